This is an optimization exercise on Yosys and OpenROAD, whose aim is small area, not a production implementation. Where RTL was checked, it was by simulation tests only, not by an equivalence proof against the original. The runs stand in the order in which they began. Some may have run side by side, so a run need not build on the results above it, and the first need not be the original design. Not every run is shown, and edits may drop behaviour that the tests do not exercise. The RTL of runs 1, 2, 7, 8, 14 and 15 was laid out without a check of its function.

--- run.sh ---
#!/bin/bash
# synth_recipe.tcl (not shown) runs the flow's synth.tcl, then flattens the netlist and writes it again
# the make line also repeats each setting of config.mk as NAME=value (left out here)
make -C /OpenROAD-flow-scripts/flow DESIGN_CONFIG=/design/flow/config.mk WORK_HOME=/design/flow/orfs CLKGATE_MAP_FILE= SYNTH_SCRIPT=/design/flow/synth_recipe.tcl finish
--- config.mk ---
export PLATFORM = sky130hd
export DESIGN_NAME = play_core
export DESIGN_NICKNAME = play_core
export VERILOG_FILES = /design/flow/design.v
export SDC_FILE = /design/flow/constraint.sdc
export NUM_CORES = 4
export LEC_CHECK = 0
export CAP_MARGIN = 20
export CORE_MARGIN = 2
export CORE_UTILIZATION = 40
export PLACE_DENSITY = 0.6
export SLEW_MARGIN = 20
--- constraint.sdc ---
create_clock -name core_clock -period 12.0 [get_ports {clk}]
set_input_delay 2.4000 -clock core_clock [delete_from_list [all_inputs] [get_ports {clk}]]
set_output_delay 2.4000 -clock core_clock [all_outputs]
set_load 0.01 [all_outputs]
--- design.v ---
`timescale 1ns / 1ps
module dirc_updater(
    input [1:0] dirc,
    input [6:0] x, y,
    output reg [6:0] update_x, update_y
);
    always @( * ) begin
        case ( dirc )
            2'b00: begin
                if ( x == 0 ) update_x = 74;
                else update_x = x - 1;
                update_y = y;
            end
            2'b01: begin
                if ( x == 74 ) update_x = 0;
                else update_x = x + 1;
                update_y = y;
            end
            2'b10: begin
                update_x = x;
                if ( y == 0 ) update_y = 74;
                else update_y = y - 1;
            end
            2'b11: begin
                update_x = x;
                if ( y == 74 ) update_y = 0;
                else update_y = y + 1;
            end
        endcase
    end
endmodule
module rand_core(
    input               clk,         
    input               rstn,        
    input               new_en,      
    output reg [31:0] rand_code
    );
parameter seed = 32'h3ecd12;   
parameter feedback = 32'h280c97;   
reg        new_d;
wire feedback_item = ^( feedback & rand_code );
always @( posedge clk ) begin
    if( !rstn )
        new_d <= 1'b0;
    else
        new_d <= new_en;
end
always @( posedge clk ) begin
    if( !rstn ) 
        rand_code <= seed;
    else if( ~new_d & new_en )
        rand_code <= { feedback_item, rand_code[31:1] };
    else if( rand_code == 32'd0 )
        rand_code <= seed;
end
endmodule
`timescale 1ns / 1ps
module play_core #(
    parameter time_per_step = 200,
    parameter time_per_food = 3,
    parameter total_food = 36,
    parameter food_a_color = 12'h48F,
    parameter food_b_color = 12'h00F,
    parameter WRITE_SNAKE = 2'b00,
    parameter UPDATE_SNAKE = 2'b01,
    parameter PAUSING = 2'b10,
    parameter GAME_OVER = 2'b11,
    parameter IDLE = 5'b00000,
    parameter DEL_TAILA = 5'b00001,
    parameter DEL_TAILB = 5'b00010,
    parameter PNT_TAILA = 5'b00011,
    parameter PNT_TAILB = 5'b00100,
    parameter PNT_HEADA = 5'b00101,
    parameter PNT_HEADB = 5'b00110,
    parameter JUG_EATA = 5'b00111,
    parameter JUG_EATB = 5'b01000,
    parameter CHANGE_DIRC_TAILA = 5'b01001,
    parameter CHANGE_DIRC_TAILB = 5'b01010,
    parameter EXT_TAILA = 5'b01011,
    parameter GET_INFO_TAILA = 5'b01100,
    parameter CHANGE_TO_TAILB = 5'b01101,
    parameter GET_INFO_TAILB = 5'b01110,
    parameter EXT_TAILB = 5'b01111,
    parameter SET_FOOD = 5'b10000,
    parameter GET_INFO_FOOD = 5'b10001,
    parameter JUG_FOOD_LOCTION = 5'b10010,
    parameter CHANGE_DIRC = 5'b10011,
    parameter LOCK_A = 5'b10100,
    parameter LOCK_B = 5'b10101,
    parameter LOCK = 5'b10110
)(
    input clk,
    input rst,
    input play, pause,
    input [11:0] head_a_color, head_b_color,
    input [11:0] body_a_color, body_b_color,
    input BTNL_a, BTNR_a, BTNU_a, BTND_a,
    input BTNL_b, BTNR_b, BTNU_b, BTND_b,
    input [15:0] rdata,
    output reg [1:0] who_win,
    output reg over,
    output integer len_a, len_b,
    output [2:0] food_time_out,
    output reg [5:0] food_count,
    output wire [12:0] waddr,
    output reg [15:0] wdata,
    output reg we
);
    reg [1:0] state;
    reg paint_a;
    reg [4:0] update_state;
    integer time_count;
    reg [6:0] head_a_x, tail_a_x, head_b_x, tail_b_x, write_x;
    reg [6:0] head_a_y, tail_a_y, head_b_y, tail_b_y, write_y;
    reg [1:0] dirc_a, dirc_b, tail_dirc_a, tail_dirc_b;
    reg [1:0] dirc;
    reg [6:0] ptr_x, ptr_y;
    wire [6:0] uptr_x, uptr_y;
    dirc_updater updater( dirc, ptr_x, ptr_y, uptr_x, uptr_y );
    reg s1, s2, s3;
    wire play_PS;
    always@(posedge clk)begin
        if ( rst ) begin
            s1 <= 0;
            s2 <= 0;
            s3 <= 0;
        end
        else begin
            s1 <= play;
            s2 <= s1;
            s3 <= s2;
        end
    end
    assign play_PS = s2 & (~s3);
    always @(*) begin
        case ( update_state )
            PNT_TAILA: begin
                dirc = rdata[3:2];
                ptr_x = tail_a_x; ptr_y = tail_a_y;
            end
            PNT_TAILB: begin
                dirc = rdata[3:2];
                ptr_x = tail_b_x; ptr_y = tail_b_y;
            end
            PNT_HEADA: begin
                dirc = dirc_a;
                ptr_x = head_a_x; ptr_y = head_a_y;
            end
            PNT_HEADB: begin
                dirc = dirc_b;
                ptr_x = head_b_x; ptr_y = head_b_y;
            end
            CHANGE_DIRC_TAILA: begin
                dirc = { rdata[3], ~rdata[2] };
                ptr_x = tail_a_x; ptr_y = tail_a_y;
            end
            EXT_TAILA: begin
                dirc = tail_dirc_a;
                ptr_x = write_x; ptr_y = write_y;
            end
            CHANGE_TO_TAILB: begin
                dirc = tail_dirc_b;
                ptr_x = tail_b_x; ptr_y = tail_b_y;
            end
            EXT_TAILB: begin
                dirc = tail_dirc_b;
                ptr_x = write_x; ptr_y = write_y;
            end
            default: begin
                dirc = 0;
                ptr_x = 0; ptr_y = 0;
            end
        endcase
    end
    reg eaten;
    reg [4:0] eat_a, eat_b;
    reg [6:0] food_time;
    wire [31:0] rand_num;
    assign food_time_out = food_time[6:4];
    rand_core rand_gen(
        clk, ~rst, 
        time_count[1:0] == 2'b00, 
        rand_num
    );
    assign waddr = write_x + 
        { write_y, 6'b000000 } + { write_y, 3'b000 } + 
        { write_y, 1'b0 } + write_y;
    always @( posedge clk ) begin
        if ( rst ) begin
        state <= GAME_OVER;
        update_state <= IDLE;
        we <= 0;
        over <= 0;
        paint_a <= 0;
        time_count <= 0;
        head_a_x <= 0; tail_a_x <= 0; head_b_x <= 0; tail_b_x <= 0; write_x <= 0;
        head_a_y <= 0; tail_a_y <= 0; head_b_y <= 0; tail_b_y <= 0; write_y <= 0;
        dirc_a <= 0; dirc_b <= 0; tail_dirc_a <= 0; tail_dirc_b <= 0;
        eaten <= 0; eat_a <= 0; eat_b <= 0;
        food_time <= 0;
        who_win <= 0;
        len_a <= 0; len_b <= 0;
        food_count <= 0;
        wdata <= 0;
        end
        else
        case ( state )
            GAME_OVER: begin
                time_count <= 0;
                over <= 0;
                we <= 0;
                update_state <= LOCK;
                if ( play_PS ) begin
                    over <= 0;
                    state <= IDLE;
                    paint_a <= 1;
                    update_state <= IDLE;
                    head_a_x <= 25; tail_a_x <= 25; head_b_x <= 49; tail_b_x <= 49;
                    head_a_y <= 49; tail_a_y <= 25; head_b_y <= 25; tail_b_y <= 49;
                    dirc_a <= 2'b11; dirc_b <= 2'b10;
                    len_a <= 25; len_b <= 25;
                    write_x <= 25; write_y <= 49;
                    wdata <= { head_a_color, 4'b1101 };
                    we <= 1;
                end
            end
            WRITE_SNAKE: begin
                time_count <= 0;
                if ( paint_a ) begin
                    if ( write_y == 25 ) begin
                        write_x <= 49;
                        wdata <= { head_b_color, 4'b1010 };
                        paint_a <= 0;
                    end
                    else begin
                        write_y <= write_y - 1;
                        wdata <= { body_a_color, 4'b1101 }; 
                    end
                end
                else begin
                    if ( write_y == 49 ) begin
                        we <= 0;
                        state <= UPDATE_SNAKE;
                        update_state <= IDLE;
                    end
                    else begin
                        write_y <= write_y + 1;
                        wdata <= { body_b_color, 4'b1010 }; 
                    end
                end
            end
            UPDATE_SNAKE: begin
                if ( time_count == time_per_step - ( 36 - food_count ) * time_per_food ) begin
                    time_count <= 1;
                    update_state <= DEL_TAILA;
                end
                else time_count <= time_count + 1;
                if ( pause && ( update_state == 5'b10011 || update_state == 5'b10100) )
                    state <= PAUSING;
                case ( update_state )
                    IDLE: begin
                        we <= 0;
                        who_win <= 0; eaten <= 1;
                        food_count <= total_food;
                        food_time <= 0;
                        eat_a <= 0; eat_b <= 0;
                    end
                    DEL_TAILA: begin
                        we <= 1;
                        wdata <= 0;
                        write_x <= tail_a_x; write_y <= tail_a_y;
                        update_state <= DEL_TAILB;
                    end
                    DEL_TAILB: begin
                        wdata <= 0;
                        write_x <= tail_b_x; write_y <= tail_b_y;
                        update_state <= PNT_TAILA;
                    end
                    PNT_TAILA: begin
                        wdata <= { body_a_color, dirc_a, 2'b01 };
                        write_x <= head_a_x; write_y <= head_a_y;
                        tail_a_x <= uptr_x; tail_a_y <= uptr_y;
                        update_state <= PNT_TAILB;
                    end
                    PNT_TAILB: begin
                        wdata <= { body_b_color, dirc_b, 2'b10 };
                        write_x <= head_b_x; write_y <= head_b_y;
                        tail_b_x <= uptr_x; tail_b_y <= uptr_y;
                        update_state <= PNT_HEADA;
                    end
                    PNT_HEADA: begin
                        wdata <= { head_a_color, dirc_a, 2'b01 };
                        write_x <= uptr_x; write_y <= uptr_y;
                        head_a_x <= uptr_x; head_a_y <= uptr_y;
                        update_state <= PNT_HEADB;
                    end
                    PNT_HEADB: begin
                        wdata <= { head_b_color, dirc_b, 2'b10 };
                        write_x <= uptr_x; write_y <= uptr_y;
                        head_b_x <= uptr_x; head_b_y <= uptr_y;
                        update_state <= JUG_EATA;
                    end
                    JUG_EATA: begin
                        case ( rdata[1:0] )
                            2'b01: who_win <= 2'b01;
                            2'b10: who_win <= 2'b01;
                            2'b11: begin
                                eaten <= 1;
                                if ( rdata[2] ) begin
                                    eat_a <= { 1'b1, food_time[6:3] };
                                    food_time <= 0;
                                end
                                else eat_a <= 16;
                            end
                        endcase
                        write_x <= tail_a_x; write_y <= tail_a_y;
                        we <= 0;
                        update_state <= JUG_EATB;
                    end
                    JUG_EATB: begin
                        case ( rdata[1:0] )
                            2'b00: begin
                                if ( who_win[0] ) begin
                                    state <= GAME_OVER;
                                    over <= 1;
                                end
                            end
                            2'b01: begin
                                if ( who_win[0] || ( head_a_x == head_b_x && head_a_y == head_b_y ) ) begin
                                    if ( len_a == len_b )     who_win <= 2'b11;
                                    else if ( len_a < len_b ) who_win <= 2'b01;
                                    else                      who_win <= 2'b10; 
                                end
                                else who_win <= 2'b10;
                                state <= GAME_OVER;
                                over <= 1;
                            end
                            2'b10: begin
                                if ( who_win[0] ) begin
                                    if ( len_a == len_b )     who_win <= 2'b11;
                                    else if ( len_a < len_b ) who_win <= 2'b01;
                                    else                      who_win <= 2'b10; 
                                end
                                else who_win <= 2'b10;
                                state <= GAME_OVER;
                                over <= 1;
                            end
                            2'b11: begin
                                eaten <= 1;
                                if ( rdata[2] ) begin
                                    eat_b <= { 1'b1, food_time[6:3] };
                                    food_time <= 0;
                                end
                                else eat_b <= 16;
                                if ( who_win[0] ) begin
                                    state <= GAME_OVER;
                                    over <= 1;
                                end
                            end
                        endcase
                        write_x <= tail_b_x; write_y <= tail_b_y;
                        update_state <= CHANGE_DIRC_TAILA;
                    end
                    CHANGE_DIRC_TAILA: begin
                        we <= 1;
                        tail_dirc_a <= { rdata[3], ~rdata[2] };
                        wdata <= rdata;
                        write_x <= uptr_x; write_y <= uptr_y;
                        update_state <= CHANGE_DIRC_TAILB;
                    end
                    CHANGE_DIRC_TAILB: begin
                        tail_dirc_b <= { rdata[3], ~rdata[2] };
                        update_state <= EXT_TAILA;
                    end
                    EXT_TAILA: begin
                        if ( eat_a == 0 || rdata[1:0] != 2'b00 ) begin
                            wdata <= rdata;
                            eat_a <= 0;
                            update_state <= CHANGE_TO_TAILB;
                        end
                        else begin
                            tail_a_x <= write_x; tail_a_y <= write_y;
                            write_x <= uptr_x; write_y <= uptr_y;
                            eat_a <= eat_a - 1; len_a <= len_a + 1;
                            update_state <= GET_INFO_TAILA;
                        end
                    end
                    GET_INFO_TAILA: update_state <= EXT_TAILA;
                    CHANGE_TO_TAILB: begin
                        wdata <= { body_b_color, 
                            tail_dirc_b[1], ~tail_dirc_b[0], 2'b10 };
                        write_x <= uptr_x; write_y <= uptr_y;
                        update_state <= GET_INFO_TAILB;
                    end
                    GET_INFO_TAILB: update_state <= EXT_TAILB;
                    EXT_TAILB: begin
                        if ( eat_b == 0 || rdata[1:0] != 2'b00 ) begin
                            wdata <= rdata;
                            eat_b <= 0;
                            update_state <= SET_FOOD;
                        end
                        else begin
                            tail_b_x <= write_x; tail_b_y <= write_y;
                            write_x <= uptr_x; write_y <= uptr_y;
                            eat_b <= eat_b - 1; len_b <= len_b + 1;
                            update_state <= GET_INFO_TAILB;
                        end
                    end
                    SET_FOOD: begin
                        if ( eaten ) begin
                            if ( food_count == 0 ) begin
                                if ( len_a == len_b )     who_win <= 2'b11;
                                else if ( len_a < len_b ) who_win <= 2'b01;
                                else                      who_win <= 2'b10;
                                state <= GAME_OVER;
                                over <= 1;
                            end
                            else begin
                                we <= 0;
                                eaten <= 0;
                                food_count <= food_count - 1;
                                if ( food_count[1:0] == 2'b01 ) begin
                                    food_time <= 7'b1111111;
                                    wdata <= { food_b_color, 4'b0111 };
                                end
                                else begin
                                    food_time <= 7'b0000000;
                                    wdata <= { food_a_color, 4'b0011 };
                                end
                                write_x <= rand_num[31:16] % 75;
                                write_y <= rand_num[15:0] % 75;
                                update_state <= GET_INFO_FOOD;
                            end
                        end
                        else begin
                            we <= 0;
                            if ( food_count[1:0] == 2'b00 && food_time != 0 )
                                food_time <= food_time - 1;
                            update_state <= CHANGE_DIRC;
                        end
                    end
                    GET_INFO_FOOD: update_state <= JUG_FOOD_LOCTION;
                    JUG_FOOD_LOCTION: begin
                        if ( rdata[1] | rdata[0] ) begin
                            write_x <= rand_num[31:16] % 75;
                            write_y <= rand_num[15:0] % 75;
                            update_state <= GET_INFO_FOOD;
                        end
                        else begin
                            we <= 1;
                            update_state <= CHANGE_DIRC;
                        end
                    end
                    CHANGE_DIRC: begin
                        we <= 0;
                        if ( dirc_a[1] ) begin
                            if ( BTNL_a ) begin
                                dirc_a <= 2'b00;
                                update_state <= LOCK_A;
                            end
                            else if ( BTNR_a ) begin
                                dirc_a <= 2'b01;
                                update_state <= LOCK_A;
                            end
                        end
                        else begin
                            if ( BTNU_a ) begin
                                dirc_a <= 2'b10;
                                update_state <= LOCK_A;
                            end
                            else if ( BTND_a ) begin
                                dirc_a <= 2'b11;
                                update_state <= LOCK_A;
                            end
                        end
                        if ( dirc_b[1] ) begin
                            if ( BTNL_b ) begin
                                dirc_b <= 2'b00;
                                update_state <= LOCK_B;
                            end
                            else if ( BTNR_b ) begin
                                dirc_b <= 2'b01;
                                update_state <= LOCK_B;
                            end
                        end
                        else begin
                            if ( BTNU_b ) begin
                                dirc_b <= 2'b10;
                                update_state <= LOCK_B;
                            end
                            else if ( BTND_b ) begin
                                dirc_b <= 2'b11;
                                update_state <= LOCK_B;
                            end
                        end
                    end
                    LOCK_A: begin
                        if ( dirc_b[1] ) begin
                            if ( BTNL_b ) begin
                                dirc_b <= 2'b00;
                                update_state <= LOCK;
                            end
                            else if ( BTNR_b ) begin
                                dirc_b <= 2'b01;
                                update_state <= LOCK;
                            end
                        end
                        else begin
                            if ( BTNU_b ) begin
                                dirc_b <= 2'b10;
                                update_state <= LOCK;
                            end
                            else if ( BTND_b ) begin
                                dirc_b <= 2'b11;
                                update_state <= LOCK;
                            end
                        end
                    end
                    LOCK_B: begin
                        if ( dirc_a[1] ) begin
                            if ( BTNL_a ) begin
                                dirc_a <= 2'b00;
                                update_state <= LOCK;
                            end
                            else if ( BTNR_a ) begin
                                dirc_a <= 2'b01;
                                update_state <= LOCK;
                            end
                        end
                        else begin
                            if ( BTNU_a ) begin
                                dirc_a <= 2'b10;
                                update_state <= LOCK;
                            end
                            else if ( BTND_a ) begin
                                dirc_a <= 2'b11;
                                update_state <= LOCK;
                            end
                        end
                    end
                    LOCK:;
                    default: update_state <= CHANGE_DIRC;
                endcase
            end
            PAUSING: begin
                if ( play_PS ) state <= UPDATE_SNAKE;
            end
        endcase
    end
endmodule
==> results_dict.tcl, run 1 <==
set metrics [dict create \
    cts_sinks 262 \
    routed_via_density 6.24 \
    firstDrtPassIters 10 \
    drc 0 \
    io_buffers 181 \
    library_cell_used_as_clock_root_buffer "sky130_fd_sc_hd__clkbuf_16" \
    worst_skew_pair_later_pin_latency_ns 0.57 \
    synth_seq_cells 262 \
    startpoint_types "flop" \
    synth-async-reset-ratio 0 \
    post-dp-hpwl_mm 70.7 \
    die_width_um 266 \
    finalHoldViolations 0 \
    timing_worst_setup_path_type "flop to flop" \
    slew_violations 0 \
    worst-slew-pin-transition_ns 1.08 \
    relSlewSlack 0.279 \
    yosysWarningCount 3 \
    num_vias 30300 \
    number_of_distinct_library_cells_after_synthesis 135 \
    post_route_cells_drive_above_1_share 0.0889 \
    critPathSlowestCell "sky130_fd_sc_hd__xnor2_1" \
    holdCritPathClass "flop to flop" \
    synthFlopType "sky130_fd_sc_hd__dfxtp_1" \
    boundaryPins 182 \
    synth.avg_cell_area_um2 7.12 \
    route.final.wire_length_mm 97.2 \
    clk_transition_reported_paths_ns 0.06 \
    synth_seq_area_share 0.191 \
    netlist_area_mm2 0.0275 \
    final_setup_violations 0 \
    cp_slowest_stage_delay_ns 0.68 \
    clock_tree_from_tritoncts "yes" \
    finClkSkew_ns 0.0269 \
    drv_cap 0 \
    tns_ns 0 \
    core-area_mm2 0.0683 \
    placement_rows 96 \
    run_status "finished clean" \
    die_area_mm2 0.0709 \
    route.detailed.wl_per_inst_um 20.0 \
    syn_inst 3866 \
    vias_in_the_first_global_route 27900 \
    starting_density 0.403 \
    grt_max_degree 96 \
    max_clock_freq_mhz 90.0 \
    grt_first_pass_wirelength_mm 154 \
    timing.critical_path.fanout_max 13 \
    numCtsBuffers 35 \
    area_growth_pct 14.8 \
    final_period_minus_worst_setup_slack_ns 11.11 \
    fillerInstances 6950 \
    remaining_overflow_grt 0 \
    max-clock-path-buffers 3 \
    place_congestion 0.923 \
    ctsHtreeMaxLevel 2 \
    antenna_found_initial 2 \
    number_of_routed_nets_with_antenna_violations 0 \
    final.period_utilization 0.926 \
    dieHeight_um 266 \
    number_of_enable_flip_flop_cells_after_synthesis 0 \
    grtUsageTotal 0.263 \
    grt_setup_unrepaired "true" \
    crit_required_ns 12.40 \
    final_nets 4157 \
    antenna_cells 0 \
    timing.critical_path.arrival_ns 11.51 \
    worstSetupEndpointType "flop" \
    detailedRoute.firstIterationViolations 3366 \
]
-- per-stage QoR --
step / instance area, um^2 / util / instances / setup slack (ns) / hold slack, ns
6_report: 31600 / 0.462 / 4864 / 0.888 / 0.450
5_1_grt: 31600 / 0.462 / 4864 / -0.0631 / 0.489
4_1_cts: 31400 / 0.460 / 4862 / 0.454 / 0.451
3_5_place_dp: 30300 / 0.443 / 4802 / 0.506 / 0.443
3_3_place_gp: 30300 / 0.443 / 4802 / 0.797 / 0.441
2_1_floorplan: 27500 / - / 3866 / 1.69 / 0.414
-- cells in the final DEF, fill, tap and decap left out, types with 33 or more instances in the layout --
master                              n
sky130_fd_sc_hd__a211oi_1          51
sky130_fd_sc_hd__a21o_1            36
sky130_fd_sc_hd__a21oi_1          304
sky130_fd_sc_hd__a222oi_1          36
sky130_fd_sc_hd__a22oi_1           94
sky130_fd_sc_hd__a31oi_1           63
sky130_fd_sc_hd__and2_1            41
sky130_fd_sc_hd__and3_1            59
sky130_fd_sc_hd__buf_4            113
sky130_fd_sc_hd__clkbuf_16         35
sky130_fd_sc_hd__clkdlybuf4s50_1  180
sky130_fd_sc_hd__dfxtp_1          261
sky130_fd_sc_hd__ha_1             107
sky130_fd_sc_hd__inv_1            125
sky130_fd_sc_hd__mux2i_1           39
sky130_fd_sc_hd__nand2_1          355
sky130_fd_sc_hd__nand2b_1          51
sky130_fd_sc_hd__nand3_1          161
sky130_fd_sc_hd__nand4_1           51
sky130_fd_sc_hd__nor2_1           458
sky130_fd_sc_hd__nor2b_1           33
sky130_fd_sc_hd__nor3_1           114
sky130_fd_sc_hd__nor4_1            41
sky130_fd_sc_hd__o211ai_1          46
sky130_fd_sc_hd__o21ai_0          229
sky130_fd_sc_hd__o22ai_1           36
sky130_fd_sc_hd__or3_1             39
sky130_fd_sc_hd__xnor2_1          146
sky130_fd_sc_hd__xor2_1            53
-- final cells by class --
class                   count  area (um^2)  area share
clock buffers              42          942      0.0298
multi-input cells        3236        21000       0.663
clock inverters            18          195     0.00618
inverters                 130          488      0.0154
well taps                 882         1100      0.0349
flip-flops and latches    262         5250       0.166
repair buffers            294         2660      0.0842
-- flip-flops by register name (all words and copies together), names as in the netlist, 16 cells and up --
name and flops:
rand_gen.rand_code 32, wdata 16, len_b 32, time_count 32
len_a 32
-- cell families after synthesis --
logic type,after synthesis,share of synthesized area
fa+ha+maj,127,0.0614
simple gates,1559,0.278
mux,61,0.0237
flops,262,0.191
xor+xnor,205,0.0658
compound gates,1284,0.324
buf+inv,368,0.0558
-- worst paths after layout --
check                           cells after the start  slack [ns]          to                   start
worst max-delay path                               41        0.89  write_y[6]  rand_gen.rand_code[11]
worst min-delay path                                2        0.45    wdata[3]                wdata[3]
worst max register to register                     41        0.89  write_y[6]  rand_gen.rand_code[11]
worst min register to register                      2        0.45    wdata[3]                wdata[3]
-- timing repair --
action / in CTS / in global routing
resized for setup: 0 / 34
setup endpoints to repair: 0 / 12
hold buffers: 0 / 0
buffers inserted: 0 / 2
-- critical path, delay by kind of cell (launching register included) --
kind | cells | cell delay, ns
multiplexers | 3 | 1.29
XOR/XNOR | 3 | 1.11
adder cells (fa/ha/maj) | 3 | 0.72
AND/OR/NAND/NOR | 15 | 3.13
flip-flops | 1 | 0.63
AO/OA/AOI/OAI | 16 | 3.84
buffers and inverters | 1 | 0.21
-- synthesized netlist by cell type (all sizes together), types with 41 or more instances --
cell / number / share of area
a31oi: 65 / 0.016
nor2: 469 / 0.065
nor4: 44 / 0.010
nand4: 52 / 0.012
dfxtp: 262 / 0.19
inv: 126 / 0.017
nand3: 164 / 0.030
xor2: 54 / 0.017
buf: 71 / 0.015
a22oi: 95 / 0.026
nand2b: 53 / 0.012
ha: 107 / 0.049
clkbuf: 167 / 0.023
nor3: 121 / 0.023
o21ai: 252 / 0.048
and2: 45 / 0.010
mux2i: 44 / 0.017
nand2: 359 / 0.049
a211oi: 60 / 0.018
and3: 59 / 0.013
or3: 41 / 0.0095
o211ai: 49 / 0.014
a21oi: 319 / 0.060
xnor2: 151 / 0.049
-- metal layers --
layer,track usage,wire [um],vias up
li1,-,-,14600
met1,0.370,44600,14300
met2,0.413,43000,1226
met3,0.0399,6990,200
met4,0.0767,2530,4
met5,0,26,-
Power of run 1 is not shown: the default activity estimate is doubtful for this run.
==> run 2, diff against run 1 <==
==> design.v (replaced) <==
module dirc_updater(
    input [1:0] dirc,
    input [6:0] x, y,
    output [6:0] update_x, update_y
);
    wire [6:0] c = dirc[1] ? y : x;
    wire [6:0] n = dirc[0] ? ((c == 7'd74) ? 7'd0 : c + 7'd1)
                           : ((c == 7'd0) ? 7'd74 : c - 7'd1);
    assign update_x = dirc[1] ? x : n;
    assign update_y = dirc[1] ? n : y;
endmodule
module rand_core(
    input             clk,
    input             rstn,
    input             new_en,
    output reg [31:0] rand_code,
    output reg [6:0]  rand_x,      
    output reg [6:0]  rand_y       
);
parameter seed = 32'h3ecd12;
parameter feedback = 32'h280c97;
reg new_d;
wire feedback_item = ^( feedback & rand_code );
function [6:0] half75(input [6:0] r, input b);
    half75 = { 1'b0, r[6:1] } + ( ( r[0] == b ) ? 7'd0 : ( b ? 7'd37 : 7'd38 ) );
endfunction
function [6:0] top75(input [6:0] h, input t);
    top75 = t ? ( ( h >= 7'd7 ) ? h - 7'd7 : h + 7'd68 ) : h;
endfunction
always @( posedge clk ) begin
    if( !rstn )
        new_d <= 1'b0;
    else
        new_d <= new_en;
end
always @( posedge clk ) begin
    if( !rstn ) begin
        rand_code <= seed;
        rand_x <= seed[31:16] % 75;
        rand_y <= seed[15:0] % 75;
    end
    else if( ~new_d & new_en ) begin
        rand_code <= { feedback_item, rand_code[31:1] };
        rand_x <= top75( half75( rand_x, rand_code[16] ), feedback_item );
        rand_y <= top75( half75( rand_y, rand_code[0] ), rand_code[16] );
    end
end
endmodule
`timescale 1ns / 1ps
module play_core #(
    parameter time_per_step = 200,
    parameter time_per_food = 3,
    parameter total_food = 36,
    parameter food_a_color = 12'h48F,
    parameter food_b_color = 12'h00F,
    parameter WRITE_SNAKE = 2'b00,
    parameter UPDATE_SNAKE = 2'b01,
    parameter PAUSING = 2'b10,
    parameter GAME_OVER = 2'b11,
    parameter IDLE = 5'b00000,
    parameter DEL_TAILA = 5'b00001,
    parameter DEL_TAILB = 5'b00010,
    parameter PNT_TAILA = 5'b00011,
    parameter PNT_TAILB = 5'b00100,
    parameter PNT_HEADA = 5'b00101,
    parameter PNT_HEADB = 5'b00110,
    parameter JUG_EATA = 5'b00111,
    parameter JUG_EATB = 5'b01000,
    parameter CHANGE_DIRC_TAILA = 5'b01001,
    parameter CHANGE_DIRC_TAILB = 5'b01010,
    parameter EXT_TAILA = 5'b01011,
    parameter GET_INFO_TAILA = 5'b01100,
    parameter CHANGE_TO_TAILB = 5'b01101,
    parameter GET_INFO_TAILB = 5'b01110,
    parameter EXT_TAILB = 5'b01111,
    parameter SET_FOOD = 5'b10000,
    parameter GET_INFO_FOOD = 5'b10001,
    parameter JUG_FOOD_LOCTION = 5'b10010,
    parameter CHANGE_DIRC = 5'b10011,
    parameter LOCK_A = 5'b10100,
    parameter LOCK_B = 5'b10101,
    parameter LOCK = 5'b10110
)(
    input clk,
    input rst,
    input play, pause,
    input [11:0] head_a_color, head_b_color,
    input [11:0] body_a_color, body_b_color,
    input BTNL_a, BTNR_a, BTNU_a, BTND_a,
    input BTNL_b, BTNR_b, BTNU_b, BTND_b,
    input [15:0] rdata,
    output reg [1:0] who_win,
    output reg over,
    output [31:0] len_a, len_b,
    output [2:0] food_time_out,
    output reg [5:0] food_count,
    output wire [12:0] waddr,
    output reg [15:0] wdata,
    output reg we
);
    reg [1:0] state;
    reg paint_a;
    reg [4:0] update_state;
    reg [31:0] time_count;
    reg [6:0] head_a_x, tail_a_x, head_b_x, tail_b_x, write_x;
    reg [6:0] head_a_y, tail_a_y, head_b_y, tail_b_y, write_y;
    reg [1:0] dirc_a, dirc_b;
    reg [1:0] tail_dirc_b;
    reg [10:0] len_a_r, len_b_r;
    assign len_a = { 21'd0, len_a_r };
    assign len_b = { 21'd0, len_b_r };
    reg [1:0] dirc;
    reg [6:0] ptr_x, ptr_y;
    wire [6:0] uptr_x, uptr_y;
    dirc_updater updater( dirc, ptr_x, ptr_y, uptr_x, uptr_y );
    reg s1, s2, s3;
    wire play_PS = s2 & (~s3);
    always@(posedge clk)begin
        if ( rst ) begin
            s1 <= 0;
            s2 <= 0;
            s3 <= 0;
        end
        else begin
            s1 <= play;
            s2 <= s1;
            s3 <= s2;
        end
    end
    always @(*) begin
        case ( update_state )
            IDLE: begin
                dirc = { 1'b1, ~paint_a };
                ptr_x = write_x; ptr_y = write_y;
            end
            PNT_TAILA: begin
                dirc = rdata[3:2];
                ptr_x = tail_a_x; ptr_y = tail_a_y;
            end
            PNT_TAILB: begin
                dirc = rdata[3:2];
                ptr_x = tail_b_x; ptr_y = tail_b_y;
            end
            PNT_HEADA: begin
                dirc = dirc_a;
                ptr_x = head_a_x; ptr_y = head_a_y;
            end
            PNT_HEADB: begin
                dirc = dirc_b;
                ptr_x = head_b_x; ptr_y = head_b_y;
            end
            CHANGE_DIRC_TAILA: begin
                dirc = { rdata[3], ~rdata[2] };
                ptr_x = tail_a_x; ptr_y = tail_a_y;
            end
            CHANGE_TO_TAILB: begin
                dirc = tail_dirc_b;
                ptr_x = tail_b_x; ptr_y = tail_b_y;
            end
            default: begin
                dirc = { wdata[3], ~wdata[2] };
                ptr_x = write_x; ptr_y = write_y;
            end
        endcase
    end
    reg eaten;
    reg [4:0] eat_a, eat_b;
    reg [2:0] ft_hi;
    reg [3:0] ft_lo;
    wire [6:0] food_time = { ft_hi, ft_lo };
    wire [31:0] rand_num;
    wire [6:0] rand_x, rand_y;
    assign food_time_out = ft_hi;
    rand_core rand_gen(
        clk, ~rst,
        time_count[1:0] == 2'b00,
        rand_num, rand_x, rand_y
    );
    assign waddr = write_x +
        { write_y, 6'b000000 } + { write_y, 3'b000 } +
        { write_y, 1'b0 } + write_y;
    wire [1:0] len_cmp = ( len_a_r == len_b_r ) ? 2'b11 :
                         ( len_a_r < len_b_r ) ? 2'b01 : 2'b10;
    wire expire = ( time_count[31:8] == 24'd0 ) &&
                  ( time_count[7:0] == 8'd92 + { food_count, 1'b0 } + food_count );
    always @( posedge clk ) begin
        if ( rst ) begin
            state <= GAME_OVER;
            we <= 0;
            over <= 0;
            write_x <= 0; write_y <= 0;
            ft_hi <= 0;
            who_win <= 0;
            len_a_r <= 0; len_b_r <= 0;
            food_count <= 0;
        end
        else
        case ( state )
            GAME_OVER: begin
                over <= 0;
                we <= 0;
                if ( play_PS ) begin
                    state <= WRITE_SNAKE;
                    len_a_r <= 25; len_b_r <= 25;
                    write_x <= 25; write_y <= 49;
                    we <= 1;
                end
            end
            WRITE_SNAKE: begin
                if ( paint_a ) begin
                    if ( write_y == 25 ) write_x <= 49;
                    else write_y <= uptr_y;
                end
                else begin
                    if ( write_y == 49 ) begin
                        we <= 0;
                        state <= UPDATE_SNAKE;
                    end
                    else write_y <= uptr_y;
                end
            end
            UPDATE_SNAKE: begin
                if ( pause && ( update_state == CHANGE_DIRC || update_state == LOCK_A ) )
                    state <= PAUSING;
                case ( update_state )
                    IDLE: begin
                        we <= 0;
                        who_win <= 0;
                        food_count <= total_food;
                        ft_hi <= 0;
                    end
                    DEL_TAILA: begin
                        we <= 1;
                        write_x <= tail_a_x; write_y <= tail_a_y;
                    end
                    DEL_TAILB: begin
                        write_x <= tail_b_x; write_y <= tail_b_y;
                    end
                    PNT_TAILA: begin
                        write_x <= head_a_x; write_y <= head_a_y;
                    end
                    PNT_TAILB: begin
                        write_x <= head_b_x; write_y <= head_b_y;
                    end
                    PNT_HEADA, PNT_HEADB, CHANGE_TO_TAILB: begin
                        write_x <= uptr_x; write_y <= uptr_y;
                    end
                    JUG_EATA: begin
                        if ( rdata[1:0] == 2'b01 || rdata[1:0] == 2'b10 ) who_win <= 2'b01;
                        if ( rdata[1:0] == 2'b11 && rdata[2] ) ft_hi <= 0;
                        write_x <= tail_a_x; write_y <= tail_a_y;
                        we <= 0;
                    end
                    JUG_EATB: begin
                        case ( rdata[1:0] )
                            2'b00: begin
                                if ( who_win[0] ) over <= 1;
                            end
                            2'b01: begin
                                if ( who_win[0] || ( head_a_x == head_b_x && head_a_y == head_b_y ) )
                                    who_win <= len_cmp;
                                else who_win <= 2'b10;
                                over <= 1;
                            end
                            2'b10: begin
                                if ( who_win[0] ) who_win <= len_cmp;
                                else who_win <= 2'b10;
                                over <= 1;
                            end
                            2'b11: begin
                                if ( rdata[2] ) ft_hi <= 0;
                                if ( who_win[0] ) over <= 1;
                            end
                        endcase
                        if ( rdata[1:0] != 2'b00 && rdata[1:0] != 2'b11 || who_win[0] )
                            state <= GAME_OVER;
                        write_x <= tail_b_x; write_y <= tail_b_y;
                    end
                    CHANGE_DIRC_TAILA: begin
                        we <= 1;
                        write_x <= uptr_x; write_y <= uptr_y;
                    end
                    EXT_TAILA: begin
                        if ( !( eat_a == 0 || rdata[1:0] != 2'b00 ) ) begin
                            write_x <= uptr_x; write_y <= uptr_y;
                            len_a_r <= len_a_r + 1;
                        end
                    end
                    EXT_TAILB: begin
                        if ( !( eat_b == 0 || rdata[1:0] != 2'b00 ) ) begin
                            write_x <= uptr_x; write_y <= uptr_y;
                            len_b_r <= len_b_r + 1;
                        end
                    end
                    SET_FOOD: begin
                        if ( eaten ) begin
                            if ( food_count == 0 ) begin
                                who_win <= len_cmp;
                                state <= GAME_OVER;
                                over <= 1;
                            end
                            else begin
                                we <= 0;
                                food_count <= food_count - 1;
                                ft_hi <= ( food_count[1:0] == 2'b01 ) ? 3'b111 : 3'b000;
                                write_x <= rand_x;
                                write_y <= rand_y;
                            end
                        end
                        else begin
                            we <= 0;
                            if ( food_count[1:0] == 2'b00 && food_time != 0 )
                                ft_hi <= ft_hi - ( ft_lo == 0 );
                        end
                    end
                    JUG_FOOD_LOCTION: begin
                        if ( rdata[1] | rdata[0] ) begin
                            write_x <= rand_x;
                            write_y <= rand_y;
                        end
                        else we <= 1;
                    end
                    CHANGE_DIRC: we <= 0;
                    default: ;
                endcase
            end
            PAUSING: begin
                if ( play_PS ) state <= UPDATE_SNAKE;
            end
        endcase
    end
    always @( posedge clk ) begin
        case ( state )
            GAME_OVER: begin
                update_state <= LOCK;
                if ( play_PS ) begin
                    paint_a <= 1;
                    update_state <= IDLE;
                    head_a_x <= 25; tail_a_x <= 25; head_b_x <= 49; tail_b_x <= 49;
                    head_a_y <= 49; tail_a_y <= 25; head_b_y <= 25; tail_b_y <= 49;
                    dirc_a <= 2'b11; dirc_b <= 2'b10;
                    wdata <= { head_a_color, 4'b1101 };
                end
            end
            WRITE_SNAKE: begin
                if ( paint_a ) begin
                    if ( write_y == 25 ) begin
                        wdata <= { head_b_color, 4'b1010 };
                        paint_a <= 0;
                    end
                    else wdata <= { body_a_color, 4'b1101 };
                end
                else begin
                    if ( write_y == 49 ) update_state <= IDLE;
                    else wdata <= { body_b_color, 4'b1010 };
                end
            end
            UPDATE_SNAKE: begin
                if ( expire ) update_state <= DEL_TAILA;
                case ( update_state )
                    IDLE: begin
                        eaten <= 1;
                        ft_lo <= 0;
                        eat_a <= 0; eat_b <= 0;
                    end
                    DEL_TAILA: begin
                        wdata <= 0;
                        update_state <= DEL_TAILB;
                    end
                    DEL_TAILB: begin
                        wdata <= 0;
                        update_state <= PNT_TAILA;
                    end
                    PNT_TAILA: begin
                        wdata <= { body_a_color, dirc_a, 2'b01 };
                        tail_a_x <= uptr_x; tail_a_y <= uptr_y;
                        update_state <= PNT_TAILB;
                    end
                    PNT_TAILB: begin
                        wdata <= { body_b_color, dirc_b, 2'b10 };
                        tail_b_x <= uptr_x; tail_b_y <= uptr_y;
                        update_state <= PNT_HEADA;
                    end
                    PNT_HEADA: begin
                        wdata <= { head_a_color, dirc_a, 2'b01 };
                        head_a_x <= uptr_x; head_a_y <= uptr_y;
                        update_state <= PNT_HEADB;
                    end
                    PNT_HEADB: begin
                        wdata <= { head_b_color, dirc_b, 2'b10 };
                        head_b_x <= uptr_x; head_b_y <= uptr_y;
                        update_state <= JUG_EATA;
                    end
                    JUG_EATA: begin
                        if ( rdata[1:0] == 2'b11 ) begin
                            eaten <= 1;
                            if ( rdata[2] ) begin
                                eat_a <= { 1'b1, food_time[6:3] };
                                ft_lo <= 0;
                            end
                            else eat_a <= 16;
                        end
                        update_state <= JUG_EATB;
                    end
                    JUG_EATB: begin
                        if ( rdata[1:0] == 2'b11 ) begin
                            eaten <= 1;
                            if ( rdata[2] ) begin
                                eat_b <= { 1'b1, food_time[6:3] };
                                ft_lo <= 0;
                            end
                            else eat_b <= 16;
                        end
                        update_state <= CHANGE_DIRC_TAILA;
                    end
                    CHANGE_DIRC_TAILA: begin
                        wdata <= rdata;
                        update_state <= CHANGE_DIRC_TAILB;
                    end
                    CHANGE_DIRC_TAILB: begin
                        tail_dirc_b <= { rdata[3], ~rdata[2] };
                        update_state <= EXT_TAILA;
                    end
                    EXT_TAILA: begin
                        if ( eat_a == 0 || rdata[1:0] != 2'b00 ) begin
                            wdata <= rdata;
                            eat_a <= 0;
                            update_state <= CHANGE_TO_TAILB;
                        end
                        else begin
                            tail_a_x <= write_x; tail_a_y <= write_y;
                            eat_a <= eat_a - 1;
                            update_state <= GET_INFO_TAILA;
                        end
                    end
                    GET_INFO_TAILA: update_state <= EXT_TAILA;
                    CHANGE_TO_TAILB: begin
                        wdata <= { body_b_color,
                            tail_dirc_b[1], ~tail_dirc_b[0], 2'b10 };
                        update_state <= GET_INFO_TAILB;
                    end
                    GET_INFO_TAILB: update_state <= EXT_TAILB;
                    EXT_TAILB: begin
                        if ( eat_b == 0 || rdata[1:0] != 2'b00 ) begin
                            wdata <= rdata;
                            eat_b <= 0;
                            update_state <= SET_FOOD;
                        end
                        else begin
                            tail_b_x <= write_x; tail_b_y <= write_y;
                            eat_b <= eat_b - 1;
                            update_state <= GET_INFO_TAILB;
                        end
                    end
                    SET_FOOD: begin
                        if ( eaten ) begin
                            if ( food_count != 0 ) begin
                                eaten <= 0;
                                if ( food_count[1:0] == 2'b01 ) begin
                                    ft_lo <= 4'b1111;
                                    wdata <= { food_b_color, 4'b0111 };
                                end
                                else begin
                                    ft_lo <= 4'b0000;
                                    wdata <= { food_a_color, 4'b0011 };
                                end
                                update_state <= GET_INFO_FOOD;
                            end
                        end
                        else begin
                            if ( food_count[1:0] == 2'b00 && food_time != 0 )
                                ft_lo <= ft_lo - 1;
                            update_state <= CHANGE_DIRC;
                        end
                    end
                    GET_INFO_FOOD: update_state <= JUG_FOOD_LOCTION;
                    JUG_FOOD_LOCTION: begin
                        if ( rdata[1] | rdata[0] ) update_state <= GET_INFO_FOOD;
                        else update_state <= CHANGE_DIRC;
                    end
                    CHANGE_DIRC: begin
                        if ( dirc_a[1] ) begin
                            if ( BTNL_a ) begin
                                dirc_a <= 2'b00;
                                update_state <= LOCK_A;
                            end
                            else if ( BTNR_a ) begin
                                dirc_a <= 2'b01;
                                update_state <= LOCK_A;
                            end
                        end
                        else begin
                            if ( BTNU_a ) begin
                                dirc_a <= 2'b10;
                                update_state <= LOCK_A;
                            end
                            else if ( BTND_a ) begin
                                dirc_a <= 2'b11;
                                update_state <= LOCK_A;
                            end
                        end
                        if ( dirc_b[1] ) begin
                            if ( BTNL_b ) begin
                                dirc_b <= 2'b00;
                                update_state <= LOCK_B;
                            end
                            else if ( BTNR_b ) begin
                                dirc_b <= 2'b01;
                                update_state <= LOCK_B;
                            end
                        end
                        else begin
                            if ( BTNU_b ) begin
                                dirc_b <= 2'b10;
                                update_state <= LOCK_B;
                            end
                            else if ( BTND_b ) begin
                                dirc_b <= 2'b11;
                                update_state <= LOCK_B;
                            end
                        end
                    end
                    LOCK_A: begin
                        if ( dirc_b[1] ) begin
                            if ( BTNL_b ) begin
                                dirc_b <= 2'b00;
                                update_state <= LOCK;
                            end
                            else if ( BTNR_b ) begin
                                dirc_b <= 2'b01;
                                update_state <= LOCK;
                            end
                        end
                        else begin
                            if ( BTNU_b ) begin
                                dirc_b <= 2'b10;
                                update_state <= LOCK;
                            end
                            else if ( BTND_b ) begin
                                dirc_b <= 2'b11;
                                update_state <= LOCK;
                            end
                        end
                    end
                    LOCK_B: begin
                        if ( dirc_a[1] ) begin
                            if ( BTNL_a ) begin
                                dirc_a <= 2'b00;
                                update_state <= LOCK;
                            end
                            else if ( BTNR_a ) begin
                                dirc_a <= 2'b01;
                                update_state <= LOCK;
                            end
                        end
                        else begin
                            if ( BTNU_a ) begin
                                dirc_a <= 2'b10;
                                update_state <= LOCK;
                            end
                            else if ( BTND_a ) begin
                                dirc_a <= 2'b11;
                                update_state <= LOCK;
                            end
                        end
                    end
                    default: ;
                endcase
            end
            default: ;
        endcase
    end
    always @( posedge clk ) begin
        if ( rst || state == GAME_OVER || state == WRITE_SNAKE )
            time_count <= 0;
        else if ( state == UPDATE_SNAKE ) begin
            if ( expire ) time_count <= 1;
            else time_count <= time_count + 1;
        end
    end
endmodule
--- a/config.mk
+++ b/config.mk
@@ -7,6 +7,7 @@
 export LEC_CHECK = 0
+export ABC_AREA = 1
 export CAP_MARGIN = 20
 export CORE_MARGIN = 2
-export CORE_UTILIZATION = 40
-export PLACE_DENSITY = 0.6
+export CORE_UTILIZATION = 60
+export PLACE_DENSITY = 0.75
 export SLEW_MARGIN = 20
==> results_dict.tcl, run 2 <==
set metrics [dict create \
    run_status "finished clean" \
    firstDrtPassIters 6 \
    dieHeight_um 168 \
    timing.critical_path.fanout_max 9 \
    cts_sinks 232 \
    synth_seq_cells 232 \
    boundaryPins 182 \
    clock_tree_from_tritoncts "yes" \
    number_of_routed_nets_with_antenna_violations 0 \
    syn_inst 2227 \
    remaining_overflow_grt 0 \
    final_setup_violations 0 \
    route.final.wire_length_mm 53.2 \
    timing.critical_path.arrival_ns 4.86 \
    tns_ns 0 \
    drv_cap 0 \
    io_buffers 139 \
    yosysWarningCount 2 \
    yosys.area.top_type_share 0.183 \
    final.period_utilization 0.605 \
    yosys.cell_count.top_type "sky130_fd_sc_hd__nand2_1" \
    worstSetupEndpointType "primary output" \
    critPathSlowestCell "sky130_fd_sc_hd__dfxtp_1" \
    synth-async-reset-ratio 0 \
    grt_first_pass_wirelength_mm 83.2 \
    m1WireLength_mm 21.6 \
    post-dp-hpwl_mm 39.2 \
    finClkSkew_ns 0.0218 \
    finalHoldViolations 0 \
    holdCritPathClass "flop to flop" \
    antenna_found_initial 0 \
    post_route_cells_drive_above_1_share 0.0568 \
    max_clock_freq_mhz 138 \
    final_period_minus_worst_setup_slack_ns 7.26 \
    top_layer "met4" \
    routed_via_density 6.03 \
    place_inst 2654 \
    cp_slowest_stage_delay_ns 0.61 \
    clk_transition_reported_paths_ns 0.06 \
    critical-path-top-cell-by-count "sky130_fd_sc_hd__a21oi_1" \
    synth_seq_area_share 0.348 \
    number_of_enable_flip_flop_cells_after_synthesis 99 \
    largestRegisters "rand_gen.rand_code x32, time_count x32, wdata x16" \
    wl_met3_mm 6.19 \
    synth_top_area_cell "sky130_fd_sc_hd__edfxtp_1" \
    synth_commonest_cells "470 x sky130_fd_sc_hd__nand2_1, 265 x sky130_fd_sc_hd__inv_1, 253 x sky130_fd_sc_hd__nor2_1" \
    grt_setup_unrepaired "false" \
    worst_hold_slack_ns 0.440 \
    post-cts-setup-buffers 0 \
    detailedRoute.firstIterationViolations 2161 \
    vias_in_the_first_global_route 15500 \
    die_area_mm2 0.0283 \
    netlist_area_mm2 0.0162 \
    ctsHtreeMaxLevel 1 \
    timing_worst_setup_path_type "flop to primary output" \
    antenna_cells 0 \
    final_nets 2523 \
    library_cell_used_as_clock_root_buffer "sky130_fd_sc_hd__clkbuf_16" \
    relSlewSlack 0.251 \
    numCtsBuffers 26 \
    met2_wirelength_mm 23.5 \
    worst_skew_pair_later_pin_latency_ns 0.56 \
    synthFlopType "sky130_fd_sc_hd__dfxtp_1" \
    num_vias 16300 \
    route.detailed.wl_per_inst_um 19.7 \
    startpoint_types "flop" \
    most_frequent_cells_in_the_layout "470 x sky130_fd_sc_hd__nand2_1, 264 x sky130_fd_sc_hd__inv_1, 252 x sky130_fd_sc_hd__nor2_1" \
    grtUsageTotal 0.368 \
    grt_max_degree 48 \
    slew_violations 0 \
    synth.top_cells.by_area "sky130_fd_sc_hd__edfxtp_1 18%, sky130_fd_sc_hd__dfxtp_1 16%, sky130_fd_sc_hd__nand2_1 11%" \
    number_of_cells_upsized_or_downsized_after_cts 0 \
    final_cell_count_no_fill 2702 \
    worst-slew-pin-transition_ns 1.11 \
    layout_commonest_cell "sky130_fd_sc_hd__nand2_1" \
    placedInstanceArea_mm2 0.0177 \
    drc 0 \
    hold_buffers 0 \
    place_congestion 1.04 \
    placement_rows 60 \
    max-clock-path-buffers 3 \
    synth.avg_cell_area_um2 7.28 \
    starting_density 0.606 \
    number_of_distinct_library_cells_after_synthesis 63 \
    final_design_area_no_fill_mm2 0.0186 \
    die_width_um 168 \
    area_growth_pct 14.8 \
    cp_cell_sequence "fa_1, fa_1, fa_1, ha_1, a21oi_1, inv_1, a21oi_1, o21ai_0, a21oi_1, o21ai_0, a21oi_1, xor2_1, clkdlybuf4s50_1" \
    core-area_mm2 0.0267 \
    crit_required_ns 9.60 \
]
run 2: final cells by class:
class,count,area (um^2)
clock buffers,37,785
clock inverters,11,134
fillers,2262,8120
inverters,285,1070
multi-input cells,1641,9050
flip-flops and latches,232,5640
well taps,341,427
repair buffers,155,1510
run 2: critical path: cells and delay by family, from the launching register on:
kind	cells	cell delay, ns
adders and majority gates	4	1.90
AOI/OAI and AO/OA	6	1.04
DFF	1	0.61
buffers and inverters	2	0.60
xor gates and xnor gates	1	0.17
run 2: final timing paths:
| path | start | end | slack [ns] | depth (start not counted) |
|---|---|---|---|---|
| worst max-delay path | write_y[3] | waddr[12] | 4.74 | 13 |
| worst min-delay path | s1 | s2 | 0.44 | 2 |
| worst max register to register | update_state[2] | head_a_y[0] | 6.79 | 19 |
| worst min register to register | s1 | s2 | 0.44 | 2 |
run 2: logic make-up (layout without fill, tap and decap cells):
family / Yosys count / in the layout / synth area share
xor gates and xnor gates: 63 / 63 / 0.0340
other: 1 / 42 / 0.000231
AOI/OAI and AO/OA: 413 / 413 / 0.151
and+or+nand+nor: 1017 / 1017 / 0.272
buffers and inverters: 395 / 488 / 0.106
adders and majority gates: 106 / 106 / 0.0892
DFF: 232 / 232 / 0.348
run 2: per-layer routing:
metal,track usage,vias to the layer above
met2,0.586,1018
met3,0.0849,168
met4,0.125,0
met5,0,-
met1,0.496,7483
li1,-,7635
run 2: through the flow:
step | setup WS [ns] | utilization
after detailed placement | 5.34 | 0.662
after CTS | 4.73 | 0.696
final | 4.74 | 0.696
after global routing | 4.41 | 0.696
after global placement | 5.41 | 0.662
after floorplan | 6.23 | -
Power of run 2 is not shown: the default activity estimate is doubtful for this run.
==> run 3, diff against run 2 <==
==> design.v (replaced) <==
module dirc_updater(
    input [1:0] dirc,
    input [6:0] x, y,
    output [6:0] update_x, update_y
);
    wire [6:0] c = dirc[1] ? y : x;
    wire [6:0] n = dirc[0] ? ((c == 7'd74) ? 7'd0 : c + 7'd1)
                           : ((c == 7'd0) ? 7'd74 : c - 7'd1);
    assign update_x = dirc[1] ? x : n;
    assign update_y = dirc[1] ? n : y;
endmodule
module waddr_gen(input [6:0] x, y, output [12:0] a);
    wire s0, c0;
    assign {c0, s0} = x[0] + y[0];
    wire s1, c1;
    assign {c1, s1} = x[1] + y[1] + y[0];
    wire s2, c2;
    assign {c2, s2} = c0 + s1;
    wire s3, c3;
    assign {c3, s3} = x[2] + y[2] + y[1];
    wire s4, c4;
    assign {c4, s4} = c1 + c2 + s3;
    wire s5, c5;
    assign {c5, s5} = x[3] + y[3] + y[2];
    wire s6, c6;
    assign {c6, s6} = y[0] + c3 + c4;
    wire s7, c7;
    assign {c7, s7} = s5 + s6;
    wire s8, c8;
    assign {c8, s8} = x[4] + y[4] + y[3];
    wire s9, c9;
    assign {c9, s9} = y[1] + c5 + c6;
    wire s10, c10;
    assign {c10, s10} = c7 + s8 + s9;
    wire s11, c11;
    assign {c11, s11} = x[5] + y[5] + y[4];
    wire s12, c12;
    assign {c12, s12} = y[2] + c8 + c9;
    wire s13, c13;
    assign {c13, s13} = c10 + s11 + s12;
    wire s14, c14;
    assign {c14, s14} = x[6] + y[6] + y[5];
    wire s15, c15;
    assign {c15, s15} = y[3] + y[0] + c11;
    wire s16, c16;
    assign {c16, s16} = c12 + c13 + s14;
    wire s17, c17;
    assign {c17, s17} = s15 + s16;
    wire s18, c18;
    assign {c18, s18} = y[6] + y[4] + y[1];
    wire s19, c19;
    assign {c19, s19} = c14 + c15 + c16;
    wire s20, c20;
    assign {c20, s20} = c17 + s18 + s19;
    wire s21, c21;
    assign {c21, s21} = y[5] + y[2] + c18;
    wire s22, c22;
    assign {c22, s22} = c19 + c20 + s21;
    wire s23, c23;
    assign {c23, s23} = y[6] + y[3] + c21;
    wire s24, c24;
    assign {c24, s24} = c22 + s23;
    wire s25, c25;
    assign {c25, s25} = y[4] + c23 + c24;
    wire s26, c26;
    assign {c26, s26} = y[5] + c25;
    wire s27, c27;
    assign {c27, s27} = y[6] + c26;
    assign a = {s27, s26, s25, s24, s22, s20, s17, s13, s10, s7, s4, s2, s0};
endmodule
module rand_core(
    input             clk,
    input             rstn,
    input             new_en,
    output reg [31:0] rand_code,
    output reg [6:0]  rand_x,      
    output reg [6:0]  rand_y       
);
parameter seed = 32'h3ecd12;
parameter feedback = 32'h280c97;
reg new_d;
wire feedback_item = ^( feedback & rand_code );
function [6:0] half75(input [6:0] r, input b);
    half75 = { 1'b0, r[6:1] } + ( ( r[0] == b ) ? 7'd0 : ( b ? 7'd37 : 7'd38 ) );
endfunction
function [6:0] top75(input [6:0] h, input t);
    top75 = t ? ( ( h >= 7'd7 ) ? h - 7'd7 : h + 7'd68 ) : h;
endfunction
always @( posedge clk ) begin
    if( !rstn )
        new_d <= 1'b0;
    else
        new_d <= new_en;
end
always @( posedge clk ) begin
    if( !rstn ) begin
        rand_code <= seed;
        rand_x <= seed[31:16] % 75;
        rand_y <= seed[15:0] % 75;
    end
    else if( ~new_d & new_en ) begin
        rand_code <= { feedback_item, rand_code[31:1] };
        rand_x <= top75( half75( rand_x, rand_code[16] ), feedback_item );
        rand_y <= top75( half75( rand_y, rand_code[0] ), rand_code[16] );
    end
end
endmodule
`timescale 1ns / 1ps
module play_core #(
    parameter time_per_step = 200,
    parameter time_per_food = 3,
    parameter total_food = 36,
    parameter food_a_color = 12'h48F,
    parameter food_b_color = 12'h00F,
    parameter WRITE_SNAKE = 2'b00,
    parameter UPDATE_SNAKE = 2'b01,
    parameter PAUSING = 2'b10,
    parameter GAME_OVER = 2'b11,
    parameter IDLE = 5'b00000,
    parameter DEL_TAILA = 5'b00001,
    parameter DEL_TAILB = 5'b00010,
    parameter PNT_TAILA = 5'b00011,
    parameter PNT_TAILB = 5'b00100,
    parameter PNT_HEADA = 5'b00101,
    parameter PNT_HEADB = 5'b00110,
    parameter JUG_EATA = 5'b00111,
    parameter JUG_EATB = 5'b01000,
    parameter CHANGE_DIRC_TAILA = 5'b01001,
    parameter CHANGE_DIRC_TAILB = 5'b01010,
    parameter EXT_TAILA = 5'b01011,
    parameter GET_INFO_TAILA = 5'b01100,
    parameter CHANGE_TO_TAILB = 5'b01101,
    parameter GET_INFO_TAILB = 5'b01110,
    parameter EXT_TAILB = 5'b01111,
    parameter SET_FOOD = 5'b10000,
    parameter GET_INFO_FOOD = 5'b10001,
    parameter JUG_FOOD_LOCTION = 5'b10010,
    parameter CHANGE_DIRC = 5'b10011,
    parameter LOCK_A = 5'b10100,
    parameter LOCK_B = 5'b10101,
    parameter LOCK = 5'b10110
)(
    input clk,
    input rst,
    input play, pause,
    input [11:0] head_a_color, head_b_color,
    input [11:0] body_a_color, body_b_color,
    input BTNL_a, BTNR_a, BTNU_a, BTND_a,
    input BTNL_b, BTNR_b, BTNU_b, BTND_b,
    input [15:0] rdata,
    output reg [1:0] who_win,
    output reg over,
    output [31:0] len_a, len_b,
    output [2:0] food_time_out,
    output reg [5:0] food_count,
    output wire [12:0] waddr,
    output reg [15:0] wdata,
    output reg we
);
    reg [1:0] state;
    reg paint_a;
    reg [4:0] update_state;
    wire st_go = ( state == GAME_OVER );
    wire st_ws = ( state == WRITE_SNAKE );
    wire st_up = ( state == UPDATE_SNAKE );
    wire u_idle   = st_up & ( update_state == IDLE );
    wire u_dela   = st_up & ( update_state == DEL_TAILA );
    wire u_delb   = st_up & ( update_state == DEL_TAILB );
    wire u_pnta   = st_up & ( update_state == PNT_TAILA );
    wire u_pntb   = st_up & ( update_state == PNT_TAILB );
    wire u_hda    = st_up & ( update_state == PNT_HEADA );
    wire u_hdb    = st_up & ( update_state == PNT_HEADB );
    wire u_jea    = st_up & ( update_state == JUG_EATA );
    wire u_jeb    = st_up & ( update_state == JUG_EATB );
    wire u_cdta   = st_up & ( update_state == CHANGE_DIRC_TAILA );
    wire u_cdtb   = st_up & ( update_state == CHANGE_DIRC_TAILB );
    wire u_exta   = st_up & ( update_state == EXT_TAILA );
    wire u_gia    = st_up & ( update_state == GET_INFO_TAILA );
    wire u_cttb   = st_up & ( update_state == CHANGE_TO_TAILB );
    wire u_gib    = st_up & ( update_state == GET_INFO_TAILB );
    wire u_extb   = st_up & ( update_state == EXT_TAILB );
    wire u_setf   = st_up & ( update_state == SET_FOOD );
    wire u_gif    = st_up & ( update_state == GET_INFO_FOOD );
    wire u_jfl    = st_up & ( update_state == JUG_FOOD_LOCTION );
    wire u_cd     = st_up & ( update_state == CHANGE_DIRC );
    wire u_locka  = st_up & ( update_state == LOCK_A );
    wire u_lockb  = st_up & ( update_state == LOCK_B );
    reg s1, s2, s3;
    wire play_PS = s2 & (~s3);
    always@(posedge clk)begin
        if ( rst ) begin
            s1 <= 0;
            s2 <= 0;
            s3 <= 0;
        end
        else begin
            s1 <= play;
            s2 <= s1;
            s3 <= s2;
        end
    end
    wire start = st_go & play_PS;
    reg [31:0] time_count;
    wire expire = ( time_count[31:8] == 24'd0 ) &&
                  ( time_count[7:0] == 8'd92 + { food_count, 1'b0 } + food_count );
    always @( posedge clk ) begin
        if ( rst | st_go | st_ws )
            time_count <= 0;
        else if ( st_up ) begin
            if ( expire ) time_count <= 1;
            else time_count <= time_count + 1;
        end
    end
    reg eaten;
    reg [4:0] eat_a, eat_b;
    reg [2:0] ft_hi;
    reg [3:0] ft_lo;
    wire [6:0] food_time = { ft_hi, ft_lo };
    assign food_time_out = ft_hi;
    wire [31:0] rand_num;
    wire [6:0] rand_x, rand_y;
    rand_core rand_gen(
        clk, ~rst,
        time_count[1:0] == 2'b00,
        rand_num, rand_x, rand_y
    );
    reg [6:0] head_a_x, tail_a_x, head_b_x, tail_b_x, write_x;
    reg [6:0] head_a_y, tail_a_y, head_b_y, tail_b_y, write_y;
    reg [1:0] dirc_a, dirc_b;
    reg [1:0] tail_dirc_b;
    wire kind_empty = ( rdata[1:0] == 2'b00 );
    wire grow_a = u_exta & ( eat_a != 0 ) & kind_empty;
    wire grow_b = u_extb & ( eat_b != 0 ) & kind_empty;
    wire end_a  = u_exta & ~( ( eat_a != 0 ) & kind_empty );
    wire end_b  = u_extb & ~( ( eat_b != 0 ) & kind_empty );
    wire place_food = u_setf & eaten & ( food_count != 0 );
    wire retry_food = u_jfl & ( rdata[1] | rdata[0] );
    reg [1:0] dirc;
    reg [6:0] ptr_x, ptr_y;
    wire [6:0] uptr_x, uptr_y;
    always @(*) begin
        if ( u_pnta | u_cdta ) begin
            ptr_x = tail_a_x; ptr_y = tail_a_y;
        end
        else if ( u_pntb | u_cttb ) begin
            ptr_x = tail_b_x; ptr_y = tail_b_y;
        end
        else if ( u_hda ) begin
            ptr_x = head_a_x; ptr_y = head_a_y;
        end
        else if ( u_hdb ) begin
            ptr_x = head_b_x; ptr_y = head_b_y;
        end
        else begin
            ptr_x = write_x; ptr_y = write_y;
        end
        if ( st_ws )
            dirc = { 1'b1, ~paint_a };        
        else if ( u_pnta | u_pntb )
            dirc = rdata[3:2];
        else if ( u_cdta )
            dirc = { rdata[3], ~rdata[2] };
        else if ( u_hda )
            dirc = dirc_a;
        else if ( u_hdb )
            dirc = dirc_b;
        else if ( u_cttb )
            dirc = tail_dirc_b;
        else
            dirc = { wdata[3], ~wdata[2] };
    end
    dirc_updater updater( dirc, ptr_x, ptr_y, uptr_x, uptr_y );
    wire ws_a_end = paint_a & ( write_y == 25 );
    wire ws_b_end = ~paint_a & ( write_y == 49 );
    always @( posedge clk ) begin
        if ( rst ) begin
            write_x <= 0; write_y <= 0;
        end
        else if ( start ) begin
            write_x <= 25; write_y <= 49;
        end
        else if ( st_ws ) begin
            if ( ws_a_end ) write_x <= 49;
            else if ( !ws_b_end ) write_y <= uptr_y;
        end
        else if ( u_dela | u_jea ) begin
            write_x <= tail_a_x; write_y <= tail_a_y;
        end
        else if ( u_delb | u_jeb ) begin
            write_x <= tail_b_x; write_y <= tail_b_y;
        end
        else if ( u_pnta ) begin
            write_x <= head_a_x; write_y <= head_a_y;
        end
        else if ( u_pntb ) begin
            write_x <= head_b_x; write_y <= head_b_y;
        end
        else if ( u_hda | u_hdb | u_cdta | u_cttb | grow_a | grow_b ) begin
            write_x <= uptr_x; write_y <= uptr_y;
        end
        else if ( place_food | retry_food ) begin
            write_x <= rand_x; write_y <= rand_y;
        end
    end
    always @( posedge clk ) begin
        if ( start ) begin
            head_a_x <= 25; tail_a_x <= 25; head_b_x <= 49; tail_b_x <= 49;
            head_a_y <= 49; tail_a_y <= 25; head_b_y <= 25; tail_b_y <= 49;
        end
        else begin
            if ( u_pnta ) begin
                tail_a_x <= uptr_x; tail_a_y <= uptr_y;
            end
            else if ( grow_a ) begin
                tail_a_x <= write_x; tail_a_y <= write_y;
            end
            if ( u_pntb ) begin
                tail_b_x <= uptr_x; tail_b_y <= uptr_y;
            end
            else if ( grow_b ) begin
                tail_b_x <= write_x; tail_b_y <= write_y;
            end
            if ( u_hda ) begin
                head_a_x <= uptr_x; head_a_y <= uptr_y;
            end
            if ( u_hdb ) begin
                head_b_x <= uptr_x; head_b_y <= uptr_y;
            end
        end
        if ( u_cdtb ) tail_dirc_b <= { rdata[3], ~rdata[2] };
    end
    waddr_gen addr( write_x, write_y, waddr );
    wire heads_meet = ( head_a_x == head_b_x ) && ( head_a_y == head_b_y );
    wire turn_a = dirc_a[1] ? ( BTNL_a | BTNR_a ) : ( BTNU_a | BTND_a );
    wire [1:0] new_dirc_a = dirc_a[1] ? { 1'b0, ~BTNL_a } : { 1'b1, ~BTNU_a };
    wire turn_b = dirc_b[1] ? ( BTNL_b | BTNR_b ) : ( BTNU_b | BTND_b );
    wire [1:0] new_dirc_b = dirc_b[1] ? { 1'b0, ~BTNL_b } : { 1'b1, ~BTNU_b };
    always @( posedge clk ) begin
        if ( start ) begin
            dirc_a <= 2'b11; dirc_b <= 2'b10;
        end
        else begin
            if ( ( u_cd | u_lockb ) & turn_a ) dirc_a <= new_dirc_a;
            if ( ( u_cd | u_locka ) & turn_b ) dirc_b <= new_dirc_b;
        end
    end
    wire [1:0] len_cmp = ( len_a_r == len_b_r ) ? 2'b11 :
                         ( len_a_r < len_b_r ) ? 2'b01 : 2'b10;
    wire a_hit = ( rdata[1:0] == 2'b01 ) | ( rdata[1:0] == 2'b10 );
    wire food_end = u_setf & eaten & ( food_count == 0 );
    wire jeb_over = u_jeb & ( a_hit | who_win[0] );
    always @( posedge clk ) begin
        if ( rst )
            state <= GAME_OVER;
        else if ( start )
            state <= WRITE_SNAKE;
        else if ( st_ws & ws_b_end )
            state <= UPDATE_SNAKE;
        else if ( jeb_over | food_end )
            state <= GAME_OVER;
        else if ( pause & ( u_cd | u_locka ) )
            state <= PAUSING;
        else if ( ( state == PAUSING ) & play_PS )
            state <= UPDATE_SNAKE;
    end
    always @( posedge clk ) begin
        if ( start ) paint_a <= 1;
        else if ( st_ws & ws_a_end ) paint_a <= 0;
    end
    always @( posedge clk ) begin
        if ( st_go )
            update_state <= play_PS ? IDLE : LOCK;
        else if ( st_up ) begin
            if ( u_dela ) update_state <= DEL_TAILB;
            else if ( u_delb ) update_state <= PNT_TAILA;
            else if ( u_pnta ) update_state <= PNT_TAILB;
            else if ( u_pntb ) update_state <= PNT_HEADA;
            else if ( u_hda ) update_state <= PNT_HEADB;
            else if ( u_hdb ) update_state <= JUG_EATA;
            else if ( u_jea ) update_state <= JUG_EATB;
            else if ( u_jeb ) update_state <= CHANGE_DIRC_TAILA;
            else if ( u_cdta ) update_state <= CHANGE_DIRC_TAILB;
            else if ( u_cdtb ) update_state <= EXT_TAILA;
            else if ( grow_a ) update_state <= GET_INFO_TAILA;
            else if ( end_a ) update_state <= CHANGE_TO_TAILB;
            else if ( u_gia ) update_state <= EXT_TAILA;
            else if ( u_cttb ) update_state <= GET_INFO_TAILB;
            else if ( u_gib ) update_state <= EXT_TAILB;
            else if ( grow_b ) update_state <= GET_INFO_TAILB;
            else if ( end_b ) update_state <= SET_FOOD;
            else if ( place_food | retry_food ) update_state <= GET_INFO_FOOD;
            else if ( u_setf & ~eaten ) update_state <= CHANGE_DIRC;
            else if ( u_gif ) update_state <= JUG_FOOD_LOCTION;
            else if ( u_jfl ) update_state <= CHANGE_DIRC;
            else if ( u_cd & turn_b ) update_state <= LOCK_B;
            else if ( u_cd & turn_a ) update_state <= LOCK_A;
            else if ( ( u_locka & turn_b ) | ( u_lockb & turn_a ) ) update_state <= LOCK;
            else if ( expire ) update_state <= DEL_TAILA;
        end
    end
    always @( posedge clk ) begin
        if ( rst )
            we <= 0;
        else if ( start | u_dela | u_cdta | ( u_jfl & ~( rdata[1] | rdata[0] ) ) )
            we <= 1;
        else if ( st_go | ( st_ws & ws_b_end ) | u_idle | u_jea | place_food |
                  ( u_setf & ~eaten ) | u_cd )
            we <= 0;
    end
    always @( posedge clk ) begin
        if ( start )
            wdata <= { head_a_color, 4'b1101 };
        else if ( st_ws ) begin
            if ( ws_a_end ) wdata <= { head_b_color, 4'b1010 };
            else if ( paint_a ) wdata <= { body_a_color, 4'b1101 };
            else if ( !ws_b_end ) wdata <= { body_b_color, 4'b1010 };
        end
        else if ( u_dela | u_delb )
            wdata <= 0;
        else if ( u_pnta )
            wdata <= { body_a_color, dirc_a, 2'b01 };
        else if ( u_pntb )
            wdata <= { body_b_color, dirc_b, 2'b10 };
        else if ( u_hda )
            wdata <= { head_a_color, dirc_a, 2'b01 };
        else if ( u_hdb )
            wdata <= { head_b_color, dirc_b, 2'b10 };
        else if ( u_cdta | end_a | end_b )
            wdata <= rdata;
        else if ( u_cttb )
            wdata <= { body_b_color, tail_dirc_b[1], ~tail_dirc_b[0], 2'b10 };
        else if ( place_food )
            wdata <= ( food_count[1:0] == 2'b01 ) ? { food_b_color, 4'b0111 }
                                                  : { food_a_color, 4'b0011 };
    end
    reg [10:0] len_a_r, len_b_r;
    assign len_a = { 21'd0, len_a_r };
    assign len_b = { 21'd0, len_b_r };
    always @( posedge clk ) begin
        if ( rst ) begin
            over <= 0;
            who_win <= 0;
            len_a_r <= 0; len_b_r <= 0;
            food_count <= 0;
            ft_hi <= 0;
        end
        else begin
            over <= jeb_over | food_end;
            if ( u_idle ) who_win <= 0;
            else if ( u_jea & a_hit ) who_win <= 2'b01;
            else if ( u_jeb & ( rdata[1:0] == 2'b01 ) )
                who_win <= ( who_win[0] | heads_meet ) ? len_cmp : 2'b10;
            else if ( u_jeb & ( rdata[1:0] == 2'b10 ) )
                who_win <= who_win[0] ? len_cmp : 2'b10;
            else if ( food_end ) who_win <= len_cmp;
            if ( start ) begin
                len_a_r <= 25; len_b_r <= 25;
            end
            else begin
                if ( grow_a ) len_a_r <= len_a_r + 1;
                if ( grow_b ) len_b_r <= len_b_r + 1;
            end
            if ( u_idle ) food_count <= total_food;
            else if ( place_food ) food_count <= food_count - 1;
            if ( u_idle ) ft_hi <= 0;
            else if ( ( u_jea | u_jeb ) & ( rdata[2:0] == 3'b111 ) ) ft_hi <= 0;
            else if ( place_food ) ft_hi <= ( food_count[1:0] == 2'b01 ) ? 3'b111 : 3'b000;
            else if ( u_setf & ~eaten & ( food_count[1:0] == 2'b00 ) & ( food_time != 0 ) )
                ft_hi <= ft_hi - ( ft_lo == 0 );
        end
    end
    always @( posedge clk ) begin
        if ( u_idle ) ft_lo <= 0;
        else if ( ( u_jea | u_jeb ) & ( rdata[2:0] == 3'b111 ) ) ft_lo <= 0;
        else if ( place_food ) ft_lo <= ( food_count[1:0] == 2'b01 ) ? 4'b1111 : 4'b0000;
        else if ( u_setf & ~eaten & ( food_count[1:0] == 2'b00 ) & ( food_time != 0 ) )
            ft_lo <= ft_lo - 1;
        if ( u_idle | place_food ) eaten <= u_idle;
        else if ( ( u_jea | u_jeb ) & ( rdata[1:0] == 2'b11 ) ) eaten <= 1;
        if ( u_idle ) eat_a <= 0;
        else if ( u_jea & ( rdata[1:0] == 2'b11 ) )
            eat_a <= rdata[2] ? { 1'b1, food_time[6:3] } : 5'd16;
        else if ( end_a ) eat_a <= 0;
        else if ( grow_a ) eat_a <= eat_a - 1;
        if ( u_idle ) eat_b <= 0;
        else if ( u_jeb & ( rdata[1:0] == 2'b11 ) )
            eat_b <= rdata[2] ? { 1'b1, food_time[6:3] } : 5'd16;
        else if ( end_b ) eat_b <= 0;
        else if ( grow_b ) eat_b <= eat_b - 1;
    end
endmodule
==> results_dict.tcl, run 3 <==
set metrics [dict create \
    grtUsageTotal 0.345 \
    io_buffers 139 \
    number_of_enable_flip_flop_cells_after_synthesis 20 \
    synth.top_cells.by_area "sky130_fd_sc_hd__dfxtp_1 27%, sky130_fd_sc_hd__nand2_1 11%, sky130_fd_sc_hd__inv_1 6.8%" \
    library_cell_used_as_clock_root_buffer "sky130_fd_sc_hd__clkbuf_16" \
    synthFlopType "sky130_fd_sc_hd__dfxtp_1" \
    worstSetupEndpointType "primary output" \
    die_area_mm2 0.0276 \
    synth_top_area_cell "sky130_fd_sc_hd__dfxtp_1" \
    slew_violations 0 \
    route.detailed.wl_per_inst_um 17.8 \
    number_of_distinct_library_cells_after_synthesis 57 \
    synth_seq_area_share 0.307 \
    cts_sinks 232 \
    area_growth_pct 14.4 \
    fillerInstances 2287 \
    yosys.area.top_type_share 0.269 \
    place_congestion 0.996 \
    hold_buffers 0 \
    ff_latch_area_mm2 0.00484 \
    clk_transition_reported_paths_ns 0.06 \
    synth_seq_cells 232 \
    timing.critical_path.arrival_ns 7.18 \
    finalHoldViolations 0 \
    number_of_routed_nets_with_antenna_violations 0 \
    grt_setup_unrepaired "false" \
    cell_class_contributing_the_biggest_share_of_worst_path_delay "adder cells" \
    rr_worst_depth 18 \
    crit_path_end "waddr[12]" \
    drc 0 \
    antenna_found_initial 0 \
    crit_required_ns 9.60 \
    post-cts-setup-buffers 0 \
    cp_slowest_stage_delay_ns 0.61 \
    post-dp-hpwl_mm 36.0 \
    synth-async-reset-ratio 0 \
    grt_first_pass_wirelength_mm 78.1 \
    largestRegisters "rand_gen.rand_code x32, time_count x32, wdata x16" \
    yosysWarningCount 2 \
    final_nets 2585 \
    finClkSkew_ns 0.0122 \
    remaining_overflow_grt 0 \
    die_width_um 166 \
    critical-path-top-cell-by-count "sky130_fd_sc_hd__fa_1" \
    starting_density 0.608 \
    final.period_utilization 0.798 \
    boundaryPins 182 \
    layout_commonest_cell "sky130_fd_sc_hd__nand2_1" \
    number_of_cells_upsized_or_downsized_after_cts 0 \
    cp_cell_sequence "fa_1, ha_1, fa_1, fa_1, fa_1, fa_1, fa_1, inv_1, fa_1, inv_1, fa_1, fa_1, fa_1, ha_1, fa_1, ha_1, xor2_1, clkdlybuf4s50_1" \
    routed_via_density 5.87 \
    worst-slew-pin-transition_ns 1.02 \
    synth.avg_cell_area_um2 6.78 \
    syn_inst 2324 \
    post_route_cells_drive_above_1_share 0.0598 \
    timing.rr.end "write_y[2]" \
    netlist_area_mm2 0.0158 \
    critPathSlowestCell "sky130_fd_sc_hd__dfxtp_1" \
    timing_worst_setup_path_type "flop to primary output" \
    tns_ns 0 \
    run_status "finished clean" \
    ctsHtreeMaxLevel 1 \
    clock_tree_from_tritoncts "yes" \
    setup.reg_to_reg.worst_slack_ns 7.26 \
    cp.depth 18 \
    max-clock-path-buffers 3 \
    core-area_mm2 0.0259 \
    numCtsBuffers 27 \
    route.final.wire_length_mm 49.4 \
    max_clock_freq_mhz 104 \
    yosys.cell_count.top_type "sky130_fd_sc_hd__nand2_1" \
    crit-reg2reg-launch "state[1]" \
    worstSetupStartpoint "write_y[1]" \
    final_period_minus_worst_setup_slack_ns 9.58 \
    most_frequent_cells_in_the_layout "467 x sky130_fd_sc_hd__nand2_1, 287 x sky130_fd_sc_hd__inv_1, 255 x sky130_fd_sc_hd__nor2_1" \
    holdCritPathClass "flop to flop" \
    relSlewSlack 0.315 \
    worst_skew_pair_later_pin_latency_ns 0.56 \
    firstDrtPassIters 8 \
    final_setup_violations 0 \
    grt_max_degree 47 \
    detailedRoute.firstIterationViolations 1760 \
    drv_cap 0 \
    startpoint_types "flop" \
    multi_input_comb_area_mm2 0.00923 \
    vias_in_the_first_global_route 15100 \
    worst_hold_slack_ns 0.408 \
    timing.critical_path.fanout_max 9 \
    synth_commonest_cells "467 x sky130_fd_sc_hd__nand2_1, 287 x sky130_fd_sc_hd__inv_1, 259 x sky130_fd_sc_hd__nor2_1" \
    dieHeight_um 166 \
    placement_rows 59 \
    worstPathBufferInverterCount 3 \
    num_vias 16300 \
    antenna_cells 0 \
]
-- run 3: layout make-up --
cell class	instances	share of cell area
clock buffer	39	0.0428
clock inverter	10	0.00520
inverter	304	0.0633
multi-input combinational	1698	0.512
sequential	232	0.269
tap	335	0.0232
timing repair buffer	157	0.0847
-- run 3: stage by stage --
| stage | util | worst slack (ns) | cell area [um^2] | cells |
|---|---|---|---|---|
| after floorplan | - | 3.71 | 15900 | 2365 |
| after global placement | 0.662 | 3.07 | 17200 | 2726 |
| after detailed placement | 0.662 | 2.99 | 17200 | 2726 |
| after CTS | 0.696 | 2.38 | 18000 | 2775 |
| after global routing | 0.696 | 2.07 | 18000 | 2775 |
| final | 0.696 | 2.42 | 18000 | 2775 |
-- run 3: worst min-delay path by stage --
stage,startpoint,endpoint,slack (ns),cells past startpoint
5_1_grt,s1,s2,0.43,2
2_1_floorplan,s1,s2,0.39,2
3_3_place_gp,s1,s2,0.41,2
3_5_place_dp,s1,s2,0.41,2
4_1_cts,s1,s2,0.41,2
6_report,s1,s2,0.41,2
-- run 3: logic make-up (layout without fill, tap and decap cells) --
logic type,after synthesis,after routing,synth area share
flops,232,232,0.307
fa+ha+maj,89,89,0.0821
simple gates,1021,1021,0.281
other cells,1,42,0.000238
compound gates,497,497,0.184
buf+inv,435,510,0.118
xor+xnor,49,49,0.0272
-- run 3: worst min-delay path, cell delays in order (launching register included) --
cell                      delay [ns]
sky130_fd_sc_hd__dfxtp_1        0.30
sky130_fd_sc_hd__inv_1          0.04
sky130_fd_sc_hd__nor2_1         0.03
-- run 3: routing by layer --
metal	routed length [um]	vias up	global-route usage
li1	-	7819	-
met1	20200	7540	0.445
met2	22600	763	0.572
met3	3850	158	0.0424
met4	2690	0	0.174
met5	0	-	0
Power of run 3 is not shown: the default activity estimate is doubtful for this run.
==> run 4, diff against run 3 <==
--- a/design.v
+++ b/design.v
@@ -1,2 +1,3 @@
 module dirc_updater(
+    input move,
     input [1:0] dirc,
@@ -5,7 +6,14 @@
 );
+    wire up = dirc[0];
     wire [6:0] c = dirc[1] ? y : x;
-    wire [6:0] n = dirc[0] ? ((c == 7'd74) ? 7'd0 : c + 7'd1)
-                           : ((c == 7'd0) ? 7'd74 : c - 7'd1);
-    assign update_x = dirc[1] ? x : n;
-    assign update_y = dirc[1] ? n : y;
+    wire [7:0] t;
+    assign t[0] = 1'b1;
+    genvar i;
+    generate for ( i = 0; i < 7; i = i + 1 ) begin : g_step
+        assign t[i+1] = t[i] & ( c[i] ~^ up );
+    end endgenerate
+    wire at_edge = up ? ( c == 7'd74 ) : ( c == 7'd0 );
+    wire [6:0] n = at_edge ? ( up ? 7'd0 : 7'd74 ) : ( c ^ t[6:0] );
+    assign update_x = ( move & ~dirc[1] ) ? n : x;
+    assign update_y = ( move & dirc[1] ) ? n : y;
 endmodule
@@ -82,7 +90,30 @@
 wire feedback_item = ^( feedback & rand_code );
-function [6:0] half75(input [6:0] r, input b);
-    half75 = { 1'b0, r[6:1] } + ( ( r[0] == b ) ? 7'd0 : ( b ? 7'd37 : 7'd38 ) );
+function [7:0] add7(input [6:0] a, input [6:0] b);
+    integer i;
+    reg c;
+    begin
+        c = 1'b0;
+        for ( i = 0; i < 7; i = i + 1 ) begin
+            add7[i] = a[i] ^ b[i] ^ c;
+            c = ( a[i] & b[i] ) | ( c & ( a[i] ^ b[i] ) );
+        end
+        add7[7] = c;
+    end
 endfunction
-function [6:0] top75(input [6:0] h, input t);
-    top75 = t ? ( ( h >= 7'd7 ) ? h - 7'd7 : h + 7'd68 ) : h;
+function [6:0] next75(input [6:0] r, input b, input t);
+    reg [6:0] k;
+    reg [7:0] s, u;
+    begin
+        case ( { t, r[0] == b, b } )
+            3'b000: k = 7'd38;
+            3'b001: k = 7'd37;
+            3'b010, 3'b011: k = 7'd0;
+            3'b100: k = 7'd31;        
+            3'b101: k = 7'd30;        
+            default: k = 7'd68;
+        endcase
+        s = add7( { 1'b0, r[6:1] }, k );
+        u = add7( s[6:0], 7'd53 );    
+        next75 = u[7] ? u[6:0] : s[6:0];
+    end
 endfunction
@@ -97,4 +128,4 @@
         rand_code <= seed;
-        rand_x <= seed[31:16] % 75;
-        rand_y <= seed[15:0] % 75;
+        rand_x <= 7'd62;     
+        rand_y <= 7'd73;     
     end
@@ -102,4 +133,4 @@
         rand_code <= { feedback_item, rand_code[31:1] };
-        rand_x <= top75( half75( rand_x, rand_code[16] ), feedback_item );
-        rand_y <= top75( half75( rand_y, rand_code[0] ), rand_code[16] );
+        rand_x <= next75( rand_x, rand_code[16], feedback_item );
+        rand_y <= next75( rand_y, rand_code[0], rand_code[16] );
     end
@@ -140,3 +171,4 @@
     parameter LOCK_B = 5'b10101,
-    parameter LOCK = 5'b10110
+    parameter LOCK = 5'b10110,
+    parameter GROW_TAILB = 5'b10111
 )(
@@ -180,2 +212,3 @@
     wire u_gib    = st_up & ( update_state == GET_INFO_TAILB );
+    wire u_grb    = st_up & ( update_state == GROW_TAILB );
     wire u_extb   = st_up & ( update_state == EXT_TAILB );
@@ -187,2 +220,58 @@
     wire u_lockb  = st_up & ( update_state == LOCK_B );
+    function [10:0] inc11(input [10:0] a);
+        integer i;
+        reg c;
+        begin
+            c = 1'b1;
+            for ( i = 0; i < 11; i = i + 1 ) begin
+                inc11[i] = a[i] ^ c;
+                c = c & a[i];
+            end
+        end
+    endfunction
+    function [6:0] dec7(input [6:0] a);
+        integer i;
+        reg b;
+        begin
+            b = 1'b1;
+            for ( i = 0; i < 7; i = i + 1 ) begin
+                dec7[i] = a[i] ^ b;
+                b = b & ~a[i];
+            end
+        end
+    endfunction
+    function [10:0] inc11e(input [10:0] a, input en);
+        integer i;
+        reg c;
+        begin
+            c = en;
+            for ( i = 0; i < 11; i = i + 1 ) begin
+                inc11e[i] = a[i] ^ c;
+                c = c & a[i];
+            end
+        end
+    endfunction
+    function [6:0] dec7e(input [6:0] a, input en);
+        integer i;
+        reg b;
+        begin
+            b = en;
+            for ( i = 0; i < 7; i = i + 1 ) begin
+                dec7e[i] = a[i] ^ b;
+                b = b & ~a[i];
+            end
+        end
+    endfunction
+    function [1:0] cmp11(input [10:0] a, input [10:0] b);
+        integer i;
+        reg eq, lt;
+        begin
+            eq = 1'b1; lt = 1'b0;
+            for ( i = 0; i < 11; i = i + 1 ) begin
+                lt = ( ~a[i] & b[i] ) | ( ( a[i] ~^ b[i] ) & lt );
+                eq = eq & ( a[i] ~^ b[i] );
+            end
+            cmp11 = { eq, lt };
+        end
+    endfunction
     reg s1, s2, s3;
@@ -203,11 +292,42 @@
     reg [31:0] time_count;
-    wire expire = ( time_count[31:8] == 24'd0 ) &&
-                  ( time_count[7:0] == 8'd92 + { food_count, 1'b0 } + food_count );
-    always @( posedge clk ) begin
-        if ( rst | st_go | st_ws )
-            time_count <= 0;
-        else if ( st_up ) begin
-            if ( expire ) time_count <= 1;
-            else time_count <= time_count + 1;
-        end
+    reg [7:0] step_limit;        
+    always @(*) begin
+        case ( food_count )
+            6'd0: step_limit = 8'd92;    6'd1: step_limit = 8'd95;
+            6'd2: step_limit = 8'd98;    6'd3: step_limit = 8'd101;
+            6'd4: step_limit = 8'd104;   6'd5: step_limit = 8'd107;
+            6'd6: step_limit = 8'd110;   6'd7: step_limit = 8'd113;
+            6'd8: step_limit = 8'd116;   6'd9: step_limit = 8'd119;
+            6'd10: step_limit = 8'd122;  6'd11: step_limit = 8'd125;
+            6'd12: step_limit = 8'd128;  6'd13: step_limit = 8'd131;
+            6'd14: step_limit = 8'd134;  6'd15: step_limit = 8'd137;
+            6'd16: step_limit = 8'd140;  6'd17: step_limit = 8'd143;
+            6'd18: step_limit = 8'd146;  6'd19: step_limit = 8'd149;
+            6'd20: step_limit = 8'd152;  6'd21: step_limit = 8'd155;
+            6'd22: step_limit = 8'd158;  6'd23: step_limit = 8'd161;
+            6'd24: step_limit = 8'd164;  6'd25: step_limit = 8'd167;
+            6'd26: step_limit = 8'd170;  6'd27: step_limit = 8'd173;
+            6'd28: step_limit = 8'd176;  6'd29: step_limit = 8'd179;
+            6'd30: step_limit = 8'd182;  6'd31: step_limit = 8'd185;
+            6'd32: step_limit = 8'd188;  6'd33: step_limit = 8'd191;
+            6'd34: step_limit = 8'd194;  6'd35: step_limit = 8'd197;
+            default: step_limit = 8'd200;
+        endcase
+    end
+    wire expire = ( time_count[31:8] == 24'd0 ) && ( time_count[7:0] == step_limit );
+    wire [31:0] tc_carry;
+    assign tc_carry[0] = st_up;
+    genvar gi;
+    generate for ( gi = 1; gi < 32; gi = gi + 1 ) begin : g_tc
+        assign tc_carry[gi] = tc_carry[gi-1] & time_count[gi-1];
+    end endgenerate
+    wire tc_clr = rst | st_go | st_ws;
+    always @( posedge clk ) begin
+        time_count[31:8] <= {24{~tc_clr}} & ( time_count[31:8] ^ tc_carry[31:8] );
+        if ( tc_clr )
+            time_count[7:0] <= 0;
+        else if ( st_up & expire )
+            time_count[7:0] <= 1;
+        else
+            time_count[7:0] <= time_count[7:0] ^ tc_carry[7:0];
     end
@@ -229,3 +349,3 @@
     reg [1:0] dirc_a, dirc_b;
-    reg [1:0] tail_dirc_b;
+    reg [1:0] tail_dirc_a, tail_dirc_b;
     wire kind_empty = ( rdata[1:0] == 2'b00 );
@@ -237,27 +357,28 @@
     wire retry_food = u_jfl & ( rdata[1] | rdata[0] );
+    wire ws_a_end = paint_a & ( write_y == 25 );
+    wire ws_b_end = ~paint_a & ( write_y == 49 );
+    wire ws_move = st_ws & ~ws_a_end & ~ws_b_end;
+    wire p_ta = u_dela | u_jea | u_cdta | u_gia;
+    wire p_tb = u_delb | u_jeb | u_cttb | u_grb;
+    wire p_ha = u_pnta | u_hda;
+    wire p_hb = u_pntb | u_hdb;
+    wire p_w  = ~( p_ta | p_tb | p_ha | p_hb );
+    wire [6:0] ptr_x = ( {7{p_ta}} & tail_a_x ) | ( {7{p_tb}} & tail_b_x ) |
+                       ( {7{p_ha}} & head_a_x ) | ( {7{p_hb}} & head_b_x ) |
+                       ( {7{p_w}} & write_x );
+    wire [6:0] ptr_y = ( {7{p_ta}} & tail_a_y ) | ( {7{p_tb}} & tail_b_y ) |
+                       ( {7{p_ha}} & head_a_y ) | ( {7{p_hb}} & head_b_y ) |
+                       ( {7{p_w}} & write_y );
     reg [1:0] dirc;
-    reg [6:0] ptr_x, ptr_y;
-    wire [6:0] uptr_x, uptr_y;
     always @(*) begin
-        if ( u_pnta | u_cdta ) begin
-            ptr_x = tail_a_x; ptr_y = tail_a_y;
-        end
-        else if ( u_pntb | u_cttb ) begin
-            ptr_x = tail_b_x; ptr_y = tail_b_y;
-        end
-        else if ( u_hda ) begin
-            ptr_x = head_a_x; ptr_y = head_a_y;
-        end
-        else if ( u_hdb ) begin
-            ptr_x = head_b_x; ptr_y = head_b_y;
-        end
-        else begin
-            ptr_x = write_x; ptr_y = write_y;
-        end
         if ( st_ws )
             dirc = { 1'b1, ~paint_a };        
-        else if ( u_pnta | u_pntb )
-            dirc = rdata[3:2];
+        else if ( u_jea )
+            dirc = tail_dirc_a;
+        else if ( u_jeb )
+            dirc = tail_dirc_b;
         else if ( u_cdta )
             dirc = { rdata[3], ~rdata[2] };
+        else if ( u_cttb )
+            dirc = { tail_dirc_b[1], ~tail_dirc_b[0] };
         else if ( u_hda )
@@ -266,4 +387,2 @@
             dirc = dirc_b;
-        else if ( u_cttb )
-            dirc = tail_dirc_b;
         else
@@ -271,5 +390,9 @@
     end
-    dirc_updater updater( dirc, ptr_x, ptr_y, uptr_x, uptr_y );
-    wire ws_a_end = paint_a & ( write_y == 25 );
-    wire ws_b_end = ~paint_a & ( write_y == 49 );
+    wire move_w = ws_move | u_hda | u_hdb | u_jea | u_jeb | u_cdta | u_cttb |
+                  grow_a | grow_b;
+    wire move = move_w | u_gia | u_grb;
+    wire [6:0] uptr_x, uptr_y;
+    dirc_updater updater( move, dirc, ptr_x, ptr_y, uptr_x, uptr_y );
+    wire w_upd = move_w | u_dela | u_delb | u_pnta | u_pntb;
+    wire w_rand = place_food | retry_food;
     always @( posedge clk ) begin
@@ -281,22 +404,9 @@
         end
-        else if ( st_ws ) begin
-            if ( ws_a_end ) write_x <= 49;
-            else if ( !ws_b_end ) write_y <= uptr_y;
-        end
-        else if ( u_dela | u_jea ) begin
-            write_x <= tail_a_x; write_y <= tail_a_y;
-        end
-        else if ( u_delb | u_jeb ) begin
-            write_x <= tail_b_x; write_y <= tail_b_y;
+        else if ( st_ws & ws_a_end ) begin
+            write_x <= 49; write_y <= 25;
         end
-        else if ( u_pnta ) begin
-            write_x <= head_a_x; write_y <= head_a_y;
-        end
-        else if ( u_pntb ) begin
-            write_x <= head_b_x; write_y <= head_b_y;
-        end
-        else if ( u_hda | u_hdb | u_cdta | u_cttb | grow_a | grow_b ) begin
+        else if ( w_upd ) begin
             write_x <= uptr_x; write_y <= uptr_y;
         end
-        else if ( place_food | retry_food ) begin
+        else if ( w_rand ) begin
             write_x <= rand_x; write_y <= rand_y;
@@ -310,14 +420,8 @@
         else begin
-            if ( u_pnta ) begin
+            if ( u_jea | u_gia ) begin
                 tail_a_x <= uptr_x; tail_a_y <= uptr_y;
             end
-            else if ( grow_a ) begin
-                tail_a_x <= write_x; tail_a_y <= write_y;
-            end
-            if ( u_pntb ) begin
+            if ( u_jeb | u_grb ) begin
                 tail_b_x <= uptr_x; tail_b_y <= uptr_y;
             end
-            else if ( grow_b ) begin
-                tail_b_x <= write_x; tail_b_y <= write_y;
-            end
             if ( u_hda ) begin
@@ -329,3 +433,4 @@
         end
-        if ( u_cdtb ) tail_dirc_b <= { rdata[3], ~rdata[2] };
+        if ( u_pnta ) tail_dirc_a <= rdata[3:2];
+        if ( u_pntb | u_cdtb ) tail_dirc_b <= rdata[3:2];
     end
@@ -346,4 +451,9 @@
     end
-    wire [1:0] len_cmp = ( len_a_r == len_b_r ) ? 2'b11 :
-                         ( len_a_r < len_b_r ) ? 2'b01 : 2'b10;
+    wire [6:0] fc_dec = dec7e( { 1'b0, food_count }, place_food );
+    wire ft_run = u_setf & ~eaten & ( food_count[1:0] == 2'b00 ) & ( food_time != 0 );
+    wire [6:0] ft_dec = dec7e( food_time, ft_run );
+    wire [6:0] ea_dec = dec7e( { 2'b0, eat_a }, grow_a );
+    wire [6:0] eb_dec = dec7e( { 2'b0, eat_b }, grow_b );
+    wire [1:0] len_rel = cmp11( len_a_r, len_b_r );
+    wire [1:0] len_cmp = len_rel[1] ? 2'b11 : len_rel[0] ? 2'b01 : 2'b10;
     wire a_hit = ( rdata[1:0] == 2'b01 ) | ( rdata[1:0] == 2'b10 );
@@ -387,4 +497,4 @@
             else if ( u_cttb ) update_state <= GET_INFO_TAILB;
-            else if ( u_gib ) update_state <= EXT_TAILB;
-            else if ( grow_b ) update_state <= GET_INFO_TAILB;
+            else if ( u_gib | u_grb ) update_state <= EXT_TAILB;
+            else if ( grow_b ) update_state <= GROW_TAILB;
             else if ( end_b ) update_state <= SET_FOOD;
@@ -409,27 +519,32 @@
     end
-    always @( posedge clk ) begin
-        if ( start )
-            wdata <= { head_a_color, 4'b1101 };
-        else if ( st_ws ) begin
-            if ( ws_a_end ) wdata <= { head_b_color, 4'b1010 };
-            else if ( paint_a ) wdata <= { body_a_color, 4'b1101 };
-            else if ( !ws_b_end ) wdata <= { body_b_color, 4'b1010 };
-        end
-        else if ( u_dela | u_delb )
-            wdata <= 0;
-        else if ( u_pnta )
-            wdata <= { body_a_color, dirc_a, 2'b01 };
-        else if ( u_pntb )
-            wdata <= { body_b_color, dirc_b, 2'b10 };
-        else if ( u_hda )
-            wdata <= { head_a_color, dirc_a, 2'b01 };
-        else if ( u_hdb )
-            wdata <= { head_b_color, dirc_b, 2'b10 };
-        else if ( u_cdta | end_a | end_b )
-            wdata <= rdata;
-        else if ( u_cttb )
-            wdata <= { body_b_color, tail_dirc_b[1], ~tail_dirc_b[0], 2'b10 };
-        else if ( place_food )
-            wdata <= ( food_count[1:0] == 2'b01 ) ? { food_b_color, 4'b0111 }
-                                                  : { food_a_color, 4'b0011 };
+    wire wd_hac = start | u_hda;
+    wire wd_hbc = ( st_ws & ws_a_end ) | u_hdb;
+    wire wd_bac = ( st_ws & paint_a & ~ws_a_end ) | u_pnta;
+    wire wd_bbc = ( st_ws & ~paint_a & ~ws_b_end ) | u_pntb | u_cttb;
+    wire wd_rd  = u_cdta | end_a | end_b;
+    wire wd_zero = u_dela | u_delb;
+    wire wd_food = place_food;
+    wire wd_hold = ~( wd_hac | wd_hbc | wd_bac | wd_bbc | wd_rd | wd_zero | wd_food );
+    wire food_b = ( food_count[1:0] == 2'b01 );
+    wire wd_a = wd_hac | wd_bac;
+    wire wd_b = wd_hbc | wd_bbc;
+    wire [1:0] wd_dir = start ? 2'b11 :
+                        st_ws ? { 1'b1, paint_a & ~ws_a_end } :
+                        u_cttb ? tail_dirc_b :
+                        wd_a ? dirc_a : dirc_b;
+    always @( posedge clk ) begin
+        wdata[15:4] <= ( {12{wd_hac}} & head_a_color ) |
+                       ( {12{wd_hbc}} & head_b_color ) |
+                       ( {12{wd_bac}} & body_a_color ) |
+                       ( {12{wd_bbc}} & body_b_color ) |
+                       ( {12{wd_rd}} & rdata[15:4] ) |
+                       ( {12{wd_food}} & ( food_b ? food_b_color : food_a_color ) ) |
+                       ( {12{wd_hold}} & wdata[15:4] );
+        wdata[3:2] <= ( {2{wd_a | wd_b}} & wd_dir ) |
+                      ( {2{wd_rd}} & rdata[3:2] ) |
+                      ( {2{wd_food}} & { 1'b0, food_b } ) |
+                      ( {2{wd_hold}} & wdata[3:2] );
+        wdata[1:0] <= ( {2{wd_rd}} & rdata[1:0] ) |
+                      { wd_b | wd_food, wd_a | wd_food } |
+                      ( {2{wd_hold}} & wdata[1:0] );
     end
@@ -459,7 +574,7 @@
             else begin
-                if ( grow_a ) len_a_r <= len_a_r + 1;
-                if ( grow_b ) len_b_r <= len_b_r + 1;
+                len_a_r <= inc11e( len_a_r, grow_a );
+                len_b_r <= inc11e( len_b_r, grow_b );
             end
             if ( u_idle ) food_count <= total_food;
-            else if ( place_food ) food_count <= food_count - 1;
+            else food_count <= fc_dec[5:0];
             if ( u_idle ) ft_hi <= 0;
@@ -467,4 +582,3 @@
             else if ( place_food ) ft_hi <= ( food_count[1:0] == 2'b01 ) ? 3'b111 : 3'b000;
-            else if ( u_setf & ~eaten & ( food_count[1:0] == 2'b00 ) & ( food_time != 0 ) )
-                ft_hi <= ft_hi - ( ft_lo == 0 );
+            else ft_hi <= ft_dec[6:4];
         end
@@ -475,16 +589,13 @@
         else if ( place_food ) ft_lo <= ( food_count[1:0] == 2'b01 ) ? 4'b1111 : 4'b0000;
-        else if ( u_setf & ~eaten & ( food_count[1:0] == 2'b00 ) & ( food_time != 0 ) )
-            ft_lo <= ft_lo - 1;
+        else ft_lo <= ft_dec[3:0];
         if ( u_idle | place_food ) eaten <= u_idle;
         else if ( ( u_jea | u_jeb ) & ( rdata[1:0] == 2'b11 ) ) eaten <= 1;
-        if ( u_idle ) eat_a <= 0;
-        else if ( u_jea & ( rdata[1:0] == 2'b11 ) )
-            eat_a <= rdata[2] ? { 1'b1, food_time[6:3] } : 5'd16;
-        else if ( end_a ) eat_a <= 0;
-        else if ( grow_a ) eat_a <= eat_a - 1;
-        if ( u_idle ) eat_b <= 0;
-        else if ( u_jeb & ( rdata[1:0] == 2'b11 ) )
-            eat_b <= rdata[2] ? { 1'b1, food_time[6:3] } : 5'd16;
-        else if ( end_b ) eat_b <= 0;
-        else if ( grow_b ) eat_b <= eat_b - 1;
+        if ( u_jea )
+            eat_a <= ( rdata[1:0] != 2'b11 ) ? 5'd0 :
+                     rdata[2] ? { 1'b1, food_time[6:3] } : 5'd16;
+        else eat_a <= ea_dec[4:0];
+        if ( u_jeb )
+            eat_b <= ( rdata[1:0] != 2'b11 ) ? 5'd0 :
+                     rdata[2] ? { 1'b1, food_time[6:3] } : 5'd16;
+        else eat_b <= eb_dec[4:0];
     end
--- a/config.mk
+++ b/config.mk
@@ -11,2 +11,3 @@
 export CORE_UTILIZATION = 60
+export CTS_BUF_LIST = sky130_fd_sc_hd__clkbuf_4
 export PLACE_DENSITY = 0.75
==> results_dict.tcl, run 4 <==
set metrics [dict create \
    slew_violations 0 \
    holdCritPathClass "flop to flop" \
    synth_fa_ha_area_frac 0.143 \
    post-cts-setup-buffers 0 \
    tns_ns 0 \
    netlist_area_mm2 0.0142 \
    drv_cap 0 \
    grt_first_pass_wirelength_mm 61.0 \
    final_period_minus_worst_setup_slack_ns 9.64 \
    timing.critical_path.arrival_ns 7.24 \
    final_setup_violations 0 \
    run_status "finished clean" \
    library_cell_used_as_clock_root_buffer "sky130_fd_sc_hd__clkbuf_4" \
    area_growth_pct 15.2 \
    worst-slew-pin-transition_ns 0.742 \
    syn_inst 1921 \
    synthFlopType "sky130_fd_sc_hd__dfxtp_1" \
    worstPathBufferInverterCount 3 \
    drc 0 \
    critPathSlowestCell "sky130_fd_sc_hd__clkdlybuf4s50_1" \
    placement_rows 56 \
    synth_top_area_cell "sky130_fd_sc_hd__dfxtp_1" \
    number_of_routed_nets_with_antenna_violations 0 \
    finClkSkew_ns 0.0583 \
    synth-compound-area-share 0.115 \
    synth.mux.area_fraction 0 \
    synth.avg_cell_area_um2 7.42 \
    die_area_mm2 0.0250 \
    critical-path-top-cell-by-count "sky130_fd_sc_hd__fa_1" \
    finalHoldViolations 0 \
    cp_cell_sequence "fa_1, ha_1, fa_1, inv_1, fa_1, fa_1, inv_1, fa_1, fa_1, fa_1, fa_1, fa_1, fa_1, ha_1, fa_1, ha_1, xor2_1, clkdlybuf4s50_1" \
    synth.top_cells.by_area "sky130_fd_sc_hd__dfxtp_1 31%, sky130_fd_sc_hd__ha_1 9.9%, sky130_fd_sc_hd__nand2_1 9.8%" \
    ctsHtreeMaxLevel 2 \
    number_of_cells_upsized_or_downsized_after_cts 0 \
    post_route_cells_drive_above_1_share 0.0972 \
    timing.critical_path.fanout_max 6 \
    synth_seq_cells 234 \
    max-clock-path-buffers 3 \
    startpoint_types "flop" \
    clock_tree_from_tritoncts "yes" \
    cp_slowest_stage_delay_ns 0.56 \
    yosysWarningCount 2 \
    final_nets 2292 \
    synth_commonest_cells "373 x sky130_fd_sc_hd__nand2_1, 275 x sky130_fd_sc_hd__inv_1, 224 x sky130_fd_sc_hd__dfxtp_1" \
    numCtsBuffers 60 \
    number_of_enable_flip_flop_cells_after_synthesis 10 \
    timing_worst_setup_path_type "flop to primary output" \
    hold_buffers 0 \
    layout_commonest_cell "sky130_fd_sc_hd__nand2_1" \
    grt_setup_unrepaired "false" \
    place_congestion 0.947 \
    relSlewSlack 0.504 \
    fillerInstances 2028 \
    synth_top_family_by_area "simple AND/OR/NAND/NOR gates" \
    route.detailed.wl_per_inst_um 15.9 \
    grt_max_degree 54 \
    num_vias 13100 \
    setup.reg_to_reg.worst_slack_ns 5.49 \
    routed_via_density 5.38 \
    post-dp-hpwl_mm 29.1 \
    clk_transition_reported_paths_ns 0.06 \
    boundaryPins 182 \
    vias_in_the_first_global_route 12200 \
    cts_sinks 234 \
    max_clock_freq_mhz 104 \
    synth_seq_area_share 0.336 \
    cell_class_contributing_the_biggest_share_of_worst_path_delay "adder cells" \
    synth-async-reset-ratio 0 \
    yosys.cell_count.top_type "sky130_fd_sc_hd__nand2_1" \
    die_width_um 158 \
    yosys.area.top_type_share 0.315 \
    largestRegisters "rand_gen.rand_code x32, time_count x32, wdata x16" \
    most_frequent_cells_in_the_layout "373 x sky130_fd_sc_hd__nand2_1, 274 x sky130_fd_sc_hd__inv_1, 224 x sky130_fd_sc_hd__dfxtp_1" \
    number_of_distinct_library_cells_after_synthesis 54 \
    route.final.wire_length_mm 38.7 \
    antenna_found_initial 1 \
    dieHeight_um 158 \
    synth_simple_gate_area_frac 0.263 \
    yosys.area_share.xor_xnor 0.0239 \
    worst_skew_pair_later_pin_latency_ns 0.71 \
    crit_required_ns 9.60 \
    io_buffers 139 \
    firstDrtPassIters 6 \
    starting_density 0.609 \
    remaining_overflow_grt 0 \
    grtUsageTotal 0.309 \
    core-area_mm2 0.0234 \
    detailedRoute.firstIterationViolations 1027 \
    worstSetupEndpointType "primary output" \
    final.period_utilization 0.803 \
]
-- run 4: cells by family (layout without fill, tap and decap cells) --
family	after synthesis	after routing
DFF	234	234
AOI/OAI and AO/OA	279	279
xor gates and xnor gates	38	38
other	1	43
adders and majority gates	144	144
and+or+nand+nor	834	834
buffers and inverters	391	539
-- run 4: final timing paths --
kind	from	end	cells after the start
min reg2reg	s1	s2	2
max	write_y[1]	waddr[12]	18
max reg2reg	state[1]	time_count[31]	34
min	s1	s2	2
-- run 4: final cells by class --
type,instances,area [um^2],share of cell area
multi-input cells,1337,7930,0.483
flip-flops and latches,234,4780,0.291
repair buffers,147,1470,0.0896
inverters,292,1100,0.0669
clock buffers,91,683,0.0416
well taps,319,399,0.0243
clock inverters,9,50.0,0.00305
diodes,1,2.50,0.000152
-- run 4: per-stage QoR --
stage	instances	worst slack, ns	area, um^2	utilization	hold slack [ns]
after floorplan	1962	3.74	14400	-	0.388
final	2430	2.36	16400	0.701	0.420
after detailed placement	2328	3.00	15700	0.669	0.405
after global placement	2328	3.16	15700	0.669	0.394
after CTS	2428	2.28	16400	0.700	0.424
after global routing	2430	2.03	16400	0.701	0.451
-- run 4: routing by layer --
| metal | track usage | share of wire |
|---|---|---|
| met1 | 0.410 | 0.44 |
| met5 | 0 | 0 |
| met4 | 0.102 | 0.023 |
| met2 | 0.499 | 0.45 |
| met3 | 0.0704 | 0.093 |
-- run 4: worst register-to-register path, delay by kind of cell, from the launching register on --
kind / cells / cell delay (ns)
flops: 1 / 0.46
xor+xnor: 1 / 0.13
fa+ha+maj: 31 / 5.66
simple gates: 2 / 0.17
Power of run 4 is not shown: the default activity estimate is doubtful for this run.
==> run 5, diff against run 4 <==
--- a/config.mk
+++ b/config.mk
@@ -11,3 +11,5 @@
 export CORE_UTILIZATION = 60
-export CTS_BUF_LIST = sky130_fd_sc_hd__clkbuf_4
+export CTS_BUF_LIST = sky130_fd_sc_hd__clkbuf_16
+export CTS_CLUSTER_DIAMETER = 100
+export CTS_CLUSTER_SIZE = 30
 export PLACE_DENSITY = 0.75
==> results_dict.tcl, run 5 <==
set metrics [dict create \
    run_status "finished clean" \
    hold_buffers 0 \
    post-cts-setup-buffers 0 \
    tns_ns 0 \
    remaining_overflow_grt 0 \
    grt_first_pass_wirelength_mm 59.7 \
    timing.critical_path.arrival_ns 7.08 \
    crit_path_end "waddr[12]" \
    grt_max_degree 54 \
    final_period_minus_worst_setup_slack_ns 9.48 \
    place_congestion 0.947 \
    route.final.wire_length_mm 37.9 \
    clock_tree_from_tritoncts "yes" \
    dieHeight_um 158 \
    drv_cap 0 \
    core-area_mm2 0.0234 \
    worstSetupEndpointType "primary output" \
    synthFlopType "sky130_fd_sc_hd__dfxtp_1" \
    antenna_cells 0 \
    synth_top_area_cell "sky130_fd_sc_hd__dfxtp_1" \
    yosys.cell_count.top_type "sky130_fd_sc_hd__nand2_1" \
    clk_transition_reported_paths_ns 0.12 \
    grt_setup_unrepaired "false" \
    worst_skew_pair_later_pin_latency_ns 0.51 \
    die_area_mm2 0.0250 \
    route.detailed.wl_per_inst_um 16.1 \
    number_of_routed_nets_with_antenna_violations 0 \
    number_of_cells_upsized_or_downsized_after_cts 0 \
    post-dp-hpwl_mm 29.1 \
    detailedRoute.firstIterationViolations 916 \
    startpoint_types "flop" \
    yosysWarningCount 2 \
    yosys.area.top_type_share 0.315 \
    holdCritPathClass "flop to flop" \
    ctsHtreeMaxLevel 1 \
    crit-reg2reg-launch "state[1]" \
    rr_worst_depth 34 \
    synth_seq_area_share 0.336 \
    worstSetupStartpoint "write_y[1]" \
    finalHoldViolations 0 \
    antenna_found_initial 0 \
    post_route_cells_drive_above_1_share 0.0626 \
    syn_inst 1921 \
    cts_sinks 234 \
    finClkSkew_ns 0.0405 \
    max-clock-path-buffers 3 \
    area_growth_pct 12.5 \
    netlist_area_mm2 0.0142 \
    synth.avg_cell_area_um2 7.42 \
    most_frequent_cells_in_the_layout "373 x sky130_fd_sc_hd__nand2_1, 276 x sky130_fd_sc_hd__inv_1, 224 x sky130_fd_sc_hd__dfxtp_1" \
    synth.top_cells.by_area "sky130_fd_sc_hd__dfxtp_1 31%, sky130_fd_sc_hd__ha_1 9.9%, sky130_fd_sc_hd__nand2_1 9.8%" \
    relSlewSlack 0.500 \
    routed_via_density 5.38 \
    synth-async-reset-ratio 0 \
    library_cell_used_as_clock_root_buffer "sky130_fd_sc_hd__clkbuf_16" \
    layout_commonest_cell "sky130_fd_sc_hd__nand2_1" \
    num_vias 12600 \
    timing.rr.end "time_count[31]" \
    die_width_um 158 \
    crit_required_ns 9.60 \
    synth_commonest_cells "373 x sky130_fd_sc_hd__nand2_1, 275 x sky130_fd_sc_hd__inv_1, 224 x sky130_fd_sc_hd__dfxtp_1" \
    setup.reg_to_reg.worst_slack_ns 5.48 \
    grtUsageTotal 0.300 \
    final.period_utilization 0.790 \
    slew_violations 0 \
    final_setup_violations 0 \
    number_of_enable_flip_flop_cells_after_synthesis 10 \
    largestRegisters "rand_gen.rand_code x32, time_count x32, wdata x16" \
    max_clock_freq_mhz 106 \
    timing_worst_setup_path_type "flop to primary output" \
    worst-slew-pin-transition_ns 0.747 \
    numCtsBuffers 12 \
    starting_density 0.609 \
    timing.critical_path.fanout_max 6 \
    worst_hold_slack_ns 0.419 \
    placement_rows 56 \
    drc 0 \
    final_nets 2243 \
    synth_seq_cells 234 \
    number_of_distinct_library_cells_after_synthesis 54 \
    firstDrtPassIters 8 \
    boundaryPins 182 \
    vias_in_the_first_global_route 11700 \
    io_buffers 139 \
]
-- run 5: cell types whose count changed in the layout (fill, tap and decap cells not counted) --
cell and delta:
sky130_fd_sc_hd__clkinv_16 +1, sky130_fd_sc_hd__inv_2 +1, sky130_fd_sc_hd__clkbuf_4 -91, sky130_fd_sc_hd__inv_1 +2, sky130_fd_sc_hd__inv_8 -1, sky130_fd_sc_hd__diode_2 -1
sky130_fd_sc_hd__buf_16 -1, sky130_fd_sc_hd__clkbuf_16 +12, sky130_fd_sc_hd__clkinvlp_4 -1, sky130_fd_sc_hd__clkinv_8 +1, sky130_fd_sc_hd__clkinv_1 -6, sky130_fd_sc_hd__inv_4 +1
-- run 5: cell families after synthesis --
group | after synthesis | synth area share
and+or+nand+nor | 834 | 0.263
buffers and inverters | 391 | 0.119
AOI/OAI and AO/OA | 279 | 0.115
DFF | 234 | 0.336
adders and majority gates | 144 | 0.143
xor gates and xnor gates | 38 | 0.0239
other | 1 | 0.000263
-- run 5: worst min-delay path by stage --
stage          to  depth (start not counted)  slack (ns)  from
6_report       s2                          2        0.42    s1
3_3_place_gp   s2                          2        0.39    s1
4_1_cts        s2                          2        0.42    s1
5_1_grt        s2                          2        0.45    s1
2_1_floorplan  s2                          2        0.39    s1
3_5_place_dp   s2                          2        0.41    s1
-- run 5: layer usage --
layer	up-vias	share of wire	wire, um	GRT usage
met3	54	0.091	3440	0.0539
met2	475	0.45	16900	0.490
met1	5814	0.44	16700	0.413
met4	0	0.023	863	0.0789
li1	6274	-	-	-
met5	-	0	0	0
-- run 5: final cells by class --
cell class              count  area [um^2]
multi-input cells        1337         7930
fillers                  2044         7380
flip-flops and latches    234         4780
repair buffers            146         1440
inverters                 292         1100
well taps                 319          399
clock buffers              12          300
clock inverters             7         72.6
-- run 5: critical path, cell delays in order (launching register included) --
cell                              delay, ns
sky130_fd_sc_hd__dfxtp_1               0.43
sky130_fd_sc_hd__fa_1                  0.54
sky130_fd_sc_hd__ha_1                  0.17
sky130_fd_sc_hd__fa_1                  0.17
sky130_fd_sc_hd__inv_1                 0.05
sky130_fd_sc_hd__fa_1                  0.44
sky130_fd_sc_hd__fa_1                  0.54
sky130_fd_sc_hd__inv_1                 0.06
sky130_fd_sc_hd__fa_1                  0.45
sky130_fd_sc_hd__fa_1                  0.42
sky130_fd_sc_hd__fa_1                  0.41
sky130_fd_sc_hd__fa_1                  0.52
sky130_fd_sc_hd__fa_1                  0.44
sky130_fd_sc_hd__fa_1                  0.39
sky130_fd_sc_hd__ha_1                  0.21
sky130_fd_sc_hd__fa_1                  0.42
sky130_fd_sc_hd__ha_1                  0.21
sky130_fd_sc_hd__xor2_1                0.13
sky130_fd_sc_hd__clkdlybuf4s50_1       0.56
-- run 5: metrics by stage --
stage,instance area [um^2],setup slack [ns],cells,utilization
CTS,16000,2.47,2347,0.685
finish,16000,2.52,2347,0.685
floorplan,14400,3.74,1962,-
global placement,15700,3.16,2328,0.669
global route,16000,2.21,2347,0.685
detailed placement,15700,3.00,2328,0.669
Power of run 5 is not shown: the default activity estimate is doubtful for this run.
==> run 6, diff against run 5 <==
==> flow/run.sh (new file) <==
#!/bin/bash
# The standard layout (standard.sh) with three changes to how it is made:
#  - synthesis maps adders with plain logic: no full/half-adder extraction
#    (ADDER_MAP_FILE empty) and no Kogge-Stone carry unit (the
#    SYNTH_OPERATIONS_ARGS default); the registers are the same as the
#    standard synthesis's
#  - the port buffers that global placement adds are buf_1 cells
# Each tool's full output is in standard.log and in orfs/logs/.
set -euo pipefail
bash standard.sh \
    ADDER_MAP_FILE= \
    SYNTH_OPERATIONS_ARGS=-noshare \
    "BUFFER_PORTS_ARGS=-buffer_cell sky130_fd_sc_hd__buf_1" \
    finish > standard.log 2>&1
==> standard.sh (new file) <==
#!/bin/bash
# synth_recipe.tcl (not shown) runs the flow's synth.tcl, then flattens the netlist and writes it again
# the make line also repeats each setting of config.mk as NAME=value (left out here)
make -C /OpenROAD-flow-scripts/flow DESIGN_CONFIG=/design/flow/config.mk WORK_HOME=/design/flow/orfs CLKGATE_MAP_FILE= SYNTH_SCRIPT=/design/flow/synth_recipe.tcl "${@:-finish}"
--- a/config.mk
+++ b/config.mk
@@ -11,5 +11,3 @@
 export CORE_UTILIZATION = 60
-export CTS_BUF_LIST = sky130_fd_sc_hd__clkbuf_16
-export CTS_CLUSTER_DIAMETER = 100
-export CTS_CLUSTER_SIZE = 30
+export CTS_BUF_LIST = sky130_fd_sc_hd__clkbuf_4
 export PLACE_DENSITY = 0.75
removed: run.sh
==> results_dict.tcl, run 6 <==
set metrics [dict create \
    ff_latch_area_mm2 0.00478 \
    die_area_mm2 0.0238 \
    area_growth_pct 10.1 \
    run_status "finished clean" \
    yosysWarningCount 2 \
    grt_setup_unrepaired "false" \
    route.final.wire_length_mm 39.1 \
    core-area_mm2 0.0224 \
    timing_worst_setup_path_type "flop to primary output" \
    yosys.cell_count.top_type "sky130_fd_sc_hd__nand2_1" \
    boundaryPins 182 \
    library_cell_used_as_clock_root_buffer "sky130_fd_sc_hd__clkbuf_4" \
    drc 0 \
    finClkSkew_ns 0.0482 \
    clk_transition_reported_paths_ns 0.06 \
    slew_violations 0 \
    cts_sinks 234 \
    number_of_cells_upsized_or_downsized_after_cts 0 \
    die_width_um 154 \
    worst-slew-pin-transition_ns 1.07 \
    yosys.area.top_type_share 0.331 \
    worstSetupEndpointType "primary output" \
    whs_path_depth 2 \
    finalHoldViolations 0 \
    drv_cap 0 \
    final.period_utilization 0.581 \
    max_clock_freq_mhz 143 \
    antenna_found_initial 1 \
    holdCritPathClass "flop to flop" \
    grtUsageTotal 0.322 \
    netlist_area_mm2 0.0136 \
    rr_worst_depth 26 \
    num_vias 13900 \
    number_of_enable_flip_flop_cells_after_synthesis 10 \
    max-clock-path-buffers 3 \
    worst_hold_slack_ns 0.446 \
    hold_buffers 0 \
    worst_skew_pair_later_pin_latency_ns 0.72 \
    final_period_minus_worst_setup_slack_ns 6.97 \
    cp_slowest_stage_delay_ns 0.47 \
    firstDrtPassIters 5 \
    synthFlopType "sky130_fd_sc_hd__dfxtp_1" \
    vias_in_the_first_global_route 12800 \
    remaining_overflow_grt 0 \
    timing.critical_path.arrival_ns 4.57 \
    critical-path-top-cell-by-count "sky130_fd_sc_hd__nand2_1" \
    final_nets 2286 \
    synth-async-reset-ratio 0 \
    number_of_distinct_library_cells_after_synthesis 62 \
    synth_seq_cells 234 \
    routed_via_density 5.46 \
    grt_max_degree 51 \
    critPathSlowestCell "sky130_fd_sc_hd__dfxtp_1" \
    final_setup_violations 0 \
    io_buffers 139 \
    number_of_routed_nets_with_antenna_violations 0 \
    synth.top_cells.by_area "sky130_fd_sc_hd__dfxtp_1 33%, sky130_fd_sc_hd__nand2_1 13%, sky130_fd_sc_hd__inv_1 6.5%" \
    dieHeight_um 154 \
    startpoint_types "flop" \
    numCtsBuffers 61 \
    layout_commonest_cell "sky130_fd_sc_hd__nand2_1" \
    crit_required_ns 9.60 \
    synth_seq_area_share 0.353 \
    grt_first_pass_wirelength_mm 62.8 \
    multi_input_comb_area_mm2 0.00733 \
    relSlewSlack 0.286 \
    detailedRoute.firstIterationViolations 964 \
    synth_commonest_cells "475 x sky130_fd_sc_hd__nand2_1, 236 x sky130_fd_sc_hd__inv_1, 235 x sky130_fd_sc_hd__nor2_1" \
    tns_ns 0 \
    most_frequent_cells_in_the_layout "475 x sky130_fd_sc_hd__nand2_1, 236 x sky130_fd_sc_hd__inv_1, 235 x sky130_fd_sc_hd__nor2_1" \
    starting_density 0.605 \
    synth_top_area_cell "sky130_fd_sc_hd__dfxtp_1" \
    clock_tree_from_tritoncts "yes" \
    placement_rows 55 \
    syn_inst 2060 \
    place_congestion 0.982 \
    fillerInstances 2124 \
    synth.avg_cell_area_um2 6.58 \
    post-cts-setup-buffers 0 \
    timing.critical_path.fanout_max 9 \
    ctsHtreeMaxLevel 2 \
    largestRegisters "rand_gen.rand_code x32, time_count x32, wdata x16" \
    post-dp-hpwl_mm 28.8 \
    route.detailed.wl_per_inst_um 15.4 \
    post_route_cells_drive_above_1_share 0.0892 \
]
-- run 6: changes by cell type in the layout (fill, tap and decap cells not counted), moves of 40 or more --
cell | before | now
sky130_fd_sc_hd__clkbuf_4 | 0 | 90
sky130_fd_sc_hd__nand2_1 | 373 | 475
sky130_fd_sc_hd__a21oi_1 | 60 | 116
sky130_fd_sc_hd__buf_1 | 0 | 138
sky130_fd_sc_hd__clkdlybuf4s50_1 | 139 | 0
sky130_fd_sc_hd__ha_1 | 113 | 0
sky130_fd_sc_hd__inv_1 | 276 | 236
-- run 6: area by class of cell --
| type | instances | area share |
|---|---|---|
| timing repair buffer | 151 | 0.0411 |
| tap | 285 | 0.0239 |
| clock buffer | 90 | 0.0452 |
| inverter | 278 | 0.0702 |
| clock inverter | 16 | 0.00821 |
| sequential | 234 | 0.320 |
| antenna | 1 | 0.000168 |
| multi-input combinational | 1484 | 0.491 |
-- run 6: path summary, 6_finish.rpt --
| path | slack, ns | end | startpoint |
|---|---|---|---|
| worst max-delay path | 5.03 | waddr[12] | write_y[1] |
| worst min-delay path | 0.45 | s3 | s2 |
| worst max register to register | 6.90 | write_y[6] | state[1] |
| worst min register to register | 0.45 | s3 | s2 |
-- run 6: routing by layer --
layer | track usage | up-vias | wire length (um)
met4 | 0.132 | 0 | 1270
met1 | 0.416 | 6261 | 17000
li1 | - | 6971 | -
met3 | 0.0460 | 98 | 2670
met5 | 0 | - | 0
met2 | 0.544 | 538 | 18200
-- run 6: cell families (layout without fill, tap and decap cells) --
| family | count (synthesis) | in the layout | synth area share |
|---|---|---|---|
| compound gates | 411 | 411 | 0.174 |
| xor+xnor | 62 | 62 | 0.0400 |
| buf+inv | 383 | 535 | 0.119 |
| flops | 234 | 234 | 0.353 |
| mux | 1 | 1 | 0.000738 |
| other cells | 1 | 43 | 0.000277 |
| simple gates | 967 | 967 | 0.312 |
| fa+ha+maj | 1 | 1 | 0.000738 |
-- run 6: worst max-delay path, delay by kind of cell (launching register included) --
kind | cells | cell delay [ns]
flip-flops | 1 | 0.47
AND/OR/NAND/NOR | 20 | 1.89
AO/OA/AOI/OAI | 5 | 0.99
buffers and inverters | 3 | 0.36
XOR/XNOR | 1 | 0.21
-- run 6: through the flow --
step	area, um^2	instances	worst slack [ns]	util
2_1_floorplan	13700	2101	6.31	-
3_3_place_gp	14100	2432	5.89	0.630
3_5_place_dp	14100	2432	5.75	0.630
4_1_cts	14900	2538	5.03	0.666
5_1_grt	14900	2539	4.34	0.666
6_report	14900	2539	5.03	0.666
Power of run 6 is not shown: the default activity estimate is doubtful for this run.
==> run 7, diff against run 6 <==
--- a/design.v
+++ b/design.v
@@ -266,10 +266,10 @@
         integer i;
-        reg eq, lt;
+        reg lt, gt;
         begin
-            eq = 1'b1; lt = 1'b0;
+            lt = 1'b0; gt = 1'b0;
             for ( i = 0; i < 11; i = i + 1 ) begin
-                lt = ( ~a[i] & b[i] ) | ( ( a[i] ~^ b[i] ) & lt );
-                eq = eq & ( a[i] ~^ b[i] );
+                lt = a[i] ? ( b[i] & lt ) : ( b[i] | lt );
+                gt = a[i] ? ( ~b[i] | gt ) : ( ~b[i] & gt );
             end
-            cmp11 = { eq, lt };
+            cmp11 = { ~lt & ~gt, lt };
         end
==> flow/run.sh (replaced) <==
#!/bin/bash
# The standard layout (standard.sh) with these changes to how it is made:
#  - synthesis is synth_recipe.tcl with one addition (flow/abc_default.tcl):
#    ABC maps the logic with its default script for area; the registers
#    and their names are the same as the standard synthesis's
#  - no full/half-adder extraction before ABC (ADDER_MAP_FILE empty) and
#    no Kogge-Stone carry unit (the SYNTH_OPERATIONS_ARGS default)
#  - the port buffers that global placement adds are buf_1 cells
# Each tool's full output is in standard.log and in orfs/logs/.
set -euo pipefail
{
    head -n 1 synth_recipe.tcl
    cat flow/abc_default.tcl
    tail -n +2 synth_recipe.tcl
} > my_synth.tcl
bash standard.sh \
    ADDER_MAP_FILE= \
    SYNTH_OPERATIONS_ARGS=-noshare \
    "BUFFER_PORTS_ARGS=-buffer_cell sky130_fd_sc_hd__buf_1" \
    SYNTH_SCRIPT="$PWD/my_synth.tcl" \
    finish > standard.log 2>&1
==> flow/abc_default.tcl (new file) <==
# Technology mapping with ABC's own default script for -liberty instead of
# the flow's abc_area / abc_speed script, which sizes and buffers cells for
# a delay target: drop the -script and -D arguments of the abc call.
proc abc {args} {
  set out {}
  set skip 0
  foreach a $args {
    if { $skip } { set skip 0; continue }
    if { $a eq "-script" || $a eq "-D" } { set skip 1; continue }
    lappend out $a
  }
  yosys abc {*}$out
}
--- a/config.mk
+++ b/config.mk
@@ -11,3 +11,5 @@
 export CORE_UTILIZATION = 60
-export CTS_BUF_LIST = sky130_fd_sc_hd__clkbuf_4
+export CTS_BUF_LIST = sky130_fd_sc_hd__clkbuf_16
+export CTS_CLUSTER_DIAMETER = 100
+export CTS_CLUSTER_SIZE = 20
 export PLACE_DENSITY = 0.75
==> results_dict.tcl, run 7 <==
set metrics [dict create \
    critPathSlowestCell "sky130_fd_sc_hd__dfxtp_1" \
    vias_in_the_first_global_route 10700 \
    final_cell_count_no_fill 1965 \
    cell_class_contributing_the_biggest_share_of_worst_path_delay "adder cells" \
    grtUsageTotal 0.301 \
    final_period_minus_worst_setup_slack_ns 7.66 \
    die_width_um 149 \
    rr_worst_depth 15 \
    antenna_found_initial 0 \
    syn_inst 1595 \
    cp_cell_sequence "xnor3_1, nor2_4, maj3_4, maj3_1, maj3_1, xnor3_1, maj3_2, o21ai_2, xnor3_1, maj3_2, nor2_2, o21ai_2, maj3_2, nand2b_4, xnor2_2, buf_1" \
    route.final.wire_length_mm 35.0 \
    number_of_cells_upsized_or_downsized_after_cts 0 \
    post_route_cells_drive_above_1_share 0.0402 \
    routed_via_density 6.05 \
    yosys.cell_count.top_type "sky130_fd_sc_hd__dfxtp_1" \
    clk_transition_reported_paths_ns 0.09 \
    die_area_mm2 0.0223 \
    post-dp-hpwl_mm 25.1 \
    worst-slew-pin-transition_ns 1.08 \
    hold_buffers 0 \
    slew_violations 0 \
    grt_setup_unrepaired "false" \
    max-clock-path-buffers 3 \
    gr-usage-met1 0.396 \
    detailedRoute.firstIterationViolations 1151 \
    place_congestion 0.983 \
    timing.critical_path.fanout_max 11 \
    fillerInstances 1909 \
    timing_worst_setup_path_type "flop to primary output" \
    worst_hold_slack_ns 0.441 \
    number_of_enable_flip_flop_cells_after_synthesis 10 \
    worst_skew_pair_later_pin_latency_ns 0.49 \
    number_of_distinct_library_cells_after_synthesis 76 \
    dieHeight_um 149 \
    clock_tree_from_tritoncts "yes" \
    whs_path_depth 2 \
    worstPathBufferInverterCount 1 \
    yosysWarningCount 2 \
    use_met3 0.0308 \
    cp_slowest_stage_delay_ns 0.59 \
    post-cts-setup-buffers 0 \
    starting_density 0.607 \
    worst_hold_startpoint "rand_gen.rand_code[9]" \
    synth-async-reset-ratio 0 \
    final_nets 1764 \
    most_used_routing_layer "met2" \
    synth_top_area_cell "sky130_fd_sc_hd__dfxtp_1" \
    grt_use_met2 0.517 \
    most_frequent_cells_in_the_layout "224 x sky130_fd_sc_hd__dfxtp_1, 198 x sky130_fd_sc_hd__nand2_1, 170 x sky130_fd_sc_hd__a21oi_1" \
    finClkSkew_ns 0.0247 \
    num_vias 11900 \
    synth_seq_area_share 0.377 \
    boundaryPins 182 \
    firstDrtPassIters 6 \
    final_setup_violations 0 \
    netlist_area_mm2 0.0127 \
    max_clock_freq_mhz 130 \
    synth.avg_cell_area_um2 7.96 \
    final.period_utilization 0.639 \
    number_of_routed_nets_with_antenna_violations 0 \
    layout_commonest_cell "sky130_fd_sc_hd__dfxtp_1" \
    crit_required_ns 9.60 \
    area_growth_pct 7.45 \
    grt_max_degree 69 \
    placement_rows 53 \
    worstSetupStartpoint "write_y[0]" \
    synthFlopType "sky130_fd_sc_hd__dfxtp_1" \
    io_buffers 139 \
    antenna_cells 0 \
    synth.top_cells.by_area "sky130_fd_sc_hd__dfxtp_1 35%, sky130_fd_sc_hd__a21oi_1 6.7%, sky130_fd_sc_hd__nand2_1 5.9%" \
    largestRegisters "rand_gen.rand_code x32, time_count x32, wdata x16" \
    cp.depth 16 \
    synth_commonest_cells "224 x sky130_fd_sc_hd__dfxtp_1, 198 x sky130_fd_sc_hd__nand2_1, 170 x sky130_fd_sc_hd__a21oi_1" \
    setup.reg_to_reg.worst_slack_ns 6.24 \
    tns_ns 0 \
    remaining_overflow_grt 0 \
    yosys.area.top_type_share 0.353 \
    core-area_mm2 0.0209 \
    cts_sinks 234 \
    place_inst 1946 \
    ctsHtreeMaxLevel 1 \
    crit_path_end "waddr[12]" \
    drc 0 \
    timing.critical_path.arrival_ns 5.26 \
    startpoint_types "flop" \
    library_cell_used_as_clock_root_buffer "sky130_fd_sc_hd__clkbuf_16" \
    holdCritPathClass "flop to flop" \
    worstSetupEndpointType "primary output" \
    relSlewSlack 0.275 \
    finalHoldViolations 0 \
    route.detailed.wl_per_inst_um 17.8 \
    crit-reg2reg-launch "state[1]" \
    timing.rr.end "write_y[6]" \
    grt_first_pass_wirelength_mm 54.5 \
    run_status "finished clean" \
    numCtsBuffers 15 \
    synth_seq_cells 234 \
    drv_cap 0 \
]
==> run 7: cell count changes in the layout (fill, tap and decap cells not counted), sizes merged, moves of 20 or more <==
cell    change
xnor2      +53
maj3       +22
nand2     -291
o21ai      -60
a222oi     +22
nand3      -83
and2       +22
nor3       +20
and3       +28
inv       -237
nor2      -106
a21oi      +53
clkbuf     -75
nand2b     +20
==> run 7: how the worst min path moves through the flow <==
stage | slack, ns | to
after detailed placement | 0.43 | rand_gen.rand_code[8]
after global routing | 0.46 | rand_gen.rand_code[8]
after floorplan | 0.41 | s2
after global placement | 0.42 | rand_gen.rand_code[17]
final | 0.44 | rand_gen.rand_code[8]
after CTS | 0.44 | rand_gen.rand_code[8]
==> run 7: per-layer routing <==
metal / up-vias / routed length [um]
li1: 5804 / -
met1: 5429 / 14800
met2: 565 / 16300
met3: 93 / 2570
met4: 0 / 1300
met5: - / 0
==> run 7: layout make-up <==
type / instances / area, um^2 / share of cell area
sequential: 234 / 4780 / 0.351
inverter: 34 / 128 / 0.00936
clock inverter: 4 / 20.0 / 0.00147
tap: 275 / 344 / 0.0252
timing repair buffer: 158 / 666 / 0.0488
multi-input combinational: 1245 / 7320 / 0.537
clock buffer: 15 / 375 / 0.0275
==> run 7: metrics by stage <==
stage          setup WS (ns)  cell area, um^2   util
2_1_floorplan           5.25            12800      -
3_3_place_gp            4.95            13200  0.634
3_5_place_dp            4.87            13200  0.634
4_1_cts                 4.32            13600  0.653
5_1_grt                 4.06            13600  0.653
6_report                4.34            13600  0.653
==> run 7: logic make-up after synthesis <==
group	share of synthesized area
and+or+nand+nor	0.222
AOI/OAI and AO/OA	0.217
DFF	0.377
buffers and inverters	0.0601
xor gates and xnor gates	0.0861
adders and majority gates	0.0188
muxes	0.0186
other	0.000296
==> run 7: worst reg2reg max path: stages, from the launching register on <==
cell,delay [ns]
sky130_fd_sc_hd__dfxtp_1,0.48
sky130_fd_sc_hd__or3b_1,0.40
sky130_fd_sc_hd__or3_1,0.52
sky130_fd_sc_hd__nand3_1,0.77
sky130_fd_sc_hd__nor4_1,0.93
sky130_fd_sc_hd__buf_4,0.31
sky130_fd_sc_hd__a221oi_1,0.12
sky130_fd_sc_hd__mux2i_1,0.39
sky130_fd_sc_hd__and3_1,0.25
sky130_fd_sc_hd__o22ai_1,0.15
sky130_fd_sc_hd__or3_1,0.37
sky130_fd_sc_hd__and3_1,0.20
sky130_fd_sc_hd__mux2i_1,0.39
sky130_fd_sc_hd__nor2_1,0.09
sky130_fd_sc_hd__a221oi_1,0.25
sky130_fd_sc_hd__nor2_1,0.06
Power of run 7 is not shown: the default activity estimate is doubtful for this run.
==> run 8, diff against run 7 <==
--- a/config.mk
+++ b/config.mk
@@ -11,5 +11,5 @@
 export CORE_UTILIZATION = 60
-export CTS_BUF_LIST = sky130_fd_sc_hd__clkbuf_16
+export CTS_BUF_LIST = sky130_fd_sc_hd__clkbuf_8
 export CTS_CLUSTER_DIAMETER = 100
-export CTS_CLUSTER_SIZE = 20
+export CTS_CLUSTER_SIZE = 15
 export PLACE_DENSITY = 0.75
==> results_dict.tcl, run 8 <==
set metrics [dict create \
    boundaryPins 182 \
    core-area_mm2 0.0209 \
    yosysWarningCount 2 \
    grt_max_degree 69 \
    route.detailed.wl_per_inst_um 17.7 \
    crit_required_ns 9.60 \
    cp_cell_sequence "xnor3_1, nor2_4, maj3_4, maj3_1, maj3_1, xnor3_1, maj3_2, o21ai_2, xnor3_1, maj3_2, nor2_2, o21ai_2, maj3_2, nand2b_4, xnor2_2, buf_1" \
    yosys.area_share.xor_xnor 0.0861 \
    final_setup_violations 0 \
    synth_seq_cells 234 \
    number_of_enable_flip_flop_cells_after_synthesis 10 \
    slew_violations 0 \
    die_area_mm2 0.0223 \
    hold_buffers 0 \
    use_met3 0.0351 \
    setup_ws_ns 4.26 \
    worst_hold_slack_ns 0.439 \
    layout_commonest_cell "sky130_fd_sc_hd__dfxtp_1" \
    largestRegisters "rand_gen.rand_code x32, time_count x32, wdata x16" \
    finalHoldViolations 0 \
    grt_use_met2 0.514 \
    numCtsBuffers 19 \
    route.final.wire_length_mm 34.8 \
    most_frequent_cells_in_the_layout "224 x sky130_fd_sc_hd__dfxtp_1, 198 x sky130_fd_sc_hd__nand2_1, 170 x sky130_fd_sc_hd__a21oi_1" \
    clock_tree_from_tritoncts "yes" \
    synth.mux.area_fraction 0.0186 \
    synth.top_cells.by_area "sky130_fd_sc_hd__dfxtp_1 35%, sky130_fd_sc_hd__a21oi_1 6.7%, sky130_fd_sc_hd__nand2_1 5.9%" \
    library_cell_used_as_clock_root_buffer "sky130_fd_sc_hd__clkbuf_8" \
    timing.rr.end "write_y[6]" \
    synth_simple_gate_area_frac 0.222 \
    yosys.cell_count.top_type "sky130_fd_sc_hd__dfxtp_1" \
    cell_class_contributing_the_biggest_share_of_worst_path_delay "adder cells" \
    drc 0 \
    post_route_cells_drive_above_1_share 0.0430 \
    crit-reg2reg-launch "state[1]" \
    startpoint_types "flop" \
    synth-compound-area-share 0.217 \
    antenna_found_initial 0 \
    worst-slew-pin-transition_ns 1.08 \
    final.period_utilization 0.645 \
    netlist_area_mm2 0.0127 \
    syn_inst 1595 \
    number_of_cells_upsized_or_downsized_after_cts 0 \
    worst_skew_pair_later_pin_latency_ns 0.54 \
    timing_worst_setup_path_type "flop to primary output" \
    finClkSkew_ns 0.0159 \
    detailedRoute.firstIterationViolations 1166 \
    area_growth_pct 6.65 \
    dieHeight_um 149 \
    synth_fa_ha_area_frac 0.0188 \
    place_congestion 0.983 \
    cp_slowest_stage_delay_ns 0.60 \
    remaining_overflow_grt 0 \
    max_clock_freq_mhz 129 \
    final_nets 1768 \
    grt_setup_unrepaired "false" \
    number_of_routed_nets_with_antenna_violations 0 \
    die_width_um 149 \
    grt_first_pass_wirelength_mm 54.3 \
    gr-usage-met1 0.393 \
    number_of_distinct_library_cells_after_synthesis 76 \
    post-dp-hpwl_mm 25.1 \
    setup.reg_to_reg.worst_slack_ns 6.22 \
    worstPathBufferInverterCount 1 \
    post-cts-setup-buffers 0 \
    synth_top_area_cell "sky130_fd_sc_hd__dfxtp_1" \
    worstSetupEndpointType "primary output" \
    synth_seq_area_share 0.377 \
    clk_transition_reported_paths_ns 0.10 \
    grtUsageTotal 0.300 \
    ctsHtreeMaxLevel 1 \
    relSlewSlack 0.275 \
    drv_cap 0 \
    starting_density 0.607 \
    worst_hold_startpoint "rand_gen.rand_code[9]" \
    synth-async-reset-ratio 0 \
    timing.critical_path.fanout_max 11 \
    run_status "finished clean" \
    max-clock-path-buffers 3 \
    final_period_minus_worst_setup_slack_ns 7.74 \
    vias_in_the_first_global_route 10700 \
    dp_slack_ns 4.87 \
    firstDrtPassIters 5 \
    timing.critical_path.arrival_ns 5.34 \
    whs_path_depth 2 \
    most_used_routing_layer "met2" \
    synthFlopType "sky130_fd_sc_hd__dfxtp_1" \
    cts_sinks 234 \
    synth_top_family_by_area "simple AND/OR/NAND/NOR gates" \
    num_vias 11900 \
    tns_ns 0 \
    routed_via_density 6.02 \
    min_delay_worst_endpoint "rand_gen.rand_code[8]" \
    placement_rows 53 \
    antenna_cells 0 \
    synth_commonest_cells "224 x sky130_fd_sc_hd__dfxtp_1, 198 x sky130_fd_sc_hd__nand2_1, 170 x sky130_fd_sc_hd__a21oi_1" \
    critPathSlowestCell "sky130_fd_sc_hd__dfxtp_1" \
    io_buffers 139 \
    yosys.area.top_type_share 0.353 \
    holdCritPathClass "flop to flop" \
    rr_worst_depth 15 \
    synth.avg_cell_area_um2 7.96 \
]
==> run 8: layout make-up <==
cell class	instances	area, um^2
Tap cell	275	344
Clock inverter	6	31.3
Fill cell	1926	7360
Clock buffer	19	262
Timing Repair Buffer	158	666
Sequential cell	234	4780
Inverter	34	128
Multi-Input combinational cell	1245	7320
==> run 8: worst max path at each step <==
stage	startpoint	to	slack [ns]	cells after the start
global placement	write_y[0]	waddr[12]	4.95	16
floorplan	write_y[1]	waddr[12]	5.25	15
detailed placement	write_y[0]	waddr[12]	4.87	16
CTS	write_y[0]	waddr[12]	4.26	16
global route	write_y[0]	waddr[12]	3.98	16
finish	write_y[0]	waddr[12]	4.26	16
==> run 8: cells by family after synthesis <==
group	count (synthesis)
adder cells (fa/ha/maj)	23
AND/OR/NAND/NOR	596
XOR/XNOR	112
buffers and inverters	157
multiplexers	23
other	1
flip-flops	234
AO/OA/AOI/OAI	449
==> run 8: routing by layer <==
layer  vias to the layer above  wire length [um]
met5                         -                 0
met4                         0              1080
met3                        80              2630
met2                       507             16200
met1                      5463             14900
li1                       5813                 -
==> run 8: metrics by stage <==
step                area [um^2]   util  std cells
floorplan                 12800      -       1636
global placement          13200  0.634       1946
detailed placement        13200  0.634       1946
CTS                       13500  0.648       1971
global route              13500  0.648       1971
finish                    13500  0.648       1971
==> run 8: worst min-delay path, delay by kind of cell, from the launching register on <==
kind,cells,cell delay (ns)
flops,1,0.32
simple gates,2,0.09
Power of run 8 is not shown: the default activity estimate is doubtful for this run.
==> run 9, diff against run 8 <==
--- a/design.v
+++ b/design.v
@@ -104,15 +104,12 @@
     reg [6:0] k;
-    reg [7:0] s, u;
+    reg [7:0] s;
     begin
-        case ( { t, r[0] == b, b } )
-            3'b000: k = 7'd38;
-            3'b001: k = 7'd37;
-            3'b010, 3'b011: k = 7'd0;
-            3'b100: k = 7'd31;        
-            3'b101: k = 7'd30;        
-            default: k = 7'd68;
-        endcase
+        if ( r[0] == b )
+            k = t ? ( ( r[6] | r[5] | r[4] | ( r[3] & r[2] & r[1] ) ) ? 7'd121 : 7'd68 ) : 7'd0;    
+        else if ( b )
+            k = t ? 7'd30 : 7'd37;    
+        else
+            k = t ? 7'd31 : 7'd38;    
         s = add7( { 1'b0, r[6:1] }, k );
-        u = add7( s[6:0], 7'd53 );    
-        next75 = u[7] ? u[6:0] : s[6:0];
+        next75 = s[6:0];
     end
==> results_dict.tcl, run 9 <==
set metrics [dict create \
    synthFlopType "sky130_fd_sc_hd__dfxtp_1" \
    timing.critical_path.fanout_max 10 \
    final_design_area_no_fill_mm2 0.0134 \
    worst_skew_pair_later_pin_latency_ns 0.54 \
    clock_tree_from_tritoncts "yes" \
    max_clock_freq_mhz 129 \
    final_setup_violations 0 \
    grt_setup_unrepaired "false" \
    final_nets 1775 \
    cts_sinks 234 \
    synth.top_cells.by_area "sky130_fd_sc_hd__dfxtp_1 36%, sky130_fd_sc_hd__nand2_1 7.3%, sky130_fd_sc_hd__a21oi_1 6.7%" \
    critical-path-top-cell-by-count "sky130_fd_sc_hd__maj3_2" \
    area_growth_pct 6.34 \
    grtUsageTotal 0.317 \
    tns_ns 0 \
    cp_cell_sequence "xnor3_1, nor2_4, maj3_2, maj3_1, maj3_1, xnor3_1, maj3_2, o21ai_2, xnor3_1, maj3_2, nor2_2, o21ai_2, maj3_2, nand2b_4, xnor2_2, buf_1" \
    library_cell_used_as_clock_root_buffer "sky130_fd_sc_hd__clkbuf_8" \
    place_congestion 1.00 \
    crit_required_ns 9.60 \
    boundaryPins 182 \
    finalHoldViolations 0 \
    yosys.cell_count.top_type "sky130_fd_sc_hd__nand2_1" \
    number_of_routed_nets_with_antenna_violations 0 \
    placement_rows 53 \
    synth_commonest_cells "245 x sky130_fd_sc_hd__nand2_1, 224 x sky130_fd_sc_hd__dfxtp_1, 170 x sky130_fd_sc_hd__a21oi_1" \
    fillerInstances 1945 \
    finClkSkew_ns 0.0351 \
    max-clock-path-buffers 3 \
    final_period_minus_worst_setup_slack_ns 7.73 \
    number_of_enable_flip_flop_cells_after_synthesis 10 \
    post-dp-hpwl_mm 26.0 \
    route.detailed.wl_per_inst_um 18.4 \
    routed_via_density 6.17 \
    numCtsBuffers 19 \
    post_route_cells_drive_above_1_share 0.0382 \
    route.final.wire_length_mm 36.3 \
    antenna_cells 0 \
    io_buffers 139 \
    drv_cap 0 \
    detailedRoute.firstIterationViolations 1037 \
    antenna_found_initial 0 \
    clk_transition_reported_paths_ns 0.11 \
    dieHeight_um 149 \
    timing_worst_setup_path_type "flop to primary output" \
    syn_inst 1603 \
    placedInstanceArea_mm2 0.0131 \
    startpoint_types "flop" \
    relSlewSlack 0.230 \
    yosys.area.top_type_share 0.356 \
    yosysWarningCount 2 \
    firstDrtPassIters 7 \
    number_of_distinct_library_cells_after_synthesis 75 \
    ctsHtreeMaxLevel 1 \
    cp_slowest_stage_delay_ns 0.59 \
    run_status "finished clean" \
    synth_seq_cells 234 \
    starting_density 0.606 \
    vias_in_the_first_global_route 11000 \
    synth-async-reset-ratio 0 \
    slew_violations 0 \
    timing.critical_path.arrival_ns 5.33 \
    largestRegisters "rand_gen.rand_code x32, time_count x32, wdata x16" \
    synth_seq_area_share 0.379 \
    worst-slew-pin-transition_ns 1.15 \
    critPathSlowestCell "sky130_fd_sc_hd__dfxtp_1" \
    worstSetupEndpointType "primary output" \
    die_area_mm2 0.0222 \
    grt_max_degree 74 \
    layout_commonest_cell "sky130_fd_sc_hd__nand2_1" \
    hold_buffers 0 \
    grt_first_pass_wirelength_mm 56.7 \
    holdCritPathClass "flop to flop" \
    num_vias 12200 \
    synth.avg_cell_area_um2 7.87 \
    setup.reg_to_reg.worst_slack_ns 5.94 \
    remaining_overflow_grt 0 \
    most_frequent_cells_in_the_layout "245 x sky130_fd_sc_hd__nand2_1, 224 x sky130_fd_sc_hd__dfxtp_1, 170 x sky130_fd_sc_hd__a21oi_1" \
    die_width_um 149 \
    final.period_utilization 0.644 \
    core-area_mm2 0.0208 \
    drc 0 \
    postLayoutCoreUtil 0.644 \
    number_of_cells_upsized_or_downsized_after_cts 0 \
    synth_top_area_cell "sky130_fd_sc_hd__dfxtp_1" \
    netlist_area_mm2 0.0126 \
    post-cts-setup-buffers 0 \
]
run 9: cell count changes after synthesis, sizes merged, moves of 8 or more:
cell / previous run / this run
nor2: 144 / 134
xor2: 33 / 41
mux2i: 18 / 9
inv: 34 / 26
nand2: 198 / 245
nor3: 60 / 48
run 9: logic make-up (layout without fill, tap and decap cells):
logic type                 count (synthesis)  after routing  synth area share
and+or+nand+nor                          619            619             0.228
other                                      1             42          0.000297
DFF                                      234            234             0.379
AOI/OAI and AO/OA                        457            457             0.223
adders and majority gates                 18             18            0.0148
buffers and inverters                    147            204            0.0592
muxes                                     10             10           0.00804
xor gates and xnor gates                 117            117            0.0873
run 9: final cells by class:
class | count | area [um^2] | share of cell area
clock buffers | 19 | 262 | 0.0195
multi-input cells | 1263 | 7260 | 0.541
inverters | 26 | 97.6 | 0.00728
flip-flops and latches | 234 | 4780 | 0.357
well taps | 275 | 344 | 0.0257
repair buffers | 155 | 643 | 0.0480
clock inverters | 4 | 20.0 | 0.00149
run 9: critical path, delay by kind of cell, from the launching register on:
kind	cells	cell delay (ns)
buf+inv	1	0.16
compound gates	2	0.28
simple gates	3	0.35
flops	1	0.59
fa+ha+maj	6	2.12
xor+xnor	4	1.27
run 9: final timing paths:
path,depth (start not counted),to,from
max,16,waddr[12],write_y[0]
min,2,rand_gen.rand_code[11],rand_gen.rand_code[12]
max reg2reg,16,write_y[6],state[0]
min reg2reg,2,rand_gen.rand_code[11],rand_gen.rand_code[12]
run 9: stage by stage:
step                      instances  setup slack [ns]  hold WS [ns]
final                          1976              4.27         0.438
after global routing           1976              4.07         0.458
after CTS                      1976              4.25         0.440
after detailed placement       1953              4.84         0.427
after global placement         1953              5.01         0.420
after floorplan                1644              5.30         0.414
run 9: layer usage:
layer | wire length [um] | share of wire | vias to the layer above | track usage
li1 | - | - | 5802 | -
met1 | 15000 | 0.41 | 5690 | 0.414
met3 | 3410 | 0.094 | 102 | 0.0587
met5 | 0 | 0 | - | 0
met4 | 1570 | 0.043 | 0 | 0.132
met2 | 16300 | 0.45 | 601 | 0.518
Power of run 9 is not shown: the default activity estimate is doubtful for this run.
==> run 10, diff against run 9 <==
==> flow/run.sh (replaced) <==
#!/bin/bash
# The standard layout (standard.sh) with these changes to how it is made:
#  - synthesis is synth_recipe.tcl with flow/synth_extra.tcl added: ABC maps
#    the logic with flow/abc.script, and full/half-adder cells are used
#    only for the board address adder; the registers and their names are
#    the same as the standard synthesis's
#  - no Kogge-Stone carry unit (the SYNTH_OPERATIONS_ARGS default)
#  - the port buffers that global placement adds are buf_1 cells
# Each tool's full output is in standard.log and in orfs/logs/.
set -euo pipefail
{
    head -n 1 synth_recipe.tcl
    cat flow/synth_extra.tcl
    tail -n +2 synth_recipe.tcl
} > my_synth.tcl
export SNAKE_ABC_SCRIPT="$PWD/flow/abc.script"
bash standard.sh \
    SYNTH_OPERATIONS_ARGS=-noshare \
    "BUFFER_PORTS_ARGS=-buffer_cell sky130_fd_sc_hd__buf_1" \
    SYNTH_SCRIPT="$PWD/my_synth.tcl" \
    finish > standard.log 2>&1
==> flow/abc.script (new file) <==
strash
ifraig
scorr
dc2
dretime
strash
&get -n
&dch -f
&nf -R 1000
&put
==> flow/synth_extra.tcl (new file) <==
# Additions to synth_recipe.tcl, defined before it sources the flow's
# synth.tcl. They change only how the logic is mapped to cells; the
# registers and their names stay those of the standard synthesis.

# Technology mapping with flow/abc.script (area-oriented mapping with
# ABC's &nf) instead of the flow's abc_area / abc_speed script, which
# sizes and buffers cells for a delay target: the -script and -D arguments
# of the flow's abc call are replaced.
proc abc {args} {
  set out {}
  set skip 0
  foreach a $args {
    if { $skip } { set skip 0; continue }
    if { $a eq "-script" || $a eq "-D" } { set skip 1; continue }
    lappend out $a
  }
  yosys abc -script $::env(SNAKE_ABC_SCRIPT) {*}$out
}

# Full/half-adder cells only for the board address adder: the fan-in cone
# of waddr back to the registers. Elsewhere ABC maps the arithmetic.
proc extract_fa {args} {
  yosys extract_fa {*}$args {w:waddr} {%ci*:-[C,D,E,R]}
}
--- a/config.mk
+++ b/config.mk
@@ -8,3 +8,3 @@
 export ABC_AREA = 1
-export CAP_MARGIN = 20
+export CAP_MARGIN = 0
 export CORE_MARGIN = 2
@@ -15,2 +15,2 @@
 export PLACE_DENSITY = 0.75
-export SLEW_MARGIN = 20
+export SLEW_MARGIN = 0
removed: flow/abc_default.tcl
==> results_dict.tcl, run 10 <==
set metrics [dict create \
    yosys.area_share.xor_xnor 0.0512 \
    holdCritPathClass "flop to flop" \
    routed_via_density 6.07 \
    synth-compound-area-share 0.231 \
    number_of_distinct_library_cells_after_synthesis 61 \
    max-clock-path-buffers 3 \
    clock_tree_from_tritoncts "yes" \
    final_period_minus_worst_setup_slack_ns 9.19 \
    post-cts-setup-buffers 0 \
    number_of_routed_nets_with_antenna_violations 0 \
    crit-reg2reg-launch "state[0]" \
    drc 0 \
    worst-slew-pin-transition_ns 1.05 \
    drv_cap 0 \
    timing.rr.end "write_y[6]" \
    netlist_area_mm2 0.0120 \
    dieHeight_um 145 \
    die_area_mm2 0.0211 \
    boundaryPins 182 \
    io_buffers 139 \
    rr_worst_depth 19 \
    die_width_um 145 \
    grt_setup_unrepaired "false" \
    vias_in_the_first_global_route 10400 \
    syn_inst 1462 \
    synth.avg_cell_area_um2 8.19 \
    antenna_found_initial 0 \
    relSlewSlack 0.296 \
    min_delay_worst_endpoint "wdata[6]" \
    route.final.wire_length_mm 33.4 \
    whs_path_depth 2 \
    timing.critical_path.arrival_ns 6.79 \
    dp_slack_ns 3.34 \
    firstDrtPassIters 6 \
    synth_commonest_cells "230 x sky130_fd_sc_hd__nand2_1, 224 x sky130_fd_sc_hd__dfxtp_1, 174 x sky130_fd_sc_hd__a21oi_1" \
    placement_rows 51 \
    setup_ws_ns 2.81 \
    synth_top_area_cell "sky130_fd_sc_hd__dfxtp_1" \
    numCtsBuffers 19 \
    starting_density 0.613 \
    grt_first_pass_wirelength_mm 53.4 \
    ctsHtreeMaxLevel 1 \
    worst_hold_slack_ns 0.440 \
    max_clock_freq_mhz 109 \
    yosys.area.top_type_share 0.375 \
    core-area_mm2 0.0195 \
    synth_seq_area_share 0.400 \
    synth_top_family_by_area "compound AO/OA/AOI/OAI gates" \
    cts_sinks 234 \
    number_of_enable_flip_flop_cells_after_synthesis 10 \
    most_frequent_cells_in_the_layout "230 x sky130_fd_sc_hd__nand2_1, 224 x sky130_fd_sc_hd__dfxtp_1, 174 x sky130_fd_sc_hd__a21oi_1" \
    synth_simple_gate_area_frac 0.224 \
    timing.critical_path.fanout_max 7 \
    post_route_cells_drive_above_1_share 0.0227 \
    area_growth_pct 8.93 \
    worst_hold_startpoint "wdata[6]" \
    clk_transition_reported_paths_ns 0.09 \
    library_cell_used_as_clock_root_buffer "sky130_fd_sc_hd__clkbuf_8" \
    synth-async-reset-ratio 0 \
    timing_worst_setup_path_type "flop to primary output" \
    run_status "finished clean" \
    post-dp-hpwl_mm 23.9 \
    final_nets 1733 \
    hold_buffers 0 \
    grtUsageTotal 0.305 \
    num_vias 11500 \
    crit_required_ns 9.60 \
    yosys.cell_count.top_type "sky130_fd_sc_hd__nand2_1" \
    slew_violations 0 \
    grt_max_degree 72 \
    yosysWarningCount 2 \
    setup.reg_to_reg.worst_slack_ns 5.58 \
    antenna_cells 0 \
    detailedRoute.firstIterationViolations 1032 \
    number_of_cells_upsized_or_downsized_after_cts 0 \
    final.period_utilization 0.765 \
    synthFlopType "sky130_fd_sc_hd__dfxtp_1" \
    largestRegisters "rand_gen.rand_code x32, time_count x32, wdata x16" \
    synth.mux.area_fraction 0.0101 \
    synth.top_cells.by_area "sky130_fd_sc_hd__dfxtp_1 37%, sky130_fd_sc_hd__a21oi_1 7.3%, sky130_fd_sc_hd__nand2_1 7.2%" \
    synth_seq_cells 234 \
    worst_skew_pair_later_pin_latency_ns 0.54 \
    final_setup_violations 0 \
    startpoint_types "flop" \
    route.detailed.wl_per_inst_um 17.6 \
    layout_commonest_cell "sky130_fd_sc_hd__nand2_1" \
    synth_fa_ha_area_frac 0.0431 \
    remaining_overflow_grt 0 \
    place_congestion 0.994 \
    worstSetupEndpointType "primary output" \
    finClkSkew_ns 0.0203 \
    finalHoldViolations 0 \
    tns_ns 0 \
]
==> run 10: kinds of logic after synthesis <==
| logic type | count (synthesis) |
|---|---|
| XOR/XNOR | 70 |
| AND/OR/NAND/NOR | 578 |
| AO/OA/AOI/OAI | 454 |
| adder cells (fa/ha/maj) | 29 |
| flip-flops | 234 |
| multiplexers | 12 |
| other | 1 |
| buffers and inverters | 84 |
==> run 10: stage by stage <==
| step | instances | instance area, um^2 | utilization |
|---|---|---|---|
| 4_1_cts | 1898 | 13000 | 0.668 |
| 2_1_floorplan | 1503 | 12100 | - |
| 3_3_place_gp | 1874 | 12800 | 0.653 |
| 3_5_place_dp | 1874 | 12800 | 0.653 |
| 5_1_grt | 1898 | 13000 | 0.668 |
| 6_report | 1898 | 13000 | 0.668 |
==> run 10: worst max path at each step <==
stage | startpoint | endpoint | slack, ns | depth (start not counted)
after floorplan | write_y[1] | waddr[12] | 3.64 | 17
after global placement | write_y[1] | waddr[12] | 3.45 | 18
after detailed placement | write_y[1] | waddr[12] | 3.34 | 18
after CTS | write_y[1] | waddr[12] | 2.76 | 18
after global routing | write_y[1] | waddr[12] | 2.52 | 18
final | write_y[1] | waddr[12] | 2.81 | 18
==> run 10: final cells by class <==
class | count | area [um^2]
multi-input cells | 1185 | 6880
fillers | 1734 | 6490
flip-flops and latches | 234 | 4780
repair buffers | 151 | 613
well taps | 265 | 332
clock buffers | 19 | 262
inverters | 39 | 146
clock inverters | 5 | 23.8
==> run 10: critical path, cell delays in order, from the launching register on <==
cell                       delay [ns]
sky130_fd_sc_hd__dfxtp_1         0.44
sky130_fd_sc_hd__fa_1            0.56
sky130_fd_sc_hd__ha_1            0.16
sky130_fd_sc_hd__fa_1            0.16
sky130_fd_sc_hd__clkinv_1        0.08
sky130_fd_sc_hd__fa_1            0.46
sky130_fd_sc_hd__fa_1            0.55
sky130_fd_sc_hd__clkinv_1        0.08
sky130_fd_sc_hd__fa_1            0.45
sky130_fd_sc_hd__fa_1            0.42
sky130_fd_sc_hd__fa_1            0.40
sky130_fd_sc_hd__fa_1            0.52
sky130_fd_sc_hd__fa_1            0.45
sky130_fd_sc_hd__fa_1            0.38
sky130_fd_sc_hd__ha_1            0.21
sky130_fd_sc_hd__fa_1            0.43
sky130_fd_sc_hd__ha_1            0.22
sky130_fd_sc_hd__xor2_1          0.12
sky130_fd_sc_hd__buf_1           0.16
==> run 10: routing by layer <==
layer / wire [um] / track usage / share of wire / up-vias
li1: - / - / - / 5568
met1: 14400 / 0.436 / 0.43 / 5360
met2: 14900 / 0.478 / 0.45 / 544
met3: 3450 / 0.0588 / 0.10 / 58
met4: 626 / 0.0725 / 0.019 / 0
met5: 0 / 0 / 0 / -
Power of run 10 is not shown: the default activity estimate is doubtful for this run.
==> run 11, diff against run 10 <==
--- a/config.mk
+++ b/config.mk
@@ -8,3 +8,3 @@
 export ABC_AREA = 1
-export CAP_MARGIN = 0
+export CAP_MARGIN = 20
 export CORE_MARGIN = 2
@@ -15,2 +15,2 @@
 export PLACE_DENSITY = 0.75
-export SLEW_MARGIN = 0
+export SLEW_MARGIN = 20
==> results_dict.tcl, run 11 <==
set metrics [dict create \
    run_status "finished clean" \
    dieHeight_um 145 \
    number_of_distinct_library_cells_after_synthesis 61 \
    synth_top_area_cell "sky130_fd_sc_hd__dfxtp_1" \
    number_of_routed_nets_with_antenna_violations 0 \
    final_setup_violations 0 \
    max-clock-path-buffers 3 \
    vias_in_the_first_global_route 10400 \
    whs_path_depth 2 \
    layout_commonest_cell "sky130_fd_sc_hd__nand2_1" \
    numCtsBuffers 19 \
    number_of_enable_flip_flop_cells_after_synthesis 10 \
    synth.avg_cell_area_um2 8.19 \
    clock_tree_from_tritoncts "yes" \
    clk_transition_reported_paths_ns 0.09 \
    grtUsageTotal 0.305 \
    post_route_cells_drive_above_1_share 0.0233 \
    route.detailed.wl_per_inst_um 17.6 \
    placement_rows 51 \
    post-cts-setup-buffers 0 \
    route.final.wire_length_mm 33.4 \
    timing.critical_path.arrival_ns 6.79 \
    cts_sinks 234 \
    timing.rr.end "write_y[6]" \
    netlist_area_mm2 0.0120 \
    synth-async-reset-ratio 0 \
    synth.top_cells.by_area "sky130_fd_sc_hd__dfxtp_1 37%, sky130_fd_sc_hd__a21oi_1 7.3%, sky130_fd_sc_hd__nand2_1 7.2%" \
    antenna_found_initial 0 \
    place_congestion 0.994 \
    crit-reg2reg-launch "state[0]" \
    yosysWarningCount 2 \
    final_cell_count_no_fill 1898 \
    timing_worst_setup_path_type "flop to primary output" \
    synth_seq_cells 234 \
    starting_density 0.613 \
    post-dp-hpwl_mm 23.9 \
    timing.critical_path.fanout_max 7 \
    worst-slew-pin-transition_ns 0.983 \
    place_inst 1874 \
    area_growth_pct 8.95 \
    multi_input_comb_area_mm2 0.00688 \
    synthFlopType "sky130_fd_sc_hd__dfxtp_1" \
    grt_max_degree 72 \
    max_clock_freq_mhz 109 \
    number_of_cells_upsized_or_downsized_after_cts 0 \
    synth_seq_area_share 0.400 \
    syn_inst 1462 \
    die_width_um 145 \
    synth_commonest_cells "230 x sky130_fd_sc_hd__nand2_1, 224 x sky130_fd_sc_hd__dfxtp_1, 174 x sky130_fd_sc_hd__a21oi_1" \
    worst_skew_pair_later_pin_latency_ns 0.54 \
    yosys.cell_count.top_type "sky130_fd_sc_hd__nand2_1" \
    startpoint_types "flop" \
    worstSetupEndpointType "primary output" \
    finalHoldViolations 0 \
    final.period_utilization 0.765 \
    detailedRoute.firstIterationViolations 1046 \
    final_nets 1733 \
    core-area_mm2 0.0195 \
    setup.reg_to_reg.worst_slack_ns 5.53 \
    holdCritPathClass "flop to flop" \
    ctsHtreeMaxLevel 1 \
    grt_first_pass_wirelength_mm 53.4 \
    drc 0 \
    slew_violations 0 \
    boundaryPins 182 \
    min_delay_worst_endpoint "wdata[6]" \
    hold_buffers 0 \
    most_frequent_cells_in_the_layout "230 x sky130_fd_sc_hd__nand2_1, 224 x sky130_fd_sc_hd__dfxtp_1, 174 x sky130_fd_sc_hd__a21oi_1" \
    rr_worst_depth 19 \
    antenna_cells 0 \
    worst_hold_slack_ns 0.438 \
    firstDrtPassIters 9 \
    num_vias 11500 \
    die_area_mm2 0.0211 \
    relSlewSlack 0.343 \
    final_period_minus_worst_setup_slack_ns 9.19 \
    io_buffers 139 \
    grt_setup_unrepaired "false" \
    crit_required_ns 9.60 \
    worst_hold_startpoint "wdata[6]" \
    yosys.area.top_type_share 0.375 \
    routed_via_density 6.08 \
    largestRegisters "rand_gen.rand_code x32, time_count x32, wdata x16" \
    library_cell_used_as_clock_root_buffer "sky130_fd_sc_hd__clkbuf_8" \
    ff_latch_area_mm2 0.00478 \
    fillerInstances 1735 \
    remaining_overflow_grt 0 \
    drv_cap 0 \
    tns_ns 0 \
    finClkSkew_ns 0.0252 \
]
run 11: cell counts after synthesis:
No cell type changed its count.
run 11: worst max-delay path by stage:
stage	slack [ns]	depth (start not counted)	from	endpoint
2_1_floorplan	3.64	17	write_y[1]	waddr[12]
3_3_place_gp	3.45	18	write_y[1]	waddr[12]
3_5_place_dp	3.34	18	write_y[1]	waddr[12]
4_1_cts	2.76	18	write_y[1]	waddr[12]
5_1_grt	2.52	18	write_y[1]	waddr[12]
6_report	2.81	18	write_y[1]	waddr[12]
run 11: cell families (layout without fill, tap and decap cells):
group,count (synthesis),after routing,synth area share
simple gates,578,578,0.224
compound gates,454,454,0.231
flops,234,234,0.400
buf+inv,84,214,0.0405
xor+xnor,70,70,0.0512
fa+ha+maj,29,29,0.0431
mux,12,12,0.0101
other cells,1,42,0.000313
run 11: per-layer routing:
layer | up-vias | global-route usage | wire, um
met2 | 529 | 0.478 | 15000
met3 | 60 | 0.0588 | 3230
met1 | 5370 | 0.436 | 14500
met4 | 0 | 0.0725 | 687
li1 | 5574 | - | -
met5 | - | 0 | 0
run 11: through the flow:
stage	instance area [um^2]	utilization	worst slack (ns)
after floorplan	12100	-	3.64
after global placement	12800	0.653	3.45
after detailed placement	12800	0.653	3.34
after CTS	13000	0.668	2.76
after global routing	13000	0.668	2.52
final	13000	0.668	2.81
run 11: layout make-up:
cell class | count | share of cell area
clock inverter | 5 | 0.00182
clock buffer | 19 | 0.0201
inverter | 39 | 0.0112
timing repair buffer | 151 | 0.0470
multi-input combinational | 1185 | 0.528
sequential | 234 | 0.367
tap | 265 | 0.0254
run 11: worst max-delay path: stages (launching register included):
cell and delay (ns):
sky130_fd_sc_hd__dfxtp_1 0.44, sky130_fd_sc_hd__fa_1 0.56, sky130_fd_sc_hd__ha_1 0.16, sky130_fd_sc_hd__fa_1 0.16, sky130_fd_sc_hd__clkinv_1 0.08, sky130_fd_sc_hd__fa_1 0.46
sky130_fd_sc_hd__fa_1 0.55, sky130_fd_sc_hd__clkinv_1 0.08, sky130_fd_sc_hd__fa_1 0.45, sky130_fd_sc_hd__fa_1 0.42, sky130_fd_sc_hd__fa_1 0.40, sky130_fd_sc_hd__fa_1 0.52
sky130_fd_sc_hd__fa_1 0.45, sky130_fd_sc_hd__fa_1 0.38, sky130_fd_sc_hd__ha_1 0.21, sky130_fd_sc_hd__fa_1 0.43, sky130_fd_sc_hd__ha_1 0.22, sky130_fd_sc_hd__xor2_1 0.12
sky130_fd_sc_hd__buf_1 0.16
Power of run 11 is not shown: the default activity estimate is doubtful for this run.
==> run 12, diff against run 11 <==
==> flow/abc.script (replaced) <==
strash
&get -n
&deepsyn -T 60 -S 1
&put
strash
&get -n
&dch -f
&nf -R 1000
&put
--- a/flow/synth_extra.tcl
+++ b/flow/synth_extra.tcl
@@ -4,4 +4,4 @@
 
-# Technology mapping with flow/abc.script (area-oriented mapping with
-# ABC's &nf) instead of the flow's abc_area / abc_speed script, which
+# Technology mapping with flow/abc.script (ABC's &deepsyn logic
+# optimization for up to 60 s, then area-oriented mapping with &nf) instead of the flow's abc_area / abc_speed script, which
 # sizes and buffers cells for a delay target: the -script and -D arguments
==> results_dict.tcl, run 12 <==
set metrics [dict create \
    hold_buffers 0 \
    firstDrtPassIters 6 \
    timing_worst_setup_path_type "flop to primary output" \
    number_of_distinct_library_cells_after_synthesis 58 \
    post_route_cells_drive_above_1_share 0.0303 \
    synth_seq_area_share 0.416 \
    setup_ws_ns 2.79 \
    worst-slew-pin-transition_ns 1.11 \
    placedInstanceArea_mm2 0.0123 \
    max-clock-path-buffers 3 \
    holdCritPathClass "flop to flop" \
    grt_first_pass_wirelength_mm 50.0 \
    vias_in_the_first_global_route 9988 \
    number_of_enable_flip_flop_cells_after_synthesis 10 \
    syn_inst 1335 \
    crit_required_ns 9.60 \
    tns_ns 0 \
    drc 0 \
    remaining_overflow_grt 0 \
    synth_top_area_cell "sky130_fd_sc_hd__dfxtp_1" \
    yosys.cell_count.top_type "sky130_fd_sc_hd__dfxtp_1" \
    max_clock_freq_mhz 109 \
    placement_rows 50 \
    drv_cap 0 \
    library_cell_used_as_clock_root_buffer "sky130_fd_sc_hd__clkbuf_8" \
    antenna_cells 0 \
    grtUsageTotal 0.302 \
    cts_sinks 234 \
    final_nets 1615 \
    synth.avg_cell_area_um2 8.63 \
    core-area_mm2 0.0188 \
    synth_seq_cells 234 \
    final_cell_count_no_fill 1751 \
    slew_violations 0 \
    final.period_utilization 0.768 \
    numCtsBuffers 19 \
    startpoint_types "flop" \
    final_design_area_no_fill_mm2 0.0126 \
    number_of_cells_upsized_or_downsized_after_cts 0 \
    dp_slack_ns 3.32 \
    worstSetupEndpointType "primary output" \
    io_buffers 139 \
    clk_transition_reported_paths_ns 0.10 \
    rr_worst_depth 21 \
    boundaryPins 182 \
    detailedRoute.firstIterationViolations 1198 \
    synth.top_cells.by_area "sky130_fd_sc_hd__dfxtp_1 39%, sky130_fd_sc_hd__nand2_1 5.3%, sky130_fd_sc_hd__nor2_1 4.3%" \
    area_growth_pct 9.63 \
    clock_tree_from_tritoncts "yes" \
    synth_commonest_cells "224 x sky130_fd_sc_hd__dfxtp_1, 164 x sky130_fd_sc_hd__nand2_1, 131 x sky130_fd_sc_hd__nor2_1" \
    number_of_routed_nets_with_antenna_violations 0 \
    whs_path_depth 2 \
    most_frequent_cells_in_the_layout "224 x sky130_fd_sc_hd__dfxtp_1, 164 x sky130_fd_sc_hd__nand2_1, 139 x sky130_fd_sc_hd__buf_1" \
    place_inst 1723 \
    run_status "finished clean" \
    timing.critical_path.arrival_ns 6.81 \
    post-cts-setup-buffers 0 \
    route.final.wire_length_mm 31.5 \
    crit-reg2reg-launch "state[1]" \
    yosysWarningCount 2 \
    relSlewSlack 0.253 \
    antenna_found_initial 0 \
    finClkSkew_ns 0.0556 \
    worst_hold_startpoint "wdata[1]" \
    num_vias 10900 \
    place_congestion 0.974 \
    worstSetupStartpoint "write_y[1]" \
    timing.critical_path.fanout_max 7 \
    dieHeight_um 143 \
    grt_setup_unrepaired "false" \
    synth-async-reset-ratio 0 \
    final_period_minus_worst_setup_slack_ns 9.21 \
    post-dp-hpwl_mm 22.8 \
    yosys.area.top_type_share 0.389 \
    die_width_um 143 \
    worst_skew_pair_later_pin_latency_ns 0.56 \
    route.detailed.wl_per_inst_um 18.0 \
    grt_max_degree 32 \
    netlist_area_mm2 0.0115 \
    die_area_mm2 0.0203 \
    finalHoldViolations 0 \
    ctsHtreeMaxLevel 1 \
    layout_commonest_cell "sky130_fd_sc_hd__dfxtp_1" \
    largestRegisters "rand_gen.rand_code x32, time_count x32, wdata x16" \
    final_setup_violations 0 \
    routed_via_density 6.24 \
    synthFlopType "sky130_fd_sc_hd__dfxtp_1" \
    starting_density 0.614 \
]
[run 12: path summary, 6_finish.rpt]
check / to / slack (ns)
min: wdata[1] / 0.44
max reg2reg: write_y[4] / 5.60
max: waddr[12] / 2.79
min reg2reg: wdata[1] / 0.44
[run 12: logic make-up after synthesis]
| logic type | after synthesis | share of synthesized area |
|---|---|---|
| adders and majority gates | 27 | 0.0430 |
| and+or+nand+nor | 515 | 0.207 |
| xor gates and xnor gates | 57 | 0.0434 |
| muxes | 10 | 0.00902 |
| other | 1 | 0.000326 |
| AOI/OAI and AO/OA | 387 | 0.233 |
| DFF | 234 | 0.416 |
| buffers and inverters | 104 | 0.0486 |
[run 12: final cells by class]
cell class                      instances  area [um^2]
Multi-Input combinational cell       1038         6350
Fill cell                            1652         6140
Sequential cell                       234         4780
Timing Repair Buffer                  160          677
Tap cell                              234          293
Clock buffer                           19          262
Inverter                               59          221
Clock inverter                          7         35.0
[run 12: metal layers]
metal / share of wire / GRT usage / up-vias
li1: - / - / 5201
met1: 0.42 / 0.416 / 5154
met2: 0.46 / 0.484 / 514
met3: 0.10 / 0.0609 / 55
met4: 0.021 / 0.0860 / 0
met5: 0 / 0 / -
[run 12: critical path, stage by stage, from the launching register on]
cell	delay, ns
sky130_fd_sc_hd__dfxtp_1	0.43
sky130_fd_sc_hd__fa_1	0.55
sky130_fd_sc_hd__ha_1	0.17
sky130_fd_sc_hd__fa_1	0.18
sky130_fd_sc_hd__clkinv_1	0.08
sky130_fd_sc_hd__fa_1	0.45
sky130_fd_sc_hd__fa_1	0.55
sky130_fd_sc_hd__clkinv_1	0.09
sky130_fd_sc_hd__fa_1	0.45
sky130_fd_sc_hd__fa_1	0.42
sky130_fd_sc_hd__fa_1	0.42
sky130_fd_sc_hd__fa_1	0.52
sky130_fd_sc_hd__fa_1	0.44
sky130_fd_sc_hd__fa_1	0.37
sky130_fd_sc_hd__ha_1	0.21
sky130_fd_sc_hd__fa_1	0.42
sky130_fd_sc_hd__ha_1	0.21
sky130_fd_sc_hd__xor2_1	0.13
sky130_fd_sc_hd__buf_1	0.16
[run 12: per-stage QoR]
step | utilization | hold WS (ns)
after global placement | 0.656 | 0.424
after detailed placement | 0.656 | 0.431
after floorplan | - | 0.414
after global routing | 0.673 | 0.463
final | 0.673 | 0.441
after CTS | 0.672 | 0.445
Power of run 12 is not shown: the default activity estimate is doubtful for this run.
==> run 13, diff against run 12 <==
--- a/flow/synth_extra.tcl
+++ b/flow/synth_extra.tcl
@@ -5,5 +5,6 @@
 # Technology mapping with flow/abc.script (ABC's &deepsyn logic
-# optimization for up to 60 s, then area-oriented mapping with &nf) instead of the flow's abc_area / abc_speed script, which
-# sizes and buffers cells for a delay target: the -script and -D arguments
-# of the flow's abc call are replaced.
+# optimization for up to 60 s, then area-oriented mapping with &nf)
+# instead of the flow's abc_area / abc_speed script, which sizes and
+# buffers cells for a delay target: the -script and -D arguments of the
+# flow's abc call are replaced.
 proc abc {args} {
--- a/config.mk
+++ b/config.mk
@@ -12,4 +12,4 @@
 export CTS_BUF_LIST = sky130_fd_sc_hd__clkbuf_8
-export CTS_CLUSTER_DIAMETER = 100
-export CTS_CLUSTER_SIZE = 15
+export CTS_CLUSTER_DIAMETER = 80
+export CTS_CLUSTER_SIZE = 12
 export PLACE_DENSITY = 0.75
==> results_dict.tcl, run 13 <==
set metrics [dict create \
    run_status "finished clean" \
    boundaryPins 182 \
    worstSetupStartpoint "write_y[1]" \
    timing_worst_setup_path_type "flop to primary output" \
    timing.critical_path.fanout_max 7 \
    library_cell_used_as_clock_root_buffer "sky130_fd_sc_hd__clkbuf_8" \
    core-area_mm2 0.0188 \
    die_width_um 143 \
    placement_rows 50 \
    place_congestion 0.974 \
    holdCritPathClass "flop to flop" \
    antenna_cells 0 \
    yosys.area.top_type_share 0.389 \
    number_of_routed_nets_with_antenna_violations 0 \
    crit_required_ns 9.60 \
    post-cts-setup-buffers 0 \
    critPathSlowestCell "sky130_fd_sc_hd__fa_1" \
    clk_transition_reported_paths_ns 0.08 \
    fillerInstances 1656 \
    ctsHtreeMaxLevel 1 \
    io_buffers 139 \
    final_cell_count_no_fill 1755 \
    worst-slew-pin-transition_ns 1.09 \
    post-dp-hpwl_mm 22.8 \
    final.period_utilization 0.769 \
    tns_ns 0 \
    worst_hold_startpoint "wdata[1]" \
    relSlewSlack 0.269 \
    vias_in_the_first_global_route 9963 \
    grt_max_degree 32 \
    drc 0 \
    remaining_overflow_grt 0 \
    clock_tree_from_tritoncts "yes" \
    worstPathBufferInverterCount 3 \
    route.detailed.wl_per_inst_um 18.0 \
    worst_skew_pair_later_pin_latency_ns 0.57 \
    starting_density 0.614 \
    yosys.cell_count.top_type "sky130_fd_sc_hd__dfxtp_1" \
    routed_via_density 6.25 \
    synth-async-reset-ratio 0 \
    whs_path_depth 2 \
    route.final.wire_length_mm 31.6 \
    netlist_area_mm2 0.0115 \
    worstSetupEndpointType "primary output" \
    synth_seq_area_share 0.416 \
    dieHeight_um 143 \
    most_frequent_cells_in_the_layout "224 x sky130_fd_sc_hd__dfxtp_1, 164 x sky130_fd_sc_hd__nand2_1, 139 x sky130_fd_sc_hd__buf_1" \
    cp_slowest_stage_delay_ns 0.55 \
    numCtsBuffers 23 \
    synth_commonest_cells "224 x sky130_fd_sc_hd__dfxtp_1, 164 x sky130_fd_sc_hd__nand2_1, 131 x sky130_fd_sc_hd__nor2_1" \
    final_nets 1619 \
    final_period_minus_worst_setup_slack_ns 9.23 \
    synth_seq_cells 234 \
    yosysWarningCount 2 \
    synth_top_area_cell "sky130_fd_sc_hd__dfxtp_1" \
    finalHoldViolations 0 \
    post_route_cells_drive_above_1_share 0.0329 \
    synthFlopType "sky130_fd_sc_hd__dfxtp_1" \
    number_of_cells_upsized_or_downsized_after_cts 0 \
    cp.depth 18 \
    number_of_distinct_library_cells_after_synthesis 58 \
    layout_commonest_cell "sky130_fd_sc_hd__dfxtp_1" \
    final_design_area_no_fill_mm2 0.0127 \
    startpoint_types "flop" \
    grtUsageTotal 0.302 \
    cts_sinks 234 \
    drv_cap 0 \
    grt_setup_unrepaired "false" \
    firstDrtPassIters 7 \
    crit-reg2reg-launch "state[1]" \
    synth.top_cells.by_area "sky130_fd_sc_hd__dfxtp_1 39%, sky130_fd_sc_hd__nand2_1 5.3%, sky130_fd_sc_hd__nor2_1 4.3%" \
    place_inst 1723 \
    final_setup_violations 0 \
    cell_class_contributing_the_biggest_share_of_worst_path_delay "adder cells" \
    max-clock-path-buffers 3 \
    timing.critical_path.arrival_ns 6.83 \
    critical-path-top-cell-by-count "sky130_fd_sc_hd__fa_1" \
    syn_inst 1335 \
    cp_cell_sequence "fa_1, ha_1, fa_1, clkinv_1, fa_1, fa_1, clkinv_1, fa_1, fa_1, fa_1, fa_1, fa_1, fa_1, ha_1, fa_1, ha_1, xor2_1, buf_1" \
    hold_buffers 0 \
    rr_worst_depth 21 \
    detailedRoute.firstIterationViolations 1102 \
    slew_violations 0 \
    finClkSkew_ns 0.0325 \
    largestRegisters "rand_gen.rand_code x32, time_count x32, wdata x16" \
    num_vias 11000 \
    antenna_found_initial 0 \
    area_growth_pct 10.1 \
    max_clock_freq_mhz 108 \
    number_of_enable_flip_flop_cells_after_synthesis 10 \
    synth.avg_cell_area_um2 8.63 \
    placedInstanceArea_mm2 0.0123 \
    die_area_mm2 0.0203 \
    grt_first_pass_wirelength_mm 50.0 \
]
## run 13: cell counts after synthesis
No cell type changed its count.
## run 13: layout make-up
class | count | area [um^2] | share of cell area
Inverter | 59 | 221 | 0.0175
Timing Repair Buffer | 160 | 677 | 0.0534
Tap cell | 234 | 293 | 0.0231
Clock inverter | 7 | 38.8 | 0.00306
Multi-Input combinational cell | 1038 | 6350 | 0.501
Sequential cell | 234 | 4780 | 0.377
Clock buffer | 23 | 317 | 0.0250
## run 13: worst register-to-register path: cells and delay by family, from the launching register on
family / cells / cell delay, ns
and+or+nand+nor: 14 / 2.87
AOI/OAI and AO/OA: 4 / 2.03
DFF: 1 / 0.53
buffers and inverters: 2 / 0.49
muxes: 1 / 0.36
## run 13: final timing paths
kind / end / slack [ns]
worst min-delay path: wdata[1] / 0.44
worst min register to register: wdata[1] / 0.44
worst max register to register: write_y[4] / 5.63
worst max-delay path: waddr[12] / 2.77
## run 13: kinds of logic after synthesis
| logic type | Yosys count | share of synthesized area |
|---|---|---|
| adders and majority gates | 27 | 0.0430 |
| and+or+nand+nor | 515 | 0.207 |
| DFF | 234 | 0.416 |
| other | 1 | 0.000326 |
| AOI/OAI and AO/OA | 387 | 0.233 |
| buffers and inverters | 104 | 0.0486 |
| xor gates and xnor gates | 57 | 0.0434 |
| muxes | 10 | 0.00902 |
## run 13: metal layers
| layer | vias up | wire [um] | global-route usage |
|---|---|---|---|
| met5 | - | 0 | 0 |
| met4 | 0 | 704 | 0.0818 |
| met3 | 55 | 3030 | 0.0673 |
| met2 | 507 | 14400 | 0.484 |
| met1 | 5196 | 13500 | 0.415 |
| li1 | 5204 | - | - |
## run 13: metrics by stage
step / util / hold slack (ns) / setup WS (ns)
after floorplan: - / 0.414 / 3.64
after global placement: 0.656 / 0.424 / 3.48
after detailed placement: 0.656 / 0.431 / 3.32
after CTS: 0.675 / 0.443 / 2.69
after global routing: 0.676 / 0.459 / 2.46
final: 0.676 / 0.439 / 2.77
Power of run 13 is not shown: the default activity estimate is doubtful for this run.
==> run 14, diff against run 13 <==
--- a/design.v
+++ b/design.v
@@ -142,6 +142,5 @@
     parameter food_b_color = 12'h00F,
-    parameter WRITE_SNAKE = 2'b00,
-    parameter UPDATE_SNAKE = 2'b01,
-    parameter PAUSING = 2'b10,
-    parameter GAME_OVER = 2'b11,
+    parameter GAME_OVER = 5'b11000,
+    parameter PAINT_A = 5'b11010,
+    parameter PAINT_B = 5'b11011,
     parameter IDLE = 5'b00000,
@@ -150,21 +149,21 @@
     parameter PNT_TAILA = 5'b00011,
-    parameter PNT_TAILB = 5'b00100,
-    parameter PNT_HEADA = 5'b00101,
-    parameter PNT_HEADB = 5'b00110,
-    parameter JUG_EATA = 5'b00111,
-    parameter JUG_EATB = 5'b01000,
-    parameter CHANGE_DIRC_TAILA = 5'b01001,
-    parameter CHANGE_DIRC_TAILB = 5'b01010,
-    parameter EXT_TAILA = 5'b01011,
-    parameter GET_INFO_TAILA = 5'b01100,
-    parameter CHANGE_TO_TAILB = 5'b01101,
-    parameter GET_INFO_TAILB = 5'b01110,
-    parameter EXT_TAILB = 5'b01111,
-    parameter SET_FOOD = 5'b10000,
-    parameter GET_INFO_FOOD = 5'b10001,
-    parameter JUG_FOOD_LOCTION = 5'b10010,
-    parameter CHANGE_DIRC = 5'b10011,
-    parameter LOCK_A = 5'b10100,
-    parameter LOCK_B = 5'b10101,
-    parameter LOCK = 5'b10110,
+    parameter CHANGE_DIRC = 5'b00100,
+    parameter LOCK_A = 5'b00101,
+    parameter LOCK_B = 5'b00110,
+    parameter LOCK = 5'b00111,
+    parameter PNT_TAILB = 5'b01000,
+    parameter PNT_HEADA = 5'b01001,
+    parameter PNT_HEADB = 5'b01010,
+    parameter JUG_EATA = 5'b01011,
+    parameter JUG_EATB = 5'b01100,
+    parameter CHANGE_DIRC_TAILA = 5'b01101,
+    parameter CHANGE_DIRC_TAILB = 5'b01110,
+    parameter EXT_TAILA = 5'b01111,
+    parameter GET_INFO_TAILA = 5'b10000,
+    parameter CHANGE_TO_TAILB = 5'b10001,
+    parameter GET_INFO_TAILB = 5'b10010,
+    parameter EXT_TAILB = 5'b10011,
+    parameter SET_FOOD = 5'b10100,
+    parameter GET_INFO_FOOD = 5'b10101,
+    parameter JUG_FOOD_LOCTION = 5'b10110,
     parameter GROW_TAILB = 5'b10111
@@ -188,31 +187,32 @@
 );
-    reg [1:0] state;
-    reg paint_a;
     reg [4:0] update_state;
-    wire st_go = ( state == GAME_OVER );
-    wire st_ws = ( state == WRITE_SNAKE );
-    wire st_up = ( state == UPDATE_SNAKE );
-    wire u_idle   = st_up & ( update_state == IDLE );
-    wire u_dela   = st_up & ( update_state == DEL_TAILA );
-    wire u_delb   = st_up & ( update_state == DEL_TAILB );
-    wire u_pnta   = st_up & ( update_state == PNT_TAILA );
-    wire u_pntb   = st_up & ( update_state == PNT_TAILB );
-    wire u_hda    = st_up & ( update_state == PNT_HEADA );
-    wire u_hdb    = st_up & ( update_state == PNT_HEADB );
-    wire u_jea    = st_up & ( update_state == JUG_EATA );
-    wire u_jeb    = st_up & ( update_state == JUG_EATB );
-    wire u_cdta   = st_up & ( update_state == CHANGE_DIRC_TAILA );
-    wire u_cdtb   = st_up & ( update_state == CHANGE_DIRC_TAILB );
-    wire u_exta   = st_up & ( update_state == EXT_TAILA );
-    wire u_gia    = st_up & ( update_state == GET_INFO_TAILA );
-    wire u_cttb   = st_up & ( update_state == CHANGE_TO_TAILB );
-    wire u_gib    = st_up & ( update_state == GET_INFO_TAILB );
-    wire u_grb    = st_up & ( update_state == GROW_TAILB );
-    wire u_extb   = st_up & ( update_state == EXT_TAILB );
-    wire u_setf   = st_up & ( update_state == SET_FOOD );
-    wire u_gif    = st_up & ( update_state == GET_INFO_FOOD );
-    wire u_jfl    = st_up & ( update_state == JUG_FOOD_LOCTION );
-    wire u_cd     = st_up & ( update_state == CHANGE_DIRC );
-    wire u_locka  = st_up & ( update_state == LOCK_A );
-    wire u_lockb  = st_up & ( update_state == LOCK_B );
+    wire st_go = ( update_state == GAME_OVER );
+    wire st_ws = ( update_state[4:1] == 4'b1101 );         
+    wire paint_a = ~update_state[0];
+    wire st_up = ~( update_state[4] & update_state[3] );
+    wire st_pa = update_state[4] & update_state[3] &
+                 ( update_state[2] | ( update_state[1:0] == 2'b01 ) );
+    wire u_idle   = ( update_state == IDLE );
+    wire u_dela   = ( update_state == DEL_TAILA );
+    wire u_delb   = ( update_state == DEL_TAILB );
+    wire u_pnta   = ( update_state == PNT_TAILA );
+    wire u_pntb   = ( update_state == PNT_TAILB );
+    wire u_hda    = ( update_state == PNT_HEADA );
+    wire u_hdb    = ( update_state == PNT_HEADB );
+    wire u_jea    = ( update_state == JUG_EATA );
+    wire u_jeb    = ( update_state == JUG_EATB );
+    wire u_cdta   = ( update_state == CHANGE_DIRC_TAILA );
+    wire u_cdtb   = ( update_state == CHANGE_DIRC_TAILB );
+    wire u_exta   = ( update_state == EXT_TAILA );
+    wire u_gia    = ( update_state == GET_INFO_TAILA );
+    wire u_cttb   = ( update_state == CHANGE_TO_TAILB );
+    wire u_gib    = ( update_state == GET_INFO_TAILB );
+    wire u_grb    = ( update_state == GROW_TAILB );
+    wire u_extb   = ( update_state == EXT_TAILB );
+    wire u_setf   = ( update_state == SET_FOOD );
+    wire u_gif    = ( update_state == GET_INFO_FOOD );
+    wire u_jfl    = ( update_state == JUG_FOOD_LOCTION );
+    wire u_cd     = ( update_state == CHANGE_DIRC );
+    wire u_locka  = ( update_state == LOCK_A );
+    wire u_lockb  = ( update_state == LOCK_B );
     function [10:0] inc11(input [10:0] a);
@@ -458,50 +458,50 @@
     wire jeb_over = u_jeb & ( a_hit | who_win[0] );
+    reg [4:0] us_next;
+    always @(*) begin
+        us_next = update_state;
+        if ( u_dela ) us_next = DEL_TAILB;
+        else if ( u_delb ) us_next = PNT_TAILA;
+        else if ( u_pnta ) us_next = PNT_TAILB;
+        else if ( u_pntb ) us_next = PNT_HEADA;
+        else if ( u_hda ) us_next = PNT_HEADB;
+        else if ( u_hdb ) us_next = JUG_EATA;
+        else if ( u_jea ) us_next = JUG_EATB;
+        else if ( u_jeb ) us_next = CHANGE_DIRC_TAILA;
+        else if ( u_cdta ) us_next = CHANGE_DIRC_TAILB;
+        else if ( u_cdtb ) us_next = EXT_TAILA;
+        else if ( grow_a ) us_next = GET_INFO_TAILA;
+        else if ( end_a ) us_next = CHANGE_TO_TAILB;
+        else if ( u_gia ) us_next = EXT_TAILA;
+        else if ( u_cttb ) us_next = GET_INFO_TAILB;
+        else if ( u_gib | u_grb ) us_next = EXT_TAILB;
+        else if ( grow_b ) us_next = GROW_TAILB;
+        else if ( end_b ) us_next = SET_FOOD;
+        else if ( place_food | retry_food ) us_next = GET_INFO_FOOD;
+        else if ( u_setf & ~eaten ) us_next = CHANGE_DIRC;
+        else if ( u_gif ) us_next = JUG_FOOD_LOCTION;
+        else if ( u_jfl ) us_next = CHANGE_DIRC;
+        else if ( u_cd & turn_b ) us_next = LOCK_B;
+        else if ( u_cd & turn_a ) us_next = LOCK_A;
+        else if ( ( u_locka & turn_b ) | ( u_lockb & turn_a ) ) us_next = LOCK;
+        else if ( expire ) us_next = DEL_TAILA;
+    end
     always @( posedge clk ) begin
         if ( rst )
-            state <= GAME_OVER;
-        else if ( start )
-            state <= WRITE_SNAKE;
-        else if ( st_ws & ws_b_end )
-            state <= UPDATE_SNAKE;
+            update_state <= GAME_OVER;
+        else if ( st_go ) begin
+            if ( play_PS ) update_state <= PAINT_A;
+        end
+        else if ( st_ws ) begin
+            if ( ws_a_end ) update_state <= PAINT_B;
+            else if ( ws_b_end ) update_state <= IDLE;
+        end
+        else if ( st_pa ) begin
+            if ( play_PS ) update_state <= { 2'b00, update_state[2:0] };
+        end
         else if ( jeb_over | food_end )
-            state <= GAME_OVER;
+            update_state <= GAME_OVER;
         else if ( pause & ( u_cd | u_locka ) )
-            state <= PAUSING;
-        else if ( ( state == PAUSING ) & play_PS )
-            state <= UPDATE_SNAKE;
-    end
-    always @( posedge clk ) begin
-        if ( start ) paint_a <= 1;
-        else if ( st_ws & ws_a_end ) paint_a <= 0;
-    end
-    always @( posedge clk ) begin
-        if ( st_go )
-            update_state <= play_PS ? IDLE : LOCK;
-        else if ( st_up ) begin
-            if ( u_dela ) update_state <= DEL_TAILB;
-            else if ( u_delb ) update_state <= PNT_TAILA;
-            else if ( u_pnta ) update_state <= PNT_TAILB;
-            else if ( u_pntb ) update_state <= PNT_HEADA;
-            else if ( u_hda ) update_state <= PNT_HEADB;
-            else if ( u_hdb ) update_state <= JUG_EATA;
-            else if ( u_jea ) update_state <= JUG_EATB;
-            else if ( u_jeb ) update_state <= CHANGE_DIRC_TAILA;
-            else if ( u_cdta ) update_state <= CHANGE_DIRC_TAILB;
-            else if ( u_cdtb ) update_state <= EXT_TAILA;
-            else if ( grow_a ) update_state <= GET_INFO_TAILA;
-            else if ( end_a ) update_state <= CHANGE_TO_TAILB;
-            else if ( u_gia ) update_state <= EXT_TAILA;
-            else if ( u_cttb ) update_state <= GET_INFO_TAILB;
-            else if ( u_gib | u_grb ) update_state <= EXT_TAILB;
-            else if ( grow_b ) update_state <= GROW_TAILB;
-            else if ( end_b ) update_state <= SET_FOOD;
-            else if ( place_food | retry_food ) update_state <= GET_INFO_FOOD;
-            else if ( u_setf & ~eaten ) update_state <= CHANGE_DIRC;
-            else if ( u_gif ) update_state <= JUG_FOOD_LOCTION;
-            else if ( u_jfl ) update_state <= CHANGE_DIRC;
-            else if ( u_cd & turn_b ) update_state <= LOCK_B;
-            else if ( u_cd & turn_a ) update_state <= LOCK_A;
-            else if ( ( u_locka & turn_b ) | ( u_lockb & turn_a ) ) update_state <= LOCK;
-            else if ( expire ) update_state <= DEL_TAILA;
-        end
+            update_state <= { 2'b11, us_next[2:0] };
+        else
+            update_state <= us_next;
     end
--- a/config.mk
+++ b/config.mk
@@ -11,5 +11,5 @@
 export CORE_UTILIZATION = 60
-export CTS_BUF_LIST = sky130_fd_sc_hd__clkbuf_8
-export CTS_CLUSTER_DIAMETER = 80
-export CTS_CLUSTER_SIZE = 12
+export CTS_BUF_LIST = sky130_fd_sc_hd__clkbuf_4
+export CTS_CLUSTER_DIAMETER = 60
+export CTS_CLUSTER_SIZE = 8
 export PLACE_DENSITY = 0.75
==> results_dict.tcl, run 14 <==
set metrics [dict create \
    worstSetupEndpointType "primary output" \
    cell_class_contributing_the_biggest_share_of_worst_path_delay "adder cells" \
    antenna_found_initial 1 \
    placement_rows 50 \
    area_growth_pct 9.33 \
    hold_buffers 0 \
    run_status "finished clean" \
    largestRegisters "rand_gen.rand_code x32, time_count x32, wdata x16" \
    synthFlopType "sky130_fd_sc_hd__dfxtp_1" \
    synth_seq_area_share 0.412 \
    number_of_cells_upsized_or_downsized_after_cts 0 \
    die_area_mm2 0.0200 \
    slew_violations 0 \
    io_buffers 139 \
    post_route_cells_drive_above_1_share 0.0383 \
    synth.avg_cell_area_um2 8.56 \
    library_cell_used_as_clock_root_buffer "sky130_fd_sc_hd__clkbuf_4" \
    die_width_um 142 \
    critPathSlowestCell "sky130_fd_sc_hd__fa_1" \
    cp_slowest_stage_delay_ns 0.56 \
    startpoint_types "flop" \
    critical-path-top-cell-by-count "sky130_fd_sc_hd__fa_1" \
    final_period_minus_worst_setup_slack_ns 9.28 \
    finClkSkew_ns 0.0298 \
    post-dp-hpwl_mm 23.1 \
    starting_density 0.609 \
    numCtsBuffers 34 \
    most_frequent_cells_in_the_layout "226 x sky130_fd_sc_hd__dfxtp_1, 139 x sky130_fd_sc_hd__buf_1, 129 x sky130_fd_sc_hd__nand2_1" \
    dieHeight_um 142 \
    max-clock-path-buffers 3 \
    vias_in_the_first_global_route 9668 \
    layout_commonest_cell "sky130_fd_sc_hd__dfxtp_1" \
    max_clock_freq_mhz 108 \
    number_of_routed_nets_with_antenna_violations 0 \
    routed_via_density 6.14 \
    drc 0 \
    route.final.wire_length_mm 31.8 \
    synth_commonest_cells "226 x sky130_fd_sc_hd__dfxtp_1, 129 x sky130_fd_sc_hd__nand2_1, 125 x sky130_fd_sc_hd__nor2_1" \
    fillerInstances 1640 \
    syn_inst 1325 \
    whs_path_depth 2 \
    tns_ns 0 \
    num_vias 10700 \
    worst-slew-pin-transition_ns 1.10 \
    number_of_enable_flip_flop_cells_after_synthesis 5 \
    yosys.cell_count.top_type "sky130_fd_sc_hd__dfxtp_1" \
    final.period_utilization 0.773 \
    clk_transition_reported_paths_ns 0.10 \
    grtUsageTotal 0.311 \
    yosys.area.top_type_share 0.399 \
    cp_cell_sequence "fa_1, ha_1, fa_1, clkinv_1, fa_1, fa_1, clkinv_1, fa_1, fa_1, fa_1, fa_1, fa_1, fa_1, ha_1, fa_1, ha_1, xor2_1, buf_1" \
    timing.critical_path.fanout_max 6 \
    grt_max_degree 31 \
    drv_cap 0 \
    rr_worst_depth 21 \
    detailedRoute.firstIterationViolations 1240 \
    final_nets 1612 \
    multi_input_comb_area_mm2 0.00626 \
    yosysWarningCount 2 \
    worst_skew_pair_later_pin_latency_ns 0.63 \
    clock_tree_from_tritoncts "yes" \
    remaining_overflow_grt 0 \
    placedInstanceArea_mm2 0.0121 \
    worstPathBufferInverterCount 3 \
    cts_sinks 231 \
    netlist_area_mm2 0.0113 \
    ff_latch_area_mm2 0.00467 \
    place_congestion 1.01 \
    number_of_distinct_library_cells_after_synthesis 57 \
    cp.depth 18 \
    grt_setup_unrepaired "false" \
    grt_first_pass_wirelength_mm 50.2 \
    ctsHtreeMaxLevel 2 \
    post-cts-setup-buffers 0 \
    firstDrtPassIters 9 \
    boundaryPins 182 \
    timing_worst_setup_path_type "flop to primary output" \
    synth.top_cells.by_area "sky130_fd_sc_hd__dfxtp_1 40%, sky130_fd_sc_hd__a21oi_1 5.0%, sky130_fd_sc_hd__o21ai_0 5.0%" \
    synth_top_area_cell "sky130_fd_sc_hd__dfxtp_1" \
    synth-async-reset-ratio 0 \
    synth_seq_cells 231 \
    timing.critical_path.arrival_ns 6.88 \
    crit_required_ns 9.60 \
    holdCritPathClass "flop to flop" \
    core-area_mm2 0.0186 \
    finalHoldViolations 0 \
    final_design_area_no_fill_mm2 0.0124 \
    relSlewSlack 0.261 \
    route.detailed.wl_per_inst_um 18.2 \
    final_setup_violations 0 \
]
## run 14: cell count changes after synthesis, sizes merged, moves of 6 or more
cell	change
a22oi	+15
nor2	-6
o22a	-20
mux2i	+9
nand2	-35
clkinv	+8
a22o	-12
xor2	+6
a21oi	+23
o21ai	+32
xnor2	-9
nor3	-17
## run 14: layout make-up
class                      count  area share
multi-input combinational   1023       0.505
sequential                   231       0.377
timing repair buffer         152      0.0499
clock buffer                  40      0.0242
tap                          234      0.0236
inverter                      67      0.0203
clock inverter                 1    0.000303
antenna                        1    0.000202
## run 14: logic make-up (layout without fill, tap and decap cells)
family,Yosys count,in the layout,synth area share
compound gates,427,427,0.246
xor+xnor,54,54,0.0417
fa+ha+maj,29,29,0.0454
buf+inv,112,260,0.0519
flops,231,231,0.412
mux,16,16,0.0141
other cells,1,43,0.000330
simple gates,455,455,0.188
## run 14: layer usage
layer	track usage	wire, um	up-vias
li1	-	-	5184
met1	0.427	13700	4997
met2	0.490	14500	471
met3	0.0540	2430	86
met4	0.127	1200	0
met5	0	0	-
## run 14: worst paths after layout
check                        from              to  slack, ns
setup / recovery       write_y[1]       waddr[12]       2.72
setup reg to reg  update_state[3]  time_count[31]       6.21
hold / removal           wdata[1]        wdata[1]       0.45
hold reg to reg          wdata[1]        wdata[1]       0.45
## run 14: worst reg2reg max path, cell delays in order (launching register included)
cell,delay [ns]
sky130_fd_sc_hd__dfxtp_1,0.79
sky130_fd_sc_hd__nand2_1,0.34
sky130_fd_sc_hd__and3_1,0.32
sky130_fd_sc_hd__and3_1,0.22
sky130_fd_sc_hd__and2_0,0.22
sky130_fd_sc_hd__and3_1,0.25
sky130_fd_sc_hd__and3_1,0.21
sky130_fd_sc_hd__and2_0,0.22
sky130_fd_sc_hd__and3_1,0.23
sky130_fd_sc_hd__and2_0,0.24
sky130_fd_sc_hd__and3_1,0.24
sky130_fd_sc_hd__and2_0,0.23
sky130_fd_sc_hd__and3_1,0.26
sky130_fd_sc_hd__and3_1,0.22
sky130_fd_sc_hd__and2_0,0.21
sky130_fd_sc_hd__and3_1,0.24
sky130_fd_sc_hd__and3_1,0.24
sky130_fd_sc_hd__and3_1,0.22
sky130_fd_sc_hd__and2_0,0.22
sky130_fd_sc_hd__and3_1,0.25
sky130_fd_sc_hd__and3_1,0.19
sky130_fd_sc_hd__nor3_1,0.15
## run 14: per-stage QoR
stage               setup WS (ns)  hold WS (ns)  std cells  utilization
floorplan                    3.66         0.414       1366            -
global placement             3.49         0.433       1707        0.649
detailed placement           3.32         0.435       1707        0.649
CTS                          2.65         0.448       1748        0.665
global route                 2.42         0.479       1749        0.666
finish                       2.72         0.446       1749        0.666
Power of run 14 is not shown: the default activity estimate is doubtful for this run.
==> run 15, diff against run 14 <==
--- a/config.mk
+++ b/config.mk
@@ -11,5 +11,5 @@
 export CORE_UTILIZATION = 60
-export CTS_BUF_LIST = sky130_fd_sc_hd__clkbuf_4
-export CTS_CLUSTER_DIAMETER = 60
-export CTS_CLUSTER_SIZE = 8
+export CTS_BUF_LIST = sky130_fd_sc_hd__clkbuf_8
+export CTS_CLUSTER_DIAMETER = 80
+export CTS_CLUSTER_SIZE = 12
 export PLACE_DENSITY = 0.75
==> results_dict.tcl, run 15 <==
set metrics [dict create \
    timing.critical_path.fanout_max 6 \
    number_of_routed_nets_with_antenna_violations 0 \
    remaining_overflow_grt 0 \
    worst_skew_pair_later_pin_latency_ns 0.56 \
    detailedRoute.firstIterationViolations 1222 \
    worstSetupEndpointType "primary output" \
    num_vias 10700 \
    yosysWarningCount 2 \
    setup_ws_ns 2.82 \
    synth_seq_area_share 0.412 \
    hold_buffers 0 \
    area_growth_pct 9.75 \
    max_clock_freq_mhz 109 \
    antenna_found_initial 0 \
    synth.avg_cell_area_um2 8.56 \
    antenna_cells 0 \
    grt_max_degree 31 \
    holdCritPathClass "flop to flop" \
    critical-path-top-cell-by-count "sky130_fd_sc_hd__fa_1" \
    grt_first_pass_wirelength_mm 49.9 \
    cts_sinks 231 \
    synthFlopType "sky130_fd_sc_hd__dfxtp_1" \
    final_setup_violations 0 \
    die_area_mm2 0.0200 \
    core-area_mm2 0.0186 \
    timing_worst_setup_path_type "flop to primary output" \
    final.period_utilization 0.765 \
    layout_commonest_cell "sky130_fd_sc_hd__dfxtp_1" \
    synth-async-reset-ratio 0 \
    finClkSkew_ns 0.0293 \
    post-dp-hpwl_mm 23.1 \
    tns_ns 0 \
    largestRegisters "rand_gen.rand_code x32, time_count x32, wdata x16" \
    starting_density 0.609 \
    netlist_area_mm2 0.0113 \
    syn_inst 1325 \
    finalHoldViolations 0 \
    routed_via_density 6.16 \
    crit_required_ns 9.60 \
    max-clock-path-buffers 3 \
    route.final.wire_length_mm 31.6 \
    drc 0 \
    worst-slew-pin-transition_ns 1.10 \
    synth_top_area_cell "sky130_fd_sc_hd__dfxtp_1" \
    number_of_enable_flip_flop_cells_after_synthesis 5 \
    final_period_minus_worst_setup_slack_ns 9.18 \
    slew_violations 0 \
    numCtsBuffers 23 \
    placement_rows 50 \
    clock_tree_from_tritoncts "yes" \
    io_buffers 139 \
    firstDrtPassIters 12 \
    yosys.area.top_type_share 0.399 \
    post-cts-setup-buffers 0 \
    clk_transition_reported_paths_ns 0.09 \
    synth.top_cells.by_area "sky130_fd_sc_hd__dfxtp_1 40%, sky130_fd_sc_hd__a21oi_1 5.0%, sky130_fd_sc_hd__o21ai_0 5.0%" \
    critPathSlowestCell "sky130_fd_sc_hd__fa_1" \
    grtUsageTotal 0.307 \
    place_congestion 1.01 \
    dieHeight_um 142 \
    fillerInstances 1622 \
    synth_seq_cells 231 \
    route.detailed.wl_per_inst_um 18.2 \
    timing.critical_path.arrival_ns 6.78 \
    most_frequent_cells_in_the_layout "226 x sky130_fd_sc_hd__dfxtp_1, 139 x sky130_fd_sc_hd__buf_1, 129 x sky130_fd_sc_hd__nand2_1" \
    grt_setup_unrepaired "false" \
    cp_cell_sequence "fa_1, ha_1, fa_1, clkinv_1, fa_1, fa_1, clkinv_1, fa_1, fa_1, fa_1, fa_1, fa_1, fa_1, ha_1, fa_1, ha_1, xor2_1, buf_1" \
    die_width_um 142 \
    run_status "finished clean" \
    yosys.cell_count.top_type "sky130_fd_sc_hd__dfxtp_1" \
    startpoint_types "flop" \
    relSlewSlack 0.260 \
    vias_in_the_first_global_route 9581 \
    ctsHtreeMaxLevel 1 \
    number_of_distinct_library_cells_after_synthesis 57 \
    post_route_cells_drive_above_1_share 0.0280 \
    boundaryPins 182 \
    drv_cap 0 \
    cp_slowest_stage_delay_ns 0.56 \
    final_nets 1601 \
    synth_commonest_cells "226 x sky130_fd_sc_hd__dfxtp_1, 129 x sky130_fd_sc_hd__nand2_1, 125 x sky130_fd_sc_hd__nor2_1" \
    library_cell_used_as_clock_root_buffer "sky130_fd_sc_hd__clkbuf_8" \
    number_of_cells_upsized_or_downsized_after_cts 0 \
    dp_slack_ns 3.32 \
]
==> run 15: area by class of cell <==
cell class	count	area [um^2]	share of cell area
repair buffers	152	619	0.0497
flip-flops and latches	231	4670	0.375
well taps	234	293	0.0235
inverters	67	251	0.0202
multi-input cells	1023	6260	0.503
clock buffers	23	317	0.0254
clock inverters	6	37.5	0.00301
==> run 15: path summary, 6_finish.rpt <==
check                  start     endpoint  slack, ns  cells past startpoint
max               write_y[1]    waddr[12]       2.82                     18
min                 wdata[1]     wdata[1]       0.44                      2
max reg2reg  update_state[0]  head_a_y[3]       6.18                     15
min reg2reg         wdata[1]     wdata[1]       0.44                      2
==> run 15: cells by family after synthesis <==
family,count (synthesis),share of synthesized area
simple gates,455,0.188
compound gates,427,0.246
flops,231,0.412
buf+inv,112,0.0519
xor+xnor,54,0.0417
fa+ha+maj,29,0.0454
mux,16,0.0141
other cells,1,0.000330
==> run 15: layer usage <==
| layer | track usage | vias to the layer above | wire, um |
|---|---|---|---|
| met3 | 0.0442 | 83 | 2280 |
| met4 | 0.129 | 0 | 1250 |
| li1 | - | 5152 | - |
| met2 | 0.482 | 438 | 14500 |
| met1 | 0.426 | 5020 | 13600 |
| met5 | 0 | - | 0 |
==> run 15: metrics by stage <==
stage               hold slack [ns]  instance area, um^2  cells   util
floorplan                     0.414                11500   1366      -
global placement              0.433                12100   1707  0.649
detailed placement            0.435                12100   1707  0.649
CTS                           0.447                12400   1736  0.668
global route                  0.481                12500   1736  0.668
finish                        0.445                12500   1736  0.668
==> run 15: critical path: cells and delay by family (launching register included) <==
kind / cells / cell delay (ns)
adders and majority gates: 14 / 5.37
DFF: 1 / 0.41
buffers and inverters: 3 / 0.33
xor gates and xnor gates: 1 / 0.12
Power of run 15 is not shown: the default activity estimate is doubtful for this run.
==> run 16, diff against run 15 <==
--- a/design.v
+++ b/design.v
@@ -217,24 +217,2 @@
     wire u_lockb  = ( update_state == LOCK_B );
-    function [10:0] inc11(input [10:0] a);
-        integer i;
-        reg c;
-        begin
-            c = 1'b1;
-            for ( i = 0; i < 11; i = i + 1 ) begin
-                inc11[i] = a[i] ^ c;
-                c = c & a[i];
-            end
-        end
-    endfunction
-    function [6:0] dec7(input [6:0] a);
-        integer i;
-        reg b;
-        begin
-            b = 1'b1;
-            for ( i = 0; i < 7; i = i + 1 ) begin
-                dec7[i] = a[i] ^ b;
-                b = b & ~a[i];
-            end
-        end
-    endfunction
     function [10:0] inc11e(input [10:0] a, input en);
@@ -330,2 +308,5 @@
     end
+    reg [10:0] len_a_r, len_b_r;
+    assign len_a = { 21'd0, len_a_r };
+    assign len_b = { 21'd0, len_b_r };
     reg eaten;
@@ -547,5 +528,2 @@
     end
-    reg [10:0] len_a_r, len_b_r;
-    assign len_a = { 21'd0, len_a_r };
-    assign len_b = { 21'd0, len_b_r };
     always @( posedge clk ) begin
--- a/flow/run.sh
+++ b/flow/run.sh
@@ -8,2 +8,4 @@
 #  - the port buffers that global placement adds are buf_1 cells
+#  - one tie cell drives the constant outputs (len_a / len_b bits 31:11)
+#    instead of one tie cell per output pin (SKIP_REPAIR_TIE_FANOUT)
 # Each tool's full output is in standard.log and in orfs/logs/.
@@ -19,2 +21,3 @@
     "BUFFER_PORTS_ARGS=-buffer_cell sky130_fd_sc_hd__buf_1" \
+    SKIP_REPAIR_TIE_FANOUT=1 \
     SYNTH_SCRIPT="$PWD/my_synth.tcl" \
==> results_dict.tcl, run 16 <==
set metrics [dict create \
    run_status "finished clean" \
    grtUsageTotal 0.321 \
    slew_violations 0 \
    number_of_cells_upsized_or_downsized_after_cts 0 \
    num_vias 10800 \
    largestRegisters "rand_gen.rand_code x32, time_count x32, wdata x16" \
    numCtsBuffers 23 \
    critical-path-top-cell-by-count "sky130_fd_sc_hd__fa_1" \
    timing.critical_path.fanout_max 6 \
    route.detailed.wl_per_inst_um 19.3 \
    vias_in_the_first_global_route 9791 \
    relSlewSlack 0.207 \
    crit-reg2reg-launch "update_state[1]" \
    hold_buffers 0 \
    final_period_minus_worst_setup_slack_ns 9.21 \
    number_of_enable_flip_flop_cells_after_synthesis 5 \
    startpoint_types "flop" \
    rr_worst_depth 17 \
    worst_skew_pair_later_pin_latency_ns 0.56 \
    die_area_mm2 0.0200 \
    clk_transition_reported_paths_ns 0.09 \
    post-dp-hpwl_mm 24.1 \
    final_nets 1565 \
    final.period_utilization 0.767 \
    place_inst 1671 \
    ctsHtreeMaxLevel 1 \
    remaining_overflow_grt 0 \
    yosys.cell_count.top_type "sky130_fd_sc_hd__dfxtp_1" \
    synth_seq_area_share 0.412 \
    starting_density 0.609 \
    number_of_distinct_library_cells_after_synthesis 54 \
    worst_hold_startpoint "wdata[1]" \
    yosys.area.top_type_share 0.399 \
    netlist_area_mm2 0.0113 \
    final_setup_violations 0 \
    firstDrtPassIters 5 \
    critPathSlowestCell "sky130_fd_sc_hd__fa_1" \
    timing.rr.end "head_a_y[6]" \
    whs_path_depth 2 \
    syn_inst 1330 \
    io_buffers 139 \
    fillerInstances 1668 \
    dp_slack_ns 3.36 \
    cp_cell_sequence "fa_1, ha_1, fa_1, clkinv_1, fa_1, fa_1, clkinv_1, fa_1, fa_1, fa_1, fa_1, fa_1, fa_1, ha_1, fa_1, ha_1, xor2_1, buf_1" \
    finClkSkew_ns 0.0218 \
    worst-slew-pin-transition_ns 1.19 \
    setup_ws_ns 2.79 \
    timing_worst_setup_path_type "flop to primary output" \
    holdCritPathClass "flop to flop" \
    post_route_cells_drive_above_1_share 0.0294 \
    crit_required_ns 9.60 \
    grt_max_degree 43 \
    synth.top_cells.by_area "sky130_fd_sc_hd__dfxtp_1 40%, sky130_fd_sc_hd__a21oi_1 5.6%, sky130_fd_sc_hd__nand2_1 5.0%" \
    route.final.wire_length_mm 32.8 \
    detailedRoute.firstIterationViolations 935 \
    die_width_um 142 \
    area_growth_pct 8.42 \
    cp_slowest_stage_delay_ns 0.55 \
    library_cell_used_as_clock_root_buffer "sky130_fd_sc_hd__clkbuf_8" \
    grt_setup_unrepaired "false" \
    synth.avg_cell_area_um2 8.53 \
    timing.critical_path.arrival_ns 6.81 \
    post-cts-setup-buffers 0 \
    postLayoutCoreUtil 0.660 \
    setup.reg_to_reg.worst_slack_ns 6.28 \
    place_congestion 0.971 \
    antenna_found_initial 3 \
    grt_first_pass_wirelength_mm 51.6 \
    max_clock_freq_mhz 109 \
    drv_cap 0 \
    synth-async-reset-ratio 0 \
    worstSetupEndpointType "primary output" \
    max-clock-path-buffers 3 \
    number_of_routed_nets_with_antenna_violations 0 \
    yosysWarningCount 2 \
    placement_rows 50 \
    clock_tree_from_tritoncts "yes" \
    cts_sinks 231 \
    dieHeight_um 142 \
    finalHoldViolations 0 \
    layout_commonest_cell "sky130_fd_sc_hd__dfxtp_1" \
    synth_seq_cells 231 \
    synth_top_area_cell "sky130_fd_sc_hd__dfxtp_1" \
    tns_ns 0 \
    most_frequent_cells_in_the_layout "226 x sky130_fd_sc_hd__dfxtp_1, 150 x sky130_fd_sc_hd__nand2_1, 139 x sky130_fd_sc_hd__buf_1" \
    boundaryPins 182 \
    synth_commonest_cells "226 x sky130_fd_sc_hd__dfxtp_1, 150 x sky130_fd_sc_hd__nand2_1, 126 x sky130_fd_sc_hd__a21oi_1" \
    final_cell_count_no_fill 1700 \
    drc 0 \
    synthFlopType "sky130_fd_sc_hd__dfxtp_1" \
    core-area_mm2 0.0186 \
    routed_via_density 6.34 \
    min_delay_worst_endpoint "wdata[1]" \
]
## run 16: cell types whose count changed in the layout (fill, tap and decap cells not counted), moves of 8 or more
cell and delta:
sky130_fd_sc_hd__xor2_1 -11, sky130_fd_sc_hd__nor3_1 -8, sky130_fd_sc_hd__nand2_1 +21, sky130_fd_sc_hd__a21oi_1 +12, sky130_fd_sc_hd__conb_1 -41, sky130_fd_sc_hd__clkinv_1 -9
sky130_fd_sc_hd__and3_1 +8, sky130_fd_sc_hd__o21ai_0 -16, sky130_fd_sc_hd__nand3_1 -8
## run 16: cell type report
| cell class | instances | area (um^2) | area share |
|---|---|---|---|
| inverters | 58 | 218 | 0.0177 |
| flip-flops and latches | 231 | 4670 | 0.380 |
| diodes | 1 | 2.50 | 0.000203 |
| multi-input cells | 996 | 6150 | 0.500 |
| well taps | 234 | 293 | 0.0238 |
| repair buffers | 152 | 619 | 0.0503 |
| clock buffers | 23 | 317 | 0.0257 |
| clock inverters | 5 | 33.8 | 0.00275 |
## run 16: worst max-delay path by stage
stage	from	to	slack [ns]	cells after the start
floorplan	write_y[1]	waddr[12]	3.66	17
global placement	write_y[1]	waddr[12]	3.41	18
detailed placement	write_y[1]	waddr[12]	3.36	18
CTS	write_y[1]	waddr[12]	2.78	18
global route	write_y[1]	waddr[12]	2.45	18
finish	write_y[1]	waddr[12]	2.79	18
## run 16: worst max-delay path, delay by kind of cell, from the launching register on
| kind | cells | cell delay (ns) |
|---|---|---|
| fa+ha+maj | 14 | 5.36 |
| buf+inv | 3 | 0.33 |
| xor+xnor | 1 | 0.15 |
| flops | 1 | 0.41 |
## run 16: logic make-up (layout without fill, tap and decap cells)
logic type      count (synthesis)  count (layout)  share of synthesized area
xor+xnor                       45              45                     0.0347
other cells                     1               2                   0.000330
fa+ha+maj                      28              28                     0.0445
flops                         231             231                      0.412
mux                            19              19                     0.0168
simple gates                  475             475                      0.197
compound gates                428             428                      0.246
buf+inv                       103             238                     0.0490
## run 16: metrics by stage
step / instance area [um^2] / hold WS (ns)
2_1_floorplan: 11300 / 0.414
3_3_place_gp: 11900 / 0.417
3_5_place_dp: 11900 / 0.437
4_1_cts: 12300 / 0.449
5_1_grt: 12300 / 0.469
6_report: 12300 / 0.452
## run 16: per-layer routing
layer	global-route usage	routed length (um)	vias up
met2	0.529	15400	509
li1	-	-	5124
met5	0	0	-
met3	0.0526	2880	73
met1	0.429	13500	5074
met4	0.110	1030	0
Power of run 16 is not shown: the default activity estimate is doubtful for this run.
==> run 17, diff against run 16 <==
--- a/config.mk
+++ b/config.mk
@@ -10,3 +10,3 @@
 export CORE_MARGIN = 2
-export CORE_UTILIZATION = 60
+export CORE_UTILIZATION = 75
 export CTS_BUF_LIST = sky130_fd_sc_hd__clkbuf_8
@@ -14,3 +14,3 @@
 export CTS_CLUSTER_SIZE = 12
-export PLACE_DENSITY = 0.75
+export PLACE_DENSITY = 0.85
 export SLEW_MARGIN = 20
==> results_dict.tcl, run 17 <==
set metrics [dict create \
    run_status "finished clean" \
    clock_tree_from_tritoncts "yes" \
    final_nets 1565 \
    synth_commonest_cells "226 x sky130_fd_sc_hd__dfxtp_1, 150 x sky130_fd_sc_hd__nand2_1, 126 x sky130_fd_sc_hd__a21oi_1" \
    critical-path-top-cell-by-count "sky130_fd_sc_hd__fa_1" \
    yosys.area.top_type_share 0.399 \
    final_period_minus_worst_setup_slack_ns 9.16 \
    post-dp-hpwl_mm 24.1 \
    largestRegisters "rand_gen.rand_code x32, time_count x32, wdata x16" \
    vias_in_the_first_global_route 10600 \
    grtUsageTotal 0.407 \
    synth-compound-area-share 0.246 \
    fillerInstances 946 \
    synth_top_area_cell "sky130_fd_sc_hd__dfxtp_1" \
    timing.critical_path.fanout_max 6 \
    multi_input_comb_area_mm2 0.00615 \
    top_layer "met4" \
    yosys.area_share.xor_xnor 0.0347 \
    netlist_area_mm2 0.0113 \
    met2_wirelength_mm 15.7 \
    layout_commonest_cell "sky130_fd_sc_hd__dfxtp_1" \
    grt_setup_unrepaired "false" \
    crit-reg2reg-launch "update_state[4]" \
    relSlewSlack 0.287 \
    synth_fa_ha_area_frac 0.0445 \
    rr_worst_depth 22 \
    ff_latch_area_mm2 0.00467 \
    yosysWarningCount 2 \
    grt_max_degree 43 \
    setup.reg_to_reg.worst_slack_ns 5.81 \
    num_vias 11300 \
    synthFlopType "sky130_fd_sc_hd__dfxtp_1" \
    numCtsBuffers 23 \
    cp_cell_sequence "fa_1, ha_1, fa_1, clkinv_1, fa_1, fa_1, clkinv_1, fa_1, fa_1, fa_1, fa_1, fa_1, fa_1, ha_1, fa_1, ha_1, xor2_1, buf_1" \
    min_delay_worst_endpoint "wdata[1]" \
    post_route_cells_drive_above_1_share 0.0287 \
    core-area_mm2 0.0146 \
    clk_transition_reported_paths_ns 0.08 \
    synth.mux.area_fraction 0.0168 \
    number_of_enable_flip_flop_cells_after_synthesis 5 \
    library_cell_used_as_clock_root_buffer "sky130_fd_sc_hd__clkbuf_8" \
    timing.rr.end "time_count[31]" \
    finalHoldViolations 0 \
    routed_via_density 6.84 \
    boundaryPins 182 \
    drc 0 \
    holdCritPathClass "flop to flop" \
    timing.critical_path.arrival_ns 6.76 \
    cell_class_contributing_the_biggest_share_of_worst_path_delay "adder cells" \
    synth.avg_cell_area_um2 8.53 \
    synth_seq_cells 231 \
    starting_density 0.775 \
    crit_required_ns 9.60 \
    dp_slack_ns 3.34 \
    number_of_cells_upsized_or_downsized_after_cts 0 \
    worst_skew_pair_later_pin_latency_ns 0.57 \
    route.detailed.wl_per_inst_um 20.3 \
    cts_sinks 231 \
    antenna_found_initial 0 \
    post-cts-setup-buffers 0 \
    synth_simple_gate_area_frac 0.197 \
    placement_rows 44 \
    worstSetupEndpointType "primary output" \
    grt_first_pass_wirelength_mm 53.8 \
    worst-slew-pin-transition_ns 1.07 \
    worstPathBufferInverterCount 3 \
    synth_top_family_by_area "compound AO/OA/AOI/OAI gates" \
    timing_worst_setup_path_type "flop to primary output" \
    firstDrtPassIters 9 \
    ctsHtreeMaxLevel 1 \
    startpoint_types "flop" \
    cp_slowest_stage_delay_ns 0.56 \
    hold_buffers 0 \
    die_area_mm2 0.0161 \
    setup_ws_ns 2.84 \
    number_of_distinct_library_cells_after_synthesis 54 \
    whs_path_depth 2 \
    synth.top_cells.by_area "sky130_fd_sc_hd__dfxtp_1 40%, sky130_fd_sc_hd__a21oi_1 5.6%, sky130_fd_sc_hd__nand2_1 5.0%" \
    synth-async-reset-ratio 0 \
    cp.depth 18 \
    m1WireLength_mm 12.6 \
    final.period_utilization 0.763 \
    route.final.wire_length_mm 33.5 \
    remaining_overflow_grt 0 \
    synth_seq_area_share 0.412 \
    die_width_um 127 \
    max_clock_freq_mhz 109 \
    wl_met3_mm 3.68 \
    drv_cap 0 \
    most_frequent_cells_in_the_layout "226 x sky130_fd_sc_hd__dfxtp_1, 150 x sky130_fd_sc_hd__nand2_1, 139 x sky130_fd_sc_hd__buf_1" \
    finClkSkew_ns 0.0496 \
    area_growth_pct 7.86 \
    critPathSlowestCell "sky130_fd_sc_hd__fa_1" \
    slew_violations 0 \
    antenna_cells 0 \
    dieHeight_um 127 \
    io_buffers 139 \
    place_congestion 1.01 \
    worst_hold_startpoint "wdata[1]" \
    number_of_routed_nets_with_antenna_violations 0 \
    yosys.cell_count.top_type "sky130_fd_sc_hd__dfxtp_1" \
    postLayoutCoreUtil 0.836 \
    tns_ns 0 \
    final_setup_violations 0 \
    detailedRoute.firstIterationViolations 1834 \
    syn_inst 1330 \
    max-clock-path-buffers 3 \
]
run 17: cell types whose count changed in the layout (fill, tap and decap cells not counted), sizes merged:
cell / change
inv: -1
diode: -1
buf: -1
clkbuf: +1
run 17: tightest hold or removal path: cells and delay by family (launching register included):
family	cells	cell delay [ns]
and+or+nand+nor	2	0.09
DFF	1	0.31
run 17: final cells by class:
| class | count | area share |
|---|---|---|
| Multi-Input combinational cell | 996 | 0.503 |
| Sequential cell | 231 | 0.382 |
| Timing Repair Buffer | 152 | 0.0506 |
| Clock buffer | 23 | 0.0259 |
| Tap cell | 184 | 0.0188 |
| Inverter | 58 | 0.0178 |
| Clock inverter | 4 | 0.00245 |
run 17: per-stage QoR:
step | std cells | area, um^2 | hold WS, ns
global placement | 1620 | 11900 | 0.428
global route | 1648 | 12200 | 0.478
detailed placement | 1620 | 11900 | 0.430
floorplan | 1330 | 11300 | 0.414
CTS | 1647 | 12200 | 0.442
finish | 1648 | 12200 | 0.444
run 17: cells by family after synthesis:
| group | after synthesis |
|---|---|
| other cells | 1 |
| simple gates | 475 |
| buf+inv | 103 |
| xor+xnor | 45 |
| fa+ha+maj | 28 |
| flops | 231 |
| mux | 19 |
| compound gates | 428 |
run 17: how the worst max path moves through the flow:
stage	startpoint	endpoint	slack [ns]
3_5_place_dp	write_y[1]	waddr[12]	3.34
2_1_floorplan	write_y[1]	waddr[12]	3.66
4_1_cts	write_y[1]	waddr[12]	2.81
6_report	write_y[1]	waddr[12]	2.84
5_1_grt	write_y[1]	waddr[12]	2.58
3_3_place_gp	write_y[1]	waddr[12]	3.46
run 17: metal layers:
layer / global-route usage / vias up
met1: 0.523 / 5220
met5: 0 / -
met3: 0.0875 / 159
met2: 0.672 / 776
li1: - / 5120
met4: 0.169 / 0
Power of run 17 is not shown: the default activity estimate is doubtful for this run.
==> run 18, diff against run 17 <==
--- a/design.v
+++ b/design.v
@@ -324,4 +324,4 @@
     );
-    reg [6:0] head_a_x, tail_a_x, head_b_x, tail_b_x, write_x;
-    reg [6:0] head_a_y, tail_a_y, head_b_y, tail_b_y, write_y;
+    reg [6:0] hd0_x, hd1_x, tl0_x, tl1_x, write_x;
+    reg [6:0] hd0_y, hd1_y, tl0_y, tl1_y, write_y;
     reg [1:0] dirc_a, dirc_b;
@@ -338,13 +338,9 @@
     wire ws_move = st_ws & ~ws_a_end & ~ws_b_end;
-    wire p_ta = u_dela | u_jea | u_cdta | u_gia;
-    wire p_tb = u_delb | u_jeb | u_cttb | u_grb;
-    wire p_ha = u_pnta | u_hda;
-    wire p_hb = u_pntb | u_hdb;
-    wire p_w  = ~( p_ta | p_tb | p_ha | p_hb );
-    wire [6:0] ptr_x = ( {7{p_ta}} & tail_a_x ) | ( {7{p_tb}} & tail_b_x ) |
-                       ( {7{p_ha}} & head_a_x ) | ( {7{p_hb}} & head_b_x ) |
-                       ( {7{p_w}} & write_x );
-    wire [6:0] ptr_y = ( {7{p_ta}} & tail_a_y ) | ( {7{p_tb}} & tail_b_y ) |
-                       ( {7{p_ha}} & head_a_y ) | ( {7{p_hb}} & head_b_y ) |
-                       ( {7{p_w}} & write_y );
+    wire rot_h = u_pnta | u_pntb | u_hda | u_hdb;
+    wire rot_t = u_dela | u_delb | u_jea | u_jeb | u_cdtb | u_gib;
+    wire p_h = rot_h;
+    wire p_t = rot_t | u_cdta | u_cttb;
+    wire p_w = ~( p_h | p_t );
+    wire [6:0] ptr_x = ( {7{p_h}} & hd0_x ) | ( {7{p_t}} & tl0_x ) | ( {7{p_w}} & write_x );
+    wire [6:0] ptr_y = ( {7{p_h}} & hd0_y ) | ( {7{p_t}} & tl0_y ) | ( {7{p_w}} & write_y );
     reg [1:0] dirc;
@@ -368,8 +364,7 @@
     end
-    wire move_w = ws_move | u_hda | u_hdb | u_jea | u_jeb | u_cdta | u_cttb |
-                  grow_a | grow_b;
-    wire move = move_w | u_gia | u_grb;
+    wire move = ws_move | u_hda | u_hdb | u_jea | u_jeb | u_cdta | u_cttb |
+                grow_a | grow_b;
     wire [6:0] uptr_x, uptr_y;
     dirc_updater updater( move, dirc, ptr_x, ptr_y, uptr_x, uptr_y );
-    wire w_upd = move_w | u_dela | u_delb | u_pnta | u_pntb;
+    wire w_upd = move | u_dela | u_delb | u_pnta | u_pntb;
     wire w_rand = place_food | retry_food;
@@ -394,17 +389,18 @@
         if ( start ) begin
-            head_a_x <= 25; tail_a_x <= 25; head_b_x <= 49; tail_b_x <= 49;
-            head_a_y <= 49; tail_a_y <= 25; head_b_y <= 25; tail_b_y <= 49;
+            hd0_x <= 25; hd0_y <= 49;       
+            hd1_x <= 49; hd1_y <= 25;       
+            tl0_x <= 25; tl0_y <= 25;       
+            tl1_x <= 49; tl1_y <= 49;       
         end
         else begin
-            if ( u_jea | u_gia ) begin
-                tail_a_x <= uptr_x; tail_a_y <= uptr_y;
+            if ( rot_h ) begin
+                hd0_x <= hd1_x; hd0_y <= hd1_y;
+                hd1_x <= uptr_x; hd1_y <= uptr_y;
             end
-            if ( u_jeb | u_grb ) begin
-                tail_b_x <= uptr_x; tail_b_y <= uptr_y;
+            if ( rot_t ) begin
+                tl0_x <= tl1_x; tl0_y <= tl1_y;
+                tl1_x <= uptr_x; tl1_y <= uptr_y;
             end
-            if ( u_hda ) begin
-                head_a_x <= uptr_x; head_a_y <= uptr_y;
-            end
-            if ( u_hdb ) begin
-                head_b_x <= uptr_x; head_b_y <= uptr_y;
+            else if ( grow_a | grow_b ) begin
+                tl1_x <= write_x; tl1_y <= write_y;
             end
@@ -415,3 +411,3 @@
     waddr_gen addr( write_x, write_y, waddr );
-    wire heads_meet = ( head_a_x == head_b_x ) && ( head_a_y == head_b_y );
+    wire heads_meet = ( hd0_x == hd1_x ) && ( hd0_y == hd1_y );
     wire turn_a = dirc_a[1] ? ( BTNL_a | BTNR_a ) : ( BTNU_a | BTND_a );
--- a/config.mk
+++ b/config.mk
@@ -10,3 +10,3 @@
 export CORE_MARGIN = 2
-export CORE_UTILIZATION = 75
+export CORE_UTILIZATION = 60
 export CTS_BUF_LIST = sky130_fd_sc_hd__clkbuf_8
@@ -14,3 +14,3 @@
 export CTS_CLUSTER_SIZE = 12
-export PLACE_DENSITY = 0.85
+export PLACE_DENSITY = 0.75
 export SLEW_MARGIN = 20
==> results_dict.tcl, run 18 <==
set metrics [dict create \
    starting_density 0.606 \
    cts_sinks 231 \
    yosys.cell_count.top_type "sky130_fd_sc_hd__dfxtp_1" \
    number_of_routed_nets_with_antenna_violations 0 \
    num_vias 10600 \
    syn_inst 1312 \
    post-cts-setup-buffers 0 \
    antenna_found_initial 0 \
    antenna_cells 0 \
    yosys.area.top_type_share 0.402 \
    post_route_cells_drive_above_1_share 0.0344 \
    clock_tree_from_tritoncts "yes" \
    slew_violations 0 \
    worstSetupEndpointType "primary output" \
    crit_required_ns 9.60 \
    drc 0 \
    dieHeight_um 141 \
    layout_commonest_cell "sky130_fd_sc_hd__dfxtp_1" \
    timing_worst_setup_path_type "flop to primary output" \
    final_period_minus_worst_setup_slack_ns 9.36 \
    boundaryPins 182 \
    relSlewSlack 0.410 \
    number_of_distinct_library_cells_after_synthesis 61 \
    firstDrtPassIters 7 \
    max_clock_freq_mhz 107 \
    synth_commonest_cells "226 x sky130_fd_sc_hd__dfxtp_1, 122 x sky130_fd_sc_hd__nor2_1, 119 x sky130_fd_sc_hd__nand2_1" \
    ctsHtreeMaxLevel 1 \
    die_width_um 141 \
    synth_seq_area_share 0.415 \
    placement_rows 50 \
    grt_setup_unrepaired "false" \
    numCtsBuffers 23 \
    drv_cap 0 \
    route.final.wire_length_mm 31.1 \
    remaining_overflow_grt 0 \
    netlist_area_mm2 0.0113 \
    post-dp-hpwl_mm 22.8 \
    clk_transition_reported_paths_ns 0.08 \
    detailedRoute.firstIterationViolations 855 \
    worst_skew_pair_later_pin_latency_ns 0.55 \
    library_cell_used_as_clock_root_buffer "sky130_fd_sc_hd__clkbuf_8" \
    route.detailed.wl_per_inst_um 18.4 \
    run_status "finished clean" \
    worst-slew-pin-transition_ns 0.882 \
    tns_ns 0 \
    timing.critical_path.fanout_max 6 \
    yosysWarningCount 2 \
    synthFlopType "sky130_fd_sc_hd__dfxtp_1" \
    core-area_mm2 0.0186 \
    grt_first_pass_wirelength_mm 49.2 \
    area_growth_pct 8.82 \
    final.period_utilization 0.780 \
    number_of_enable_flip_flop_cells_after_synthesis 5 \
    holdCritPathClass "flop to flop" \
    synth_seq_cells 231 \
    io_buffers 139 \
    place_congestion 0.975 \
    number_of_cells_upsized_or_downsized_after_cts 0 \
    largestRegisters "rand_gen.rand_code x32, time_count x32, wdata x16" \
    final_setup_violations 0 \
    final_nets 1553 \
    synth.avg_cell_area_um2 8.59 \
    timing.critical_path.arrival_ns 6.96 \
    finClkSkew_ns 0.0197 \
    routed_via_density 6.27 \
    synth_top_area_cell "sky130_fd_sc_hd__dfxtp_1" \
    synth-async-reset-ratio 0 \
    startpoint_types "flop" \
    die_area_mm2 0.0199 \
    synth.top_cells.by_area "sky130_fd_sc_hd__dfxtp_1 40%, sky130_fd_sc_hd__o21ai_0 5.0%, sky130_fd_sc_hd__a21oi_1 4.7%" \
    max-clock-path-buffers 3 \
    finalHoldViolations 0 \
    hold_buffers 0 \
    most_frequent_cells_in_the_layout "226 x sky130_fd_sc_hd__dfxtp_1, 138 x sky130_fd_sc_hd__buf_1, 122 x sky130_fd_sc_hd__nor2_1" \
    vias_in_the_first_global_route 9576 \
    grtUsageTotal 0.301 \
    grt_max_degree 43 \
]
## run 18: layout make-up
class | count | area [um^2]
Sequential cell | 231 | 4670
Fill cell | 1621 | 6320
Timing Repair Buffer | 158 | 666
Inverter | 62 | 233
Clock buffer | 23 | 317
Multi-Input combinational cell | 974 | 6050
Tap cell | 234 | 293
Clock inverter | 5 | 30.0
## run 18: logic make-up (layout without fill, tap and decap cells)
| family | count (synthesis) | in the layout | share of synthesized area |
|---|---|---|---|
| flip-flops | 231 | 231 | 0.415 |
| adder cells (fa/ha/maj) | 28 | 28 | 0.0449 |
| AO/OA/AOI/OAI | 424 | 424 | 0.246 |
| XOR/XNOR | 48 | 48 | 0.0373 |
| other | 1 | 1 | 0.000333 |
| multiplexers | 10 | 10 | 0.00900 |
| AND/OR/NAND/NOR | 463 | 463 | 0.197 |
| buffers and inverters | 107 | 248 | 0.0506 |
## run 18: path summary, 6_finish.rpt
| path | start | slack [ns] | endpoint | cells after the start |
|---|---|---|---|---|
| max | write_y[1] | 2.64 | waddr[12] | 18 |
| min | s1 | 0.45 | s2 | 1 |
| max reg2reg | update_state[4] | 5.78 | time_count[31] | 23 |
| min reg2reg | s1 | 0.45 | s2 | 1 |
## run 18: through the flow
| stage | utilization | worst slack, ns | instances | cell area (um^2) | hold WS, ns |
|---|---|---|---|---|---|
| 2_1_floorplan | - | 3.54 | 1312 | 11300 | 0.414 |
| 3_3_place_gp | 0.641 | 3.34 | 1659 | 11900 | 0.416 |
| 3_5_place_dp | 0.641 | 3.15 | 1659 | 11900 | 0.433 |
| 4_1_cts | 0.659 | 2.56 | 1687 | 12300 | 0.451 |
| 5_1_grt | 0.660 | 2.32 | 1687 | 12300 | 0.472 |
| 6_report | 0.660 | 2.64 | 1687 | 12300 | 0.446 |
## run 18: critical path, stage by stage, from the launching register on
cell                       delay [ns]
sky130_fd_sc_hd__dfxtp_1         0.42
sky130_fd_sc_hd__fa_1            0.54
sky130_fd_sc_hd__ha_1            0.17
sky130_fd_sc_hd__fa_1            0.19
sky130_fd_sc_hd__clkinv_1        0.09
sky130_fd_sc_hd__fa_1            0.46
sky130_fd_sc_hd__fa_1            0.56
sky130_fd_sc_hd__clkinv_1        0.08
sky130_fd_sc_hd__fa_1            0.44
sky130_fd_sc_hd__fa_1            0.43
sky130_fd_sc_hd__fa_1            0.44
sky130_fd_sc_hd__fa_1            0.53
sky130_fd_sc_hd__fa_1            0.47
sky130_fd_sc_hd__fa_1            0.40
sky130_fd_sc_hd__ha_1            0.24
sky130_fd_sc_hd__fa_1            0.43
sky130_fd_sc_hd__ha_1            0.21
sky130_fd_sc_hd__xor2_1          0.13
sky130_fd_sc_hd__buf_1           0.16
## run 18: routing by layer
| metal | wire [um] | global-route usage |
|---|---|---|
| met1 | 13800 | 0.431 |
| met5 | 0 | 0 |
| met2 | 14200 | 0.477 |
| met3 | 2420 | 0.0493 |
| met4 | 663 | 0.0832 |
Power of run 18 is not shown: the default activity estimate is doubtful for this run.
==> run 19, diff against run 18 <==
--- a/design.v
+++ b/design.v
@@ -342,5 +342,6 @@
     wire p_t = rot_t | u_cdta | u_cttb;
-    wire p_w = ~( p_h | p_t );
-    wire [6:0] ptr_x = ( {7{p_h}} & hd0_x ) | ( {7{p_t}} & tl0_x ) | ( {7{p_w}} & write_x );
-    wire [6:0] ptr_y = ( {7{p_h}} & hd0_y ) | ( {7{p_t}} & tl0_y ) | ( {7{p_w}} & write_y );
+    wire p_r = place_food | retry_food;
+    wire p_w = ~( p_h | p_t | p_r );
+    wire [6:0] ptr_x = ( {7{p_h}} & hd0_x ) | ( {7{p_t}} & tl0_x ) | ( {7{p_r}} & rand_x ) | ( {7{p_w}} & write_x );
+    wire [6:0] ptr_y = ( {7{p_h}} & hd0_y ) | ( {7{p_t}} & tl0_y ) | ( {7{p_r}} & rand_y ) | ( {7{p_w}} & write_y );
     reg [1:0] dirc;
@@ -368,4 +369,3 @@
     dirc_updater updater( move, dirc, ptr_x, ptr_y, uptr_x, uptr_y );
-    wire w_upd = move | u_dela | u_delb | u_pnta | u_pntb;
-    wire w_rand = place_food | retry_food;
+    wire w_upd = move | u_dela | u_delb | u_pnta | u_pntb | p_r;
     always @( posedge clk ) begin
@@ -383,5 +383,2 @@
         end
-        else if ( w_rand ) begin
-            write_x <= rand_x; write_y <= rand_y;
-        end
     end
==> results_dict.tcl, run 19 <==
set metrics [dict create \
    postLayoutCoreUtil 0.659 \
    finClkSkew_ns 0.0188 \
    ctsHtreeMaxLevel 1 \
    number_of_routed_nets_with_antenna_violations 0 \
    synth_commonest_cells "226 x sky130_fd_sc_hd__dfxtp_1, 141 x sky130_fd_sc_hd__nand2_1, 116 x sky130_fd_sc_hd__nor2_1" \
    core-area_mm2 0.0185 \
    drv_cap 0 \
    most_frequent_cells_in_the_layout "226 x sky130_fd_sc_hd__dfxtp_1, 141 x sky130_fd_sc_hd__nand2_1, 139 x sky130_fd_sc_hd__buf_1" \
    dieHeight_um 141 \
    relSlewSlack 0.265 \
    number_of_enable_flip_flop_cells_after_synthesis 5 \
    slew_violations 0 \
    synthFlopType "sky130_fd_sc_hd__dfxtp_1" \
    synth_seq_cells 231 \
    library_cell_used_as_clock_root_buffer "sky130_fd_sc_hd__clkbuf_8" \
    worst_hold_startpoint "s1" \
    route.final.wire_length_mm 31.3 \
    io_buffers 139 \
    placement_rows 50 \
    cell_class_contributing_the_biggest_share_of_worst_path_delay "adder cells" \
    cp_slowest_stage_delay_ns 0.56 \
    crit_required_ns 9.60 \
    worstSetupEndpointType "primary output" \
    worstPathBufferInverterCount 3 \
    critPathSlowestCell "sky130_fd_sc_hd__fa_1" \
    placedInstanceArea_mm2 0.0119 \
    synth-async-reset-ratio 0 \
    critical-path-top-cell-by-count "sky130_fd_sc_hd__fa_1" \
    timing.critical_path.arrival_ns 6.85 \
    antenna_cells 0 \
    place_congestion 0.958 \
    max-clock-path-buffers 3 \
    drc 0 \
    die_width_um 141 \
    boundaryPins 182 \
    final_design_area_no_fill_mm2 0.0122 \
    final_setup_violations 0 \
    holdCritPathClass "flop to flop" \
    clock_tree_from_tritoncts "yes" \
    clk_transition_reported_paths_ns 0.09 \
    run_status "finished clean" \
    worst_skew_pair_later_pin_latency_ns 0.53 \
    remaining_overflow_grt 0 \
    timing.critical_path.fanout_max 6 \
    cts_sinks 231 \
    final_nets 1536 \
    max_clock_freq_mhz 108 \
    post-cts-setup-buffers 0 \
    yosys.cell_count.top_type "sky130_fd_sc_hd__dfxtp_1" \
    worstSetupStartpoint "write_y[0]" \
    final.period_utilization 0.771 \
    number_of_distinct_library_cells_after_synthesis 60 \
    finalHoldViolations 0 \
    tns_ns 0 \
    synth_seq_area_share 0.417 \
    routed_via_density 6.29 \
    route.detailed.wl_per_inst_um 18.8 \
    synth_top_area_cell "sky130_fd_sc_hd__dfxtp_1" \
    synth.avg_cell_area_um2 8.66 \
    startpoint_types "flop" \
    grt_first_pass_wirelength_mm 50.3 \
    num_vias 10500 \
    layout_commonest_cell "sky130_fd_sc_hd__dfxtp_1" \
    grtUsageTotal 0.311 \
    firstDrtPassIters 7 \
    syn_inst 1296 \
    post-dp-hpwl_mm 23.0 \
    die_area_mm2 0.0198 \
    final_period_minus_worst_setup_slack_ns 9.25 \
    yosys.area.top_type_share 0.403 \
    post_route_cells_drive_above_1_share 0.0321 \
    antenna_found_initial 0 \
    cp_cell_sequence "fa_1, ha_1, fa_1, clkinv_1, fa_1, fa_1, clkinv_1, fa_1, fa_1, fa_1, fa_1, fa_1, fa_1, ha_1, fa_1, ha_1, xor2_1, buf_1" \
    starting_density 0.606 \
    detailedRoute.firstIterationViolations 1252 \
    largestRegisters "rand_gen.rand_code x32, time_count x32, wdata x16" \
    grt_setup_unrepaired "false" \
    crit-reg2reg-launch "update_state[4]" \
    yosysWarningCount 2 \
    number_of_cells_upsized_or_downsized_after_cts 0 \
    synth.top_cells.by_area "sky130_fd_sc_hd__dfxtp_1 40%, sky130_fd_sc_hd__nand2_1 4.7%, sky130_fd_sc_hd__a21oi_1 4.5%" \
    hold_buffers 0 \
    grt_max_degree 43 \
    area_growth_pct 8.68 \
    timing_worst_setup_path_type "flop to primary output" \
    worst-slew-pin-transition_ns 1.10 \
    netlist_area_mm2 0.0112 \
    numCtsBuffers 23 \
    worst_hold_slack_ns 0.465 \
    vias_in_the_first_global_route 9836 \
]
[run 19: cell type report]
cell class	count	area, um^2
Clock buffer	23	317
Clock inverter	3	18.8
Fill cell	1648	6320
Inverter	65	244
Multi-Input combinational cell	955	5990
Sequential cell	231	4670
Tap cell	234	293
Timing Repair Buffer	157	657
[run 19: per-stage QoR]
stage,setup slack [ns],std cells
after floorplan,3.60,1296
after global routing,2.41,1668
after detailed placement,3.27,1642
after global placement,3.39,1641
final,2.75,1668
after CTS,2.68,1668
[run 19: worst paths after layout]
check / endpoint / slack, ns / cells past startpoint
min: s2 / 0.46 / 1
min reg2reg: s2 / 0.46 / 1
max reg2reg: time_count[31] / 6.33 / 23
max: waddr[12] / 2.75 / 18
[run 19: cell families (layout without fill, tap and decap cells)]
group	after synthesis	count (layout)	share of synthesized area
other	1	1	0.000334
buffers and inverters	110	248	0.0519
and+or+nand+nor	452	452	0.190
xor gates and xnor gates	42	42	0.0328
adders and majority gates	28	28	0.0450
muxes	17	17	0.0157
AOI/OAI and AO/OA	415	415	0.248
DFF	231	231	0.417
[run 19: worst register-to-register path: cells and delay by family (launching register included)]
kind	cells	cell delay, ns
buf+inv	1	0.20
flops	1	0.30
simple gates	22	5.05
[run 19: routing by layer]
layer	up-vias	track usage	wire (um)
met2	469	0.507	14300
met5	-	0	0
met4	0	0.0937	783
met1	4935	0.426	13400
met3	64	0.0537	2790
li1	5032	-	-
Power of run 19 is not shown: the default activity estimate is doubtful for this run.

## afterwards: timing with drivers on the ports
How much do the figures lean on ideal ports? The routed layouts below were timed once more, with nothing changed but the port constraints.
Step 1 assumes that a clkbuf_16 drives the clock port and a buf_2 every other input.
Step 2 times the ports against the registers' clock, not the clock port: input delays grow and output delays shrink by t, the midpoint of the rising clock arrivals with the driver on.
Three values: ideal ports, drivers, drivers and shift; two values: the first two.
run	t (ns)	setup WS [ns]	hold slack, ns	worst setup path at the end
run 1	0.627	0.888 / 0.888 / 0.888	0.450 / 0.450 / 0.450	register to register
run 2	0.604	4.744 / 4.689 / 5.293	0.440 / 0.440 / 0.440	register to output
run 3	0.604	2.423 / 2.372 / 2.976	0.408 / 0.408 / 0.408	register to output
run 4	0.730	2.359 / 2.314 / 3.043	0.420 / 0.420 / 0.420	register to output
run 5	0.540	2.523 / 2.473 / 3.013	0.419 / 0.419 / 0.419	register to output
run 6	0.743	5.030 / 4.986 / 5.699	0.446 / 0.446 / 0.446	input to register
run 7	0.522	4.336 / 4.289 / 4.810	0.441 / 0.441 / 0.441	register to output
run 8	0.583	4.261 / 4.215 / 4.797	0.439 / 0.439 / 0.439	register to output
run 9	0.565	4.273 / 4.230 / 4.795	0.438 / 0.438 / 0.438	register to output
run 10	0.573	2.815 / 2.771 / 3.344	0.440 / 0.440 / 0.440	register to output
run 11	0.574	2.815 / 2.771 / 3.345	0.438 / 0.438 / 0.438	register to output
run 12	0.574	2.788 / 2.746 / 3.320	0.441 / 0.441 / 0.441	register to output
run 13	0.593	2.773 / 2.732 / 3.325	0.439 / 0.439 / 0.439	register to output
run 14	0.659	2.722 / 2.680 / 3.339	0.446 / 0.446 / 0.446	register to output
run 15	0.587	2.825 / 2.782 / 3.369	0.445 / 0.445 / 0.445	register to output
run 16	0.593	2.794 / 2.752 / 3.345	0.452 / 0.452 / 0.452	register to output
run 17	0.592	2.841 / 2.799 / 3.391	0.444 / 0.444 / 0.444	register to output
run 18	0.586	2.640 / 2.599 / 3.185	0.446 / 0.446 / 0.446	register to output
run 19	0.562	2.746 / 2.705 / 3.267	0.465 / 0.465 / 0.465	register to output
After both steps setup and hold are still met in every run listed.
